From an optimization exercise on the open Yosys and OpenROAD flow, aimed at small area and a short achievable clock period; shortcuts taken in it are not production practice. The RTL was checked by simulation tests, not by an equivalence proof against the original design. Runs are listed by start time; runs that overlapped did not see each other's results, and the first one shown may already differ from the original design. Not every run is shown, and edits may drop behaviour that the tests do not exercise. Power figures rest on the tool's default switching activity, not on a simulated workload.

==> flow/design.v <==
/*verilator lint_off UNUSEDSIGNAL*/
/*verilator lint_off UNUSEDPARAM*/
/*verilator lint_off WIDTHEXPAND*/
/*verilator lint_off WIDTHTRUNC*/
/*verilator lint_off CASEINCOMPLETE*/
module IntegerUnits #(
    parameter NUM_PHYS_REGS = 64,
    parameter NUM_ALU = 2,
    parameter CDB_WIDTH = 4
) (
    input   logic                           clk,
    input   logic                           rst,
    input   logic   [NUM_ALU-1:0]           alu_valid,
    input   logic   [NUM_ALU-1:0][$clog2(NUM_PHYS_REGS)-1:0] alu_prd,
    input   logic   [NUM_ALU-1:0][31:0]                  alu_src1,
    input   logic   [NUM_ALU-1:0][31:0]                  alu_src2,
    input   logic   [NUM_ALU-1:0][3:0]                   alu_control,
    input   logic   [NUM_ALU-1:0][1:0]                   alu_src_sel,
    input   logic   [NUM_ALU-1:0][31:0]                  alu_imm,
    input   logic   [NUM_ALU-1:0][4:0]                   alu_shamt,
    input   logic   [NUM_ALU-1:0]           alu_reg_write,
    input   logic   [NUM_ALU-1:0][31:0]                  alu_pc,
    input   logic   [NUM_ALU-1:0][31:0]                  alu_pc_plus_4,
    input   logic   [NUM_ALU-1:0][6:0]                   alu_rob_idx,
    output  logic   [NUM_ALU-1:0]           alu_available,
    output  logic   [NUM_ALU-1:0]           alu_result_valid,
    output  logic   [NUM_ALU-1:0][$clog2(NUM_PHYS_REGS)-1:0] alu_result_prd,
    output  logic   [NUM_ALU-1:0][31:0]                  alu_result_data,
    output  logic   [NUM_ALU-1:0][6:0]                   alu_result_rob_idx,
    input   logic                           mul_valid,
    input   logic   [$clog2(NUM_PHYS_REGS)-1:0] mul_prd,
    input   logic   [31:0]                  mul_src1,
    input   logic   [31:0]                  mul_src2,
    input   logic                           mul_signed_op,   
    input   logic   [6:0]                   mul_rob_idx,
    output  logic                           mul_available,
    output  logic                           mul_result_valid,
    output  logic   [$clog2(NUM_PHYS_REGS)-1:0] mul_result_prd,
    output  logic   [31:0]                  mul_result_data,
    output  logic   [6:0]                   mul_result_rob_idx,
    input   logic                           div_valid,
    input   logic   [$clog2(NUM_PHYS_REGS)-1:0] div_prd,
    input   logic   [31:0]                  div_src1,
    input   logic   [31:0]                  div_src2,
    input   logic                           div_signed_op,   
    input   logic                           div_remainder,   
    input   logic   [6:0]                   div_rob_idx,
    output  logic                           div_available,
    output  logic                           div_result_valid,
    output  logic   [$clog2(NUM_PHYS_REGS)-1:0] div_result_prd,
    output  logic   [31:0]                  div_result_data,
    output  logic   [6:0]                   div_result_rob_idx,
    input   logic                           flush
);
    localparam PREG_BITS = $clog2(NUM_PHYS_REGS);
    logic [NUM_ALU-1:0][31:0] alu_op1;
    logic [NUM_ALU-1:0][31:0] alu_op2;
    logic [NUM_ALU-1:0][31:0] alu_raw_result;
    generate
        for (genvar a = 0; a < NUM_ALU; a++) begin : alu_gen
            always_comb begin
                alu_op1[a] = alu_src_sel[a][0] ? {27'b0, alu_shamt[a]} : alu_src1[a];
                alu_op2[a] = alu_src_sel[a][1] ? alu_imm[a] : alu_src2[a];
            end
            always_comb begin
                case (alu_control[a])
                    4'b0000: alu_raw_result[a] = alu_op1[a] + alu_op2[a];                     
                    4'b0001: alu_raw_result[a] = alu_op1[a] - alu_op2[a];                     
                    4'b0010: alu_raw_result[a] = alu_op1[a] & alu_op2[a];                     
                    4'b0011: alu_raw_result[a] = alu_op1[a] | alu_op2[a];                     
                    4'b0100: alu_raw_result[a] = ~(alu_op1[a] | alu_op2[a]);                  
                    4'b0101: alu_raw_result[a] = alu_op1[a] ^ alu_op2[a];                     
                    4'b0110: alu_raw_result[a] = alu_op2[a] << alu_op1[a][4:0];               
                    4'b0111: alu_raw_result[a] = $signed(alu_op2[a]) >>> alu_op1[a][4:0];     
                    4'b1000: alu_raw_result[a] = alu_op2[a] >> alu_op1[a][4:0];               
                    4'b1001: alu_raw_result[a] = {31'b0, $signed(alu_op1[a]) < $signed(alu_op2[a])};  
                    4'b1010: alu_raw_result[a] = {31'b0, alu_op1[a] < alu_op2[a]};            
                    4'b1011: alu_raw_result[a] = {alu_op2[a][15:0], 16'b0};                   
                    4'b1100: alu_raw_result[a] = alu_pc_plus_4[a] + 32'd4;                    
                    4'b1110: alu_raw_result[a] = alu_op1[a];                                  
                    4'b1111: alu_raw_result[a] = alu_op2[a];                                  
                    default: alu_raw_result[a] = 32'b0;
                endcase
            end
        end
    endgenerate
    assign alu_available = {NUM_ALU{1'b1}};
    always_ff @(posedge clk) begin
        if (rst || flush) begin
            for (int a = 0; a < NUM_ALU; a++) begin
                alu_result_valid[a] <= 1'b0;
                alu_result_prd[a] <= '0;
                alu_result_data[a] <= '0;
                alu_result_rob_idx[a] <= '0;
            end
        end else begin
            for (int a = 0; a < NUM_ALU; a++) begin
                alu_result_valid[a] <= alu_valid[a] && alu_reg_write[a];
                alu_result_prd[a] <= alu_prd[a];
                alu_result_data[a] <= alu_raw_result[a];
                alu_result_rob_idx[a] <= alu_rob_idx[a];
            end
        end
    end
    localparam MUL_STAGES = 4;
    logic [MUL_STAGES-1:0] mul_pipe_valid;
    logic [MUL_STAGES-1:0][PREG_BITS-1:0] mul_pipe_prd;
    logic [MUL_STAGES-1:0][6:0] mul_pipe_rob_idx;
    logic [MUL_STAGES-1:0][63:0] mul_pipe_result;
    assign mul_available = 1'b1;
    always_ff @(posedge clk) begin
        if (rst || flush) begin
            for (int s = 0; s < MUL_STAGES; s++) begin
                mul_pipe_valid[s] <= 1'b0;
                mul_pipe_prd[s] <= '0;
                mul_pipe_rob_idx[s] <= '0;
                mul_pipe_result[s] <= '0;
            end
            mul_result_valid <= 1'b0;
            mul_result_prd <= '0;
            mul_result_data <= '0;
            mul_result_rob_idx <= '0;
        end else begin
            mul_pipe_valid[0] <= mul_valid;
            mul_pipe_prd[0] <= mul_prd;
            mul_pipe_rob_idx[0] <= mul_rob_idx;
            if (mul_signed_op) begin
                mul_pipe_result[0] <= $signed(mul_src1) * $signed(mul_src2);
            end else begin
                mul_pipe_result[0] <= mul_src1 * mul_src2;
            end
            for (int s = 1; s < MUL_STAGES; s++) begin
                mul_pipe_valid[s] <= mul_pipe_valid[s-1];
                mul_pipe_prd[s] <= mul_pipe_prd[s-1];
                mul_pipe_rob_idx[s] <= mul_pipe_rob_idx[s-1];
                mul_pipe_result[s] <= mul_pipe_result[s-1];
            end
            mul_result_valid <= mul_pipe_valid[MUL_STAGES-1];
            mul_result_prd <= mul_pipe_prd[MUL_STAGES-1];
            mul_result_data <= mul_pipe_result[MUL_STAGES-1][31:0];  
            mul_result_rob_idx <= mul_pipe_rob_idx[MUL_STAGES-1];
        end
    end
    localparam DIV_LATENCY = 16;
    typedef enum logic [1:0] {
        DIV_IDLE,
        DIV_BUSY,
        DIV_DONE
    } div_state_t;
    div_state_t div_state;
    logic [4:0] div_counter;
    logic [PREG_BITS-1:0] div_saved_prd;
    logic [6:0] div_saved_rob_idx;
    logic [31:0] div_saved_src1, div_saved_src2;
    logic div_saved_signed, div_saved_remainder;
    logic [31:0] div_quotient, div_remainder_val;
    logic [31:0] div_abs1, div_abs2;
    assign div_abs1 = div_saved_src1[31] ? (~div_saved_src1 + 32'd1) : div_saved_src1;
    assign div_abs2 = div_saved_src2[31] ? (~div_saved_src2 + 32'd1) : div_saved_src2;
    assign div_available = (div_state == DIV_IDLE);
    always_ff @(posedge clk) begin
        if (rst || flush) begin
            div_state <= DIV_IDLE;
            div_counter <= '0;
            div_result_valid <= 1'b0;
            div_result_prd <= '0;
            div_result_data <= '0;
            div_result_rob_idx <= '0;
            div_saved_prd <= '0;
            div_saved_rob_idx <= '0;
            div_saved_src1 <= '0;
            div_saved_src2 <= '0;
            div_saved_signed <= 1'b0;
            div_saved_remainder <= 1'b0;
        end else begin
            div_result_valid <= 1'b0;
            case (div_state)
                DIV_IDLE: begin
                    if (div_valid && div_src2 != 32'b0) begin
                        div_state <= DIV_BUSY;
                        div_counter <= DIV_LATENCY - 1;
                        div_saved_prd <= div_prd;
                        div_saved_rob_idx <= div_rob_idx;
                        div_saved_src1 <= div_src1;
                        div_saved_src2 <= div_src2;
                        div_saved_signed <= div_signed_op;
                        div_saved_remainder <= div_remainder;
                    end
                end
                DIV_BUSY: begin
                    if (div_counter == 0) begin
                        div_state <= DIV_DONE;
                        if (div_saved_signed) begin
                            div_quotient <= (div_saved_src1[31] ^ div_saved_src2[31]) ?
                                            -(div_abs1 / div_abs2) : (div_abs1 / div_abs2);
                            div_remainder_val <= div_saved_src1[31] ?
                                            -(div_abs1 % div_abs2) : (div_abs1 % div_abs2);
                        end else begin
                            div_quotient <= div_saved_src1 / div_saved_src2;
                            div_remainder_val <= div_saved_src1 % div_saved_src2;
                        end
                    end else begin
                        div_counter <= div_counter - 1;
                    end
                end
                DIV_DONE: begin
                    div_state <= DIV_IDLE;
                    div_result_valid <= 1'b1;
                    div_result_prd <= div_saved_prd;
                    div_result_rob_idx <= div_saved_rob_idx;
                    div_result_data <= div_saved_remainder ? div_remainder_val : div_quotient;
                end
            endcase
        end
    end
endmodule
module int_exec (
    input  logic        clk,
    input  logic        rst,
    input  logic        flush,
    input  logic [1:0]  alu_valid,
    input  logic [11:0] alu_prd,
    input  logic [63:0] alu_src1,
    input  logic [63:0] alu_src2,
    input  logic [7:0]  alu_control,
    input  logic [3:0]  alu_src_sel,
    input  logic [63:0] alu_imm,
    input  logic [9:0]  alu_shamt,
    input  logic [1:0]  alu_reg_write,
    input  logic [63:0] alu_pc,
    input  logic [63:0] alu_pc_plus_4,
    input  logic [13:0] alu_rob_idx,
    output logic [1:0]  alu_available,
    output logic [1:0]  alu_result_valid,
    output logic [11:0] alu_result_prd,
    output logic [63:0] alu_result_data,
    output logic [13:0] alu_result_rob_idx,
    input  logic        mul_valid,
    input  logic [5:0]  mul_prd,
    input  logic [31:0] mul_src1,
    input  logic [31:0] mul_src2,
    input  logic        mul_signed_op,
    input  logic [6:0]  mul_rob_idx,
    output logic        mul_available,
    output logic        mul_result_valid,
    output logic [5:0]  mul_result_prd,
    output logic [31:0] mul_result_data,
    output logic [6:0]  mul_result_rob_idx,
    input  logic        div_valid,
    input  logic [5:0]  div_prd,
    input  logic [31:0] div_src1,
    input  logic [31:0] div_src2,
    input  logic        div_signed_op,
    input  logic        div_remainder,
    input  logic [6:0]  div_rob_idx,
    output logic        div_available,
    output logic        div_result_valid,
    output logic [5:0]  div_result_prd,
    output logic [31:0] div_result_data,
    output logic [6:0]  div_result_rob_idx
);
    IntegerUnits #(
        .NUM_PHYS_REGS(64),
        .NUM_ALU(2),
        .CDB_WIDTH(4)
    ) units (
        .clk(clk),
        .rst(rst),
        .alu_valid(alu_valid),
        .alu_prd(alu_prd),
        .alu_src1(alu_src1),
        .alu_src2(alu_src2),
        .alu_control(alu_control),
        .alu_src_sel(alu_src_sel),
        .alu_imm(alu_imm),
        .alu_shamt(alu_shamt),
        .alu_reg_write(alu_reg_write),
        .alu_pc(alu_pc),
        .alu_pc_plus_4(alu_pc_plus_4),
        .alu_rob_idx(alu_rob_idx),
        .alu_available(alu_available),
        .alu_result_valid(alu_result_valid),
        .alu_result_prd(alu_result_prd),
        .alu_result_data(alu_result_data),
        .alu_result_rob_idx(alu_result_rob_idx),
        .mul_valid(mul_valid),
        .mul_prd(mul_prd),
        .mul_src1(mul_src1),
        .mul_src2(mul_src2),
        .mul_signed_op(mul_signed_op),
        .mul_rob_idx(mul_rob_idx),
        .mul_available(mul_available),
        .mul_result_valid(mul_result_valid),
        .mul_result_prd(mul_result_prd),
        .mul_result_data(mul_result_data),
        .mul_result_rob_idx(mul_result_rob_idx),
        .div_valid(div_valid),
        .div_prd(div_prd),
        .div_src1(div_src1),
        .div_src2(div_src2),
        .div_signed_op(div_signed_op),
        .div_remainder(div_remainder),
        .div_rob_idx(div_rob_idx),
        .div_available(div_available),
        .div_result_valid(div_result_valid),
        .div_result_prd(div_result_prd),
        .div_result_data(div_result_data),
        .div_result_rob_idx(div_result_rob_idx),
        .flush(flush)
    );
endmodule
==> flow/run.sh <==
#!/bin/bash
# synth_recipe.tcl (not shown) runs the flow's synth.tcl, then flattens the netlist and writes it again
# the make line also repeats each setting of config.mk as NAME=value (left out here)
make -C /OpenROAD-flow-scripts/flow DESIGN_CONFIG=/design/flow/config.mk WORK_HOME=/design/flow/orfs CLKGATE_MAP_FILE= SYNTH_SCRIPT=/design/flow/synth_recipe.tcl finish
==> flow/config.mk <==
export PLATFORM = sky130hd
export DESIGN_NAME = int_exec
export DESIGN_NICKNAME = int_exec
export VERILOG_FILES = /design/flow/design.v
export SDC_FILE = /design/flow/constraint.sdc
export NUM_CORES = 4
export LEC_CHECK = 0
export CAP_MARGIN = 20
export CORE_MARGIN = 2
export CORE_UTILIZATION = 40
export SLEW_MARGIN = 20
==> flow/constraint.sdc <==
create_clock -name core_clock -period 90.0 [get_ports {clk}]
set_input_delay 18.0000 -clock core_clock [delete_from_list [all_inputs] [get_ports {clk}]]
set_output_delay 18.0000 -clock core_clock [all_outputs]
set_load 0.01 [all_outputs]
==> impl_metrics.py, run 1 <==
metrics = {
    "timing": {
        "clock_skew_ps": 62.1,
        "tightestPinTransition_ps": 1250,
        "fin_crit_ps": 85250,
        "period_share": 0.947,
        "hold_viol": 0,
        "finalMaxSlewViolations": 0,
        "setup_viol": 0,
        "fmax_mhz": 11.7,
        "slew_headroom": 0.165,
    },
    "outcome": {
        "outcome": "no timing/DRC/antenna violations",
    },
    "logic_synthesis": {
        "async_flop_share": 0,
        "synth.area.top_cells": "ha_1, fa_1, dfxtp_1",
        "synth.most_common_cell": "nand2_1",
        "syn_inst": 16300,
        "synthFlopType": "dfxtp_1",
        "synth_area_leader_cell": "ha_1",
        "synth_edf_count": 64,
        "ys_seq_area_frac": 0.0936,
        "synth_commonest_cells": "nand2_1, nor2_1, ha_1",
        "syn_area_um2": 118000,
        "yosysWarnings": 1,
        "yosysUniqueCellTypes": 120,
        "synth_top_area_share": 0.157,
        "synth-seq-cells": 518,
        "synth.avg_cell_area_um2": 7.21,
    },
    "clock_tree": {
        "cts-root-buf": "clkbuf_16",
        "cts_made_buffers": 73,
        "cts_tree": "built",
        "insertion_delay_ps": 810,
        "cts.path.max_buffers": 4,
        "clk_pin_slew_worst_paths_ps": 60,
        "htreeDepth": 3,
        "cts.sinks": 518,
    },
    "job": {
        "drv_cap": 0,
    },
    "worst_setup_path": {
        "cp.arrival_ps": 85750,
        "cp_top_family": "compound AO/OA/AOI/OAI gates",
        "cp_num_buf_inv": 50,
        "critPathMaxStageDelay_ps": 700,
        "cp_max_fo": 25,
        "crit_path_top_delay_cell": "or4b_4",
        "critPathKind": "reg -> reg",
        "crit_top_cell": "buf_4",
        "crit_required_ps": 90500,
        "critPathCaptureType": "register",
        "start_kind": "register",
    },
    "global_routing": {
        "grt_pass1_wl_mm": 756,
        "overflow": 0,
        "grt_pass1_vias": 124000,
        "track_usage": 0.326,
        "grt_max_degree": 203,
        "antenna_found_initial": 22,
    },
    "placed_design": {
        "gp_congestion": 1.06,
        "placed_area_um2": 143000,
        "port_buffers": 654,
        "place_hpwl_mm": 403,
    },
    "floorplan": {
        "placement_rows": 199,
        "core_area_um2": 293000,
        "die_area_um2": 298000,
        "die_y_um": 546,
        "die_w_um": 546,
        "ios": 722,
        "initial_core_util": 0.401,
    },
    "routing": {
        "ant_nets": 0,
        "drt_wl_total_mm": 505,
        "wl_per_cell_um": 22.5,
        "drtIter0Drc": 12600,
        "via_count": 131000,
        "viasPerCell": 5.82,
        "drc_errors": 0,
        "drt-pass1-iter-count": 7,
    },
    "hold_path": {
        "hold_class": "reg -> reg",
    },
    "cells_and_area": {
        "final_area_um2": 146000,
        "final_nets": 21000,
        "area_growth_pct": 24.1,
        "drive_above_1_share": 0.151,
    },
}
==> placed cells by master (no fill, tap or decap), drive strengths merged, types with 347 or more instances in the layout <==
| cell | instances |
|---|---|
| a21oi | 1310 |
| clkdlybuf4s50 | 647 |
| inv | 1303 |
| xnor2 | 635 |
| buf | 2180 |
| dfxtp | 454 |
| fa | 565 |
| nand2 | 1957 |
| ha | 1475 |
| a21o | 347 |
| o21ai | 909 |
| nor2 | 1516 |
| xor2 | 364 |
| nor3 | 429 |
| and2 | 420 |
==> per-stage QoR <==
| stage | TNS, ps | hold WS [ps] | util | setup WS [ps] | cells |
|---|---|---|---|---|---|
| 3_3_place_gp | 0 | 406 | 0.488 | 2350 | 22300 |
| 2_1_floorplan | 0 | 406 | - | 8370 | 16300 |
| 3_5_place_dp | 0 | 410 | 0.488 | 1900 | 22300 |
| 5_1_grt | -719 | 429 | 0.497 | -138 | 22400 |
| 4_1_cts | 0 | 406 | 0.496 | 1390 | 22400 |
| 6_report | 0 | 414 | 0.498 | 4750 | 22400 |
==> cell families (layout without fill, tap and decap cells) <==
kind of cell               Yosys count  after routing  synth area share
AOI/OAI and AO/OA                 4581           4581             0.253
adders and majority gates         2040           2040             0.253
other                                1              9         0.0000319
and+or+nand+nor                   5774           5774             0.229
muxes                              348            348            0.0308
DFF                                518            518            0.0936
xor gates and xnor gates           999            999            0.0744
buffers and inverters             2037           4255            0.0657
==> flip-flops by register name (all words and copies together) (netlist names), 4 cells and up <==
signal / count
units.mul_result_prd: 6
units.div_saved_src1: 32
units.div_remainder_val: 32
units.div_result_data: 32
units.alu_result_data: 64
units.div_saved_src2: 32
units.mul_pipe_result: 128
units.div_saved_rob_idx: 7
units.mul_result_data: 32
units.mul_result_rob_idx: 7
units.div_quotient: 32
units.alu_result_rob_idx: 14
units.div_counter: 5
units.mul_pipe_rob_idx: 28
units.mul_pipe_valid: 4
units.div_result_prd: 6
units.div_saved_prd: 6
units.alu_result_prd: 12
units.div_result_rob_idx: 7
units.mul_pipe_prd: 24
==> what timing repair did <==
item                                    in CTS  in global routing
resized for setup                            0                 86
setup buffers                                0                  9
hold buffers                                 0                  0
endpoints found under the setup margin       0                 64
==> area by class of cell <==
class	instances	area, µm²
diodes	6	15.0
clock buffers	90	1970
clock inverters	34	363
fillers	29700	147000
inverters	1304	4900
multi-input cells	13700	99900
flip-flops and latches	518	11000
well taps	3919	4900
repair buffers	2827	22900
==> routing by layer <==
| metal | GRT usage | up-vias | part of all wire |
|---|---|---|---|
| met1 | 0.432 | 61800 | 0.42 |
| li1 | - | 62100 | - |
| met2 | 0.513 | 5575 | 0.43 |
| met3 | 0.0500 | 1124 | 0.086 |
| met5 | 0 | - | 0.00015 |
| met4 | 0.160 | 12 | 0.057 |
==> path summary, 6_finish.rpt <==
kind                                 endpoint  slack [ps]  depth (start not counted)                  startpoint
hold / removal     units.mul_pipe_result[215]         410                          1  units.mul_pipe_result[151]
setup reg to reg  units.div_remainder_val[21]        4750                        349     units.div_saved_src2[1]
setup / recovery  units.div_remainder_val[21]        4750                        349     units.div_saved_src2[1]
hold reg to reg    units.mul_pipe_result[215]         410                          1  units.mul_pipe_result[151]
Power of run 1 is left out: the tool's default activity adds up to more than one toggle a clock period on the data nets, which glitch-free logic cannot reach.
==> inputs of run 2 (changes only) <==
==> flow/design.v (replaced) <==
/*verilator lint_off UNUSEDSIGNAL*/
/*verilator lint_off UNUSEDPARAM*/
module IntegerUnits #(
    parameter NUM_PHYS_REGS = 64,
    parameter NUM_ALU = 2,
    parameter CDB_WIDTH = 4
) (
    input   logic                           clk,
    input   logic                           rst,
    input   logic   [NUM_ALU-1:0]           alu_valid,
    input   logic   [NUM_ALU-1:0][$clog2(NUM_PHYS_REGS)-1:0] alu_prd,
    input   logic   [NUM_ALU-1:0][31:0]                  alu_src1,
    input   logic   [NUM_ALU-1:0][31:0]                  alu_src2,
    input   logic   [NUM_ALU-1:0][3:0]                   alu_control,
    input   logic   [NUM_ALU-1:0][1:0]                   alu_src_sel,
    input   logic   [NUM_ALU-1:0][31:0]                  alu_imm,
    input   logic   [NUM_ALU-1:0][4:0]                   alu_shamt,
    input   logic   [NUM_ALU-1:0]           alu_reg_write,
    input   logic   [NUM_ALU-1:0][31:0]                  alu_pc,
    input   logic   [NUM_ALU-1:0][31:0]                  alu_pc_plus_4,
    input   logic   [NUM_ALU-1:0][6:0]                   alu_rob_idx,
    output  logic   [NUM_ALU-1:0]           alu_available,
    output  logic   [NUM_ALU-1:0]           alu_result_valid,
    output  logic   [NUM_ALU-1:0][$clog2(NUM_PHYS_REGS)-1:0] alu_result_prd,
    output  logic   [NUM_ALU-1:0][31:0]                  alu_result_data,
    output  logic   [NUM_ALU-1:0][6:0]                   alu_result_rob_idx,
    input   logic                           mul_valid,
    input   logic   [$clog2(NUM_PHYS_REGS)-1:0] mul_prd,
    input   logic   [31:0]                  mul_src1,
    input   logic   [31:0]                  mul_src2,
    input   logic                           mul_signed_op,
    input   logic   [6:0]                   mul_rob_idx,
    output  logic                           mul_available,
    output  logic                           mul_result_valid,
    output  logic   [$clog2(NUM_PHYS_REGS)-1:0] mul_result_prd,
    output  logic   [31:0]                  mul_result_data,
    output  logic   [6:0]                   mul_result_rob_idx,
    input   logic                           div_valid,
    input   logic   [$clog2(NUM_PHYS_REGS)-1:0] div_prd,
    input   logic   [31:0]                  div_src1,
    input   logic   [31:0]                  div_src2,
    input   logic                           div_signed_op,
    input   logic                           div_remainder,
    input   logic   [6:0]                   div_rob_idx,
    output  logic                           div_available,
    output  logic                           div_result_valid,
    output  logic   [$clog2(NUM_PHYS_REGS)-1:0] div_result_prd,
    output  logic   [31:0]                  div_result_data,
    output  logic   [6:0]                   div_result_rob_idx,
    input   logic                           flush
);
    localparam PREG_BITS = $clog2(NUM_PHYS_REGS);
    logic kill;
    assign kill = rst | flush;
    assign alu_available = {NUM_ALU{1'b1}};
    assign mul_available = 1'b1;
    generate
        for (genvar a = 0; a < NUM_ALU; a++) begin : alu_gen
            int_alu alu (
                .clk(clk), .kill(kill),
                .valid(alu_valid[a] & alu_reg_write[a]),
                .prd(alu_prd[a]), .rob_idx(alu_rob_idx[a]),
                .src1(alu_src1[a]), .src2(alu_src2[a]), .imm(alu_imm[a]),
                .shamt(alu_shamt[a]), .src_sel(alu_src_sel[a]), .ctl(alu_control[a]),
                .pc_plus_4(alu_pc_plus_4[a]),
                .res_valid(alu_result_valid[a]), .res_prd(alu_result_prd[a]),
                .res_data(alu_result_data[a]), .res_rob_idx(alu_result_rob_idx[a])
            );
        end
    endgenerate
    int_mul #(.TAG_BITS(PREG_BITS + 7)) mul (
        .clk(clk), .kill(kill), .valid(mul_valid),
        .tag({mul_prd, mul_rob_idx}), .src1(mul_src1), .src2(mul_src2),
        .res_valid(mul_result_valid), .res_tag({mul_result_prd, mul_result_rob_idx}),
        .res_data(mul_result_data)
    );
    int_div #(.TAG_BITS(PREG_BITS + 7)) div (
        .clk(clk), .kill(kill), .valid(div_valid),
        .tag({div_prd, div_rob_idx}), .src1(div_src1), .src2(div_src2),
        .signed_op(div_signed_op), .rem(div_remainder),
        .available(div_available),
        .res_valid(div_result_valid), .res_tag({div_result_prd, div_result_rob_idx}),
        .res_data(div_result_data)
    );
endmodule
module int_alu (
    input  logic        clk,
    input  logic        kill,
    input  logic        valid,
    input  logic [5:0]  prd,
    input  logic [6:0]  rob_idx,
    input  logic [31:0] src1,
    input  logic [31:0] src2,
    input  logic [31:0] imm,
    input  logic [4:0]  shamt,
    input  logic [1:0]  src_sel,
    input  logic [3:0]  ctl,
    input  logic [31:0] pc_plus_4,
    output logic        res_valid,
    output logic [5:0]  res_prd,
    output logic [31:0] res_data,
    output logic [6:0]  res_rob_idx
);
    logic [31:0] op1, op2, res;
    assign op1 = src_sel[0] ? {27'b0, shamt} : src1;
    assign op2 = src_sel[1] ? imm : src2;
    logic        sub, co, slt, sltu, lt;
    logic [31:0] sum;
    assign sub = ctl[0] | ctl[3];       
    int_add #(32) add (.a(op1), .b(op2 ^ {32{sub}}), .ci(sub), .s(sum), .co(co));
    assign sltu = ~co;
    assign slt  = (op1[31] ^ op2[31]) ? op1[31] : sum[31];
    assign lt   = ctl[0] ? slt : sltu;
    logic        rev, fill, lui;
    logic [4:0]  amt;
    logic [31:0] shin, shr, shl, s0, s1, s2, s3;
    assign rev  = ~(ctl[3] ^ ctl[0]);   
    assign lui  = ctl[3] & ctl[0];      
    assign fill = ~ctl[3] & ctl[0] & op2[31];   
    assign amt  = lui ? 5'd16 : op1[4:0];
    for (genvar i = 0; i < 32; i++) begin : g_rev
        assign shin[i] = rev ? op2[31-i] : op2[i];
        assign shl[i]  = shr[31-i];
    end
    assign s0  = amt[0] ? {fill, shin[31:1]} : shin;
    assign s1  = amt[1] ? {{2{fill}}, s0[31:2]} : s0;
    assign s2  = amt[2] ? {{4{fill}}, s1[31:4]} : s1;
    assign s3  = amt[3] ? {{8{fill}}, s2[31:8]} : s2;
    assign shr = amt[4] ? {{16{fill}}, s3[31:16]} : s3;
    logic [3:0]  tt;
    logic [31:0] lg;
    always_comb begin
        case (ctl)
            4'd2:    tt = 4'b1000;    
            4'd3:    tt = 4'b1110;    
            4'd4:    tt = 4'b0001;    
            4'd5:    tt = 4'b0110;    
            4'd14:   tt = 4'b1100;    
            default: tt = 4'b1010;    
        endcase
    end
    for (genvar i = 0; i < 32; i++) begin : g_lg
        assign lg[i] = tt[{op1[i], op2[i]}];
    end
    logic [29:0] pcinc;
    int_add #(30) inc (.a(pc_plus_4[31:2]), .b(30'b0), .ci(1'b1), .s(pcinc), .co());
    always_comb begin
        case (ctl)
            4'd0, 4'd1:                     res = sum;
            4'd2, 4'd3, 4'd4, 4'd5,
            4'd14, 4'd15:                   res = lg;
            4'd6, 4'd11:                    res = shl;
            4'd7, 4'd8:                     res = shr;
            4'd9, 4'd10:                    res = {31'b0, lt};
            4'd12:                          res = {pcinc, pc_plus_4[1:0]};
            default:                        res = 32'b0;
        endcase
    end
    always_ff @(posedge clk) begin
        res_valid   <= ~kill & valid;
        res_prd     <= prd;
        res_data    <= res;
        res_rob_idx <= rob_idx;
    end
endmodule
module int_add #(parameter W = 32) (
    input  logic [W-1:0] a,
    input  logic [W-1:0] b,
    input  logic         ci,
    output logic [W-1:0] s,
    output logic         co
);
    localparam L = $clog2(W);
    logic [W-1:0] g0, p0;
    logic [2*L-1:0][W-1:0] G, P;
    assign g0 = a & b;
    assign p0 = a ^ b;
    assign G[0] = {g0[W-1:1], g0[0] | (p0[0] & ci)};
    assign P[0] = p0;
    for (genvar l = 0; l < L; l++) begin : up
        for (genvar i = 0; i < W; i++) begin : b
            if (((i + 1) % (2 << l)) == 0) begin : n
                assign G[l+1][i] = G[l][i] | (P[l][i] & G[l][i-(1<<l)]);
                assign P[l+1][i] = P[l][i] & P[l][i-(1<<l)];
            end else begin : w
                assign G[l+1][i] = G[l][i];
                assign P[l+1][i] = P[l][i];
            end
        end
    end
    for (genvar l = L - 2; l >= 0; l--) begin : dn
        for (genvar i = 0; i < W; i++) begin : b
            if (((i + 1) % (2 << l)) == (1 << l) && i >= (2 << l)) begin : n
                assign G[2*L-1-l][i] = G[2*L-2-l][i] | (P[2*L-2-l][i] & G[2*L-2-l][i-(1<<l)]);
                assign P[2*L-1-l][i] = P[2*L-2-l][i] & P[2*L-2-l][i-(1<<l)];
            end else begin : w
                assign G[2*L-1-l][i] = G[2*L-2-l][i];
                assign P[2*L-1-l][i] = P[2*L-2-l][i];
            end
        end
    end
    assign s  = p0 ^ {G[2*L-1][W-2:0], ci};
    assign co = G[2*L-1][W-1];
endmodule
module int_csel #(parameter W = 32, parameter H = 16) (
    input  logic [W-1:0] a,
    input  logic [W-1:0] b,
    input  logic         ci,
    output logic [W-1:0] s,
    output logic         co
);
    logic [W:0] c, c0, c1;
    logic [W-1:0] s0, s1;
    assign c[0] = ci;
    for (genvar i = 0; i < H; i++) begin : lo
        assign s[i]   = a[i] ^ b[i] ^ c[i];
        assign c[i+1] = (a[i] & b[i]) | (a[i] & c[i]) | (b[i] & c[i]);
    end
    assign c0[H] = 1'b0;
    assign c1[H] = 1'b1;
    for (genvar i = H; i < W; i++) begin : hi
        assign s0[i]   = a[i] ^ b[i] ^ c0[i];
        assign c0[i+1] = (a[i] & b[i]) | (a[i] & c0[i]) | (b[i] & c0[i]);
        assign s1[i]   = a[i] ^ b[i] ^ c1[i];
        assign c1[i+1] = (a[i] & b[i]) | (a[i] & c1[i]) | (b[i] & c1[i]);
    end
    assign s[W-1:H] = c[H] ? s1[W-1:H] : s0[W-1:H];
    assign co = c[H] ? c1[W] : c0[W];
endmodule
module int_mul #(parameter TAG_BITS = 13) (
    input  logic                clk,
    input  logic                kill,
    input  logic                valid,
    input  logic [TAG_BITS-1:0] tag,
    input  logic [31:0]         src1,
    input  logic [31:0]         src2,
    output logic                res_valid,
    output logic [TAG_BITS-1:0] res_tag,
    output logic [31:0]         res_data
);
    logic [31:0] a, b, p0, p1, p2, p3;
    logic [3:0]  v;
    logic [3:0][TAG_BITS-1:0] t;
    int_mul_lo32 core (.a(a), .b(b), .p(p0));
    always_ff @(posedge clk) begin
        v         <= {v[2:0], valid} & {4{~kill}};
        res_valid <= v[3] & ~kill;
        t         <= {t[2:0], tag};
        res_tag   <= t[3];
        a         <= src1;
        b         <= src2;
        p1        <= p0;
        p2        <= p1;
        p3        <= p2;
        res_data  <= p3;
    end
endmodule
module int_div #(parameter TAG_BITS = 13) (
    input  logic                clk,
    input  logic                kill,
    input  logic                valid,
    input  logic [TAG_BITS-1:0] tag,
    input  logic [31:0]         src1,
    input  logic [31:0]         src2,
    input  logic                signed_op,
    input  logic                rem,
    output logic                available,
    output logic                res_valid,
    output logic [TAG_BITS-1:0] res_tag,
    output logic [31:0]         res_data
);
    logic        busy, last;
    logic [3:0]  cnt;
    logic [31:0] r, q, dx;
    logic        dcin, negq, negr, rsel;
    assign available = ~busy;
    logic s1n, s2n;
    assign s1n = signed_op & src1[31];
    assign s2n = signed_op & src2[31];
    logic [31:0] x1, x2, t1, t2, r1, r2;
    logic        c1, c2, k1, k2;
    assign x1 = {r[30:0], q[31]};
    int_csel #(32, 16) a1 (.a(x1), .b(dx), .ci(dcin), .s(t1), .co(c1));
    assign k1 = r[31] | c1;
    assign r1 = k1 ? t1 : x1;
    assign x2 = {r1[30:0], q[30]};
    int_csel #(32, 16) a2 (.a(x2), .b(dx), .ci(dcin), .s(t2), .co(c2));
    assign k2 = r1[31] | c2;
    assign r2 = k2 ? t2 : x2;
    logic [31:0] nin, nout, por;
    logic        nen;
    assign nin = busy ? (rsel ? r : q) : src1;
    assign nen = busy ? (rsel ? negr : negq) : s1n;
    assign por[0] = 1'b0;
    for (genvar i = 1; i < 32; i++) begin : g_por
        assign por[i] = |nin[i-1:0];
    end
    assign nout = nin ^ (por & {32{nen}});
    always_ff @(posedge clk) begin
        if (kill) begin
            busy      <= 1'b0;
            res_valid <= 1'b0;
        end else begin
            res_valid <= busy & last;
            if (!busy) busy <= valid & (src2 != 32'b0);
            else if (last) busy <= 1'b0;
        end
        cnt  <= busy ? cnt + 4'd1 : 4'd0;
        last <= busy & ~last & (cnt == 4'd15);
        r    <= busy ? r2 : 32'b0;
        q    <= (busy & ~last) ? {q[29:0], k1, k2} : nout;
        if (!busy) begin
            dx      <= s2n ? src2 : ~src2;
            dcin    <= ~s2n;
            negq    <= s1n ^ s2n;
            negr    <= s1n;
            rsel    <= rem;
            res_tag <= tag;
        end
    end
    assign res_data = q;
endmodule
module int_mul_lo32 (
    input  logic [31:0] a,
    input  logic [31:0] b,
    output logic [31:0] p
);
    wire m1 = b[0] ^ 1'b0;
    wire m2 = (b[1] & ~b[0] & ~1'b0) | (~b[1] & b[0] & 1'b0);
    wire m3 = ((m1 & a[0]) | (m2 & 1'b0)) ^ b[1];
    wire m4 = ((m1 & a[1]) | (m2 & a[0])) ^ b[1];
    wire m5 = ((m1 & a[2]) | (m2 & a[1])) ^ b[1];
    wire m6 = ((m1 & a[3]) | (m2 & a[2])) ^ b[1];
    wire m7 = ((m1 & a[4]) | (m2 & a[3])) ^ b[1];
    wire m8 = ((m1 & a[5]) | (m2 & a[4])) ^ b[1];
    wire m9 = ((m1 & a[6]) | (m2 & a[5])) ^ b[1];
    wire m10 = ((m1 & a[7]) | (m2 & a[6])) ^ b[1];
    wire m11 = ((m1 & a[8]) | (m2 & a[7])) ^ b[1];
    wire m12 = ((m1 & a[9]) | (m2 & a[8])) ^ b[1];
    wire m13 = ((m1 & a[10]) | (m2 & a[9])) ^ b[1];
    wire m14 = ((m1 & a[11]) | (m2 & a[10])) ^ b[1];
    wire m15 = ((m1 & a[12]) | (m2 & a[11])) ^ b[1];
    wire m16 = ((m1 & a[13]) | (m2 & a[12])) ^ b[1];
    wire m17 = ((m1 & a[14]) | (m2 & a[13])) ^ b[1];
    wire m18 = ((m1 & a[15]) | (m2 & a[14])) ^ b[1];
    wire m19 = ((m1 & a[16]) | (m2 & a[15])) ^ b[1];
    wire m20 = ((m1 & a[17]) | (m2 & a[16])) ^ b[1];
    wire m21 = ((m1 & a[18]) | (m2 & a[17])) ^ b[1];
    wire m22 = ((m1 & a[19]) | (m2 & a[18])) ^ b[1];
    wire m23 = ((m1 & a[20]) | (m2 & a[19])) ^ b[1];
    wire m24 = ((m1 & a[21]) | (m2 & a[20])) ^ b[1];
    wire m25 = ((m1 & a[22]) | (m2 & a[21])) ^ b[1];
    wire m26 = ((m1 & a[23]) | (m2 & a[22])) ^ b[1];
    wire m27 = ((m1 & a[24]) | (m2 & a[23])) ^ b[1];
    wire m28 = ((m1 & a[25]) | (m2 & a[24])) ^ b[1];
    wire m29 = ((m1 & a[26]) | (m2 & a[25])) ^ b[1];
    wire m30 = ((m1 & a[27]) | (m2 & a[26])) ^ b[1];
    wire m31 = ((m1 & a[28]) | (m2 & a[27])) ^ b[1];
    wire m32 = ((m1 & a[29]) | (m2 & a[28])) ^ b[1];
    wire m33 = ((m1 & a[30]) | (m2 & a[29])) ^ b[1];
    wire m34 = ((m1 & a[31]) | (m2 & a[30])) ^ b[1];
    wire m35 = b[2] ^ b[1];
    wire m36 = (b[3] & ~b[2] & ~b[1]) | (~b[3] & b[2] & b[1]);
    wire m37 = ((m35 & a[0]) | (m36 & 1'b0)) ^ b[3];
    wire m38 = ((m35 & a[1]) | (m36 & a[0])) ^ b[3];
    wire m39 = ((m35 & a[2]) | (m36 & a[1])) ^ b[3];
    wire m40 = ((m35 & a[3]) | (m36 & a[2])) ^ b[3];
    wire m41 = ((m35 & a[4]) | (m36 & a[3])) ^ b[3];
    wire m42 = ((m35 & a[5]) | (m36 & a[4])) ^ b[3];
    wire m43 = ((m35 & a[6]) | (m36 & a[5])) ^ b[3];
    wire m44 = ((m35 & a[7]) | (m36 & a[6])) ^ b[3];
    wire m45 = ((m35 & a[8]) | (m36 & a[7])) ^ b[3];
    wire m46 = ((m35 & a[9]) | (m36 & a[8])) ^ b[3];
    wire m47 = ((m35 & a[10]) | (m36 & a[9])) ^ b[3];
    wire m48 = ((m35 & a[11]) | (m36 & a[10])) ^ b[3];
    wire m49 = ((m35 & a[12]) | (m36 & a[11])) ^ b[3];
    wire m50 = ((m35 & a[13]) | (m36 & a[12])) ^ b[3];
    wire m51 = ((m35 & a[14]) | (m36 & a[13])) ^ b[3];
    wire m52 = ((m35 & a[15]) | (m36 & a[14])) ^ b[3];
    wire m53 = ((m35 & a[16]) | (m36 & a[15])) ^ b[3];
    wire m54 = ((m35 & a[17]) | (m36 & a[16])) ^ b[3];
    wire m55 = ((m35 & a[18]) | (m36 & a[17])) ^ b[3];
    wire m56 = ((m35 & a[19]) | (m36 & a[18])) ^ b[3];
    wire m57 = ((m35 & a[20]) | (m36 & a[19])) ^ b[3];
    wire m58 = ((m35 & a[21]) | (m36 & a[20])) ^ b[3];
    wire m59 = ((m35 & a[22]) | (m36 & a[21])) ^ b[3];
    wire m60 = ((m35 & a[23]) | (m36 & a[22])) ^ b[3];
    wire m61 = ((m35 & a[24]) | (m36 & a[23])) ^ b[3];
    wire m62 = ((m35 & a[25]) | (m36 & a[24])) ^ b[3];
    wire m63 = ((m35 & a[26]) | (m36 & a[25])) ^ b[3];
    wire m64 = ((m35 & a[27]) | (m36 & a[26])) ^ b[3];
    wire m65 = ((m35 & a[28]) | (m36 & a[27])) ^ b[3];
    wire m66 = ((m35 & a[29]) | (m36 & a[28])) ^ b[3];
    wire m67 = b[4] ^ b[3];
    wire m68 = (b[5] & ~b[4] & ~b[3]) | (~b[5] & b[4] & b[3]);
    wire m69 = ((m67 & a[0]) | (m68 & 1'b0)) ^ b[5];
    wire m70 = ((m67 & a[1]) | (m68 & a[0])) ^ b[5];
    wire m71 = ((m67 & a[2]) | (m68 & a[1])) ^ b[5];
    wire m72 = ((m67 & a[3]) | (m68 & a[2])) ^ b[5];
    wire m73 = ((m67 & a[4]) | (m68 & a[3])) ^ b[5];
    wire m74 = ((m67 & a[5]) | (m68 & a[4])) ^ b[5];
    wire m75 = ((m67 & a[6]) | (m68 & a[5])) ^ b[5];
    wire m76 = ((m67 & a[7]) | (m68 & a[6])) ^ b[5];
    wire m77 = ((m67 & a[8]) | (m68 & a[7])) ^ b[5];
    wire m78 = ((m67 & a[9]) | (m68 & a[8])) ^ b[5];
    wire m79 = ((m67 & a[10]) | (m68 & a[9])) ^ b[5];
    wire m80 = ((m67 & a[11]) | (m68 & a[10])) ^ b[5];
    wire m81 = ((m67 & a[12]) | (m68 & a[11])) ^ b[5];
    wire m82 = ((m67 & a[13]) | (m68 & a[12])) ^ b[5];
    wire m83 = ((m67 & a[14]) | (m68 & a[13])) ^ b[5];
    wire m84 = ((m67 & a[15]) | (m68 & a[14])) ^ b[5];
    wire m85 = ((m67 & a[16]) | (m68 & a[15])) ^ b[5];
    wire m86 = ((m67 & a[17]) | (m68 & a[16])) ^ b[5];
    wire m87 = ((m67 & a[18]) | (m68 & a[17])) ^ b[5];
    wire m88 = ((m67 & a[19]) | (m68 & a[18])) ^ b[5];
    wire m89 = ((m67 & a[20]) | (m68 & a[19])) ^ b[5];
    wire m90 = ((m67 & a[21]) | (m68 & a[20])) ^ b[5];
    wire m91 = ((m67 & a[22]) | (m68 & a[21])) ^ b[5];
    wire m92 = ((m67 & a[23]) | (m68 & a[22])) ^ b[5];
    wire m93 = ((m67 & a[24]) | (m68 & a[23])) ^ b[5];
    wire m94 = ((m67 & a[25]) | (m68 & a[24])) ^ b[5];
    wire m95 = ((m67 & a[26]) | (m68 & a[25])) ^ b[5];
    wire m96 = ((m67 & a[27]) | (m68 & a[26])) ^ b[5];
    wire m97 = b[6] ^ b[5];
    wire m98 = (b[7] & ~b[6] & ~b[5]) | (~b[7] & b[6] & b[5]);
    wire m99 = ((m97 & a[0]) | (m98 & 1'b0)) ^ b[7];
    wire m100 = ((m97 & a[1]) | (m98 & a[0])) ^ b[7];
    wire m101 = ((m97 & a[2]) | (m98 & a[1])) ^ b[7];
    wire m102 = ((m97 & a[3]) | (m98 & a[2])) ^ b[7];
    wire m103 = ((m97 & a[4]) | (m98 & a[3])) ^ b[7];
    wire m104 = ((m97 & a[5]) | (m98 & a[4])) ^ b[7];
    wire m105 = ((m97 & a[6]) | (m98 & a[5])) ^ b[7];
    wire m106 = ((m97 & a[7]) | (m98 & a[6])) ^ b[7];
    wire m107 = ((m97 & a[8]) | (m98 & a[7])) ^ b[7];
    wire m108 = ((m97 & a[9]) | (m98 & a[8])) ^ b[7];
    wire m109 = ((m97 & a[10]) | (m98 & a[9])) ^ b[7];
    wire m110 = ((m97 & a[11]) | (m98 & a[10])) ^ b[7];
    wire m111 = ((m97 & a[12]) | (m98 & a[11])) ^ b[7];
    wire m112 = ((m97 & a[13]) | (m98 & a[12])) ^ b[7];
    wire m113 = ((m97 & a[14]) | (m98 & a[13])) ^ b[7];
    wire m114 = ((m97 & a[15]) | (m98 & a[14])) ^ b[7];
    wire m115 = ((m97 & a[16]) | (m98 & a[15])) ^ b[7];
    wire m116 = ((m97 & a[17]) | (m98 & a[16])) ^ b[7];
    wire m117 = ((m97 & a[18]) | (m98 & a[17])) ^ b[7];
    wire m118 = ((m97 & a[19]) | (m98 & a[18])) ^ b[7];
    wire m119 = ((m97 & a[20]) | (m98 & a[19])) ^ b[7];
    wire m120 = ((m97 & a[21]) | (m98 & a[20])) ^ b[7];
    wire m121 = ((m97 & a[22]) | (m98 & a[21])) ^ b[7];
    wire m122 = ((m97 & a[23]) | (m98 & a[22])) ^ b[7];
    wire m123 = ((m97 & a[24]) | (m98 & a[23])) ^ b[7];
    wire m124 = ((m97 & a[25]) | (m98 & a[24])) ^ b[7];
    wire m125 = b[8] ^ b[7];
    wire m126 = (b[9] & ~b[8] & ~b[7]) | (~b[9] & b[8] & b[7]);
    wire m127 = ((m125 & a[0]) | (m126 & 1'b0)) ^ b[9];
    wire m128 = ((m125 & a[1]) | (m126 & a[0])) ^ b[9];
    wire m129 = ((m125 & a[2]) | (m126 & a[1])) ^ b[9];
    wire m130 = ((m125 & a[3]) | (m126 & a[2])) ^ b[9];
    wire m131 = ((m125 & a[4]) | (m126 & a[3])) ^ b[9];
    wire m132 = ((m125 & a[5]) | (m126 & a[4])) ^ b[9];
    wire m133 = ((m125 & a[6]) | (m126 & a[5])) ^ b[9];
    wire m134 = ((m125 & a[7]) | (m126 & a[6])) ^ b[9];
    wire m135 = ((m125 & a[8]) | (m126 & a[7])) ^ b[9];
    wire m136 = ((m125 & a[9]) | (m126 & a[8])) ^ b[9];
    wire m137 = ((m125 & a[10]) | (m126 & a[9])) ^ b[9];
    wire m138 = ((m125 & a[11]) | (m126 & a[10])) ^ b[9];
    wire m139 = ((m125 & a[12]) | (m126 & a[11])) ^ b[9];
    wire m140 = ((m125 & a[13]) | (m126 & a[12])) ^ b[9];
    wire m141 = ((m125 & a[14]) | (m126 & a[13])) ^ b[9];
    wire m142 = ((m125 & a[15]) | (m126 & a[14])) ^ b[9];
    wire m143 = ((m125 & a[16]) | (m126 & a[15])) ^ b[9];
    wire m144 = ((m125 & a[17]) | (m126 & a[16])) ^ b[9];
    wire m145 = ((m125 & a[18]) | (m126 & a[17])) ^ b[9];
    wire m146 = ((m125 & a[19]) | (m126 & a[18])) ^ b[9];
    wire m147 = ((m125 & a[20]) | (m126 & a[19])) ^ b[9];
    wire m148 = ((m125 & a[21]) | (m126 & a[20])) ^ b[9];
    wire m149 = ((m125 & a[22]) | (m126 & a[21])) ^ b[9];
    wire m150 = ((m125 & a[23]) | (m126 & a[22])) ^ b[9];
    wire m151 = b[10] ^ b[9];
    wire m152 = (b[11] & ~b[10] & ~b[9]) | (~b[11] & b[10] & b[9]);
    wire m153 = ((m151 & a[0]) | (m152 & 1'b0)) ^ b[11];
    wire m154 = ((m151 & a[1]) | (m152 & a[0])) ^ b[11];
    wire m155 = ((m151 & a[2]) | (m152 & a[1])) ^ b[11];
    wire m156 = ((m151 & a[3]) | (m152 & a[2])) ^ b[11];
    wire m157 = ((m151 & a[4]) | (m152 & a[3])) ^ b[11];
    wire m158 = ((m151 & a[5]) | (m152 & a[4])) ^ b[11];
    wire m159 = ((m151 & a[6]) | (m152 & a[5])) ^ b[11];
    wire m160 = ((m151 & a[7]) | (m152 & a[6])) ^ b[11];
    wire m161 = ((m151 & a[8]) | (m152 & a[7])) ^ b[11];
    wire m162 = ((m151 & a[9]) | (m152 & a[8])) ^ b[11];
    wire m163 = ((m151 & a[10]) | (m152 & a[9])) ^ b[11];
    wire m164 = ((m151 & a[11]) | (m152 & a[10])) ^ b[11];
    wire m165 = ((m151 & a[12]) | (m152 & a[11])) ^ b[11];
    wire m166 = ((m151 & a[13]) | (m152 & a[12])) ^ b[11];
    wire m167 = ((m151 & a[14]) | (m152 & a[13])) ^ b[11];
    wire m168 = ((m151 & a[15]) | (m152 & a[14])) ^ b[11];
    wire m169 = ((m151 & a[16]) | (m152 & a[15])) ^ b[11];
    wire m170 = ((m151 & a[17]) | (m152 & a[16])) ^ b[11];
    wire m171 = ((m151 & a[18]) | (m152 & a[17])) ^ b[11];
    wire m172 = ((m151 & a[19]) | (m152 & a[18])) ^ b[11];
    wire m173 = ((m151 & a[20]) | (m152 & a[19])) ^ b[11];
    wire m174 = ((m151 & a[21]) | (m152 & a[20])) ^ b[11];
    wire m175 = b[12] ^ b[11];
    wire m176 = (b[13] & ~b[12] & ~b[11]) | (~b[13] & b[12] & b[11]);
    wire m177 = ((m175 & a[0]) | (m176 & 1'b0)) ^ b[13];
    wire m178 = ((m175 & a[1]) | (m176 & a[0])) ^ b[13];
    wire m179 = ((m175 & a[2]) | (m176 & a[1])) ^ b[13];
    wire m180 = ((m175 & a[3]) | (m176 & a[2])) ^ b[13];
    wire m181 = ((m175 & a[4]) | (m176 & a[3])) ^ b[13];
    wire m182 = ((m175 & a[5]) | (m176 & a[4])) ^ b[13];
    wire m183 = ((m175 & a[6]) | (m176 & a[5])) ^ b[13];
    wire m184 = ((m175 & a[7]) | (m176 & a[6])) ^ b[13];
    wire m185 = ((m175 & a[8]) | (m176 & a[7])) ^ b[13];
    wire m186 = ((m175 & a[9]) | (m176 & a[8])) ^ b[13];
    wire m187 = ((m175 & a[10]) | (m176 & a[9])) ^ b[13];
    wire m188 = ((m175 & a[11]) | (m176 & a[10])) ^ b[13];
    wire m189 = ((m175 & a[12]) | (m176 & a[11])) ^ b[13];
    wire m190 = ((m175 & a[13]) | (m176 & a[12])) ^ b[13];
    wire m191 = ((m175 & a[14]) | (m176 & a[13])) ^ b[13];
    wire m192 = ((m175 & a[15]) | (m176 & a[14])) ^ b[13];
    wire m193 = ((m175 & a[16]) | (m176 & a[15])) ^ b[13];
    wire m194 = ((m175 & a[17]) | (m176 & a[16])) ^ b[13];
    wire m195 = ((m175 & a[18]) | (m176 & a[17])) ^ b[13];
    wire m196 = ((m175 & a[19]) | (m176 & a[18])) ^ b[13];
    wire m197 = b[14] ^ b[13];
    wire m198 = (b[15] & ~b[14] & ~b[13]) | (~b[15] & b[14] & b[13]);
    wire m199 = ((m197 & a[0]) | (m198 & 1'b0)) ^ b[15];
    wire m200 = ((m197 & a[1]) | (m198 & a[0])) ^ b[15];
    wire m201 = ((m197 & a[2]) | (m198 & a[1])) ^ b[15];
    wire m202 = ((m197 & a[3]) | (m198 & a[2])) ^ b[15];
    wire m203 = ((m197 & a[4]) | (m198 & a[3])) ^ b[15];
    wire m204 = ((m197 & a[5]) | (m198 & a[4])) ^ b[15];
    wire m205 = ((m197 & a[6]) | (m198 & a[5])) ^ b[15];
    wire m206 = ((m197 & a[7]) | (m198 & a[6])) ^ b[15];
    wire m207 = ((m197 & a[8]) | (m198 & a[7])) ^ b[15];
    wire m208 = ((m197 & a[9]) | (m198 & a[8])) ^ b[15];
    wire m209 = ((m197 & a[10]) | (m198 & a[9])) ^ b[15];
    wire m210 = ((m197 & a[11]) | (m198 & a[10])) ^ b[15];
    wire m211 = ((m197 & a[12]) | (m198 & a[11])) ^ b[15];
    wire m212 = ((m197 & a[13]) | (m198 & a[12])) ^ b[15];
    wire m213 = ((m197 & a[14]) | (m198 & a[13])) ^ b[15];
    wire m214 = ((m197 & a[15]) | (m198 & a[14])) ^ b[15];
    wire m215 = ((m197 & a[16]) | (m198 & a[15])) ^ b[15];
    wire m216 = ((m197 & a[17]) | (m198 & a[16])) ^ b[15];
    wire m217 = b[16] ^ b[15];
    wire m218 = (b[17] & ~b[16] & ~b[15]) | (~b[17] & b[16] & b[15]);
    wire m219 = ((m217 & a[0]) | (m218 & 1'b0)) ^ b[17];
    wire m220 = ((m217 & a[1]) | (m218 & a[0])) ^ b[17];
    wire m221 = ((m217 & a[2]) | (m218 & a[1])) ^ b[17];
    wire m222 = ((m217 & a[3]) | (m218 & a[2])) ^ b[17];
    wire m223 = ((m217 & a[4]) | (m218 & a[3])) ^ b[17];
    wire m224 = ((m217 & a[5]) | (m218 & a[4])) ^ b[17];
    wire m225 = ((m217 & a[6]) | (m218 & a[5])) ^ b[17];
    wire m226 = ((m217 & a[7]) | (m218 & a[6])) ^ b[17];
    wire m227 = ((m217 & a[8]) | (m218 & a[7])) ^ b[17];
    wire m228 = ((m217 & a[9]) | (m218 & a[8])) ^ b[17];
    wire m229 = ((m217 & a[10]) | (m218 & a[9])) ^ b[17];
    wire m230 = ((m217 & a[11]) | (m218 & a[10])) ^ b[17];
    wire m231 = ((m217 & a[12]) | (m218 & a[11])) ^ b[17];
    wire m232 = ((m217 & a[13]) | (m218 & a[12])) ^ b[17];
    wire m233 = ((m217 & a[14]) | (m218 & a[13])) ^ b[17];
    wire m234 = ((m217 & a[15]) | (m218 & a[14])) ^ b[17];
    wire m235 = b[18] ^ b[17];
    wire m236 = (b[19] & ~b[18] & ~b[17]) | (~b[19] & b[18] & b[17]);
    wire m237 = ((m235 & a[0]) | (m236 & 1'b0)) ^ b[19];
    wire m238 = ((m235 & a[1]) | (m236 & a[0])) ^ b[19];
    wire m239 = ((m235 & a[2]) | (m236 & a[1])) ^ b[19];
    wire m240 = ((m235 & a[3]) | (m236 & a[2])) ^ b[19];
    wire m241 = ((m235 & a[4]) | (m236 & a[3])) ^ b[19];
    wire m242 = ((m235 & a[5]) | (m236 & a[4])) ^ b[19];
    wire m243 = ((m235 & a[6]) | (m236 & a[5])) ^ b[19];
    wire m244 = ((m235 & a[7]) | (m236 & a[6])) ^ b[19];
    wire m245 = ((m235 & a[8]) | (m236 & a[7])) ^ b[19];
    wire m246 = ((m235 & a[9]) | (m236 & a[8])) ^ b[19];
    wire m247 = ((m235 & a[10]) | (m236 & a[9])) ^ b[19];
    wire m248 = ((m235 & a[11]) | (m236 & a[10])) ^ b[19];
    wire m249 = ((m235 & a[12]) | (m236 & a[11])) ^ b[19];
    wire m250 = ((m235 & a[13]) | (m236 & a[12])) ^ b[19];
    wire m251 = b[20] ^ b[19];
    wire m252 = (b[21] & ~b[20] & ~b[19]) | (~b[21] & b[20] & b[19]);
    wire m253 = ((m251 & a[0]) | (m252 & 1'b0)) ^ b[21];
    wire m254 = ((m251 & a[1]) | (m252 & a[0])) ^ b[21];
    wire m255 = ((m251 & a[2]) | (m252 & a[1])) ^ b[21];
    wire m256 = ((m251 & a[3]) | (m252 & a[2])) ^ b[21];
    wire m257 = ((m251 & a[4]) | (m252 & a[3])) ^ b[21];
    wire m258 = ((m251 & a[5]) | (m252 & a[4])) ^ b[21];
    wire m259 = ((m251 & a[6]) | (m252 & a[5])) ^ b[21];
    wire m260 = ((m251 & a[7]) | (m252 & a[6])) ^ b[21];
    wire m261 = ((m251 & a[8]) | (m252 & a[7])) ^ b[21];
    wire m262 = ((m251 & a[9]) | (m252 & a[8])) ^ b[21];
    wire m263 = ((m251 & a[10]) | (m252 & a[9])) ^ b[21];
    wire m264 = ((m251 & a[11]) | (m252 & a[10])) ^ b[21];
    wire m265 = b[22] ^ b[21];
    wire m266 = (b[23] & ~b[22] & ~b[21]) | (~b[23] & b[22] & b[21]);
    wire m267 = ((m265 & a[0]) | (m266 & 1'b0)) ^ b[23];
    wire m268 = ((m265 & a[1]) | (m266 & a[0])) ^ b[23];
    wire m269 = ((m265 & a[2]) | (m266 & a[1])) ^ b[23];
    wire m270 = ((m265 & a[3]) | (m266 & a[2])) ^ b[23];
    wire m271 = ((m265 & a[4]) | (m266 & a[3])) ^ b[23];
    wire m272 = ((m265 & a[5]) | (m266 & a[4])) ^ b[23];
    wire m273 = ((m265 & a[6]) | (m266 & a[5])) ^ b[23];
    wire m274 = ((m265 & a[7]) | (m266 & a[6])) ^ b[23];
    wire m275 = ((m265 & a[8]) | (m266 & a[7])) ^ b[23];
    wire m276 = ((m265 & a[9]) | (m266 & a[8])) ^ b[23];
    wire m277 = b[24] ^ b[23];
    wire m278 = (b[25] & ~b[24] & ~b[23]) | (~b[25] & b[24] & b[23]);
    wire m279 = ((m277 & a[0]) | (m278 & 1'b0)) ^ b[25];
    wire m280 = ((m277 & a[1]) | (m278 & a[0])) ^ b[25];
    wire m281 = ((m277 & a[2]) | (m278 & a[1])) ^ b[25];
    wire m282 = ((m277 & a[3]) | (m278 & a[2])) ^ b[25];
    wire m283 = ((m277 & a[4]) | (m278 & a[3])) ^ b[25];
    wire m284 = ((m277 & a[5]) | (m278 & a[4])) ^ b[25];
    wire m285 = ((m277 & a[6]) | (m278 & a[5])) ^ b[25];
    wire m286 = ((m277 & a[7]) | (m278 & a[6])) ^ b[25];
    wire m287 = b[26] ^ b[25];
    wire m288 = (b[27] & ~b[26] & ~b[25]) | (~b[27] & b[26] & b[25]);
    wire m289 = ((m287 & a[0]) | (m288 & 1'b0)) ^ b[27];
    wire m290 = ((m287 & a[1]) | (m288 & a[0])) ^ b[27];
    wire m291 = ((m287 & a[2]) | (m288 & a[1])) ^ b[27];
    wire m292 = ((m287 & a[3]) | (m288 & a[2])) ^ b[27];
    wire m293 = ((m287 & a[4]) | (m288 & a[3])) ^ b[27];
    wire m294 = ((m287 & a[5]) | (m288 & a[4])) ^ b[27];
    wire m295 = b[28] ^ b[27];
    wire m296 = (b[29] & ~b[28] & ~b[27]) | (~b[29] & b[28] & b[27]);
    wire m297 = ((m295 & a[0]) | (m296 & 1'b0)) ^ b[29];
    wire m298 = ((m295 & a[1]) | (m296 & a[0])) ^ b[29];
    wire m299 = ((m295 & a[2]) | (m296 & a[1])) ^ b[29];
    wire m300 = ((m295 & a[3]) | (m296 & a[2])) ^ b[29];
    wire m301 = b[30] ^ b[29];
    wire m302 = (b[31] & ~b[30] & ~b[29]) | (~b[31] & b[30] & b[29]);
    wire m303 = ((m301 & a[0]) | (m302 & 1'b0)) ^ b[31];
    wire m304 = ((m301 & a[1]) | (m302 & a[0])) ^ b[31];
    wire m305 = m27 ^ m59;
    wire m306 = m27 & m59;
    wire m307 = m28 ^ m60;
    wire m308 = m28 & m60;
    wire m309 = m29 ^ m61 ^ m91;
    wire m310 = (m29 & m61) | (m29 & m91) | (m61 & m91);
    wire m311 = m119 ^ m145;
    wire m312 = m119 & m145;
    wire m313 = m30 ^ m62 ^ m92;
    wire m314 = (m30 & m62) | (m30 & m92) | (m62 & m92);
    wire m315 = m120 ^ m146;
    wire m316 = m120 & m146;
    wire m317 = m31 ^ m63 ^ m93;
    wire m318 = (m31 & m63) | (m31 & m93) | (m63 & m93);
    wire m319 = m121 ^ m147 ^ m171;
    wire m320 = (m121 & m147) | (m121 & m171) | (m147 & m171);
    wire m321 = m193 ^ m213;
    wire m322 = m193 & m213;
    wire m323 = m32 ^ m64 ^ m94;
    wire m324 = (m32 & m64) | (m32 & m94) | (m64 & m94);
    wire m325 = m122 ^ m148 ^ m172;
    wire m326 = (m122 & m148) | (m122 & m172) | (m148 & m172);
    wire m327 = m194 ^ m214;
    wire m328 = m194 & m214;
    wire m329 = m33 ^ m65 ^ m95;
    wire m330 = (m33 & m65) | (m33 & m95) | (m65 & m95);
    wire m331 = m123 ^ m149 ^ m173;
    wire m332 = (m123 & m149) | (m123 & m173) | (m149 & m173);
    wire m333 = m195 ^ m215 ^ m233;
    wire m334 = (m195 & m215) | (m195 & m233) | (m215 & m233);
    wire m335 = m249 ^ m263;
    wire m336 = m249 & m263;
    wire m337 = m34 ^ m66 ^ m96;
    wire m338 = m124 ^ m150 ^ m174;
    wire m339 = m196 ^ m216 ^ m234;
    wire m340 = m250 ^ m264;
    wire m341 = m19 ^ m51;
    wire m342 = m19 & m51;
    wire m343 = m20 ^ m52;
    wire m344 = m20 & m52;
    wire m345 = m21 ^ m53 ^ m83;
    wire m346 = (m21 & m53) | (m21 & m83) | (m53 & m83);
    wire m347 = m111 ^ m137;
    wire m348 = m111 & m137;
    wire m349 = m22 ^ m54 ^ m84;
    wire m350 = (m22 & m54) | (m22 & m84) | (m54 & m84);
    wire m351 = m112 ^ m138;
    wire m352 = m112 & m138;
    wire m353 = m23 ^ m55 ^ m85;
    wire m354 = (m23 & m55) | (m23 & m85) | (m55 & m85);
    wire m355 = m113 ^ m139 ^ m163;
    wire m356 = (m113 & m139) | (m113 & m163) | (m139 & m163);
    wire m357 = m185 ^ m205;
    wire m358 = m185 & m205;
    wire m359 = m24 ^ m56 ^ m86;
    wire m360 = (m24 & m56) | (m24 & m86) | (m56 & m86);
    wire m361 = m114 ^ m140 ^ m164;
    wire m362 = (m114 & m140) | (m114 & m164) | (m140 & m164);
    wire m363 = m186 ^ m206;
    wire m364 = m186 & m206;
    wire m365 = m25 ^ m57 ^ m87;
    wire m366 = (m25 & m57) | (m25 & m87) | (m57 & m87);
    wire m367 = m115 ^ m141 ^ m165;
    wire m368 = (m115 & m141) | (m115 & m165) | (m141 & m165);
    wire m369 = m187 ^ m207 ^ m225;
    wire m370 = (m187 & m207) | (m187 & m225) | (m207 & m225);
    wire m371 = m241 ^ m255;
    wire m372 = m241 & m255;
    wire m373 = m26 ^ m58 ^ m88;
    wire m374 = (m26 & m58) | (m26 & m88) | (m58 & m88);
    wire m375 = m116 ^ m142 ^ m166;
    wire m376 = (m116 & m142) | (m116 & m166) | (m142 & m166);
    wire m377 = m188 ^ m208 ^ m226;
    wire m378 = (m188 & m208) | (m188 & m226) | (m208 & m226);
    wire m379 = m242 ^ m256;
    wire m380 = m242 & m256;
    wire m381 = m89 ^ m117 ^ m143;
    wire m382 = (m89 & m117) | (m89 & m143) | (m117 & m143);
    wire m383 = m167 ^ m189 ^ m209;
    wire m384 = (m167 & m189) | (m167 & m209) | (m189 & m209);
    wire m385 = m227 ^ m243 ^ m257;
    wire m386 = (m227 & m243) | (m227 & m257) | (m243 & m257);
    wire m387 = m269 ^ m279 ^ b[25];
    wire m388 = (m269 & m279) | (m269 & b[25]) | (m279 & b[25]);
    wire m389 = m90 ^ m118 ^ m144;
    wire m390 = (m90 & m118) | (m90 & m144) | (m118 & m144);
    wire m391 = m168 ^ m190 ^ m210;
    wire m392 = (m168 & m190) | (m168 & m210) | (m190 & m210);
    wire m393 = m228 ^ m244 ^ m258;
    wire m394 = (m228 & m244) | (m228 & m258) | (m244 & m258);
    wire m395 = m270 ^ m280 ^ m307;
    wire m396 = (m270 & m280) | (m270 & m307) | (m280 & m307);
    wire m397 = m169 ^ m191 ^ m211;
    wire m398 = (m169 & m191) | (m169 & m211) | (m191 & m211);
    wire m399 = m229 ^ m245 ^ m259;
    wire m400 = (m229 & m245) | (m229 & m259) | (m245 & m259);
    wire m401 = m271 ^ m281 ^ m289;
    wire m402 = (m271 & m281) | (m271 & m289) | (m281 & m289);
    wire m403 = b[27] ^ m309 ^ m311;
    wire m404 = (b[27] & m309) | (b[27] & m311) | (m309 & m311);
    wire m405 = m170 ^ m192 ^ m212;
    wire m406 = (m170 & m192) | (m170 & m212) | (m192 & m212);
    wire m407 = m230 ^ m246 ^ m260;
    wire m408 = (m230 & m246) | (m230 & m260) | (m246 & m260);
    wire m409 = m272 ^ m282 ^ m290;
    wire m410 = (m272 & m282) | (m272 & m290) | (m282 & m290);
    wire m411 = m313 ^ m315 ^ m310;
    wire m412 = (m313 & m315) | (m313 & m310) | (m315 & m310);
    wire m413 = m231 ^ m247 ^ m261;
    wire m414 = (m231 & m247) | (m231 & m261) | (m247 & m261);
    wire m415 = m273 ^ m283 ^ m291;
    wire m416 = (m273 & m283) | (m273 & m291) | (m283 & m291);
    wire m417 = m297 ^ b[29] ^ m317;
    wire m418 = (m297 & b[29]) | (m297 & m317) | (b[29] & m317);
    wire m419 = m319 ^ m321 ^ m314;
    wire m420 = (m319 & m321) | (m319 & m314) | (m321 & m314);
    wire m421 = m232 ^ m248 ^ m262;
    wire m422 = (m232 & m248) | (m232 & m262) | (m248 & m262);
    wire m423 = m274 ^ m284 ^ m292;
    wire m424 = (m274 & m284) | (m274 & m292) | (m284 & m292);
    wire m425 = m298 ^ m323 ^ m325;
    wire m426 = (m298 & m323) | (m298 & m325) | (m323 & m325);
    wire m427 = m327 ^ m318 ^ m320;
    wire m428 = (m327 & m318) | (m327 & m320) | (m318 & m320);
    wire m429 = m275 ^ m285 ^ m293;
    wire m430 = (m275 & m285) | (m275 & m293) | (m285 & m293);
    wire m431 = m299 ^ m303 ^ b[31];
    wire m432 = (m299 & m303) | (m299 & b[31]) | (m303 & b[31]);
    wire m433 = m329 ^ m331 ^ m333;
    wire m434 = (m329 & m331) | (m329 & m333) | (m331 & m333);
    wire m435 = m335 ^ m324 ^ m326;
    wire m436 = (m335 & m324) | (m335 & m326) | (m324 & m326);
    wire m437 = m276 ^ m286 ^ m294;
    wire m438 = m300 ^ m304 ^ m337;
    wire m439 = m338 ^ m339 ^ m340;
    wire m440 = m330 ^ m332 ^ m334;
    wire m441 = m13 ^ m45;
    wire m442 = m13 & m45;
    wire m443 = m14 ^ m46;
    wire m444 = m14 & m46;
    wire m445 = m15 ^ m47 ^ m77;
    wire m446 = (m15 & m47) | (m15 & m77) | (m47 & m77);
    wire m447 = m105 ^ m131;
    wire m448 = m105 & m131;
    wire m449 = m16 ^ m48 ^ m78;
    wire m450 = (m16 & m48) | (m16 & m78) | (m48 & m78);
    wire m451 = m106 ^ m132;
    wire m452 = m106 & m132;
    wire m453 = m17 ^ m49 ^ m79;
    wire m454 = (m17 & m49) | (m17 & m79) | (m49 & m79);
    wire m455 = m107 ^ m133 ^ m157;
    wire m456 = (m107 & m133) | (m107 & m157) | (m133 & m157);
    wire m457 = m179 ^ m199;
    wire m458 = m179 & m199;
    wire m459 = m18 ^ m50 ^ m80;
    wire m460 = (m18 & m50) | (m18 & m80) | (m50 & m80);
    wire m461 = m108 ^ m134 ^ m158;
    wire m462 = (m108 & m134) | (m108 & m158) | (m134 & m158);
    wire m463 = m180 ^ m200;
    wire m464 = m180 & m200;
    wire m465 = m81 ^ m109 ^ m135;
    wire m466 = (m81 & m109) | (m81 & m135) | (m109 & m135);
    wire m467 = m159 ^ m181 ^ m201;
    wire m468 = (m159 & m181) | (m159 & m201) | (m181 & m201);
    wire m469 = m219 ^ b[17] ^ m341;
    wire m470 = (m219 & b[17]) | (m219 & m341) | (b[17] & m341);
    wire m471 = m82 ^ m110 ^ m136;
    wire m472 = (m82 & m110) | (m82 & m136) | (m110 & m136);
    wire m473 = m160 ^ m182 ^ m202;
    wire m474 = (m160 & m182) | (m160 & m202) | (m182 & m202);
    wire m475 = m220 ^ m343 ^ m342;
    wire m476 = (m220 & m343) | (m220 & m342) | (m343 & m342);
    wire m477 = m161 ^ m183 ^ m203;
    wire m478 = (m161 & m183) | (m161 & m203) | (m183 & m203);
    wire m479 = m221 ^ m237 ^ b[19];
    wire m480 = (m221 & m237) | (m221 & b[19]) | (m237 & b[19]);
    wire m481 = m345 ^ m347 ^ m344;
    wire m482 = (m345 & m347) | (m345 & m344) | (m347 & m344);
    wire m483 = m162 ^ m184 ^ m204;
    wire m484 = (m162 & m184) | (m162 & m204) | (m184 & m204);
    wire m485 = m222 ^ m238 ^ m349;
    wire m486 = (m222 & m238) | (m222 & m349) | (m238 & m349);
    wire m487 = m351 ^ m346 ^ m348;
    wire m488 = (m351 & m346) | (m351 & m348) | (m346 & m348);
    wire m489 = m223 ^ m239 ^ m253;
    wire m490 = (m223 & m239) | (m223 & m253) | (m239 & m253);
    wire m491 = b[21] ^ m353 ^ m355;
    wire m492 = (b[21] & m353) | (b[21] & m355) | (m353 & m355);
    wire m493 = m357 ^ m350 ^ m352;
    wire m494 = (m357 & m350) | (m357 & m352) | (m350 & m352);
    wire m495 = m224 ^ m240 ^ m254;
    wire m496 = (m224 & m240) | (m224 & m254) | (m240 & m254);
    wire m497 = m359 ^ m361 ^ m363;
    wire m498 = (m359 & m361) | (m359 & m363) | (m361 & m363);
    wire m499 = m354 ^ m356 ^ m358;
    wire m500 = (m354 & m356) | (m354 & m358) | (m356 & m358);
    wire m501 = m267 ^ b[23] ^ m365;
    wire m502 = (m267 & b[23]) | (m267 & m365) | (b[23] & m365);
    wire m503 = m367 ^ m369 ^ m371;
    wire m504 = (m367 & m369) | (m367 & m371) | (m369 & m371);
    wire m505 = m360 ^ m362 ^ m364;
    wire m506 = (m360 & m362) | (m360 & m364) | (m362 & m364);
    wire m507 = m268 ^ m373 ^ m375;
    wire m508 = (m268 & m373) | (m268 & m375) | (m373 & m375);
    wire m509 = m377 ^ m379 ^ m366;
    wire m510 = (m377 & m379) | (m377 & m366) | (m379 & m366);
    wire m511 = m368 ^ m370 ^ m372;
    wire m512 = (m368 & m370) | (m368 & m372) | (m370 & m372);
    wire m513 = m305 ^ m381 ^ m383;
    wire m514 = (m305 & m381) | (m305 & m383) | (m381 & m383);
    wire m515 = m385 ^ m387 ^ m374;
    wire m516 = (m385 & m387) | (m385 & m374) | (m387 & m374);
    wire m517 = m376 ^ m378 ^ m380;
    wire m518 = (m376 & m378) | (m376 & m380) | (m378 & m380);
    wire m519 = m306 ^ m389 ^ m391;
    wire m520 = (m306 & m389) | (m306 & m391) | (m389 & m391);
    wire m521 = m393 ^ m395 ^ m382;
    wire m522 = (m393 & m395) | (m393 & m382) | (m395 & m382);
    wire m523 = m384 ^ m386 ^ m388;
    wire m524 = (m384 & m386) | (m384 & m388) | (m386 & m388);
    wire m525 = m308 ^ m397 ^ m399;
    wire m526 = (m308 & m397) | (m308 & m399) | (m397 & m399);
    wire m527 = m401 ^ m403 ^ m390;
    wire m528 = (m401 & m403) | (m401 & m390) | (m403 & m390);
    wire m529 = m392 ^ m394 ^ m396;
    wire m530 = (m392 & m394) | (m392 & m396) | (m394 & m396);
    wire m531 = m312 ^ m405 ^ m407;
    wire m532 = (m312 & m405) | (m312 & m407) | (m405 & m407);
    wire m533 = m409 ^ m411 ^ m398;
    wire m534 = (m409 & m411) | (m409 & m398) | (m411 & m398);
    wire m535 = m400 ^ m402 ^ m404;
    wire m536 = (m400 & m402) | (m400 & m404) | (m402 & m404);
    wire m537 = m316 ^ m413 ^ m415;
    wire m538 = (m316 & m413) | (m316 & m415) | (m413 & m415);
    wire m539 = m417 ^ m419 ^ m406;
    wire m540 = (m417 & m419) | (m417 & m406) | (m419 & m406);
    wire m541 = m408 ^ m410 ^ m412;
    wire m542 = (m408 & m410) | (m408 & m412) | (m410 & m412);
    wire m543 = m322 ^ m421 ^ m423;
    wire m544 = (m322 & m421) | (m322 & m423) | (m421 & m423);
    wire m545 = m425 ^ m427 ^ m414;
    wire m546 = (m425 & m427) | (m425 & m414) | (m427 & m414);
    wire m547 = m416 ^ m418 ^ m420;
    wire m548 = (m416 & m418) | (m416 & m420) | (m418 & m420);
    wire m549 = m328 ^ m429 ^ m431;
    wire m550 = (m328 & m429) | (m328 & m431) | (m429 & m431);
    wire m551 = m433 ^ m435 ^ m422;
    wire m552 = (m433 & m435) | (m433 & m422) | (m435 & m422);
    wire m553 = m424 ^ m426 ^ m428;
    wire m554 = (m424 & m426) | (m424 & m428) | (m426 & m428);
    wire m555 = m336 ^ m437 ^ m438;
    wire m556 = m439 ^ m440 ^ m430;
    wire m557 = m432 ^ m434 ^ m436;
    wire m558 = m9 ^ m41;
    wire m559 = m9 & m41;
    wire m560 = m10 ^ m42;
    wire m561 = m10 & m42;
    wire m562 = m11 ^ m43 ^ m73;
    wire m563 = (m11 & m43) | (m11 & m73) | (m43 & m73);
    wire m564 = m101 ^ m127;
    wire m565 = m101 & m127;
    wire m566 = m12 ^ m44 ^ m74;
    wire m567 = (m12 & m44) | (m12 & m74) | (m44 & m74);
    wire m568 = m102 ^ m128;
    wire m569 = m102 & m128;
    wire m570 = m75 ^ m103 ^ m129;
    wire m571 = (m75 & m103) | (m75 & m129) | (m103 & m129);
    wire m572 = m153 ^ b[11] ^ m441;
    wire m573 = (m153 & b[11]) | (m153 & m441) | (b[11] & m441);
    wire m574 = m76 ^ m104 ^ m130;
    wire m575 = (m76 & m104) | (m76 & m130) | (m104 & m130);
    wire m576 = m154 ^ m443 ^ m442;
    wire m577 = (m154 & m443) | (m154 & m442) | (m443 & m442);
    wire m578 = m155 ^ m177 ^ b[13];
    wire m579 = (m155 & m177) | (m155 & b[13]) | (m177 & b[13]);
    wire m580 = m445 ^ m447 ^ m444;
    wire m581 = (m445 & m447) | (m445 & m444) | (m447 & m444);
    wire m582 = m156 ^ m178 ^ m449;
    wire m583 = (m156 & m178) | (m156 & m449) | (m178 & m449);
    wire m584 = m451 ^ m446 ^ m448;
    wire m585 = (m451 & m446) | (m451 & m448) | (m446 & m448);
    wire m586 = b[15] ^ m453 ^ m455;
    wire m587 = (b[15] & m453) | (b[15] & m455) | (m453 & m455);
    wire m588 = m457 ^ m450 ^ m452;
    wire m589 = (m457 & m450) | (m457 & m452) | (m450 & m452);
    wire m590 = m459 ^ m461 ^ m463;
    wire m591 = (m459 & m461) | (m459 & m463) | (m461 & m463);
    wire m592 = m454 ^ m456 ^ m458;
    wire m593 = (m454 & m456) | (m454 & m458) | (m456 & m458);
    wire m594 = m465 ^ m467 ^ m469;
    wire m595 = (m465 & m467) | (m465 & m469) | (m467 & m469);
    wire m596 = m460 ^ m462 ^ m464;
    wire m597 = (m460 & m462) | (m460 & m464) | (m462 & m464);
    wire m598 = m471 ^ m473 ^ m475;
    wire m599 = (m471 & m473) | (m471 & m475) | (m473 & m475);
    wire m600 = m466 ^ m468 ^ m470;
    wire m601 = (m466 & m468) | (m466 & m470) | (m468 & m470);
    wire m602 = m477 ^ m479 ^ m481;
    wire m603 = (m477 & m479) | (m477 & m481) | (m479 & m481);
    wire m604 = m472 ^ m474 ^ m476;
    wire m605 = (m472 & m474) | (m472 & m476) | (m474 & m476);
    wire m606 = m483 ^ m485 ^ m487;
    wire m607 = (m483 & m485) | (m483 & m487) | (m485 & m487);
    wire m608 = m478 ^ m480 ^ m482;
    wire m609 = (m478 & m480) | (m478 & m482) | (m480 & m482);
    wire m610 = m489 ^ m491 ^ m493;
    wire m611 = (m489 & m491) | (m489 & m493) | (m491 & m493);
    wire m612 = m484 ^ m486 ^ m488;
    wire m613 = (m484 & m486) | (m484 & m488) | (m486 & m488);
    wire m614 = m495 ^ m497 ^ m499;
    wire m615 = (m495 & m497) | (m495 & m499) | (m497 & m499);
    wire m616 = m490 ^ m492 ^ m494;
    wire m617 = (m490 & m492) | (m490 & m494) | (m492 & m494);
    wire m618 = m501 ^ m503 ^ m505;
    wire m619 = (m501 & m503) | (m501 & m505) | (m503 & m505);
    wire m620 = m496 ^ m498 ^ m500;
    wire m621 = (m496 & m498) | (m496 & m500) | (m498 & m500);
    wire m622 = m507 ^ m509 ^ m511;
    wire m623 = (m507 & m509) | (m507 & m511) | (m509 & m511);
    wire m624 = m502 ^ m504 ^ m506;
    wire m625 = (m502 & m504) | (m502 & m506) | (m504 & m506);
    wire m626 = m513 ^ m515 ^ m517;
    wire m627 = (m513 & m515) | (m513 & m517) | (m515 & m517);
    wire m628 = m508 ^ m510 ^ m512;
    wire m629 = (m508 & m510) | (m508 & m512) | (m510 & m512);
    wire m630 = m519 ^ m521 ^ m523;
    wire m631 = (m519 & m521) | (m519 & m523) | (m521 & m523);
    wire m632 = m514 ^ m516 ^ m518;
    wire m633 = (m514 & m516) | (m514 & m518) | (m516 & m518);
    wire m634 = m525 ^ m527 ^ m529;
    wire m635 = (m525 & m527) | (m525 & m529) | (m527 & m529);
    wire m636 = m520 ^ m522 ^ m524;
    wire m637 = (m520 & m522) | (m520 & m524) | (m522 & m524);
    wire m638 = m531 ^ m533 ^ m535;
    wire m639 = (m531 & m533) | (m531 & m535) | (m533 & m535);
    wire m640 = m526 ^ m528 ^ m530;
    wire m641 = (m526 & m528) | (m526 & m530) | (m528 & m530);
    wire m642 = m537 ^ m539 ^ m541;
    wire m643 = (m537 & m539) | (m537 & m541) | (m539 & m541);
    wire m644 = m532 ^ m534 ^ m536;
    wire m645 = (m532 & m534) | (m532 & m536) | (m534 & m536);
    wire m646 = m543 ^ m545 ^ m547;
    wire m647 = (m543 & m545) | (m543 & m547) | (m545 & m547);
    wire m648 = m538 ^ m540 ^ m542;
    wire m649 = (m538 & m540) | (m538 & m542) | (m540 & m542);
    wire m650 = m549 ^ m551 ^ m553;
    wire m651 = (m549 & m551) | (m549 & m553) | (m551 & m553);
    wire m652 = m544 ^ m546 ^ m548;
    wire m653 = (m544 & m546) | (m544 & m548) | (m546 & m548);
    wire m654 = m555 ^ m556 ^ m557;
    wire m655 = m550 ^ m552 ^ m554;
    wire m656 = m7 ^ m39;
    wire m657 = m7 & m39;
    wire m658 = m8 ^ m40;
    wire m659 = m8 & m40;
    wire m660 = m71 ^ m99 ^ b[7];
    wire m661 = (m71 & m99) | (m71 & b[7]) | (m99 & b[7]);
    wire m662 = m72 ^ m100 ^ m560;
    wire m663 = (m72 & m100) | (m72 & m560) | (m100 & m560);
    wire m664 = b[9] ^ m562 ^ m564;
    wire m665 = (b[9] & m562) | (b[9] & m564) | (m562 & m564);
    wire m666 = m566 ^ m568 ^ m563;
    wire m667 = (m566 & m568) | (m566 & m563) | (m568 & m563);
    wire m668 = m570 ^ m572 ^ m567;
    wire m669 = (m570 & m572) | (m570 & m567) | (m572 & m567);
    wire m670 = m574 ^ m576 ^ m571;
    wire m671 = (m574 & m576) | (m574 & m571) | (m576 & m571);
    wire m672 = m578 ^ m580 ^ m575;
    wire m673 = (m578 & m580) | (m578 & m575) | (m580 & m575);
    wire m674 = m582 ^ m584 ^ m579;
    wire m675 = (m582 & m584) | (m582 & m579) | (m584 & m579);
    wire m676 = m586 ^ m588 ^ m583;
    wire m677 = (m586 & m588) | (m586 & m583) | (m588 & m583);
    wire m678 = m590 ^ m592 ^ m587;
    wire m679 = (m590 & m592) | (m590 & m587) | (m592 & m587);
    wire m680 = m594 ^ m596 ^ m591;
    wire m681 = (m594 & m596) | (m594 & m591) | (m596 & m591);
    wire m682 = m598 ^ m600 ^ m595;
    wire m683 = (m598 & m600) | (m598 & m595) | (m600 & m595);
    wire m684 = m602 ^ m604 ^ m599;
    wire m685 = (m602 & m604) | (m602 & m599) | (m604 & m599);
    wire m686 = m606 ^ m608 ^ m603;
    wire m687 = (m606 & m608) | (m606 & m603) | (m608 & m603);
    wire m688 = m610 ^ m612 ^ m607;
    wire m689 = (m610 & m612) | (m610 & m607) | (m612 & m607);
    wire m690 = m614 ^ m616 ^ m611;
    wire m691 = (m614 & m616) | (m614 & m611) | (m616 & m611);
    wire m692 = m618 ^ m620 ^ m615;
    wire m693 = (m618 & m620) | (m618 & m615) | (m620 & m615);
    wire m694 = m622 ^ m624 ^ m619;
    wire m695 = (m622 & m624) | (m622 & m619) | (m624 & m619);
    wire m696 = m626 ^ m628 ^ m623;
    wire m697 = (m626 & m628) | (m626 & m623) | (m628 & m623);
    wire m698 = m630 ^ m632 ^ m627;
    wire m699 = (m630 & m632) | (m630 & m627) | (m632 & m627);
    wire m700 = m634 ^ m636 ^ m631;
    wire m701 = (m634 & m636) | (m634 & m631) | (m636 & m631);
    wire m702 = m638 ^ m640 ^ m635;
    wire m703 = (m638 & m640) | (m638 & m635) | (m640 & m635);
    wire m704 = m642 ^ m644 ^ m639;
    wire m705 = (m642 & m644) | (m642 & m639) | (m644 & m639);
    wire m706 = m646 ^ m648 ^ m643;
    wire m707 = (m646 & m648) | (m646 & m643) | (m648 & m643);
    wire m708 = m650 ^ m652 ^ m647;
    wire m709 = (m650 & m652) | (m650 & m647) | (m652 & m647);
    wire m710 = m654 ^ m655 ^ m651;
    wire m711 = m5 ^ m37;
    wire m712 = m5 & m37;
    wire m713 = m6 ^ m38;
    wire m714 = m6 & m38;
    wire m715 = m69 ^ b[5] ^ m656;
    wire m716 = (m69 & b[5]) | (m69 & m656) | (b[5] & m656);
    wire m717 = m70 ^ m658 ^ m657;
    wire m718 = (m70 & m658) | (m70 & m657) | (m658 & m657);
    wire m719 = m558 ^ m660 ^ m659;
    wire m720 = (m558 & m660) | (m558 & m659) | (m660 & m659);
    wire m721 = m559 ^ m662 ^ m661;
    wire m722 = (m559 & m662) | (m559 & m661) | (m662 & m661);
    wire m723 = m561 ^ m664 ^ m663;
    wire m724 = (m561 & m664) | (m561 & m663) | (m664 & m663);
    wire m725 = m565 ^ m666 ^ m665;
    wire m726 = (m565 & m666) | (m565 & m665) | (m666 & m665);
    wire m727 = m569 ^ m668 ^ m667;
    wire m728 = (m569 & m668) | (m569 & m667) | (m668 & m667);
    wire m729 = m573 ^ m670 ^ m669;
    wire m730 = (m573 & m670) | (m573 & m669) | (m670 & m669);
    wire m731 = m577 ^ m672 ^ m671;
    wire m732 = (m577 & m672) | (m577 & m671) | (m672 & m671);
    wire m733 = m581 ^ m674 ^ m673;
    wire m734 = (m581 & m674) | (m581 & m673) | (m674 & m673);
    wire m735 = m585 ^ m676 ^ m675;
    wire m736 = (m585 & m676) | (m585 & m675) | (m676 & m675);
    wire m737 = m589 ^ m678 ^ m677;
    wire m738 = (m589 & m678) | (m589 & m677) | (m678 & m677);
    wire m739 = m593 ^ m680 ^ m679;
    wire m740 = (m593 & m680) | (m593 & m679) | (m680 & m679);
    wire m741 = m597 ^ m682 ^ m681;
    wire m742 = (m597 & m682) | (m597 & m681) | (m682 & m681);
    wire m743 = m601 ^ m684 ^ m683;
    wire m744 = (m601 & m684) | (m601 & m683) | (m684 & m683);
    wire m745 = m605 ^ m686 ^ m685;
    wire m746 = (m605 & m686) | (m605 & m685) | (m686 & m685);
    wire m747 = m609 ^ m688 ^ m687;
    wire m748 = (m609 & m688) | (m609 & m687) | (m688 & m687);
    wire m749 = m613 ^ m690 ^ m689;
    wire m750 = (m613 & m690) | (m613 & m689) | (m690 & m689);
    wire m751 = m617 ^ m692 ^ m691;
    wire m752 = (m617 & m692) | (m617 & m691) | (m692 & m691);
    wire m753 = m621 ^ m694 ^ m693;
    wire m754 = (m621 & m694) | (m621 & m693) | (m694 & m693);
    wire m755 = m625 ^ m696 ^ m695;
    wire m756 = (m625 & m696) | (m625 & m695) | (m696 & m695);
    wire m757 = m629 ^ m698 ^ m697;
    wire m758 = (m629 & m698) | (m629 & m697) | (m698 & m697);
    wire m759 = m633 ^ m700 ^ m699;
    wire m760 = (m633 & m700) | (m633 & m699) | (m700 & m699);
    wire m761 = m637 ^ m702 ^ m701;
    wire m762 = (m637 & m702) | (m637 & m701) | (m702 & m701);
    wire m763 = m641 ^ m704 ^ m703;
    wire m764 = (m641 & m704) | (m641 & m703) | (m704 & m703);
    wire m765 = m645 ^ m706 ^ m705;
    wire m766 = (m645 & m706) | (m645 & m705) | (m706 & m705);
    wire m767 = m649 ^ m708 ^ m707;
    wire m768 = (m649 & m708) | (m649 & m707) | (m708 & m707);
    wire m769 = m653 ^ m710 ^ m709;
    wire m770 = m3 ^ b[1];
    wire m771 = m3 & b[1];
    wire m772 = m4 ^ m771;
    wire m773 = m4 & m771;
    wire m774 = b[3] ^ m711 ^ m773;
    wire m775 = (b[3] & m711) | (b[3] & m773) | (m711 & m773);
    wire m776 = m713 ^ m712 ^ m775;
    wire m777 = (m713 & m712) | (m713 & m775) | (m712 & m775);
    wire m778 = m715 ^ m714 ^ m777;
    wire m779 = (m715 & m714) | (m715 & m777) | (m714 & m777);
    wire m780 = m717 ^ m716 ^ m779;
    wire m781 = (m717 & m716) | (m717 & m779) | (m716 & m779);
    wire m782 = m719 ^ m718 ^ m781;
    wire m783 = (m719 & m718) | (m719 & m781) | (m718 & m781);
    wire m784 = m721 ^ m720 ^ m783;
    wire m785 = (m721 & m720) | (m721 & m783) | (m720 & m783);
    wire m786 = m723 ^ m722 ^ m785;
    wire m787 = (m723 & m722) | (m723 & m785) | (m722 & m785);
    wire m788 = m725 ^ m724 ^ m787;
    wire m789 = (m725 & m724) | (m725 & m787) | (m724 & m787);
    wire m790 = m727 ^ m726 ^ m789;
    wire m791 = (m727 & m726) | (m727 & m789) | (m726 & m789);
    wire m792 = m729 ^ m728 ^ m791;
    wire m793 = (m729 & m728) | (m729 & m791) | (m728 & m791);
    wire m794 = m731 ^ m730 ^ m793;
    wire m795 = (m731 & m730) | (m731 & m793) | (m730 & m793);
    wire m796 = m733 ^ m732 ^ m795;
    wire m797 = (m733 & m732) | (m733 & m795) | (m732 & m795);
    wire m798 = m735 ^ m734 ^ m797;
    wire m799 = (m735 & m734) | (m735 & m797) | (m734 & m797);
    wire m800 = m737 ^ m736 ^ m799;
    wire m801 = (m737 & m736) | (m737 & m799) | (m736 & m799);
    wire m802 = m739 ^ m738 ^ m801;
    wire m803 = (m739 & m738) | (m739 & m801) | (m738 & m801);
    wire m804 = m741 ^ m740 ^ m803;
    wire m805 = (m741 & m740) | (m741 & m803) | (m740 & m803);
    wire m806 = m743 ^ m742 ^ m805;
    wire m807 = (m743 & m742) | (m743 & m805) | (m742 & m805);
    wire m808 = m745 ^ m744 ^ m807;
    wire m809 = (m745 & m744) | (m745 & m807) | (m744 & m807);
    wire m810 = m747 ^ m746 ^ m809;
    wire m811 = (m747 & m746) | (m747 & m809) | (m746 & m809);
    wire m812 = m749 ^ m748 ^ m811;
    wire m813 = (m749 & m748) | (m749 & m811) | (m748 & m811);
    wire m814 = m751 ^ m750 ^ m813;
    wire m815 = (m751 & m750) | (m751 & m813) | (m750 & m813);
    wire m816 = m753 ^ m752 ^ m815;
    wire m817 = (m753 & m752) | (m753 & m815) | (m752 & m815);
    wire m818 = m755 ^ m754 ^ m817;
    wire m819 = (m755 & m754) | (m755 & m817) | (m754 & m817);
    wire m820 = m757 ^ m756 ^ m819;
    wire m821 = (m757 & m756) | (m757 & m819) | (m756 & m819);
    wire m822 = m759 ^ m758 ^ m821;
    wire m823 = (m759 & m758) | (m759 & m821) | (m758 & m821);
    wire m824 = m761 ^ m760 ^ m823;
    wire m825 = (m761 & m760) | (m761 & m823) | (m760 & m823);
    wire m826 = m763 ^ m762 ^ m825;
    wire m827 = (m763 & m762) | (m763 & m825) | (m762 & m825);
    wire m828 = m765 ^ m764 ^ m827;
    wire m829 = (m765 & m764) | (m765 & m827) | (m764 & m827);
    wire m830 = m767 ^ m766 ^ m829;
    wire m831 = (m767 & m766) | (m767 & m829) | (m766 & m829);
    wire m832 = m769 ^ m768 ^ m831;
    assign p = {m832, m830, m828, m826, m824, m822, m820, m818, m816, m814, m812, m810, m808, m806, m804, m802, m800, m798, m796, m794, m792, m790, m788, m786, m784, m782, m780, m778, m776, m774, m772, m770};
endmodule
module int_exec (
    input  logic        clk,
    input  logic        rst,
    input  logic        flush,
    input  logic [1:0]  alu_valid,
    input  logic [11:0] alu_prd,
    input  logic [63:0] alu_src1,
    input  logic [63:0] alu_src2,
    input  logic [7:0]  alu_control,
    input  logic [3:0]  alu_src_sel,
    input  logic [63:0] alu_imm,
    input  logic [9:0]  alu_shamt,
    input  logic [1:0]  alu_reg_write,
    input  logic [63:0] alu_pc,
    input  logic [63:0] alu_pc_plus_4,
    input  logic [13:0] alu_rob_idx,
    output logic [1:0]  alu_available,
    output logic [1:0]  alu_result_valid,
    output logic [11:0] alu_result_prd,
    output logic [63:0] alu_result_data,
    output logic [13:0] alu_result_rob_idx,
    input  logic        mul_valid,
    input  logic [5:0]  mul_prd,
    input  logic [31:0] mul_src1,
    input  logic [31:0] mul_src2,
    input  logic        mul_signed_op,
    input  logic [6:0]  mul_rob_idx,
    output logic        mul_available,
    output logic        mul_result_valid,
    output logic [5:0]  mul_result_prd,
    output logic [31:0] mul_result_data,
    output logic [6:0]  mul_result_rob_idx,
    input  logic        div_valid,
    input  logic [5:0]  div_prd,
    input  logic [31:0] div_src1,
    input  logic [31:0] div_src2,
    input  logic        div_signed_op,
    input  logic        div_remainder,
    input  logic [6:0]  div_rob_idx,
    output logic        div_available,
    output logic        div_result_valid,
    output logic [5:0]  div_result_prd,
    output logic [31:0] div_result_data,
    output logic [6:0]  div_result_rob_idx
);
    IntegerUnits #(
        .NUM_PHYS_REGS(64),
        .NUM_ALU(2),
        .CDB_WIDTH(4)
    ) units (
        .clk(clk),
        .rst(rst),
        .alu_valid(alu_valid),
        .alu_prd(alu_prd),
        .alu_src1(alu_src1),
        .alu_src2(alu_src2),
        .alu_control(alu_control),
        .alu_src_sel(alu_src_sel),
        .alu_imm(alu_imm),
        .alu_shamt(alu_shamt),
        .alu_reg_write(alu_reg_write),
        .alu_pc(alu_pc),
        .alu_pc_plus_4(alu_pc_plus_4),
        .alu_rob_idx(alu_rob_idx),
        .alu_available(alu_available),
        .alu_result_valid(alu_result_valid),
        .alu_result_prd(alu_result_prd),
        .alu_result_data(alu_result_data),
        .alu_result_rob_idx(alu_result_rob_idx),
        .mul_valid(mul_valid),
        .mul_prd(mul_prd),
        .mul_src1(mul_src1),
        .mul_src2(mul_src2),
        .mul_signed_op(mul_signed_op),
        .mul_rob_idx(mul_rob_idx),
        .mul_available(mul_available),
        .mul_result_valid(mul_result_valid),
        .mul_result_prd(mul_result_prd),
        .mul_result_data(mul_result_data),
        .mul_result_rob_idx(mul_result_rob_idx),
        .div_valid(div_valid),
        .div_prd(div_prd),
        .div_src1(div_src1),
        .div_src2(div_src2),
        .div_signed_op(div_signed_op),
        .div_remainder(div_remainder),
        .div_rob_idx(div_rob_idx),
        .div_available(div_available),
        .div_result_valid(div_result_valid),
        .div_result_prd(div_result_prd),
        .div_result_data(div_result_data),
        .div_result_rob_idx(div_result_rob_idx),
        .flush(flush)
    );
endmodule
--- a/flow/config.mk
+++ b/flow/config.mk
@@ -5,6 +5,7 @@
 export SDC_FILE = /design/flow/constraint.sdc
 export NUM_CORES = 4
 export LEC_CHECK = 0
+export ABC_AREA = 1
 export CAP_MARGIN = 20
 export CORE_MARGIN = 2
 export CORE_UTILIZATION = 40
==> run 2 against run 1 <==
Compared with the run above:
- synthesized area fell by 66%
- worst hold slack lost 110 ps
- maximum frequency increased to 3.4 times the previous value
- cell area decreased by 66%
- still clean
- non-clock buffer count fell by 2091
- worst setup slack improved by 60000 ps
- die area down 66%
==> impl_metrics.py, run 2 <==
metrics = {
    "floorplan": {
        "core_area_um2": 98000,
        "ios": 722,
        "die_w_um": 318,
        "placement_rows": 115,
        "initial_core_util": 0.402,
        "die_y_um": 318,
        "die_area_um2": 101000,
    },
    "placed_design": {
        "port_buffers": 653,
        "gp_congestion": 0.951,
        "place_hpwl_mm": 110,
        "dp.cells": 6945,
        "pre_cts_slack_ps": 64200,
    },
    "timing": {
        "setup_viol": 0,
        "rsz0062_at_grt": "false",
        "finalMaxSlewViolations": 0,
        "slew_headroom": 0.220,
        "hold_viol": 0,
        "period_share": 0.281,
        "fin_tns_setup_ps": 0,
        "fin_crit_ps": 25330,
        "fmax_mhz": 39.5,
        "clock_skew_ps": 24.6,
        "setup_ws_ps": 64680,
        "tightestPinTransition_ps": 1170,
    },
    "clock_tree": {
        "cts.path.max_buffers": 3,
        "cts_resized": 0,
        "cts.sinks": 474,
        "clk_pin_slew_worst_paths_ps": 70,
        "cts_setup_buffers": 0,
        "cts-root-buf": "clkbuf_16",
        "htreeDepth": 2,
        "cts_tree": "built",
        "insertion_delay_ps": 640,
        "holdBufCountCts": 0,
        "cts_made_buffers": 55,
    },
    "worst_setup_path": {
        "critPathKind": "in -> reg",
        "cp-startpoint": "alu_control[4]",
        "critPathCaptureType": "register",
        "r2r_start": "units.div.q[31]",
        "cp_max_fo": 35,
        "r2r_slack_ps": 71410,
        "critPathMaxStageDelay_ps": 660,
        "crit_required_ps": 90530,
        "cp.arrival_ps": 25850,
        "start_kind": "input pin",
        "crit_path_top_delay_cell": "a221oi_1",
    },
    "global_routing": {
        "grt_max_degree": 77,
        "track_usage": 0.274,
        "overflow": 0,
        "grt_pass1_wl_mm": 216,
        "antenna_found_initial": 13,
        "grt_pass1_vias": 36000,
    },
    "routing": {
        "via_count": 37600,
        "drt_wl_total_mm": 142,
        "drt-pass1-iter-count": 6,
        "ant_nets": 0,
        "drc_errors": 0,
        "viasPerCell": 5.32,
        "wl_per_cell_um": 20.1,
        "drtIter0Drc": 3604,
    },
    "logic_synthesis": {
        "synth.most_common_cell": "nand2_1",
        "syn_area_um2": 39400,
        "synthMuxAreaShare": 0.00407,
        "synth_xor_area_frac": 0.105,
        "async_flop_share": 0,
        "synth_compound_area_frac": 0.185,
        "synth.area.top_cells": "dfxtp_1, fa_1, xor2_1",
        "synthAdderAreaFrac": 0.193,
        "synth_area_leader_cell": "dfxtp_1",
        "yosysWarnings": 3,
        "synth_top_family_by_area": "adder cells",
        "synthFlopType": "dfxtp_1",
        "syn_inst": 5227,
        "synthSimpleGateAreaFrac": 0.163,
        "synth_edf_count": 49,
        "synth-seq-cells": 474,
        "yosysUniqueCellTypes": 55,
        "synth_commonest_cells": "nand2_1, inv_1, o21ai_0",
        "ys_seq_area_frac": 0.253,
        "synth_top_area_share": 0.216,
        "synth.avg_cell_area_um2": 7.54,
    },
    "cells_and_area": {
        "final_nets": 6689,
        "mostFrequentLayoutCells": "nand2_1, inv_1, clkdlybuf4s50_1, o21ai_0, dfxtp_1",
        "top_register": "units.alu_gen.alu.res_data",
        "fin_cells": 7056,
        "area_growth_pct": 24.5,
        "reg_top3": "units.alu_gen.alu.res_data x64, units.mul.t x52",
        "largest_reg_flops": 64,
        "drive_above_1_share": 0.0583,
        "layout_commonest_cell": "nand2_1",
    },
    "hold_path": {
        "hold_path_startpoint": "units.mul.p2[13]",
        "hold_class": "reg -> reg",
    },
    "pwr": {
        "power.total_mw": 1.63,
        "power.leakage_nw": 21.8,
        "irDropWorstVdd_mv": 0.104,
        "p_per_area_nw_per_um2": 33.3,
    },
    "job": {
        "drv_cap": 0,
    },
    "outcome": {
        "outcome": "no timing/DRC/antenna violations",
    },
}
[run 2: changes by cell type in the layout (fill, tap and decap cells not counted), sizes merged, moves of 260 or more]
cell and delta:
nand2 -1022, xnor2 -566, ha -1314, and2 -419, o21a -260, a21oi -1133, nor2 -1232, buf -2097
a21o -339, fa -286, inv -621, nor3 -420
[run 2: cells by family (layout without fill, tap and decap cells)]
logic type / Yosys count / count (layout)
and+or+nand+nor: 1542 / 1542
AOI/OAI and AO/OA: 1286 / 1286
buffers and inverters: 997 / 1528
DFF: 474 / 474
xor gates and xnor gates: 471 / 471
adders and majority gates: 440 / 440
muxes: 16 / 16
other: 1 / 12
[run 2: metal layers]
| metal | up-vias | track usage | routed length [µm] |
|---|---|---|---|
| met1 | 17800 | 0.358 | 59400 |
| met5 | - | 0 | 0 |
| met4 | 0 | 0.0823 | 4050 |
| li1 | 18000 | - | - |
| met2 | 1469 | 0.468 | 68600 |
| met3 | 233 | 0.0370 | 9940 |
[run 2: worst paths after layout]
kind,cells past startpoint,endpoint
min reg2reg,0,units.mul.p3[13]
max reg2reg,48,units.div.r[1]
max,33,units.alu_gen[1].alu.res_data[0]
min,0,units.mul.p3[13]
[run 2: worst max-delay path, delay by kind of cell]
family,cells,cell delay [ps]
XOR/XNOR,1,210
adder cells (fa/ha/maj),3,1090
buffers and inverters,7,1740
AO/OA/AOI/OAI,11,3160
AND/OR/NAND/NOR,11,1580
[run 2: layout make-up]
class                      count  area, µm²
fill                        9514      49000
multi-input combinational   3758      25700
sequential                   474       9980
timing repair buffer         736       7170
inverter                     690       2590
clock buffer                  78       1660
tap                         1287       1610
clock inverter                24        267
antenna                        9       22.5
[run 2: where the power goes]
| group | total, mW | switching, mW | internal (mW) | leakage, nW |
|---|---|---|---|---|
| Clock | 0.232 | 0.0962 | 0.135 | 0.942 |
| Combinational | 1.09 | 0.633 | 0.461 | 16.8 |
| Sequential | 0.309 | 0.0253 | 0.284 | 4.08 |
[run 2: stage by stage]
step	hold slack, ps	area (µm²)	util
4_1_cts	315	49000	0.500
6_report	307	49000	0.500
3_5_place_dp	312	47100	0.481
2_1_floorplan	310	39400	-
5_1_grt	314	49000	0.500
3_3_place_gp	310	47100	0.480
==> inputs of run 3 (changes only) <==
==> flow/flow/run.sh (new file) <==
#!/bin/bash
set -euo pipefail
bash standard.sh "BUFFER_PORTS_ARGS=-buffer_cell sky130_fd_sc_hd__buf_1" \
    SETUP_SLACK_MARGIN=${SETUP_MARGIN:-67} finish > flow_make.log 2>&1
==> flow/standard.sh (new file) <==
#!/bin/bash
# synth_recipe.tcl (not shown) runs the flow's synth.tcl, then flattens the netlist and writes it again
# the make line also repeats each setting of config.mk as NAME=value (left out here)
make -C /OpenROAD-flow-scripts/flow DESIGN_CONFIG=/design/flow/config.mk WORK_HOME=/design/flow/orfs CLKGATE_MAP_FILE= SYNTH_SCRIPT=/design/flow/synth_recipe.tcl "${@:-finish}"
--- a/flow/config.mk
+++ b/flow/config.mk
@@ -9,4 +9,5 @@
 export CAP_MARGIN = 20
 export CORE_MARGIN = 2
 export CORE_UTILIZATION = 40
+export CTS_BUF_LIST = sky130_fd_sc_hd__clkbuf_4
 export SLEW_MARGIN = 20
removed: flow/run.sh
==> run 3 against run 2 <==
Compared with the run above:
- count of clock-buffer cells in the layout rose by 108
- critical path depth fell by 1
- worst hold slack got worse by 30 ps
- critical endpoint unchanged
- non-clock buffer count rose by 11
- critical path type unchanged
- die area did not move
==> impl_metrics.py, run 3 <==
metrics = {
    "logic_synthesis": {
        "synth_top_area_share": 0.216,
        "ys_seq_area_frac": 0.253,
        "synth.area.top_cells": "dfxtp_1, fa_1, xor2_1",
        "synth_area_leader_cell": "dfxtp_1",
        "yosysUniqueCellTypes": 55,
        "synth_commonest_cells": "nand2_1, inv_1, o21ai_0",
        "synth_edf_count": 49,
        "syn_area_um2": 39400,
        "syn_inst": 5227,
        "async_flop_share": 0,
        "synth.most_common_cell": "nand2_1",
        "yosysWarnings": 3,
        "synth.avg_cell_area_um2": 7.54,
        "synthFlopType": "dfxtp_1",
        "synth-seq-cells": 474,
    },
    "timing": {
        "hold_viol": 0,
        "slew_headroom": 0.310,
        "setup_ws_ps": 67130,
        "fmax_mhz": 43.7,
        "fin_crit_ps": 22870,
        "rsz0062_at_grt": "false",
        "tightestPinTransition_ps": 1030,
        "fin_tns_setup_ps": 0,
        "period_share": 0.254,
        "setup_viol": 0,
        "clock_skew_ps": 70.4,
        "timing.hold.ws_ps": 277,
        "finalMaxSlewViolations": 0,
    },
    "global_routing": {
        "antenna_found_initial": 12,
        "grt_max_degree": 77,
        "grt_pass1_wl_mm": 210,
        "grt_pass1_vias": 36300,
        "track_usage": 0.266,
        "overflow": 0,
    },
    "floorplan": {
        "core_area_um2": 98000,
        "die_y_um": 318,
        "initial_core_util": 0.402,
        "ios": 722,
        "die_w_um": 318,
        "die_area_um2": 101000,
        "placement_rows": 115,
    },
    "cells_and_area": {
        "final_util": 0.460,
        "drive_above_1_share": 0.0834,
        "largest_reg_flops": 64,
        "final_nets": 6785,
        "final_area_um2": 45100,
        "mostFrequentLayoutCells": "nand2_1, inv_1, buf_1, o21ai_0, dfxtp_1",
        "layout_commonest_cell": "nand2_1",
        "reg_top3": "units.alu_gen.alu.res_data x64, units.mul.t x52",
        "area_growth_pct": 14.5,
        "top_register": "units.alu_gen.alu.res_data",
    },
    "outcome": {
        "outcome": "no timing/DRC/antenna violations",
    },
    "clock_tree": {
        "cts.path.max_buffers": 3,
        "htreeDepth": 4,
        "insertion_delay_ps": 1030,
        "cts-root-buf": "clkbuf_4",
        "cts_made_buffers": 137,
        "cts_tree": "built",
        "clk_pin_slew_worst_paths_ps": 60,
        "cts.sinks": 474,
    },
    "routing": {
        "ant_nets": 0,
        "drt-pass1-iter-count": 7,
        "drtIter0Drc": 3139,
        "drc_errors": 0,
        "drt_wl_total_mm": 138,
        "via_count": 38300,
        "wl_per_cell_um": 19.2,
        "viasPerCell": 5.31,
    },
    "worst_setup_path": {
        "cp.arrival_ps": 23700,
        "cp_max_fo": 32,
        "critPathCaptureType": "register",
        "critPathKind": "in -> reg",
        "crit_required_ps": 90830,
        "cp_top_family": "compound AO/OA/AOI/OAI gates",
        "critPathMaxStageDelay_ps": 410,
        "start_kind": "input pin",
        "crit_path_top_delay_cell": "a221oi_4",
        "ff2ff_path_depth": 48,
        "cp_num_cells": 32,
        "cp_num_buf_inv": 6,
        "crit_top_cell": "inv_1",
    },
    "job": {
        "drv_cap": 0,
    },
    "placed_design": {
        "placed_area_um2": 42900,
        "gp_congestion": 0.993,
        "place_hpwl_mm": 105,
        "pre_cts_slack_ps": 64730,
        "port_buffers": 653,
    },
    "pwr": {
        "power.leakage_nw": 20.2,
        "irDropWorstVdd_mv": 0.119,
        "p_per_area_nw_per_um2": 34.9,
    },
    "hold_path": {
        "hold_class": "reg -> reg",
        "hold_depth": 0,
    },
}
==> run 3: final cells by class <==
class                   count  area [µm²]
repair buffers            747        3260
well taps                1287        1610
inverters                 690        2600
repair inverters            3        15.0
clock inverters            55         318
fillers                  9984       52900
diodes                      9        22.5
multi-input cells        3758       25900
flip-flops and latches    474        9980
clock buffers             186        1400
==> run 3: path summary, 6_finish.rpt <==
| path | startpoint | end | slack, ps |
|---|---|---|---|
| max | alu_src_sel[2] | units.alu_gen[1].alu.res_data[0] | 67130 |
| min | units.mul.t[6] | units.mul.t[19] | 280 |
| max reg2reg | units.div.q[31] | units.div.r[26] | 71280 |
| min reg2reg | units.mul.t[6] | units.mul.t[19] | 280 |
==> run 3: logic make-up after synthesis <==
group                      share of synthesized area
buffers and inverters                         0.0966
DFF                                            0.253
xor gates and xnor gates                       0.105
and+or+nand+nor                                0.163
AOI/OAI and AO/OA                              0.185
adders and majority gates                      0.193
other                                      0.0000952
muxes                                        0.00407
==> run 3: stage by stage <==
stage	cells	power, mW
2_1_floorplan	5229	1.08
3_3_place_gp	6938	1.39
3_5_place_dp	6938	1.39
4_1_cts	7187	1.61
5_1_grt	7207	1.77
6_report	7209	1.57
==> run 3: power by group <==
group / internal, mW / switching, mW / total, mW
Clock: 0.0987 / 0.102 / 0.200
Sequential: 0.284 / 0.0259 / 0.309
Combinational: 0.431 / 0.633 / 1.06
==> run 3: metal layers <==
layer	GRT usage	vias up	share of wire
met3	0.0475	302	0.077
met2	0.442	1535	0.47
met4	0.108	10	0.036
met1	0.342	18100	0.41
li1	-	18300	-
met5	0	-	0.00050
==> run 3: worst reg2reg max path: cells and delay by family (launching register included) <==
family	cells	cell delay (ps)
flip-flops	1	430
AND/OR/NAND/NOR	10	2450
adder cells (fa/ha/maj)	31	13520
buffers and inverters	6	1900
AO/OA/AOI/OAI	1	260
==> run 3: what timing repair did <==
action                                 4_1_cts  5_1_grt
pin swaps                                    1       11
endpoints found under the hold margin        0        0
setup endpoints to repair                   10        9
cloned                                       2        2
buffers inserted                             6       10
resized for setup                           17       41
hold buffers                                 0        0
==> inputs of run 4 (changes only) <==
==> flow/flow/run.sh (replaced) <==
#!/bin/bash
set -euo pipefail
bash standard.sh \
    "BUFFER_PORTS_ARGS=-buffer_cell sky130_fd_sc_hd__buf_1" \
    "CTS_ARGS=-sink_clustering_enable -repair_clock_nets -buf_list sky130_fd_sc_hd__clkbuf_4 -dont_use_dummy_load" \
    SETUP_SLACK_MARGIN=${SETUP_MARGIN:-68.5} finish > flow_make.log 2>&1
--- a/flow/config.mk
+++ b/flow/config.mk
@@ -8,6 +8,5 @@
 export ABC_AREA = 1
 export CAP_MARGIN = 20
 export CORE_MARGIN = 2
-export CORE_UTILIZATION = 40
-export CTS_BUF_LIST = sky130_fd_sc_hd__clkbuf_4
+export CORE_UTILIZATION = 60
 export SLEW_MARGIN = 20
==> run 4 against run 3 <==
Compared with the run above:
- non-clock buffer count increased by 66
- largest cell class unchanged
- power decreased by 2.3%
- register-to-register slack improved by 240 ps
- global-route usage increased by 11 points
- largest power group unchanged
- first-iteration DRC count increased by 30%
- maximum frequency increased by 3.7%
- wire length decreased by 4.6%
- combinational power increased by 4%
- utilization increased by 23 points
- cell area decreased by 0.42%
==> impl_metrics.py, run 4 <==
metrics = {
    "timing": {
        "fin_tns_setup_ps": 0,
        "fin_crit_ps": 22060,
        "finalMaxSlewViolations": 0,
        "hold_viol": 0,
        "slew_headroom": 0.211,
        "fmax_mhz": 45.3,
        "clock_skew_ps": 164,
        "rsz0062_at_grt": "true",
        "setup_viol": 0,
        "period_share": 0.245,
        "tightestPinTransition_ps": 1170,
    },
    "worst_setup_path": {
        "critPathKind": "in -> reg",
        "r2r_slack_ps": 71520,
        "critPathMaxStageDelay_ps": 360,
        "critPathCaptureType": "register",
        "crit_end": "units.alu_gen[1].alu.res_data[0]",
        "ff2ff_path_depth": 48,
        "cp-startpoint": "alu_src_sel[3]",
        "crit_required_ps": 90760,
        "cp_max_fo": 8,
        "crit_path_top_delay_cell": "fa_2",
        "r2r_start": "units.div.q[31]",
        "cp.arrival_ps": 22830,
        "start_kind": "input pin",
        "reg2reg_to": "units.div.r[17]",
    },
    "global_routing": {
        "antenna_found_initial": 6,
        "grt_use_met2": 0.589,
        "grt.busiest_layer": "met2",
        "grt_max_degree": 77,
        "overflow": 0,
        "met3_usage": 0.0841,
        "grt_use_met1": 0.500,
        "track_usage": 0.377,
        "grt_pass1_wl_mm": 199,
        "grt_pass1_vias": 36000,
    },
    "clock_tree": {
        "cts_tree": "built",
        "cts.sinks": 474,
        "holdBufCountCts": 0,
        "insertion_delay_ps": 940,
        "cts-root-buf": "clkbuf_4",
        "htreeDepth": 3,
        "cts.path.max_buffers": 3,
        "clk_pin_slew_worst_paths_ps": 60,
        "cts_made_buffers": 115,
    },
    "pwr": {
        "p_per_area_nw_per_um2": 34.2,
        "irDropWorstVdd_mv": 0.119,
        "power.leakage_nw": 20.3,
    },
    "routing": {
        "drt-pass1-iter-count": 6,
        "wl_per_cell_um": 19.6,
        "drtIter0Drc": 4080,
        "viasPerCell": 5.80,
        "drt_wl_total_mm": 132,
        "drc_errors": 0,
        "ant_nets": 0,
        "via_count": 39000,
    },
    "cells_and_area": {
        "reg_top3": "units.alu_gen.alu.res_data x64, units.mul.t x52",
        "final_area_um2": 44900,
        "fin_cells": 6714,
        "final_nets": 6828,
        "top_register": "units.alu_gen.alu.res_data",
        "mostFrequentLayoutCells": "nand2_1, inv_1, buf_1, o21ai_0, dfxtp_1",
        "nFillCells": 5595,
        "seqCellArea_um2": 9980,
        "drive_above_1_share": 0.0950,
        "multi_input_area_um2": 26300,
        "layout_commonest_cell": "nand2_1",
        "largest_reg_flops": 64,
        "area_growth_pct": 14.0,
    },
    "placed_design": {
        "dp.cells": 6501,
        "placed_area_um2": 42500,
        "port_buffers": 653,
        "place_hpwl_mm": 97.6,
        "gp_congestion": 1.00,
    },
    "logic_synthesis": {
        "synth_top_area_share": 0.216,
        "synth.area.top_cells": "dfxtp_1, fa_1, xor2_1",
        "syn_area_um2": 39400,
        "synth-seq-cells": 474,
        "yosysUniqueCellTypes": 55,
        "synth_edf_count": 49,
        "ys_seq_area_frac": 0.253,
        "yosysWarnings": 3,
        "synth_area_leader_cell": "dfxtp_1",
        "async_flop_share": 0,
        "synth.most_common_cell": "nand2_1",
        "synth.avg_cell_area_um2": 7.54,
        "synth_commonest_cells": "nand2_1, inv_1, o21ai_0",
        "synthFlopType": "dfxtp_1",
        "syn_inst": 5227,
    },
    "floorplan": {
        "placement_rows": 93,
        "die_area_um2": 67700,
        "die_y_um": 260,
        "core_area_um2": 64700,
        "die_w_um": 260,
        "ios": 722,
        "initial_core_util": 0.609,
    },
    "outcome": {
        "outcome": "no timing/DRC/antenna violations",
    },
    "job": {
        "drv_cap": 0,
    },
    "hold_path": {
        "hold_class": "reg -> reg",
    },
}
## run 4: cell counts after synthesis
Identical to the previous run, type by type.
## run 4: layout make-up
class                           instances  share of cell area
Antenna cell                            7            0.000390
Inverter                              690              0.0585
Timing Repair Buffer                  813              0.0889
Clock buffer                          115              0.0192
Sequential cell                       474               0.222
Tap cell                              855              0.0238
Timing Repair inverter                  2            0.000362
Multi-Input combinational cell       3758               0.586
## run 4: worst min-delay path by stage
| stage | from | endpoint | slack, ps | cells past startpoint |
|---|---|---|---|---|
| global placement | units.mul.p3[8] | units.mul.res_data[8] | 310 | 0 |
| finish | units.mul.t[20] | units.mul.t[33] | 240 | 0 |
| CTS | units.mul.t[20] | units.mul.t[33] | 240 | 0 |
| detailed placement | units.mul.p1[2] | units.mul.p2[2] | 310 | 0 |
| global route | units.mul.t[20] | units.mul.t[33] | 240 | 0 |
| floorplan | units.mul.p1[0] | units.mul.p2[0] | 310 | 0 |
## run 4: metrics by stage
| stage | power [mW] | setup slack, ps | utilization | hold WS (ps) |
|---|---|---|---|---|
| 2_1_floorplan | 1.09 | 67400 | - | 310 |
| 5_1_grt | 1.71 | 67840 | 0.694 | 240 |
| 3_3_place_gp | 1.36 | 65780 | 0.658 | 310 |
| 4_1_cts | 1.55 | 67810 | 0.686 | 240 |
| 3_5_place_dp | 1.39 | 65760 | 0.658 | 312 |
| 6_report | 1.54 | 67940 | 0.694 | 240 |
## run 4: critical path: cells and delay by family
kind	cells	cell delay, ps
buffers and inverters	7	680
AOI/OAI and AO/OA	11	1750
and+or+nand+nor	14	1420
xor gates and xnor gates	2	300
adders and majority gates	2	640
## run 4: logic make-up after synthesis
| family | count (synthesis) | share of synthesized area |
|---|---|---|
| fa+ha+maj | 440 | 0.193 |
| compound gates | 1286 | 0.185 |
| xor+xnor | 471 | 0.105 |
| simple gates | 1542 | 0.163 |
| mux | 16 | 0.00407 |
| buf+inv | 997 | 0.0966 |
| other cells | 1 | 0.0000952 |
| flops | 474 | 0.253 |
## run 4: layer usage
layer	wire (µm)	vias to the layer above	part of all wire
met5	0	-	0
li1	-	18300	-
met1	51900	17900	0.39
met2	58600	2291	0.44
met4	6260	0	0.048
met3	15100	414	0.11
## run 4: power breakdown
part | internal [mW] | switching [mW] | leakage, nW
Clock | 0.0573 | 0.0754 | 0.529
Combinational | 0.437 | 0.659 | 15.7
Sequential | 0.283 | 0.0250 | 4.08
Total | 0.777 | 0.760 | 20.3
## run 4: what timing repair did
action,CTS,global route
gates cloned,7,1
gates resized for setup,110,58
pin swaps,39,44
endpoints found under the setup margin,33,18
setup buffers,55,27
==> inputs of run 5 (changes only) <==
--- a/flow/design.v
+++ b/flow/design.v
@@ -202,30 +202,20 @@
     assign s  = p0 ^ {G[2*L-1][W-2:0], ci};
     assign co = G[2*L-1][W-1];
 endmodule
-module int_csel #(parameter W = 32, parameter H = 16) (
+module int_rca #(parameter W = 32) (
     input  logic [W-1:0] a,
     input  logic [W-1:0] b,
     input  logic         ci,
     output logic [W-1:0] s,
     output logic         co
 );
-    logic [W:0] c, c0, c1;
-    logic [W-1:0] s0, s1;
+    logic [W:0] c;
     assign c[0] = ci;
-    for (genvar i = 0; i < H; i++) begin : lo
+    for (genvar i = 0; i < W; i++) begin : g
         assign s[i]   = a[i] ^ b[i] ^ c[i];
         assign c[i+1] = (a[i] & b[i]) | (a[i] & c[i]) | (b[i] & c[i]);
     end
-    assign c0[H] = 1'b0;
-    assign c1[H] = 1'b1;
-    for (genvar i = H; i < W; i++) begin : hi
-        assign s0[i]   = a[i] ^ b[i] ^ c0[i];
-        assign c0[i+1] = (a[i] & b[i]) | (a[i] & c0[i]) | (b[i] & c0[i]);
-        assign s1[i]   = a[i] ^ b[i] ^ c1[i];
-        assign c1[i+1] = (a[i] & b[i]) | (a[i] & c1[i]) | (b[i] & c1[i]);
-    end
-    assign s[W-1:H] = c[H] ? s1[W-1:H] : s0[W-1:H];
-    assign co = c[H] ? c1[W] : c0[W];
+    assign co = c[W];
 endmodule
 module int_mul #(parameter TAG_BITS = 13) (
     input  logic                clk,
@@ -277,16 +267,19 @@
     logic s1n, s2n;
     assign s1n = signed_op & src1[31];
     assign s2n = signed_op & src2[31];
-    logic [31:0] x1, x2, t1, t2, r1, r2;
-    logic        c1, c2, k1, k2;
+    logic [31:0] x1, xa, xb, t1, ta, tb, r2;
+    logic        c1, ca, cb, k1, ka, kb, k2;
     assign x1 = {r[30:0], q[31]};
-    int_csel #(32, 16) a1 (.a(x1), .b(dx), .ci(dcin), .s(t1), .co(c1));
+    int_rca #(32) a1 (.a(x1), .b(dx), .ci(dcin), .s(t1), .co(c1));
     assign k1 = r[31] | c1;
-    assign r1 = k1 ? t1 : x1;
-    assign x2 = {r1[30:0], q[30]};
-    int_csel #(32, 16) a2 (.a(x2), .b(dx), .ci(dcin), .s(t2), .co(c2));
-    assign k2 = r1[31] | c2;
-    assign r2 = k2 ? t2 : x2;
+    assign xa = {t1[30:0], q[30]};
+    int_rca #(32) aa (.a(xa), .b(dx), .ci(dcin), .s(ta), .co(ca));
+    assign ka = t1[31] | ca;
+    assign xb = {x1[30:0], q[30]};
+    int_rca #(32) ab (.a(xb), .b(dx), .ci(dcin), .s(tb), .co(cb));
+    assign kb = x1[31] | cb;
+    assign k2 = k1 ? ka : kb;
+    assign r2 = k1 ? (ka ? ta : xa) : (kb ? tb : xb);
     logic [31:0] nin, nout, por;
     logic        nen;
     assign nin = busy ? (rsel ? r : q) : src1;
==> run 5 against run 4 <==
Compared with the run above:
- global-route usage increased by 1.1 points
- cell area decreased by 0.96%
- maximum frequency increased by 3.5%
- still clean on timing, DRC and antenna
- power decreased by 20%
- register-to-register slack improved by 1300 ps
- count of clock-buffer cells in the layout increased by 3
- first-iteration DRC count increased by 1.8%
- synthesized area increased by 2.6%
- combinational power decreased by 28%
==> impl_metrics.py, run 5 <==
metrics = {
    "placed_design": {
        "gp_congestion": 1.02,
        "place_hpwl_mm": 106,
        "dp.cells": 6638,
        "pre_cts_slack_ps": 66350,
        "placed_area_um2": 43300,
        "port_buffers": 653,
    },
    "outcome": {
        "outcome": "no timing/DRC/antenna violations",
    },
    "cells_and_area": {
        "final_util": 0.665,
        "final_area_um2": 44500,
        "fin_cells": 6781,
        "largest_reg_flops": 64,
        "area_growth_pct": 10.1,
        "reg_top3": "units.alu_gen.alu.res_data x64, units.mul.t x52",
        "final_nets": 6897,
        "drive_above_1_share": 0.0587,
        "layout_commonest_cell": "nand2_1",
        "top_register": "units.alu_gen.alu.res_data",
        "mostFrequentLayoutCells": "nand2_1, buf_1, inv_1, nand3_1, dfxtp_1",
    },
    "logic_synthesis": {
        "synth_area_leader_cell": "dfxtp_1",
        "synth-seq-cells": 474,
        "synthSimpleGateAreaFrac": 0.219,
        "synth_xor_area_frac": 0.0891,
        "synth_top_family_by_area": "simple AND/OR/NAND/NOR gates",
        "async_flop_share": 0,
        "synth_compound_area_frac": 0.144,
        "synthFlopType": "dfxtp_1",
        "ys_seq_area_frac": 0.247,
        "syn_area_um2": 40400,
        "synth.most_common_cell": "nand2_1",
        "synth.avg_cell_area_um2": 7.59,
        "synthAdderAreaFrac": 0.209,
        "yosysUniqueCellTypes": 60,
        "yosysWarnings": 3,
        "synth_commonest_cells": "nand2_1, inv_1, nand3_1",
        "syn_inst": 5322,
        "synth.area.top_cells": "dfxtp_1, fa_1, nand2_1",
        "synthMuxAreaShare": 0.00124,
        "synth_edf_count": 49,
        "synth_top_area_share": 0.211,
    },
    "worst_setup_path": {
        "critPathMaxStageDelay_ps": 400,
        "reg2reg_to": "units.div.r[24]",
        "critPathCaptureType": "register",
        "cp_max_fo": 31,
        "r2r_start": "units.div.q[31]",
        "cp_num_buf_inv": 5,
        "ff2ff_path_depth": 36,
        "crit_top_cell": "nand2_1",
        "cp_top_family": "simple AND/OR/NAND/NOR gates",
        "r2r_slack_ps": 72830,
        "critPathKind": "in -> reg",
        "crit_required_ps": 90740,
        "cp.arrival_ps": 22060,
        "start_kind": "input pin",
        "crit_path_top_delay_cell": "maj3_1",
    },
    "clock_tree": {
        "cts.sinks": 474,
        "htreeDepth": 3,
        "clk_pin_slew_worst_paths_ps": 60,
        "insertion_delay_ps": 990,
        "cts-root-buf": "clkbuf_4",
        "cts_made_buffers": 118,
        "cts.path.max_buffers": 3,
        "cts_tree": "built",
    },
    "timing": {
        "fmax_mhz": 46.9,
        "setup_viol": 0,
        "period_share": 0.237,
        "slew_headroom": 0.245,
        "tightestPinTransition_ps": 1120,
        "clock_skew_ps": 154,
        "hold_viol": 0,
        "finalMaxSlewViolations": 0,
        "fin_crit_ps": 21320,
        "fin_tns_setup_ps": 0,
        "setup_ws_ps": 68680,
        "rsz0062_at_grt": "false",
    },
    "hold_path": {
        "hold_path_startpoint": "units.mul.t[27]",
        "hold_class": "reg -> reg",
        "hold_depth": 0,
        "hold_end": "units.mul.t[40]",
    },
    "floorplan": {
        "ios": 722,
        "die_area_um2": 69400,
        "initial_core_util": 0.604,
        "core_area_um2": 66900,
        "placement_rows": 95,
        "die_y_um": 264,
        "die_w_um": 264,
    },
    "routing": {
        "drt-pass1-iter-count": 8,
        "via_count": 39700,
        "drt_wl_total_mm": 137,
        "drtIter0Drc": 4153,
        "viasPerCell": 5.86,
        "drc_errors": 0,
        "wl_per_cell_um": 20.3,
        "ant_nets": 0,
    },
    "pwr": {
        "power.leakage_nw": 20.6,
        "p_per_area_nw_per_um2": 27.5,
        "irDropWorstVdd_mv": 0.136,
    },
    "global_routing": {
        "track_usage": 0.387,
        "grt_pass1_vias": 37200,
        "grt_pass1_wl_mm": 209,
        "grt_max_degree": 68,
        "overflow": 0,
        "antenna_found_initial": 14,
    },
    "job": {
        "drv_cap": 0,
    },
}
run 5: changes by cell type after synthesis, moves of 66 or more:
cell | before | now
nand3_1 | 145 | 536
inv_1 | 667 | 558
nor2_1 | 284 | 160
buf_2 | 0 | 66
o21ai_0 | 651 | 238
clkbuf_1 | 263 | 164
or2_2 | 114 | 24
nand2_1 | 931 | 1249
run 5: through the flow:
step           total power, mW  hold slack (ps)
3_3_place_gp              1.08              309
6_report                  1.22              230
5_1_grt                   1.38              235
3_5_place_dp              1.10              312
2_1_floorplan            0.871              310
4_1_cts                   1.24              196
run 5: cell type report:
class	count	area [µm²]
well taps	873	1090
fillers	6023	22400
inverters	607	2320
repair buffers	745	3200
multi-input cells	3947	27000
flip-flops and latches	474	9980
clock buffers	118	886
diodes	17	42.5
run 5: report_power, final:
part / internal, mW / switching (mW) / total (mW)
sequential: 0.276 / 0.0202 / 0.297
combinational: 0.330 / 0.462 / 0.792
clock: 0.0587 / 0.0754 / 0.134
run 5: cells by family (layout without fill, tap and decap cells):
logic type / count (synthesis) / in the layout
AOI/OAI and AO/OA: 986 / 986
xor gates and xnor gates: 411 / 411
and+or+nand+nor: 2071 / 2071
adders and majority gates: 471 / 471
DFF: 474 / 474
buffers and inverters: 903 / 1470
other: 1 / 20
muxes: 5 / 5
run 5: layer usage:
metal | vias to the layer above | GRT usage | routed length, µm
li1 | 18600 | - | -
met1 | 18500 | 0.495 | 52600
met2 | 2285 | 0.627 | 63200
met3 | 349 | 0.0776 | 14200
met4 | 4 | 0.190 | 7350
met5 | - | 0 | 25
run 5: how the worst max path moves through the flow:
stage | from | to | slack (ps) | cells after the start
2_1_floorplan | alu_control[7] | units.alu_gen[1].alu.res_data[0] | 68500 | 25
3_3_place_gp | alu_control[0] | units.alu_gen[0].alu.res_data[0] | 66340 | 25
3_5_place_dp | alu_control[0] | units.alu_gen[0].alu.res_data[0] | 66350 | 25
4_1_cts | alu_src_sel[1] | units.alu_gen[0].alu.res_data[0] | 68530 | 27
5_1_grt | alu_src_sel[3] | units.alu_gen[1].alu.res_data[0] | 68510 | 26
6_report | alu_src_sel[0] | units.alu_gen[0].alu.res_data[0] | 68680 | 25
run 5: repair_timing:
item	in CTS	in global routing
setup endpoints to repair	41	5
hold buffers	0	0
pin swaps	2	2
gates cloned	0	1
resized for setup	24	22
setup buffers	5	1
==> inputs of run 6 (changes only) <==
==> flow/design.v (replaced) <==
/*verilator lint_off UNUSEDSIGNAL*/
/*verilator lint_off UNUSEDPARAM*/
module IntegerUnits #(
    parameter NUM_PHYS_REGS = 64,
    parameter NUM_ALU = 2,
    parameter CDB_WIDTH = 4
) (
    input   logic                           clk,
    input   logic                           rst,
    input   logic   [NUM_ALU-1:0]           alu_valid,
    input   logic   [NUM_ALU-1:0][$clog2(NUM_PHYS_REGS)-1:0] alu_prd,
    input   logic   [NUM_ALU-1:0][31:0]                  alu_src1,
    input   logic   [NUM_ALU-1:0][31:0]                  alu_src2,
    input   logic   [NUM_ALU-1:0][3:0]                   alu_control,
    input   logic   [NUM_ALU-1:0][1:0]                   alu_src_sel,
    input   logic   [NUM_ALU-1:0][31:0]                  alu_imm,
    input   logic   [NUM_ALU-1:0][4:0]                   alu_shamt,
    input   logic   [NUM_ALU-1:0]           alu_reg_write,
    input   logic   [NUM_ALU-1:0][31:0]                  alu_pc,
    input   logic   [NUM_ALU-1:0][31:0]                  alu_pc_plus_4,
    input   logic   [NUM_ALU-1:0][6:0]                   alu_rob_idx,
    output  logic   [NUM_ALU-1:0]           alu_available,
    output  logic   [NUM_ALU-1:0]           alu_result_valid,
    output  logic   [NUM_ALU-1:0][$clog2(NUM_PHYS_REGS)-1:0] alu_result_prd,
    output  logic   [NUM_ALU-1:0][31:0]                  alu_result_data,
    output  logic   [NUM_ALU-1:0][6:0]                   alu_result_rob_idx,
    input   logic                           mul_valid,
    input   logic   [$clog2(NUM_PHYS_REGS)-1:0] mul_prd,
    input   logic   [31:0]                  mul_src1,
    input   logic   [31:0]                  mul_src2,
    input   logic                           mul_signed_op,
    input   logic   [6:0]                   mul_rob_idx,
    output  logic                           mul_available,
    output  logic                           mul_result_valid,
    output  logic   [$clog2(NUM_PHYS_REGS)-1:0] mul_result_prd,
    output  logic   [31:0]                  mul_result_data,
    output  logic   [6:0]                   mul_result_rob_idx,
    input   logic                           div_valid,
    input   logic   [$clog2(NUM_PHYS_REGS)-1:0] div_prd,
    input   logic   [31:0]                  div_src1,
    input   logic   [31:0]                  div_src2,
    input   logic                           div_signed_op,
    input   logic                           div_remainder,
    input   logic   [6:0]                   div_rob_idx,
    output  logic                           div_available,
    output  logic                           div_result_valid,
    output  logic   [$clog2(NUM_PHYS_REGS)-1:0] div_result_prd,
    output  logic   [31:0]                  div_result_data,
    output  logic   [6:0]                   div_result_rob_idx,
    input   logic                           flush
);
    localparam PREG_BITS = $clog2(NUM_PHYS_REGS);
    logic kill;
    assign kill = rst | flush;
    assign alu_available = {NUM_ALU{1'b1}};
    assign mul_available = 1'b1;
    generate
        for (genvar a = 0; a < NUM_ALU; a++) begin : alu_gen
            int_alu alu (
                .clk(clk), .kill(kill),
                .valid(alu_valid[a] & alu_reg_write[a]),
                .prd(alu_prd[a]), .rob_idx(alu_rob_idx[a]),
                .src1(alu_src1[a]), .src2(alu_src2[a]), .imm(alu_imm[a]),
                .shamt(alu_shamt[a]), .src_sel(alu_src_sel[a]), .ctl(alu_control[a]),
                .pc_plus_4(alu_pc_plus_4[a]),
                .res_valid(alu_result_valid[a]), .res_prd(alu_result_prd[a]),
                .res_data(alu_result_data[a]), .res_rob_idx(alu_result_rob_idx[a])
            );
        end
    endgenerate
    int_mul #(.TAG_BITS(PREG_BITS + 7)) mul (
        .clk(clk), .kill(kill), .valid(mul_valid),
        .tag({mul_prd, mul_rob_idx}), .src1(mul_src1), .src2(mul_src2),
        .res_valid(mul_result_valid), .res_tag({mul_result_prd, mul_result_rob_idx}),
        .res_data(mul_result_data)
    );
    int_div #(.TAG_BITS(PREG_BITS + 7)) div (
        .clk(clk), .kill(kill), .valid(div_valid),
        .tag({div_prd, div_rob_idx}), .src1(div_src1), .src2(div_src2),
        .signed_op(div_signed_op), .rem(div_remainder),
        .available(div_available),
        .res_valid(div_result_valid), .res_tag({div_result_prd, div_result_rob_idx}),
        .res_data(div_result_data)
    );
endmodule
module int_alu (
    input  logic        clk,
    input  logic        kill,
    input  logic        valid,
    input  logic [5:0]  prd,
    input  logic [6:0]  rob_idx,
    input  logic [31:0] src1,
    input  logic [31:0] src2,
    input  logic [31:0] imm,
    input  logic [4:0]  shamt,
    input  logic [1:0]  src_sel,
    input  logic [3:0]  ctl,
    input  logic [31:0] pc_plus_4,
    output logic        res_valid,
    output logic [5:0]  res_prd,
    output logic [31:0] res_data,
    output logic [6:0]  res_rob_idx
);
    logic [31:0] op1, op2, res;
    assign op1 = src_sel[0] ? {27'b0, shamt} : src1;
    assign op2 = src_sel[1] ? imm : src2;
    logic        sub, co, slt, sltu, lt;
    logic [31:0] sum;
    assign sub = ctl[0] | ctl[3];       
    int_add #(32) add (.a(op1), .b(op2 ^ {32{sub}}), .ci(sub), .s(sum), .co(co));
    assign sltu = ~co;
    assign slt  = (op1[31] ^ op2[31]) ? op1[31] : sum[31];
    assign lt   = ctl[0] ? slt : sltu;
    logic        rev, fill, lui;
    logic [4:0]  amt;
    logic [31:0] shin, shr, shl, s0, s1, s2, s3;
    assign rev  = ~(ctl[3] ^ ctl[0]);   
    assign lui  = ctl[3] & ctl[0];      
    assign fill = ~ctl[3] & ctl[0] & op2[31];   
    assign amt  = lui ? 5'd16 : op1[4:0];
    for (genvar i = 0; i < 32; i++) begin : g_rev
        assign shin[i] = rev ? op2[31-i] : op2[i];
        assign shl[i]  = shr[31-i];
    end
    assign s0  = amt[0] ? {fill, shin[31:1]} : shin;
    assign s1  = amt[1] ? {{2{fill}}, s0[31:2]} : s0;
    assign s2  = amt[2] ? {{4{fill}}, s1[31:4]} : s1;
    assign s3  = amt[3] ? {{8{fill}}, s2[31:8]} : s2;
    assign shr = amt[4] ? {{16{fill}}, s3[31:16]} : s3;
    logic [3:0]  tt;
    logic [31:0] lg;
    always_comb begin
        case (ctl)
            4'd2:    tt = 4'b1000;    
            4'd3:    tt = 4'b1110;    
            4'd4:    tt = 4'b0001;    
            4'd5:    tt = 4'b0110;    
            4'd14:   tt = 4'b1100;    
            default: tt = 4'b1010;    
        endcase
    end
    for (genvar i = 0; i < 32; i++) begin : g_lg
        assign lg[i] = tt[{op1[i], op2[i]}];
    end
    logic [29:0] pcinc;
    int_add #(30) inc (.a(pc_plus_4[31:2]), .b(30'b0), .ci(1'b1), .s(pcinc), .co());
    always_comb begin
        case (ctl)
            4'd0, 4'd1:                     res = sum;
            4'd2, 4'd3, 4'd4, 4'd5,
            4'd14, 4'd15:                   res = lg;
            4'd6, 4'd11:                    res = shl;
            4'd7, 4'd8:                     res = shr;
            4'd9, 4'd10:                    res = {31'b0, lt};
            4'd12:                          res = {pcinc, pc_plus_4[1:0]};
            default:                        res = 32'b0;
        endcase
    end
    always_ff @(posedge clk) begin
        res_valid   <= ~kill & valid;
        res_prd     <= prd;
        res_data    <= res;
        res_rob_idx <= rob_idx;
    end
endmodule
module int_add #(parameter W = 32) (
    input  logic [W-1:0] a,
    input  logic [W-1:0] b,
    input  logic         ci,
    output logic [W-1:0] s,
    output logic         co
);
    localparam L = $clog2(W);
    logic [W-1:0] g0, p0;
    logic [2*L-1:0][W-1:0] G, P;
    assign g0 = a & b;
    assign p0 = a ^ b;
    assign G[0] = {g0[W-1:1], g0[0] | (p0[0] & ci)};
    assign P[0] = p0;
    for (genvar l = 0; l < L; l++) begin : up
        for (genvar i = 0; i < W; i++) begin : b
            if (((i + 1) % (2 << l)) == 0) begin : n
                assign G[l+1][i] = G[l][i] | (P[l][i] & G[l][i-(1<<l)]);
                assign P[l+1][i] = P[l][i] & P[l][i-(1<<l)];
            end else begin : w
                assign G[l+1][i] = G[l][i];
                assign P[l+1][i] = P[l][i];
            end
        end
    end
    for (genvar l = L - 2; l >= 0; l--) begin : dn
        for (genvar i = 0; i < W; i++) begin : b
            if (((i + 1) % (2 << l)) == (1 << l) && i >= (2 << l)) begin : n
                assign G[2*L-1-l][i] = G[2*L-2-l][i] | (P[2*L-2-l][i] & G[2*L-2-l][i-(1<<l)]);
                assign P[2*L-1-l][i] = P[2*L-2-l][i] & P[2*L-2-l][i-(1<<l)];
            end else begin : w
                assign G[2*L-1-l][i] = G[2*L-2-l][i];
                assign P[2*L-1-l][i] = P[2*L-2-l][i];
            end
        end
    end
    assign s  = p0 ^ {G[2*L-1][W-2:0], ci};
    assign co = G[2*L-1][W-1];
endmodule
module int_rca #(parameter W = 32) (
    input  logic [W-1:0] a,
    input  logic [W-1:0] b,
    input  logic         ci,
    output logic [W-1:0] s,
    output logic         co
);
    logic [W:0] c;
    assign c[0] = ci;
    for (genvar i = 0; i < W; i++) begin : g
        assign s[i]   = a[i] ^ b[i] ^ c[i];
        assign c[i+1] = (a[i] & b[i]) | (a[i] & c[i]) | (b[i] & c[i]);
    end
    assign co = c[W];
endmodule
module int_mul #(parameter TAG_BITS = 13) (
    input  logic                clk,
    input  logic                kill,
    input  logic                valid,
    input  logic [TAG_BITS-1:0] tag,
    input  logic [31:0]         src1,
    input  logic [31:0]         src2,
    output logic                res_valid,
    output logic [TAG_BITS-1:0] res_tag,
    output logic [31:0]         res_data
);
    logic [31:0] a, b, p0, p1, p2, p3;
    logic [3:0]  v;
    logic [3:0][TAG_BITS-1:0] t;
    int_mul_lo32 core (.a(a), .b(b), .p(p0));
    always_ff @(posedge clk) begin
        v         <= {v[2:0], valid} & {4{~kill}};
        res_valid <= v[3] & ~kill;
        t         <= {t[2:0], tag};
        res_tag   <= t[3];
        a         <= src1;
        b         <= src2;
        p1        <= p0;
        p2        <= p1;
        p3        <= p2;
        res_data  <= p3;
    end
endmodule
module int_div #(parameter TAG_BITS = 13) (
    input  logic                clk,
    input  logic                kill,
    input  logic                valid,
    input  logic [TAG_BITS-1:0] tag,
    input  logic [31:0]         src1,
    input  logic [31:0]         src2,
    input  logic                signed_op,
    input  logic                rem,
    output logic                available,
    output logic                res_valid,
    output logic [TAG_BITS-1:0] res_tag,
    output logic [31:0]         res_data
);
    logic        busy, last;
    logic [3:0]  cnt;
    logic [31:0] r, q, dx;
    logic        dcin, negq, negr, rsel;
    assign available = ~busy;
    logic s1n, s2n;
    assign s1n = signed_op & src1[31];
    assign s2n = signed_op & src2[31];
    logic [31:0] x1, xa, xb, t1, ta, tb, r2;
    logic        c1, ca, cb, k1, ka, kb, k2;
    assign x1 = {r[30:0], q[31]};
    int_rca #(32) a1 (.a(x1), .b(dx), .ci(dcin), .s(t1), .co(c1));
    assign k1 = r[31] | c1;
    assign xa = {t1[30:0], q[30]};
    int_rca #(32) aa (.a(xa), .b(dx), .ci(dcin), .s(ta), .co(ca));
    assign ka = t1[31] | ca;
    assign xb = {x1[30:0], q[30]};
    int_rca #(32) ab (.a(xb), .b(dx), .ci(dcin), .s(tb), .co(cb));
    assign kb = x1[31] | cb;
    assign k2 = k1 ? ka : kb;
    assign r2 = k1 ? (ka ? ta : xa) : (kb ? tb : xb);
    logic [31:0] nin, nout, por;
    logic        nen;
    assign nin = busy ? (rsel ? r : q) : src1;
    assign nen = busy ? (rsel ? negr : negq) : s1n;
    assign por[0] = 1'b0;
    for (genvar i = 1; i < 32; i++) begin : g_por
        assign por[i] = |nin[i-1:0];
    end
    assign nout = nin ^ (por & {32{nen}});
    always_ff @(posedge clk) begin
        if (kill) begin
            busy      <= 1'b0;
            res_valid <= 1'b0;
        end else begin
            res_valid <= busy & last;
            if (!busy) busy <= valid & (src2 != 32'b0);
            else if (last) busy <= 1'b0;
        end
        cnt  <= busy ? cnt + 4'd1 : 4'd0;
        last <= busy & ~last & (cnt == 4'd15);
        r    <= busy ? r2 : 32'b0;
        q    <= (busy & ~last) ? {q[29:0], k1, k2} : nout;
        if (!busy) begin
            dx      <= s2n ? src2 : ~src2;
            dcin    <= ~s2n;
            negq    <= s1n ^ s2n;
            negr    <= s1n;
            rsel    <= rem;
            res_tag <= tag;
        end
    end
    assign res_data = q;
endmodule
module int_mul_lo32 (
    input  logic [31:0] a,
    input  logic [31:0] b,
    output logic [31:0] p
);
    wire m1 = b[0] ^ 1'b0;
    wire m2 = (b[1] & ~b[0] & ~1'b0) | (~b[1] & b[0] & 1'b0);
    wire m3 = m1 | m2;
    wire m4 = ((m2 ? 1'b0 : a[0]) & m3) ^ b[1];
    wire m5 = ((m2 ? a[0] : a[1]) & m3) ^ b[1];
    wire m6 = ((m2 ? a[1] : a[2]) & m3) ^ b[1];
    wire m7 = ((m2 ? a[2] : a[3]) & m3) ^ b[1];
    wire m8 = ((m2 ? a[3] : a[4]) & m3) ^ b[1];
    wire m9 = ((m2 ? a[4] : a[5]) & m3) ^ b[1];
    wire m10 = ((m2 ? a[5] : a[6]) & m3) ^ b[1];
    wire m11 = ((m2 ? a[6] : a[7]) & m3) ^ b[1];
    wire m12 = ((m2 ? a[7] : a[8]) & m3) ^ b[1];
    wire m13 = ((m2 ? a[8] : a[9]) & m3) ^ b[1];
    wire m14 = ((m2 ? a[9] : a[10]) & m3) ^ b[1];
    wire m15 = ((m2 ? a[10] : a[11]) & m3) ^ b[1];
    wire m16 = ((m2 ? a[11] : a[12]) & m3) ^ b[1];
    wire m17 = ((m2 ? a[12] : a[13]) & m3) ^ b[1];
    wire m18 = ((m2 ? a[13] : a[14]) & m3) ^ b[1];
    wire m19 = ((m2 ? a[14] : a[15]) & m3) ^ b[1];
    wire m20 = ((m2 ? a[15] : a[16]) & m3) ^ b[1];
    wire m21 = ((m2 ? a[16] : a[17]) & m3) ^ b[1];
    wire m22 = ((m2 ? a[17] : a[18]) & m3) ^ b[1];
    wire m23 = ((m2 ? a[18] : a[19]) & m3) ^ b[1];
    wire m24 = ((m2 ? a[19] : a[20]) & m3) ^ b[1];
    wire m25 = ((m2 ? a[20] : a[21]) & m3) ^ b[1];
    wire m26 = ((m2 ? a[21] : a[22]) & m3) ^ b[1];
    wire m27 = ((m2 ? a[22] : a[23]) & m3) ^ b[1];
    wire m28 = ((m2 ? a[23] : a[24]) & m3) ^ b[1];
    wire m29 = ((m2 ? a[24] : a[25]) & m3) ^ b[1];
    wire m30 = ((m2 ? a[25] : a[26]) & m3) ^ b[1];
    wire m31 = ((m2 ? a[26] : a[27]) & m3) ^ b[1];
    wire m32 = ((m2 ? a[27] : a[28]) & m3) ^ b[1];
    wire m33 = ((m2 ? a[28] : a[29]) & m3) ^ b[1];
    wire m34 = ((m2 ? a[29] : a[30]) & m3) ^ b[1];
    wire m35 = ((m2 ? a[30] : a[31]) & m3) ^ b[1];
    wire m36 = b[2] ^ b[1];
    wire m37 = (b[3] & ~b[2] & ~b[1]) | (~b[3] & b[2] & b[1]);
    wire m38 = m36 | m37;
    wire m39 = ((m37 ? 1'b0 : a[0]) & m38) ^ b[3];
    wire m40 = ((m37 ? a[0] : a[1]) & m38) ^ b[3];
    wire m41 = ((m37 ? a[1] : a[2]) & m38) ^ b[3];
    wire m42 = ((m37 ? a[2] : a[3]) & m38) ^ b[3];
    wire m43 = ((m37 ? a[3] : a[4]) & m38) ^ b[3];
    wire m44 = ((m37 ? a[4] : a[5]) & m38) ^ b[3];
    wire m45 = ((m37 ? a[5] : a[6]) & m38) ^ b[3];
    wire m46 = ((m37 ? a[6] : a[7]) & m38) ^ b[3];
    wire m47 = ((m37 ? a[7] : a[8]) & m38) ^ b[3];
    wire m48 = ((m37 ? a[8] : a[9]) & m38) ^ b[3];
    wire m49 = ((m37 ? a[9] : a[10]) & m38) ^ b[3];
    wire m50 = ((m37 ? a[10] : a[11]) & m38) ^ b[3];
    wire m51 = ((m37 ? a[11] : a[12]) & m38) ^ b[3];
    wire m52 = ((m37 ? a[12] : a[13]) & m38) ^ b[3];
    wire m53 = ((m37 ? a[13] : a[14]) & m38) ^ b[3];
    wire m54 = ((m37 ? a[14] : a[15]) & m38) ^ b[3];
    wire m55 = ((m37 ? a[15] : a[16]) & m38) ^ b[3];
    wire m56 = ((m37 ? a[16] : a[17]) & m38) ^ b[3];
    wire m57 = ((m37 ? a[17] : a[18]) & m38) ^ b[3];
    wire m58 = ((m37 ? a[18] : a[19]) & m38) ^ b[3];
    wire m59 = ((m37 ? a[19] : a[20]) & m38) ^ b[3];
    wire m60 = ((m37 ? a[20] : a[21]) & m38) ^ b[3];
    wire m61 = ((m37 ? a[21] : a[22]) & m38) ^ b[3];
    wire m62 = ((m37 ? a[22] : a[23]) & m38) ^ b[3];
    wire m63 = ((m37 ? a[23] : a[24]) & m38) ^ b[3];
    wire m64 = ((m37 ? a[24] : a[25]) & m38) ^ b[3];
    wire m65 = ((m37 ? a[25] : a[26]) & m38) ^ b[3];
    wire m66 = ((m37 ? a[26] : a[27]) & m38) ^ b[3];
    wire m67 = ((m37 ? a[27] : a[28]) & m38) ^ b[3];
    wire m68 = ((m37 ? a[28] : a[29]) & m38) ^ b[3];
    wire m69 = b[4] ^ b[3];
    wire m70 = (b[5] & ~b[4] & ~b[3]) | (~b[5] & b[4] & b[3]);
    wire m71 = m69 | m70;
    wire m72 = ((m70 ? 1'b0 : a[0]) & m71) ^ b[5];
    wire m73 = ((m70 ? a[0] : a[1]) & m71) ^ b[5];
    wire m74 = ((m70 ? a[1] : a[2]) & m71) ^ b[5];
    wire m75 = ((m70 ? a[2] : a[3]) & m71) ^ b[5];
    wire m76 = ((m70 ? a[3] : a[4]) & m71) ^ b[5];
    wire m77 = ((m70 ? a[4] : a[5]) & m71) ^ b[5];
    wire m78 = ((m70 ? a[5] : a[6]) & m71) ^ b[5];
    wire m79 = ((m70 ? a[6] : a[7]) & m71) ^ b[5];
    wire m80 = ((m70 ? a[7] : a[8]) & m71) ^ b[5];
    wire m81 = ((m70 ? a[8] : a[9]) & m71) ^ b[5];
    wire m82 = ((m70 ? a[9] : a[10]) & m71) ^ b[5];
    wire m83 = ((m70 ? a[10] : a[11]) & m71) ^ b[5];
    wire m84 = ((m70 ? a[11] : a[12]) & m71) ^ b[5];
    wire m85 = ((m70 ? a[12] : a[13]) & m71) ^ b[5];
    wire m86 = ((m70 ? a[13] : a[14]) & m71) ^ b[5];
    wire m87 = ((m70 ? a[14] : a[15]) & m71) ^ b[5];
    wire m88 = ((m70 ? a[15] : a[16]) & m71) ^ b[5];
    wire m89 = ((m70 ? a[16] : a[17]) & m71) ^ b[5];
    wire m90 = ((m70 ? a[17] : a[18]) & m71) ^ b[5];
    wire m91 = ((m70 ? a[18] : a[19]) & m71) ^ b[5];
    wire m92 = ((m70 ? a[19] : a[20]) & m71) ^ b[5];
    wire m93 = ((m70 ? a[20] : a[21]) & m71) ^ b[5];
    wire m94 = ((m70 ? a[21] : a[22]) & m71) ^ b[5];
    wire m95 = ((m70 ? a[22] : a[23]) & m71) ^ b[5];
    wire m96 = ((m70 ? a[23] : a[24]) & m71) ^ b[5];
    wire m97 = ((m70 ? a[24] : a[25]) & m71) ^ b[5];
    wire m98 = ((m70 ? a[25] : a[26]) & m71) ^ b[5];
    wire m99 = ((m70 ? a[26] : a[27]) & m71) ^ b[5];
    wire m100 = b[6] ^ b[5];
    wire m101 = (b[7] & ~b[6] & ~b[5]) | (~b[7] & b[6] & b[5]);
    wire m102 = m100 | m101;
    wire m103 = ((m101 ? 1'b0 : a[0]) & m102) ^ b[7];
    wire m104 = ((m101 ? a[0] : a[1]) & m102) ^ b[7];
    wire m105 = ((m101 ? a[1] : a[2]) & m102) ^ b[7];
    wire m106 = ((m101 ? a[2] : a[3]) & m102) ^ b[7];
    wire m107 = ((m101 ? a[3] : a[4]) & m102) ^ b[7];
    wire m108 = ((m101 ? a[4] : a[5]) & m102) ^ b[7];
    wire m109 = ((m101 ? a[5] : a[6]) & m102) ^ b[7];
    wire m110 = ((m101 ? a[6] : a[7]) & m102) ^ b[7];
    wire m111 = ((m101 ? a[7] : a[8]) & m102) ^ b[7];
    wire m112 = ((m101 ? a[8] : a[9]) & m102) ^ b[7];
    wire m113 = ((m101 ? a[9] : a[10]) & m102) ^ b[7];
    wire m114 = ((m101 ? a[10] : a[11]) & m102) ^ b[7];
    wire m115 = ((m101 ? a[11] : a[12]) & m102) ^ b[7];
    wire m116 = ((m101 ? a[12] : a[13]) & m102) ^ b[7];
    wire m117 = ((m101 ? a[13] : a[14]) & m102) ^ b[7];
    wire m118 = ((m101 ? a[14] : a[15]) & m102) ^ b[7];
    wire m119 = ((m101 ? a[15] : a[16]) & m102) ^ b[7];
    wire m120 = ((m101 ? a[16] : a[17]) & m102) ^ b[7];
    wire m121 = ((m101 ? a[17] : a[18]) & m102) ^ b[7];
    wire m122 = ((m101 ? a[18] : a[19]) & m102) ^ b[7];
    wire m123 = ((m101 ? a[19] : a[20]) & m102) ^ b[7];
    wire m124 = ((m101 ? a[20] : a[21]) & m102) ^ b[7];
    wire m125 = ((m101 ? a[21] : a[22]) & m102) ^ b[7];
    wire m126 = ((m101 ? a[22] : a[23]) & m102) ^ b[7];
    wire m127 = ((m101 ? a[23] : a[24]) & m102) ^ b[7];
    wire m128 = ((m101 ? a[24] : a[25]) & m102) ^ b[7];
    wire m129 = b[8] ^ b[7];
    wire m130 = (b[9] & ~b[8] & ~b[7]) | (~b[9] & b[8] & b[7]);
    wire m131 = m129 | m130;
    wire m132 = ((m130 ? 1'b0 : a[0]) & m131) ^ b[9];
    wire m133 = ((m130 ? a[0] : a[1]) & m131) ^ b[9];
    wire m134 = ((m130 ? a[1] : a[2]) & m131) ^ b[9];
    wire m135 = ((m130 ? a[2] : a[3]) & m131) ^ b[9];
    wire m136 = ((m130 ? a[3] : a[4]) & m131) ^ b[9];
    wire m137 = ((m130 ? a[4] : a[5]) & m131) ^ b[9];
    wire m138 = ((m130 ? a[5] : a[6]) & m131) ^ b[9];
    wire m139 = ((m130 ? a[6] : a[7]) & m131) ^ b[9];
    wire m140 = ((m130 ? a[7] : a[8]) & m131) ^ b[9];
    wire m141 = ((m130 ? a[8] : a[9]) & m131) ^ b[9];
    wire m142 = ((m130 ? a[9] : a[10]) & m131) ^ b[9];
    wire m143 = ((m130 ? a[10] : a[11]) & m131) ^ b[9];
    wire m144 = ((m130 ? a[11] : a[12]) & m131) ^ b[9];
    wire m145 = ((m130 ? a[12] : a[13]) & m131) ^ b[9];
    wire m146 = ((m130 ? a[13] : a[14]) & m131) ^ b[9];
    wire m147 = ((m130 ? a[14] : a[15]) & m131) ^ b[9];
    wire m148 = ((m130 ? a[15] : a[16]) & m131) ^ b[9];
    wire m149 = ((m130 ? a[16] : a[17]) & m131) ^ b[9];
    wire m150 = ((m130 ? a[17] : a[18]) & m131) ^ b[9];
    wire m151 = ((m130 ? a[18] : a[19]) & m131) ^ b[9];
    wire m152 = ((m130 ? a[19] : a[20]) & m131) ^ b[9];
    wire m153 = ((m130 ? a[20] : a[21]) & m131) ^ b[9];
    wire m154 = ((m130 ? a[21] : a[22]) & m131) ^ b[9];
    wire m155 = ((m130 ? a[22] : a[23]) & m131) ^ b[9];
    wire m156 = b[10] ^ b[9];
    wire m157 = (b[11] & ~b[10] & ~b[9]) | (~b[11] & b[10] & b[9]);
    wire m158 = m156 | m157;
    wire m159 = ((m157 ? 1'b0 : a[0]) & m158) ^ b[11];
    wire m160 = ((m157 ? a[0] : a[1]) & m158) ^ b[11];
    wire m161 = ((m157 ? a[1] : a[2]) & m158) ^ b[11];
    wire m162 = ((m157 ? a[2] : a[3]) & m158) ^ b[11];
    wire m163 = ((m157 ? a[3] : a[4]) & m158) ^ b[11];
    wire m164 = ((m157 ? a[4] : a[5]) & m158) ^ b[11];
    wire m165 = ((m157 ? a[5] : a[6]) & m158) ^ b[11];
    wire m166 = ((m157 ? a[6] : a[7]) & m158) ^ b[11];
    wire m167 = ((m157 ? a[7] : a[8]) & m158) ^ b[11];
    wire m168 = ((m157 ? a[8] : a[9]) & m158) ^ b[11];
    wire m169 = ((m157 ? a[9] : a[10]) & m158) ^ b[11];
    wire m170 = ((m157 ? a[10] : a[11]) & m158) ^ b[11];
    wire m171 = ((m157 ? a[11] : a[12]) & m158) ^ b[11];
    wire m172 = ((m157 ? a[12] : a[13]) & m158) ^ b[11];
    wire m173 = ((m157 ? a[13] : a[14]) & m158) ^ b[11];
    wire m174 = ((m157 ? a[14] : a[15]) & m158) ^ b[11];
    wire m175 = ((m157 ? a[15] : a[16]) & m158) ^ b[11];
    wire m176 = ((m157 ? a[16] : a[17]) & m158) ^ b[11];
    wire m177 = ((m157 ? a[17] : a[18]) & m158) ^ b[11];
    wire m178 = ((m157 ? a[18] : a[19]) & m158) ^ b[11];
    wire m179 = ((m157 ? a[19] : a[20]) & m158) ^ b[11];
    wire m180 = ((m157 ? a[20] : a[21]) & m158) ^ b[11];
    wire m181 = b[12] ^ b[11];
    wire m182 = (b[13] & ~b[12] & ~b[11]) | (~b[13] & b[12] & b[11]);
    wire m183 = m181 | m182;
    wire m184 = ((m182 ? 1'b0 : a[0]) & m183) ^ b[13];
    wire m185 = ((m182 ? a[0] : a[1]) & m183) ^ b[13];
    wire m186 = ((m182 ? a[1] : a[2]) & m183) ^ b[13];
    wire m187 = ((m182 ? a[2] : a[3]) & m183) ^ b[13];
    wire m188 = ((m182 ? a[3] : a[4]) & m183) ^ b[13];
    wire m189 = ((m182 ? a[4] : a[5]) & m183) ^ b[13];
    wire m190 = ((m182 ? a[5] : a[6]) & m183) ^ b[13];
    wire m191 = ((m182 ? a[6] : a[7]) & m183) ^ b[13];
    wire m192 = ((m182 ? a[7] : a[8]) & m183) ^ b[13];
    wire m193 = ((m182 ? a[8] : a[9]) & m183) ^ b[13];
    wire m194 = ((m182 ? a[9] : a[10]) & m183) ^ b[13];
    wire m195 = ((m182 ? a[10] : a[11]) & m183) ^ b[13];
    wire m196 = ((m182 ? a[11] : a[12]) & m183) ^ b[13];
    wire m197 = ((m182 ? a[12] : a[13]) & m183) ^ b[13];
    wire m198 = ((m182 ? a[13] : a[14]) & m183) ^ b[13];
    wire m199 = ((m182 ? a[14] : a[15]) & m183) ^ b[13];
    wire m200 = ((m182 ? a[15] : a[16]) & m183) ^ b[13];
    wire m201 = ((m182 ? a[16] : a[17]) & m183) ^ b[13];
    wire m202 = ((m182 ? a[17] : a[18]) & m183) ^ b[13];
    wire m203 = ((m182 ? a[18] : a[19]) & m183) ^ b[13];
    wire m204 = b[14] ^ b[13];
    wire m205 = (b[15] & ~b[14] & ~b[13]) | (~b[15] & b[14] & b[13]);
    wire m206 = m204 | m205;
    wire m207 = ((m205 ? 1'b0 : a[0]) & m206) ^ b[15];
    wire m208 = ((m205 ? a[0] : a[1]) & m206) ^ b[15];
    wire m209 = ((m205 ? a[1] : a[2]) & m206) ^ b[15];
    wire m210 = ((m205 ? a[2] : a[3]) & m206) ^ b[15];
    wire m211 = ((m205 ? a[3] : a[4]) & m206) ^ b[15];
    wire m212 = ((m205 ? a[4] : a[5]) & m206) ^ b[15];
    wire m213 = ((m205 ? a[5] : a[6]) & m206) ^ b[15];
    wire m214 = ((m205 ? a[6] : a[7]) & m206) ^ b[15];
    wire m215 = ((m205 ? a[7] : a[8]) & m206) ^ b[15];
    wire m216 = ((m205 ? a[8] : a[9]) & m206) ^ b[15];
    wire m217 = ((m205 ? a[9] : a[10]) & m206) ^ b[15];
    wire m218 = ((m205 ? a[10] : a[11]) & m206) ^ b[15];
    wire m219 = ((m205 ? a[11] : a[12]) & m206) ^ b[15];
    wire m220 = ((m205 ? a[12] : a[13]) & m206) ^ b[15];
    wire m221 = ((m205 ? a[13] : a[14]) & m206) ^ b[15];
    wire m222 = ((m205 ? a[14] : a[15]) & m206) ^ b[15];
    wire m223 = ((m205 ? a[15] : a[16]) & m206) ^ b[15];
    wire m224 = ((m205 ? a[16] : a[17]) & m206) ^ b[15];
    wire m225 = b[16] ^ b[15];
    wire m226 = (b[17] & ~b[16] & ~b[15]) | (~b[17] & b[16] & b[15]);
    wire m227 = m225 | m226;
    wire m228 = ((m226 ? 1'b0 : a[0]) & m227) ^ b[17];
    wire m229 = ((m226 ? a[0] : a[1]) & m227) ^ b[17];
    wire m230 = ((m226 ? a[1] : a[2]) & m227) ^ b[17];
    wire m231 = ((m226 ? a[2] : a[3]) & m227) ^ b[17];
    wire m232 = ((m226 ? a[3] : a[4]) & m227) ^ b[17];
    wire m233 = ((m226 ? a[4] : a[5]) & m227) ^ b[17];
    wire m234 = ((m226 ? a[5] : a[6]) & m227) ^ b[17];
    wire m235 = ((m226 ? a[6] : a[7]) & m227) ^ b[17];
    wire m236 = ((m226 ? a[7] : a[8]) & m227) ^ b[17];
    wire m237 = ((m226 ? a[8] : a[9]) & m227) ^ b[17];
    wire m238 = ((m226 ? a[9] : a[10]) & m227) ^ b[17];
    wire m239 = ((m226 ? a[10] : a[11]) & m227) ^ b[17];
    wire m240 = ((m226 ? a[11] : a[12]) & m227) ^ b[17];
    wire m241 = ((m226 ? a[12] : a[13]) & m227) ^ b[17];
    wire m242 = ((m226 ? a[13] : a[14]) & m227) ^ b[17];
    wire m243 = ((m226 ? a[14] : a[15]) & m227) ^ b[17];
    wire m244 = b[18] ^ b[17];
    wire m245 = (b[19] & ~b[18] & ~b[17]) | (~b[19] & b[18] & b[17]);
    wire m246 = m244 | m245;
    wire m247 = ((m245 ? 1'b0 : a[0]) & m246) ^ b[19];
    wire m248 = ((m245 ? a[0] : a[1]) & m246) ^ b[19];
    wire m249 = ((m245 ? a[1] : a[2]) & m246) ^ b[19];
    wire m250 = ((m245 ? a[2] : a[3]) & m246) ^ b[19];
    wire m251 = ((m245 ? a[3] : a[4]) & m246) ^ b[19];
    wire m252 = ((m245 ? a[4] : a[5]) & m246) ^ b[19];
    wire m253 = ((m245 ? a[5] : a[6]) & m246) ^ b[19];
    wire m254 = ((m245 ? a[6] : a[7]) & m246) ^ b[19];
    wire m255 = ((m245 ? a[7] : a[8]) & m246) ^ b[19];
    wire m256 = ((m245 ? a[8] : a[9]) & m246) ^ b[19];
    wire m257 = ((m245 ? a[9] : a[10]) & m246) ^ b[19];
    wire m258 = ((m245 ? a[10] : a[11]) & m246) ^ b[19];
    wire m259 = ((m245 ? a[11] : a[12]) & m246) ^ b[19];
    wire m260 = ((m245 ? a[12] : a[13]) & m246) ^ b[19];
    wire m261 = b[20] ^ b[19];
    wire m262 = (b[21] & ~b[20] & ~b[19]) | (~b[21] & b[20] & b[19]);
    wire m263 = m261 | m262;
    wire m264 = ((m262 ? 1'b0 : a[0]) & m263) ^ b[21];
    wire m265 = ((m262 ? a[0] : a[1]) & m263) ^ b[21];
    wire m266 = ((m262 ? a[1] : a[2]) & m263) ^ b[21];
    wire m267 = ((m262 ? a[2] : a[3]) & m263) ^ b[21];
    wire m268 = ((m262 ? a[3] : a[4]) & m263) ^ b[21];
    wire m269 = ((m262 ? a[4] : a[5]) & m263) ^ b[21];
    wire m270 = ((m262 ? a[5] : a[6]) & m263) ^ b[21];
    wire m271 = ((m262 ? a[6] : a[7]) & m263) ^ b[21];
    wire m272 = ((m262 ? a[7] : a[8]) & m263) ^ b[21];
    wire m273 = ((m262 ? a[8] : a[9]) & m263) ^ b[21];
    wire m274 = ((m262 ? a[9] : a[10]) & m263) ^ b[21];
    wire m275 = ((m262 ? a[10] : a[11]) & m263) ^ b[21];
    wire m276 = b[22] ^ b[21];
    wire m277 = (b[23] & ~b[22] & ~b[21]) | (~b[23] & b[22] & b[21]);
    wire m278 = m276 | m277;
    wire m279 = ((m277 ? 1'b0 : a[0]) & m278) ^ b[23];
    wire m280 = ((m277 ? a[0] : a[1]) & m278) ^ b[23];
    wire m281 = ((m277 ? a[1] : a[2]) & m278) ^ b[23];
    wire m282 = ((m277 ? a[2] : a[3]) & m278) ^ b[23];
    wire m283 = ((m277 ? a[3] : a[4]) & m278) ^ b[23];
    wire m284 = ((m277 ? a[4] : a[5]) & m278) ^ b[23];
    wire m285 = ((m277 ? a[5] : a[6]) & m278) ^ b[23];
    wire m286 = ((m277 ? a[6] : a[7]) & m278) ^ b[23];
    wire m287 = ((m277 ? a[7] : a[8]) & m278) ^ b[23];
    wire m288 = ((m277 ? a[8] : a[9]) & m278) ^ b[23];
    wire m289 = b[24] ^ b[23];
    wire m290 = (b[25] & ~b[24] & ~b[23]) | (~b[25] & b[24] & b[23]);
    wire m291 = m289 | m290;
    wire m292 = ((m290 ? 1'b0 : a[0]) & m291) ^ b[25];
    wire m293 = ((m290 ? a[0] : a[1]) & m291) ^ b[25];
    wire m294 = ((m290 ? a[1] : a[2]) & m291) ^ b[25];
    wire m295 = ((m290 ? a[2] : a[3]) & m291) ^ b[25];
    wire m296 = ((m290 ? a[3] : a[4]) & m291) ^ b[25];
    wire m297 = ((m290 ? a[4] : a[5]) & m291) ^ b[25];
    wire m298 = ((m290 ? a[5] : a[6]) & m291) ^ b[25];
    wire m299 = ((m290 ? a[6] : a[7]) & m291) ^ b[25];
    wire m300 = b[26] ^ b[25];
    wire m301 = (b[27] & ~b[26] & ~b[25]) | (~b[27] & b[26] & b[25]);
    wire m302 = m300 | m301;
    wire m303 = ((m301 ? 1'b0 : a[0]) & m302) ^ b[27];
    wire m304 = ((m301 ? a[0] : a[1]) & m302) ^ b[27];
    wire m305 = ((m301 ? a[1] : a[2]) & m302) ^ b[27];
    wire m306 = ((m301 ? a[2] : a[3]) & m302) ^ b[27];
    wire m307 = ((m301 ? a[3] : a[4]) & m302) ^ b[27];
    wire m308 = ((m301 ? a[4] : a[5]) & m302) ^ b[27];
    wire m309 = b[28] ^ b[27];
    wire m310 = (b[29] & ~b[28] & ~b[27]) | (~b[29] & b[28] & b[27]);
    wire m311 = m309 | m310;
    wire m312 = ((m310 ? 1'b0 : a[0]) & m311) ^ b[29];
    wire m313 = ((m310 ? a[0] : a[1]) & m311) ^ b[29];
    wire m314 = ((m310 ? a[1] : a[2]) & m311) ^ b[29];
    wire m315 = ((m310 ? a[2] : a[3]) & m311) ^ b[29];
    wire m316 = b[30] ^ b[29];
    wire m317 = (b[31] & ~b[30] & ~b[29]) | (~b[31] & b[30] & b[29]);
    wire m318 = m316 | m317;
    wire m319 = ((m317 ? 1'b0 : a[0]) & m318) ^ b[31];
    wire m320 = ((m317 ? a[0] : a[1]) & m318) ^ b[31];
    wire m321 = m28 ^ m61;
    wire m322 = m28 & m61;
    wire m323 = m29 ^ m62;
    wire m324 = m29 & m62;
    wire m325 = m30 ^ m63 ^ m94;
    wire m326 = (m30 & m63) | (m30 & m94) | (m63 & m94);
    wire m327 = m123 ^ m150;
    wire m328 = m123 & m150;
    wire m329 = m31 ^ m64 ^ m95;
    wire m330 = (m31 & m64) | (m31 & m95) | (m64 & m95);
    wire m331 = m124 ^ m151;
    wire m332 = m124 & m151;
    wire m333 = m32 ^ m65 ^ m96;
    wire m334 = (m32 & m65) | (m32 & m96) | (m65 & m96);
    wire m335 = m125 ^ m152 ^ m177;
    wire m336 = (m125 & m152) | (m125 & m177) | (m152 & m177);
    wire m337 = m200 ^ m221;
    wire m338 = m200 & m221;
    wire m339 = m33 ^ m66 ^ m97;
    wire m340 = (m33 & m66) | (m33 & m97) | (m66 & m97);
    wire m341 = m126 ^ m153 ^ m178;
    wire m342 = (m126 & m153) | (m126 & m178) | (m153 & m178);
    wire m343 = m201 ^ m222;
    wire m344 = m201 & m222;
    wire m345 = m34 ^ m67 ^ m98;
    wire m346 = (m34 & m67) | (m34 & m98) | (m67 & m98);
    wire m347 = m127 ^ m154 ^ m179;
    wire m348 = (m127 & m154) | (m127 & m179) | (m154 & m179);
    wire m349 = m202 ^ m223 ^ m242;
    wire m350 = (m202 & m223) | (m202 & m242) | (m223 & m242);
    wire m351 = m259 ^ m274;
    wire m352 = m259 & m274;
    wire m353 = m35 ^ m68 ^ m99;
    wire m354 = m128 ^ m155 ^ m180;
    wire m355 = m203 ^ m224 ^ m243;
    wire m356 = m260 ^ m275;
    wire m357 = m20 ^ m53;
    wire m358 = m20 & m53;
    wire m359 = m21 ^ m54;
    wire m360 = m21 & m54;
    wire m361 = m22 ^ m55 ^ m86;
    wire m362 = (m22 & m55) | (m22 & m86) | (m55 & m86);
    wire m363 = m115 ^ m142;
    wire m364 = m115 & m142;
    wire m365 = m23 ^ m56 ^ m87;
    wire m366 = (m23 & m56) | (m23 & m87) | (m56 & m87);
    wire m367 = m116 ^ m143;
    wire m368 = m116 & m143;
    wire m369 = m24 ^ m57 ^ m88;
    wire m370 = (m24 & m57) | (m24 & m88) | (m57 & m88);
    wire m371 = m117 ^ m144 ^ m169;
    wire m372 = (m117 & m144) | (m117 & m169) | (m144 & m169);
    wire m373 = m192 ^ m213;
    wire m374 = m192 & m213;
    wire m375 = m25 ^ m58 ^ m89;
    wire m376 = (m25 & m58) | (m25 & m89) | (m58 & m89);
    wire m377 = m118 ^ m145 ^ m170;
    wire m378 = (m118 & m145) | (m118 & m170) | (m145 & m170);
    wire m379 = m193 ^ m214;
    wire m380 = m193 & m214;
    wire m381 = m26 ^ m59 ^ m90;
    wire m382 = (m26 & m59) | (m26 & m90) | (m59 & m90);
    wire m383 = m119 ^ m146 ^ m171;
    wire m384 = (m119 & m146) | (m119 & m171) | (m146 & m171);
    wire m385 = m194 ^ m215 ^ m234;
    wire m386 = (m194 & m215) | (m194 & m234) | (m215 & m234);
    wire m387 = m251 ^ m266;
    wire m388 = m251 & m266;
    wire m389 = m27 ^ m60 ^ m91;
    wire m390 = (m27 & m60) | (m27 & m91) | (m60 & m91);
    wire m391 = m120 ^ m147 ^ m172;
    wire m392 = (m120 & m147) | (m120 & m172) | (m147 & m172);
    wire m393 = m195 ^ m216 ^ m235;
    wire m394 = (m195 & m216) | (m195 & m235) | (m216 & m235);
    wire m395 = m252 ^ m267;
    wire m396 = m252 & m267;
    wire m397 = m92 ^ m121 ^ m148;
    wire m398 = (m92 & m121) | (m92 & m148) | (m121 & m148);
    wire m399 = m173 ^ m196 ^ m217;
    wire m400 = (m173 & m196) | (m173 & m217) | (m196 & m217);
    wire m401 = m236 ^ m253 ^ m268;
    wire m402 = (m236 & m253) | (m236 & m268) | (m253 & m268);
    wire m403 = m281 ^ m292 ^ b[25];
    wire m404 = (m281 & m292) | (m281 & b[25]) | (m292 & b[25]);
    wire m405 = m93 ^ m122 ^ m149;
    wire m406 = (m93 & m122) | (m93 & m149) | (m122 & m149);
    wire m407 = m174 ^ m197 ^ m218;
    wire m408 = (m174 & m197) | (m174 & m218) | (m197 & m218);
    wire m409 = m237 ^ m254 ^ m269;
    wire m410 = (m237 & m254) | (m237 & m269) | (m254 & m269);
    wire m411 = m282 ^ m293 ^ m323;
    wire m412 = (m282 & m293) | (m282 & m323) | (m293 & m323);
    wire m413 = m175 ^ m198 ^ m219;
    wire m414 = (m175 & m198) | (m175 & m219) | (m198 & m219);
    wire m415 = m238 ^ m255 ^ m270;
    wire m416 = (m238 & m255) | (m238 & m270) | (m255 & m270);
    wire m417 = m283 ^ m294 ^ m303;
    wire m418 = (m283 & m294) | (m283 & m303) | (m294 & m303);
    wire m419 = b[27] ^ m325 ^ m327;
    wire m420 = (b[27] & m325) | (b[27] & m327) | (m325 & m327);
    wire m421 = m176 ^ m199 ^ m220;
    wire m422 = (m176 & m199) | (m176 & m220) | (m199 & m220);
    wire m423 = m239 ^ m256 ^ m271;
    wire m424 = (m239 & m256) | (m239 & m271) | (m256 & m271);
    wire m425 = m284 ^ m295 ^ m304;
    wire m426 = (m284 & m295) | (m284 & m304) | (m295 & m304);
    wire m427 = m329 ^ m331 ^ m326;
    wire m428 = (m329 & m331) | (m329 & m326) | (m331 & m326);
    wire m429 = m240 ^ m257 ^ m272;
    wire m430 = (m240 & m257) | (m240 & m272) | (m257 & m272);
    wire m431 = m285 ^ m296 ^ m305;
    wire m432 = (m285 & m296) | (m285 & m305) | (m296 & m305);
    wire m433 = m312 ^ b[29] ^ m333;
    wire m434 = (m312 & b[29]) | (m312 & m333) | (b[29] & m333);
    wire m435 = m335 ^ m337 ^ m330;
    wire m436 = (m335 & m337) | (m335 & m330) | (m337 & m330);
    wire m437 = m241 ^ m258 ^ m273;
    wire m438 = (m241 & m258) | (m241 & m273) | (m258 & m273);
    wire m439 = m286 ^ m297 ^ m306;
    wire m440 = (m286 & m297) | (m286 & m306) | (m297 & m306);
    wire m441 = m313 ^ m339 ^ m341;
    wire m442 = (m313 & m339) | (m313 & m341) | (m339 & m341);
    wire m443 = m343 ^ m334 ^ m336;
    wire m444 = (m343 & m334) | (m343 & m336) | (m334 & m336);
    wire m445 = m287 ^ m298 ^ m307;
    wire m446 = (m287 & m298) | (m287 & m307) | (m298 & m307);
    wire m447 = m314 ^ m319 ^ b[31];
    wire m448 = (m314 & m319) | (m314 & b[31]) | (m319 & b[31]);
    wire m449 = m345 ^ m347 ^ m349;
    wire m450 = (m345 & m347) | (m345 & m349) | (m347 & m349);
    wire m451 = m351 ^ m340 ^ m342;
    wire m452 = (m351 & m340) | (m351 & m342) | (m340 & m342);
    wire m453 = m288 ^ m299 ^ m308;
    wire m454 = m315 ^ m320 ^ m353;
    wire m455 = m354 ^ m355 ^ m356;
    wire m456 = m346 ^ m348 ^ m350;
    wire m457 = m14 ^ m47;
    wire m458 = m14 & m47;
    wire m459 = m15 ^ m48;
    wire m460 = m15 & m48;
    wire m461 = m16 ^ m49 ^ m80;
    wire m462 = (m16 & m49) | (m16 & m80) | (m49 & m80);
    wire m463 = m109 ^ m136;
    wire m464 = m109 & m136;
    wire m465 = m17 ^ m50 ^ m81;
    wire m466 = (m17 & m50) | (m17 & m81) | (m50 & m81);
    wire m467 = m110 ^ m137;
    wire m468 = m110 & m137;
    wire m469 = m18 ^ m51 ^ m82;
    wire m470 = (m18 & m51) | (m18 & m82) | (m51 & m82);
    wire m471 = m111 ^ m138 ^ m163;
    wire m472 = (m111 & m138) | (m111 & m163) | (m138 & m163);
    wire m473 = m186 ^ m207;
    wire m474 = m186 & m207;
    wire m475 = m19 ^ m52 ^ m83;
    wire m476 = (m19 & m52) | (m19 & m83) | (m52 & m83);
    wire m477 = m112 ^ m139 ^ m164;
    wire m478 = (m112 & m139) | (m112 & m164) | (m139 & m164);
    wire m479 = m187 ^ m208;
    wire m480 = m187 & m208;
    wire m481 = m84 ^ m113 ^ m140;
    wire m482 = (m84 & m113) | (m84 & m140) | (m113 & m140);
    wire m483 = m165 ^ m188 ^ m209;
    wire m484 = (m165 & m188) | (m165 & m209) | (m188 & m209);
    wire m485 = m228 ^ b[17] ^ m357;
    wire m486 = (m228 & b[17]) | (m228 & m357) | (b[17] & m357);
    wire m487 = m85 ^ m114 ^ m141;
    wire m488 = (m85 & m114) | (m85 & m141) | (m114 & m141);
    wire m489 = m166 ^ m189 ^ m210;
    wire m490 = (m166 & m189) | (m166 & m210) | (m189 & m210);
    wire m491 = m229 ^ m359 ^ m358;
    wire m492 = (m229 & m359) | (m229 & m358) | (m359 & m358);
    wire m493 = m167 ^ m190 ^ m211;
    wire m494 = (m167 & m190) | (m167 & m211) | (m190 & m211);
    wire m495 = m230 ^ m247 ^ b[19];
    wire m496 = (m230 & m247) | (m230 & b[19]) | (m247 & b[19]);
    wire m497 = m361 ^ m363 ^ m360;
    wire m498 = (m361 & m363) | (m361 & m360) | (m363 & m360);
    wire m499 = m168 ^ m191 ^ m212;
    wire m500 = (m168 & m191) | (m168 & m212) | (m191 & m212);
    wire m501 = m231 ^ m248 ^ m365;
    wire m502 = (m231 & m248) | (m231 & m365) | (m248 & m365);
    wire m503 = m367 ^ m362 ^ m364;
    wire m504 = (m367 & m362) | (m367 & m364) | (m362 & m364);
    wire m505 = m232 ^ m249 ^ m264;
    wire m506 = (m232 & m249) | (m232 & m264) | (m249 & m264);
    wire m507 = b[21] ^ m369 ^ m371;
    wire m508 = (b[21] & m369) | (b[21] & m371) | (m369 & m371);
    wire m509 = m373 ^ m366 ^ m368;
    wire m510 = (m373 & m366) | (m373 & m368) | (m366 & m368);
    wire m511 = m233 ^ m250 ^ m265;
    wire m512 = (m233 & m250) | (m233 & m265) | (m250 & m265);
    wire m513 = m375 ^ m377 ^ m379;
    wire m514 = (m375 & m377) | (m375 & m379) | (m377 & m379);
    wire m515 = m370 ^ m372 ^ m374;
    wire m516 = (m370 & m372) | (m370 & m374) | (m372 & m374);
    wire m517 = m279 ^ b[23] ^ m381;
    wire m518 = (m279 & b[23]) | (m279 & m381) | (b[23] & m381);
    wire m519 = m383 ^ m385 ^ m387;
    wire m520 = (m383 & m385) | (m383 & m387) | (m385 & m387);
    wire m521 = m376 ^ m378 ^ m380;
    wire m522 = (m376 & m378) | (m376 & m380) | (m378 & m380);
    wire m523 = m280 ^ m389 ^ m391;
    wire m524 = (m280 & m389) | (m280 & m391) | (m389 & m391);
    wire m525 = m393 ^ m395 ^ m382;
    wire m526 = (m393 & m395) | (m393 & m382) | (m395 & m382);
    wire m527 = m384 ^ m386 ^ m388;
    wire m528 = (m384 & m386) | (m384 & m388) | (m386 & m388);
    wire m529 = m321 ^ m397 ^ m399;
    wire m530 = (m321 & m397) | (m321 & m399) | (m397 & m399);
    wire m531 = m401 ^ m403 ^ m390;
    wire m532 = (m401 & m403) | (m401 & m390) | (m403 & m390);
    wire m533 = m392 ^ m394 ^ m396;
    wire m534 = (m392 & m394) | (m392 & m396) | (m394 & m396);
    wire m535 = m322 ^ m405 ^ m407;
    wire m536 = (m322 & m405) | (m322 & m407) | (m405 & m407);
    wire m537 = m409 ^ m411 ^ m398;
    wire m538 = (m409 & m411) | (m409 & m398) | (m411 & m398);
    wire m539 = m400 ^ m402 ^ m404;
    wire m540 = (m400 & m402) | (m400 & m404) | (m402 & m404);
    wire m541 = m324 ^ m413 ^ m415;
    wire m542 = (m324 & m413) | (m324 & m415) | (m413 & m415);
    wire m543 = m417 ^ m419 ^ m406;
    wire m544 = (m417 & m419) | (m417 & m406) | (m419 & m406);
    wire m545 = m408 ^ m410 ^ m412;
    wire m546 = (m408 & m410) | (m408 & m412) | (m410 & m412);
    wire m547 = m328 ^ m421 ^ m423;
    wire m548 = (m328 & m421) | (m328 & m423) | (m421 & m423);
    wire m549 = m425 ^ m427 ^ m414;
    wire m550 = (m425 & m427) | (m425 & m414) | (m427 & m414);
    wire m551 = m416 ^ m418 ^ m420;
    wire m552 = (m416 & m418) | (m416 & m420) | (m418 & m420);
    wire m553 = m332 ^ m429 ^ m431;
    wire m554 = (m332 & m429) | (m332 & m431) | (m429 & m431);
    wire m555 = m433 ^ m435 ^ m422;
    wire m556 = (m433 & m435) | (m433 & m422) | (m435 & m422);
    wire m557 = m424 ^ m426 ^ m428;
    wire m558 = (m424 & m426) | (m424 & m428) | (m426 & m428);
    wire m559 = m338 ^ m437 ^ m439;
    wire m560 = (m338 & m437) | (m338 & m439) | (m437 & m439);
    wire m561 = m441 ^ m443 ^ m430;
    wire m562 = (m441 & m443) | (m441 & m430) | (m443 & m430);
    wire m563 = m432 ^ m434 ^ m436;
    wire m564 = (m432 & m434) | (m432 & m436) | (m434 & m436);
    wire m565 = m344 ^ m445 ^ m447;
    wire m566 = (m344 & m445) | (m344 & m447) | (m445 & m447);
    wire m567 = m449 ^ m451 ^ m438;
    wire m568 = (m449 & m451) | (m449 & m438) | (m451 & m438);
    wire m569 = m440 ^ m442 ^ m444;
    wire m570 = (m440 & m442) | (m440 & m444) | (m442 & m444);
    wire m571 = m352 ^ m453 ^ m454;
    wire m572 = m455 ^ m456 ^ m446;
    wire m573 = m448 ^ m450 ^ m452;
    wire m574 = m10 ^ m43;
    wire m575 = m10 & m43;
    wire m576 = m11 ^ m44;
    wire m577 = m11 & m44;
    wire m578 = m12 ^ m45 ^ m76;
    wire m579 = (m12 & m45) | (m12 & m76) | (m45 & m76);
    wire m580 = m105 ^ m132;
    wire m581 = m105 & m132;
    wire m582 = m13 ^ m46 ^ m77;
    wire m583 = (m13 & m46) | (m13 & m77) | (m46 & m77);
    wire m584 = m106 ^ m133;
    wire m585 = m106 & m133;
    wire m586 = m78 ^ m107 ^ m134;
    wire m587 = (m78 & m107) | (m78 & m134) | (m107 & m134);
    wire m588 = m159 ^ b[11] ^ m457;
    wire m589 = (m159 & b[11]) | (m159 & m457) | (b[11] & m457);
    wire m590 = m79 ^ m108 ^ m135;
    wire m591 = (m79 & m108) | (m79 & m135) | (m108 & m135);
    wire m592 = m160 ^ m459 ^ m458;
    wire m593 = (m160 & m459) | (m160 & m458) | (m459 & m458);
    wire m594 = m161 ^ m184 ^ b[13];
    wire m595 = (m161 & m184) | (m161 & b[13]) | (m184 & b[13]);
    wire m596 = m461 ^ m463 ^ m460;
    wire m597 = (m461 & m463) | (m461 & m460) | (m463 & m460);
    wire m598 = m162 ^ m185 ^ m465;
    wire m599 = (m162 & m185) | (m162 & m465) | (m185 & m465);
    wire m600 = m467 ^ m462 ^ m464;
    wire m601 = (m467 & m462) | (m467 & m464) | (m462 & m464);
    wire m602 = b[15] ^ m469 ^ m471;
    wire m603 = (b[15] & m469) | (b[15] & m471) | (m469 & m471);
    wire m604 = m473 ^ m466 ^ m468;
    wire m605 = (m473 & m466) | (m473 & m468) | (m466 & m468);
    wire m606 = m475 ^ m477 ^ m479;
    wire m607 = (m475 & m477) | (m475 & m479) | (m477 & m479);
    wire m608 = m470 ^ m472 ^ m474;
    wire m609 = (m470 & m472) | (m470 & m474) | (m472 & m474);
    wire m610 = m481 ^ m483 ^ m485;
    wire m611 = (m481 & m483) | (m481 & m485) | (m483 & m485);
    wire m612 = m476 ^ m478 ^ m480;
    wire m613 = (m476 & m478) | (m476 & m480) | (m478 & m480);
    wire m614 = m487 ^ m489 ^ m491;
    wire m615 = (m487 & m489) | (m487 & m491) | (m489 & m491);
    wire m616 = m482 ^ m484 ^ m486;
    wire m617 = (m482 & m484) | (m482 & m486) | (m484 & m486);
    wire m618 = m493 ^ m495 ^ m497;
    wire m619 = (m493 & m495) | (m493 & m497) | (m495 & m497);
    wire m620 = m488 ^ m490 ^ m492;
    wire m621 = (m488 & m490) | (m488 & m492) | (m490 & m492);
    wire m622 = m499 ^ m501 ^ m503;
    wire m623 = (m499 & m501) | (m499 & m503) | (m501 & m503);
    wire m624 = m494 ^ m496 ^ m498;
    wire m625 = (m494 & m496) | (m494 & m498) | (m496 & m498);
    wire m626 = m505 ^ m507 ^ m509;
    wire m627 = (m505 & m507) | (m505 & m509) | (m507 & m509);
    wire m628 = m500 ^ m502 ^ m504;
    wire m629 = (m500 & m502) | (m500 & m504) | (m502 & m504);
    wire m630 = m511 ^ m513 ^ m515;
    wire m631 = (m511 & m513) | (m511 & m515) | (m513 & m515);
    wire m632 = m506 ^ m508 ^ m510;
    wire m633 = (m506 & m508) | (m506 & m510) | (m508 & m510);
    wire m634 = m517 ^ m519 ^ m521;
    wire m635 = (m517 & m519) | (m517 & m521) | (m519 & m521);
    wire m636 = m512 ^ m514 ^ m516;
    wire m637 = (m512 & m514) | (m512 & m516) | (m514 & m516);
    wire m638 = m523 ^ m525 ^ m527;
    wire m639 = (m523 & m525) | (m523 & m527) | (m525 & m527);
    wire m640 = m518 ^ m520 ^ m522;
    wire m641 = (m518 & m520) | (m518 & m522) | (m520 & m522);
    wire m642 = m529 ^ m531 ^ m533;
    wire m643 = (m529 & m531) | (m529 & m533) | (m531 & m533);
    wire m644 = m524 ^ m526 ^ m528;
    wire m645 = (m524 & m526) | (m524 & m528) | (m526 & m528);
    wire m646 = m535 ^ m537 ^ m539;
    wire m647 = (m535 & m537) | (m535 & m539) | (m537 & m539);
    wire m648 = m530 ^ m532 ^ m534;
    wire m649 = (m530 & m532) | (m530 & m534) | (m532 & m534);
    wire m650 = m541 ^ m543 ^ m545;
    wire m651 = (m541 & m543) | (m541 & m545) | (m543 & m545);
    wire m652 = m536 ^ m538 ^ m540;
    wire m653 = (m536 & m538) | (m536 & m540) | (m538 & m540);
    wire m654 = m547 ^ m549 ^ m551;
    wire m655 = (m547 & m549) | (m547 & m551) | (m549 & m551);
    wire m656 = m542 ^ m544 ^ m546;
    wire m657 = (m542 & m544) | (m542 & m546) | (m544 & m546);
    wire m658 = m553 ^ m555 ^ m557;
    wire m659 = (m553 & m555) | (m553 & m557) | (m555 & m557);
    wire m660 = m548 ^ m550 ^ m552;
    wire m661 = (m548 & m550) | (m548 & m552) | (m550 & m552);
    wire m662 = m559 ^ m561 ^ m563;
    wire m663 = (m559 & m561) | (m559 & m563) | (m561 & m563);
    wire m664 = m554 ^ m556 ^ m558;
    wire m665 = (m554 & m556) | (m554 & m558) | (m556 & m558);
    wire m666 = m565 ^ m567 ^ m569;
    wire m667 = (m565 & m567) | (m565 & m569) | (m567 & m569);
    wire m668 = m560 ^ m562 ^ m564;
    wire m669 = (m560 & m562) | (m560 & m564) | (m562 & m564);
    wire m670 = m571 ^ m572 ^ m573;
    wire m671 = m566 ^ m568 ^ m570;
    wire m672 = m8 ^ m41;
    wire m673 = m8 & m41;
    wire m674 = m9 ^ m42;
    wire m675 = m9 & m42;
    wire m676 = m74 ^ m103 ^ b[7];
    wire m677 = (m74 & m103) | (m74 & b[7]) | (m103 & b[7]);
    wire m678 = m75 ^ m104 ^ m576;
    wire m679 = (m75 & m104) | (m75 & m576) | (m104 & m576);
    wire m680 = b[9] ^ m578 ^ m580;
    wire m681 = (b[9] & m578) | (b[9] & m580) | (m578 & m580);
    wire m682 = m582 ^ m584 ^ m579;
    wire m683 = (m582 & m584) | (m582 & m579) | (m584 & m579);
    wire m684 = m586 ^ m588 ^ m583;
    wire m685 = (m586 & m588) | (m586 & m583) | (m588 & m583);
    wire m686 = m590 ^ m592 ^ m587;
    wire m687 = (m590 & m592) | (m590 & m587) | (m592 & m587);
    wire m688 = m594 ^ m596 ^ m591;
    wire m689 = (m594 & m596) | (m594 & m591) | (m596 & m591);
    wire m690 = m598 ^ m600 ^ m595;
    wire m691 = (m598 & m600) | (m598 & m595) | (m600 & m595);
    wire m692 = m602 ^ m604 ^ m599;
    wire m693 = (m602 & m604) | (m602 & m599) | (m604 & m599);
    wire m694 = m606 ^ m608 ^ m603;
    wire m695 = (m606 & m608) | (m606 & m603) | (m608 & m603);
    wire m696 = m610 ^ m612 ^ m607;
    wire m697 = (m610 & m612) | (m610 & m607) | (m612 & m607);
    wire m698 = m614 ^ m616 ^ m611;
    wire m699 = (m614 & m616) | (m614 & m611) | (m616 & m611);
    wire m700 = m618 ^ m620 ^ m615;
    wire m701 = (m618 & m620) | (m618 & m615) | (m620 & m615);
    wire m702 = m622 ^ m624 ^ m619;
    wire m703 = (m622 & m624) | (m622 & m619) | (m624 & m619);
    wire m704 = m626 ^ m628 ^ m623;
    wire m705 = (m626 & m628) | (m626 & m623) | (m628 & m623);
    wire m706 = m630 ^ m632 ^ m627;
    wire m707 = (m630 & m632) | (m630 & m627) | (m632 & m627);
    wire m708 = m634 ^ m636 ^ m631;
    wire m709 = (m634 & m636) | (m634 & m631) | (m636 & m631);
    wire m710 = m638 ^ m640 ^ m635;
    wire m711 = (m638 & m640) | (m638 & m635) | (m640 & m635);
    wire m712 = m642 ^ m644 ^ m639;
    wire m713 = (m642 & m644) | (m642 & m639) | (m644 & m639);
    wire m714 = m646 ^ m648 ^ m643;
    wire m715 = (m646 & m648) | (m646 & m643) | (m648 & m643);
    wire m716 = m650 ^ m652 ^ m647;
    wire m717 = (m650 & m652) | (m650 & m647) | (m652 & m647);
    wire m718 = m654 ^ m656 ^ m651;
    wire m719 = (m654 & m656) | (m654 & m651) | (m656 & m651);
    wire m720 = m658 ^ m660 ^ m655;
    wire m721 = (m658 & m660) | (m658 & m655) | (m660 & m655);
    wire m722 = m662 ^ m664 ^ m659;
    wire m723 = (m662 & m664) | (m662 & m659) | (m664 & m659);
    wire m724 = m666 ^ m668 ^ m663;
    wire m725 = (m666 & m668) | (m666 & m663) | (m668 & m663);
    wire m726 = m670 ^ m671 ^ m667;
    wire m727 = m6 ^ m39;
    wire m728 = m6 & m39;
    wire m729 = m7 ^ m40;
    wire m730 = m7 & m40;
    wire m731 = m72 ^ b[5] ^ m672;
    wire m732 = (m72 & b[5]) | (m72 & m672) | (b[5] & m672);
    wire m733 = m73 ^ m674 ^ m673;
    wire m734 = (m73 & m674) | (m73 & m673) | (m674 & m673);
    wire m735 = m574 ^ m676 ^ m675;
    wire m736 = (m574 & m676) | (m574 & m675) | (m676 & m675);
    wire m737 = m575 ^ m678 ^ m677;
    wire m738 = (m575 & m678) | (m575 & m677) | (m678 & m677);
    wire m739 = m577 ^ m680 ^ m679;
    wire m740 = (m577 & m680) | (m577 & m679) | (m680 & m679);
    wire m741 = m581 ^ m682 ^ m681;
    wire m742 = (m581 & m682) | (m581 & m681) | (m682 & m681);
    wire m743 = m585 ^ m684 ^ m683;
    wire m744 = (m585 & m684) | (m585 & m683) | (m684 & m683);
    wire m745 = m589 ^ m686 ^ m685;
    wire m746 = (m589 & m686) | (m589 & m685) | (m686 & m685);
    wire m747 = m593 ^ m688 ^ m687;
    wire m748 = (m593 & m688) | (m593 & m687) | (m688 & m687);
    wire m749 = m597 ^ m690 ^ m689;
    wire m750 = (m597 & m690) | (m597 & m689) | (m690 & m689);
    wire m751 = m601 ^ m692 ^ m691;
    wire m752 = (m601 & m692) | (m601 & m691) | (m692 & m691);
    wire m753 = m605 ^ m694 ^ m693;
    wire m754 = (m605 & m694) | (m605 & m693) | (m694 & m693);
    wire m755 = m609 ^ m696 ^ m695;
    wire m756 = (m609 & m696) | (m609 & m695) | (m696 & m695);
    wire m757 = m613 ^ m698 ^ m697;
    wire m758 = (m613 & m698) | (m613 & m697) | (m698 & m697);
    wire m759 = m617 ^ m700 ^ m699;
    wire m760 = (m617 & m700) | (m617 & m699) | (m700 & m699);
    wire m761 = m621 ^ m702 ^ m701;
    wire m762 = (m621 & m702) | (m621 & m701) | (m702 & m701);
    wire m763 = m625 ^ m704 ^ m703;
    wire m764 = (m625 & m704) | (m625 & m703) | (m704 & m703);
    wire m765 = m629 ^ m706 ^ m705;
    wire m766 = (m629 & m706) | (m629 & m705) | (m706 & m705);
    wire m767 = m633 ^ m708 ^ m707;
    wire m768 = (m633 & m708) | (m633 & m707) | (m708 & m707);
    wire m769 = m637 ^ m710 ^ m709;
    wire m770 = (m637 & m710) | (m637 & m709) | (m710 & m709);
    wire m771 = m641 ^ m712 ^ m711;
    wire m772 = (m641 & m712) | (m641 & m711) | (m712 & m711);
    wire m773 = m645 ^ m714 ^ m713;
    wire m774 = (m645 & m714) | (m645 & m713) | (m714 & m713);
    wire m775 = m649 ^ m716 ^ m715;
    wire m776 = (m649 & m716) | (m649 & m715) | (m716 & m715);
    wire m777 = m653 ^ m718 ^ m717;
    wire m778 = (m653 & m718) | (m653 & m717) | (m718 & m717);
    wire m779 = m657 ^ m720 ^ m719;
    wire m780 = (m657 & m720) | (m657 & m719) | (m720 & m719);
    wire m781 = m661 ^ m722 ^ m721;
    wire m782 = (m661 & m722) | (m661 & m721) | (m722 & m721);
    wire m783 = m665 ^ m724 ^ m723;
    wire m784 = (m665 & m724) | (m665 & m723) | (m724 & m723);
    wire m785 = m669 ^ m726 ^ m725;
    wire m786 = m4 ^ b[1];
    wire m787 = m4 & b[1];
    wire m788 = m5 ^ m787;
    wire m789 = m5 & m787;
    wire m790 = b[3] ^ m727 ^ m789;
    wire m791 = (b[3] & m727) | (b[3] & m789) | (m727 & m789);
    wire m792 = m729 ^ m728 ^ m791;
    wire m793 = (m729 & m728) | (m729 & m791) | (m728 & m791);
    wire m794 = m731 ^ m730 ^ m793;
    wire m795 = (m731 & m730) | (m731 & m793) | (m730 & m793);
    wire m796 = m733 ^ m732 ^ m795;
    wire m797 = (m733 & m732) | (m733 & m795) | (m732 & m795);
    wire m798 = m735 ^ m734 ^ m797;
    wire m799 = (m735 & m734) | (m735 & m797) | (m734 & m797);
    wire m800 = m737 ^ m736 ^ m799;
    wire m801 = (m737 & m736) | (m737 & m799) | (m736 & m799);
    wire m802 = m739 ^ m738 ^ m801;
    wire m803 = (m739 & m738) | (m739 & m801) | (m738 & m801);
    wire m804 = m741 ^ m740 ^ m803;
    wire m805 = (m741 & m740) | (m741 & m803) | (m740 & m803);
    wire m806 = m743 ^ m742 ^ m805;
    wire m807 = (m743 & m742) | (m743 & m805) | (m742 & m805);
    wire m808 = m745 ^ m744 ^ m807;
    wire m809 = (m745 & m744) | (m745 & m807) | (m744 & m807);
    wire m810 = m747 ^ m746 ^ m809;
    wire m811 = (m747 & m746) | (m747 & m809) | (m746 & m809);
    wire m812 = m749 ^ m748 ^ m811;
    wire m813 = (m749 & m748) | (m749 & m811) | (m748 & m811);
    wire m814 = m751 ^ m750 ^ m813;
    wire m815 = (m751 & m750) | (m751 & m813) | (m750 & m813);
    wire m816 = m753 ^ m752 ^ m815;
    wire m817 = (m753 & m752) | (m753 & m815) | (m752 & m815);
    wire m818 = m755 ^ m754 ^ m817;
    wire m819 = (m755 & m754) | (m755 & m817) | (m754 & m817);
    wire m820 = m757 ^ m756 ^ m819;
    wire m821 = (m757 & m756) | (m757 & m819) | (m756 & m819);
    wire m822 = m759 ^ m758 ^ m821;
    wire m823 = (m759 & m758) | (m759 & m821) | (m758 & m821);
    wire m824 = m761 ^ m760 ^ m823;
    wire m825 = (m761 & m760) | (m761 & m823) | (m760 & m823);
    wire m826 = m763 ^ m762 ^ m825;
    wire m827 = (m763 & m762) | (m763 & m825) | (m762 & m825);
    wire m828 = m765 ^ m764 ^ m827;
    wire m829 = (m765 & m764) | (m765 & m827) | (m764 & m827);
    wire m830 = m767 ^ m766 ^ m829;
    wire m831 = (m767 & m766) | (m767 & m829) | (m766 & m829);
    wire m832 = m769 ^ m768 ^ m831;
    wire m833 = (m769 & m768) | (m769 & m831) | (m768 & m831);
    wire m834 = m771 ^ m770 ^ m833;
    wire m835 = (m771 & m770) | (m771 & m833) | (m770 & m833);
    wire m836 = m773 ^ m772 ^ m835;
    wire m837 = (m773 & m772) | (m773 & m835) | (m772 & m835);
    wire m838 = m775 ^ m774 ^ m837;
    wire m839 = (m775 & m774) | (m775 & m837) | (m774 & m837);
    wire m840 = m777 ^ m776 ^ m839;
    wire m841 = (m777 & m776) | (m777 & m839) | (m776 & m839);
    wire m842 = m779 ^ m778 ^ m841;
    wire m843 = (m779 & m778) | (m779 & m841) | (m778 & m841);
    wire m844 = m781 ^ m780 ^ m843;
    wire m845 = (m781 & m780) | (m781 & m843) | (m780 & m843);
    wire m846 = m783 ^ m782 ^ m845;
    wire m847 = (m783 & m782) | (m783 & m845) | (m782 & m845);
    wire m848 = m785 ^ m784 ^ m847;
    assign p = {m848, m846, m844, m842, m840, m838, m836, m834, m832, m830, m828, m826, m824, m822, m820, m818, m816, m814, m812, m810, m808, m806, m804, m802, m800, m798, m796, m794, m792, m790, m788, m786};
endmodule
module int_exec (
    input  logic        clk,
    input  logic        rst,
    input  logic        flush,
    input  logic [1:0]  alu_valid,
    input  logic [11:0] alu_prd,
    input  logic [63:0] alu_src1,
    input  logic [63:0] alu_src2,
    input  logic [7:0]  alu_control,
    input  logic [3:0]  alu_src_sel,
    input  logic [63:0] alu_imm,
    input  logic [9:0]  alu_shamt,
    input  logic [1:0]  alu_reg_write,
    input  logic [63:0] alu_pc,
    input  logic [63:0] alu_pc_plus_4,
    input  logic [13:0] alu_rob_idx,
    output logic [1:0]  alu_available,
    output logic [1:0]  alu_result_valid,
    output logic [11:0] alu_result_prd,
    output logic [63:0] alu_result_data,
    output logic [13:0] alu_result_rob_idx,
    input  logic        mul_valid,
    input  logic [5:0]  mul_prd,
    input  logic [31:0] mul_src1,
    input  logic [31:0] mul_src2,
    input  logic        mul_signed_op,
    input  logic [6:0]  mul_rob_idx,
    output logic        mul_available,
    output logic        mul_result_valid,
    output logic [5:0]  mul_result_prd,
    output logic [31:0] mul_result_data,
    output logic [6:0]  mul_result_rob_idx,
    input  logic        div_valid,
    input  logic [5:0]  div_prd,
    input  logic [31:0] div_src1,
    input  logic [31:0] div_src2,
    input  logic        div_signed_op,
    input  logic        div_remainder,
    input  logic [6:0]  div_rob_idx,
    output logic        div_available,
    output logic        div_result_valid,
    output logic [5:0]  div_result_prd,
    output logic [31:0] div_result_data,
    output logic [6:0]  div_result_rob_idx
);
    IntegerUnits #(
        .NUM_PHYS_REGS(64),
        .NUM_ALU(2),
        .CDB_WIDTH(4)
    ) units (
        .clk(clk),
        .rst(rst),
        .alu_valid(alu_valid),
        .alu_prd(alu_prd),
        .alu_src1(alu_src1),
        .alu_src2(alu_src2),
        .alu_control(alu_control),
        .alu_src_sel(alu_src_sel),
        .alu_imm(alu_imm),
        .alu_shamt(alu_shamt),
        .alu_reg_write(alu_reg_write),
        .alu_pc(alu_pc),
        .alu_pc_plus_4(alu_pc_plus_4),
        .alu_rob_idx(alu_rob_idx),
        .alu_available(alu_available),
        .alu_result_valid(alu_result_valid),
        .alu_result_prd(alu_result_prd),
        .alu_result_data(alu_result_data),
        .alu_result_rob_idx(alu_result_rob_idx),
        .mul_valid(mul_valid),
        .mul_prd(mul_prd),
        .mul_src1(mul_src1),
        .mul_src2(mul_src2),
        .mul_signed_op(mul_signed_op),
        .mul_rob_idx(mul_rob_idx),
        .mul_available(mul_available),
        .mul_result_valid(mul_result_valid),
        .mul_result_prd(mul_result_prd),
        .mul_result_data(mul_result_data),
        .mul_result_rob_idx(mul_result_rob_idx),
        .div_valid(div_valid),
        .div_prd(div_prd),
        .div_src1(div_src1),
        .div_src2(div_src2),
        .div_signed_op(div_signed_op),
        .div_remainder(div_remainder),
        .div_rob_idx(div_rob_idx),
        .div_available(div_available),
        .div_result_valid(div_result_valid),
        .div_result_prd(div_result_prd),
        .div_result_data(div_result_data),
        .div_result_rob_idx(div_result_rob_idx),
        .flush(flush)
    );
endmodule
==> run 6 against run 5 <==
Compared with the run above:
- count of clock-buffer cells in the layout fell by 3
- critical path type unchanged
- final cell count fell by 3.2%
- sequential cell count did not move
- critical path depth rose by 1
- combinational power rose by 3.9%
- critical endpoint unchanged
- sequential power barely moved
- register-to-register slack improved by 120 ps
- clock skew fell by 36 ps
- clock power barely moved
==> impl_metrics.py, run 6 <==
metrics = {
    "pwr": {
        "p_switching_uw": 577,
        "pwr-share-seq": 0.236,
        "clkPwrFrac": 0.106,
        "p_int_uw": 673,
        "irDropWorstVdd_mv": 0.166,
        "p_per_area_nw_per_um2": 28.7,
        "p_sw_frac": 0.461,
        "power.leakage_nw": 19.7,
        "comb_power_share": 0.658,
    },
    "logic_synthesis": {
        "synthFlopType": "dfxtp_1",
        "synth.avg_cell_area_um2": 7.69,
        "synth.most_common_cell": "nand2_1",
        "synth_edf_count": 49,
        "syn_area_um2": 39700,
        "syn_inst": 5161,
        "synth_commonest_cells": "nand2_1, inv_1, dfxtp_1",
        "synth_top_area_share": 0.214,
        "synth_area_leader_cell": "dfxtp_1",
        "yosysUniqueCellTypes": 57,
        "ys_seq_area_frac": 0.251,
        "async_flop_share": 0,
        "synth.area.top_cells": "dfxtp_1, fa_1, nand2_1",
        "yosysWarnings": 3,
        "synth-seq-cells": 474,
    },
    "placed_design": {
        "port_buffers": 653,
        "gp_congestion": 1.01,
        "dp.cells": 6436,
        "place_hpwl_mm": 100,
    },
    "hold_path": {
        "hold_class": "reg -> reg",
    },
    "floorplan": {
        "die_w_um": 261,
        "initial_core_util": 0.605,
        "die_y_um": 261,
        "placement_rows": 94,
        "core_area_um2": 65600,
        "die_area_um2": 68200,
        "ios": 722,
    },
    "routing": {
        "via_count": 38300,
        "ant_nets": 0,
        "drtIter0Drc": 3939,
        "drt-pass1-iter-count": 6,
        "drt_wl_total_mm": 131,
        "drc_errors": 0,
        "wl_per_cell_um": 19.9,
        "viasPerCell": 5.84,
    },
    "global_routing": {
        "grt_pass1_wl_mm": 198,
        "track_usage": 0.374,
        "overflow": 0,
        "grt_pass1_vias": 35500,
        "grt_max_degree": 67,
        "antenna_found_initial": 7,
    },
    "timing": {
        "fin_tns_setup_ps": 0,
        "fin_crit_ps": 21340,
        "clock_skew_ps": 118,
        "fmax_mhz": 46.9,
        "tightestPinTransition_ps": 1100,
        "rsz0062_at_grt": "true",
        "finalMaxSlewViolations": 0,
        "hold_viol": 0,
        "setup_viol": 0,
        "slew_headroom": 0.266,
        "period_share": 0.237,
    },
    "clock_tree": {
        "cts_tree": "built",
        "cts.sinks": 474,
        "cts_made_buffers": 115,
        "htreeDepth": 3,
        "cts-root-buf": "clkbuf_4",
        "clk_pin_slew_worst_paths_ps": 60,
        "cts.path.max_buffers": 3,
        "insertion_delay_ps": 880,
    },
    "cells_and_area": {
        "top_register": "units.alu_gen.alu.res_data",
        "final_util": 0.664,
        "mostFrequentLayoutCells": "nand2_1, buf_1, inv_1, dfxtp_1, nand3_1",
        "reg_top3": "units.alu_gen.alu.res_data x64, units.mul.t x52",
        "nFillCells": 5925,
        "final_nets": 6702,
        "area_growth_pct": 9.84,
        "fin_cells": 6563,
        "drive_above_1_share": 0.0507,
        "largest_reg_flops": 64,
        "layout_commonest_cell": "nand2_1",
    },
    "worst_setup_path": {
        "crit_path_top_delay_cell": "fa_1",
        "crit_top_cell": "nand2_1",
        "start_kind": "input pin",
        "critPathCaptureType": "register",
        "cp_top_family": "simple AND/OR/NAND/NOR gates",
        "cp_max_fo": 32,
        "cp.arrival_ps": 22010,
        "critPathMaxStageDelay_ps": 400,
        "critPathKind": "in -> reg",
        "crit_required_ps": 90670,
        "cp_num_buf_inv": 5,
    },
    "outcome": {
        "outcome": "no timing/DRC/antenna violations",
    },
    "job": {
        "drv_cap": 0,
    },
}
## run 6: final timing paths
check	from	slack, ps	depth (start not counted)	end
min	units.mul.p3[19]	210	0	units.mul.res_data[19]
max	alu_src_sel[0]	68660	26	units.alu_gen[0].alu.res_data[0]
max reg2reg	units.div.q[31]	72950	36	units.div.r[25]
min reg2reg	units.mul.p3[19]	210	0	units.mul.res_data[19]
## run 6: area by class of cell
| type | instances | area (µm²) | area share |
|---|---|---|---|
| clock buffer | 115 | 863 | 0.0198 |
| inverter | 599 | 2300 | 0.0527 |
| antenna | 3 | 7.51 | 0.000172 |
| tap | 864 | 1080 | 0.0248 |
| sequential | 474 | 9980 | 0.229 |
| multi-input combinational | 3794 | 26400 | 0.605 |
| timing repair buffer | 714 | 3010 | 0.0689 |
## run 6: logic make-up (layout without fill, tap and decap cells)
| logic type | count (synthesis) | after routing | share of synthesized area |
|---|---|---|---|
| AOI/OAI and AO/OA | 1118 | 1118 | 0.164 |
| xor gates and xnor gates | 413 | 413 | 0.0911 |
| adders and majority gates | 471 | 471 | 0.213 |
| buffers and inverters | 895 | 1428 | 0.0894 |
| DFF | 474 | 474 | 0.251 |
| muxes | 5 | 5 | 0.00126 |
| other | 1 | 6 | 0.0000945 |
| and+or+nand+nor | 1784 | 1784 | 0.189 |
## run 6: metal layers
metal	part of all wire	track usage	vias to the layer above	wire length, µm
met5	0.00041	0	-	54
met3	0.094	0.0706	402	12200
met1	0.40	0.494	17900	51800
li1	-	-	18100	-
met4	0.055	0.189	8	7120
met2	0.45	0.590	2012	59300
## run 6: per-stage QoR
stage / setup slack, ps / cell area, µm² / hold WS [ps] / total power, mW
2_1_floorplan: 68510 / 39800 / 310 / 0.854
3_3_place_gp: 66670 / 42400 / 310 / 1.10
3_5_place_dp: 66730 / 42400 / 312 / 1.12
4_1_cts: 68510 / 43400 / 200 / 1.27
5_1_grt: 68430 / 43600 / 204 / 1.40
6_report: 68660 / 43600 / 210 / 1.25
## run 6: power by group through the flow
stage | registers [mW] | logic [mW] | clock network (mW)
2_1_floorplan | 0.299 | 0.555 | 0
3_3_place_gp | 0.297 | 0.802 | 0
3_5_place_dp | 0.298 | 0.826 | 0
4_1_cts | 0.294 | 0.837 | 0.137
5_1_grt | 0.298 | 0.953 | 0.147
6_report | 0.295 | 0.823 | 0.133
## run 6: timing repair
item / CTS / global route
endpoints found under the setup margin: 34 / 14
gates resized for setup: 16 / 38
pin swaps: 1 / 1
buffers inserted: 2 / 4
cloned: 0 / 2
hold buffers: 0 / 0
endpoints found under the hold margin: 0 / 0
==> inputs of run 7 (changes only) <==
==> flow/flow/run.sh (replaced) <==
#!/bin/bash
set -euo pipefail
bash standard.sh \
    "BUFFER_PORTS_ARGS=-buffer_cell sky130_fd_sc_hd__buf_1" \
    "CTS_ARGS=-sink_clustering_enable -repair_clock_nets -buf_list sky130_fd_sc_hd__clkbuf_4 -dont_use_dummy_load" \
    SETUP_SLACK_MARGIN=${SETUP_MARGIN:-69} finish > flow_make.log 2>&1
==> run 7 against run 6 <==
Compared with the run above:
- worst hold slack worse by 12 ps
- power down 1.2%
- die area unchanged
- count of clock-buffer cells in the layout up 1
- final cell count up 0.52%
- utilization up 0.72 points
- sequential power about the same
- synthesized cell count unchanged
- critical path depth up 1
- worst setup slack better by 400 ps
==> impl_metrics.py, run 7 <==
metrics = {
    "outcome": {
        "outcome": "no timing/DRC/antenna violations",
    },
    "cells_and_area": {
        "reg_top3": "units.alu_gen.alu.res_data x64, units.mul.t x52",
        "seqCellArea_um2": 9980,
        "nFillCells": 5887,
        "layout_commonest_cell": "nand2_1",
        "top_register": "units.alu_gen.alu.res_data",
        "area_growth_pct": 11.0,
        "multi_input_area_um2": 26500,
        "final_nets": 6732,
        "mostFrequentLayoutCells": "nand2_1, buf_1, inv_1, dfxtp_1, nand3_1",
        "fin_cells": 6597,
        "largest_reg_flops": 64,
        "drive_above_1_share": 0.0623,
    },
    "pwr": {
        "comb_power_share": 0.655,
        "pwr-share-seq": 0.238,
        "power.leakage_nw": 19.9,
        "irDropWorstVdd_mv": 0.176,
        "p_switching_uw": 565,
        "clkPwrFrac": 0.106,
        "p_per_area_nw_per_um2": 28.0,
        "p_int_uw": 670,
        "p_sw_frac": 0.457,
    },
    "clock_tree": {
        "cts_tree": "built",
        "cts.path.max_buffers": 3,
        "cts_made_buffers": 116,
        "clk_pin_slew_worst_paths_ps": 60,
        "htreeDepth": 3,
        "cts-root-buf": "clkbuf_4",
        "cts.sinks": 474,
        "insertion_delay_ps": 980,
    },
    "logic_synthesis": {
        "syn_area_um2": 39700,
        "synth.avg_cell_area_um2": 7.69,
        "yosysUniqueCellTypes": 57,
        "synth.area.top_cells": "dfxtp_1, fa_1, nand2_1",
        "synth_commonest_cells": "nand2_1, inv_1, dfxtp_1",
        "async_flop_share": 0,
        "ys_seq_area_frac": 0.251,
        "syn_inst": 5161,
        "synth_top_area_share": 0.214,
        "synth-seq-cells": 474,
        "synthFlopType": "dfxtp_1",
        "synth_area_leader_cell": "dfxtp_1",
        "yosysWarnings": 3,
        "synth.most_common_cell": "nand2_1",
        "synth_edf_count": 49,
    },
    "routing": {
        "drtIter0Drc": 4022,
        "drc_errors": 0,
        "ant_nets": 0,
        "drt-pass1-iter-count": 6,
        "drt_wl_total_mm": 130,
        "wl_per_cell_um": 19.7,
        "viasPerCell": 5.81,
        "via_count": 38300,
    },
    "timing": {
        "rsz0062_at_grt": "true",
        "fmax_mhz": 47.7,
        "fin_tns_setup_ps": 0,
        "period_share": 0.233,
        "setup_viol": 0,
        "slew_headroom": 0.249,
        "tightestPinTransition_ps": 1120,
        "hold_viol": 0,
        "clock_skew_ps": 171,
        "finalMaxSlewViolations": 0,
        "fin_crit_ps": 20950,
    },
    "placed_design": {
        "place_hpwl_mm": 99.0,
        "gp_congestion": 1.01,
        "port_buffers": 653,
        "dp.cells": 6445,
    },
    "worst_setup_path": {
        "cp-startpoint": "alu_src_sel[1]",
        "critPathCaptureType": "register",
        "start_kind": "input pin",
        "cp_max_fo": 10,
        "r2r_start": "units.div.q[31]",
        "r2r_slack_ps": 72930,
        "critPathKind": "in -> reg",
        "crit_required_ps": 90730,
        "cp.arrival_ps": 21670,
    },
    "global_routing": {
        "grt_use_met1": 0.493,
        "grt_max_degree": 78,
        "grt_pass1_wl_mm": 196,
        "met3_usage": 0.0572,
        "grt_pass1_vias": 35500,
        "grt_use_met2": 0.593,
        "antenna_found_initial": 4,
        "track_usage": 0.370,
        "grt.busiest_layer": "met2",
        "overflow": 0,
    },
    "floorplan": {
        "die_w_um": 261,
        "ios": 722,
        "initial_core_util": 0.605,
        "core_area_um2": 65600,
        "placement_rows": 94,
        "die_y_um": 261,
        "die_area_um2": 68200,
    },
    "hold_path": {
        "hold_class": "reg -> reg",
        "hold_path_startpoint": "units.mul.p2[16]",
    },
    "job": {
        "drv_cap": 0,
    },
}
-- run 7: cell counts after synthesis --
No cell type changed its count.
-- run 7: cells by family after synthesis --
group | Yosys count | share of synthesized area
and+or+nand+nor | 1784 | 0.189
AOI/OAI and AO/OA | 1118 | 0.164
buffers and inverters | 895 | 0.0894
DFF | 474 | 0.251
adders and majority gates | 471 | 0.213
xor gates and xnor gates | 413 | 0.0911
muxes | 5 | 0.00126
other | 1 | 0.0000945
-- run 7: stage by stage --
step | area (µm²) | power, mW | setup slack, ps | utilization | hold WS (ps)
after global routing | 44100 | 1.38 | 68920 | 0.671 | 188
after floorplan | 39900 | 0.856 | 68610 | - | 310
after CTS | 43700 | 1.25 | 69000 | 0.666 | 205
after detailed placement | 42600 | 1.10 | 66850 | 0.649 | 312
final | 44100 | 1.24 | 69050 | 0.672 | 199
after global placement | 42600 | 1.10 | 66850 | 0.649 | 310
-- run 7: what timing repair did --
item                                    in CTS  in global routing
hold buffers                                 0                  0
resized for setup                           47                 40
hold endpoints to repair                     0                  0
gates cloned                                 3                  1
setup buffers                                6                 18
pin swaps                                    1                  9
endpoints found under the setup margin      54                 13
-- run 7: worst paths after layout --
kind                                      end  cells past startpoint
max          units.alu_gen[0].alu.res_data[0]                     27
min                          units.mul.p3[16]                      0
max reg2reg                   units.div.r[21]                     36
min reg2reg                  units.mul.p3[16]                      0
-- run 7: layer usage --
layer	vias to the layer above	part of all wire
li1	18100	-
met1	17800	0.39
met2	2005	0.46
met3	354	0.091
met4	2	0.051
met5	-	0.000092
-- run 7: power by group through the flow --
stage | Combinational (mW) | Clock [mW] | Sequential (mW)
after global placement | 0.799 | 0 | 0.297
after CTS | 0.821 | 0.136 | 0.294
after global routing | 0.937 | 0.146 | 0.298
after floorplan | 0.556 | 0 | 0.299
final | 0.809 | 0.131 | 0.294
after detailed placement | 0.805 | 0 | 0.298
-- run 7: area by class of cell --
type                    count  share of cell area
repair inverters            1            0.000199
clock buffers             116              0.0198
multi-input cells        3794               0.601
diodes                      7            0.000397
flip-flops and latches    474               0.226
inverters                 599              0.0529
well taps                 864              0.0245
repair buffers            742              0.0746
-- run 7: critical path, cell delays in order --
cell and delay (ps):
buf_2 150, buf_12 160, nand2_1 180, nand2_2 140, nand2_1 120, o21ai_0 120
fa_2 380, nand3_2 100, nand3_2 100, nand2_1 90, and2_4 170, inv_2 40
nand3b_1 80, nand2_2 110, nand2_1 80, nand2_1 100, inv_1 100, nor2_1 60
nor2_2 130, o21ai_2 100, fa_2 410, xor2_2 170, maj3_2 310, nand2_1 60
a21oi_1 60, nand2_1 60, nand4_1 80
==> inputs of run 8 (changes only) <==
==> flow/flow/run.sh (replaced) <==
#!/bin/bash
set -euo pipefail
bash standard.sh \
    "BUFFER_PORTS_ARGS=-buffer_cell sky130_fd_sc_hd__buf_1" \
    "CTS_ARGS=-sink_clustering_enable -repair_clock_nets -buf_list sky130_fd_sc_hd__clkbuf_4 -dont_use_dummy_load -sink_clustering_size 8 -sink_clustering_max_diameter 40" \
    SETUP_SLACK_MARGIN=${SETUP_MARGIN:-69} finish > flow_make.log 2>&1
==> run 8 against run 7 <==
Compared with the run above:
- utilization decreased by 0.23 points
- cell area down 0.35%
- critical endpoint is now units.alu_gen[1].alu.res_data[29]
- global-route usage is 0.19 points lower
- worst hold slack improved by 86 ps
- non-clock buffer count up 8
- final cell count shrank 0.44%
- sequential share of layout area rose by 0.079 points
- worst setup slack got worse by 24 ps
- critical path type unchanged
- die area unchanged
- critical path depth decreased by 4
- register-to-register slack improved by 80 ps
- sequential cell count unchanged
==> impl_metrics.py, run 8 <==
metrics = {
    "global_routing": {
        "overflow": 0,
        "grt_pass1_vias": 35100,
        "grt_pass1_wl_mm": 195,
        "track_usage": 0.368,
        "antenna_found_initial": 5,
        "grt_max_degree": 78,
    },
    "cells_and_area": {
        "reg_top3": "units.alu_gen.alu.res_data x64, units.mul.t x52",
        "multi_input_area_um2": 26500,
        "layout_commonest_cell": "nand2_1",
        "largest_reg_flops": 64,
        "seqCellArea_um2": 9980,
        "mostFrequentLayoutCells": "nand2_1, buf_1, inv_1, dfxtp_1, nand3_1",
        "fin_cells": 6568,
        "final_nets": 6704,
        "drive_above_1_share": 0.0595,
        "final_util": 0.669,
        "nFillCells": 5930,
        "area_growth_pct": 10.6,
        "top_register": "units.alu_gen.alu.res_data",
    },
    "routing": {
        "drt-pass1-iter-count": 7,
        "drtIter0Drc": 4137,
        "viasPerCell": 5.82,
        "wl_per_cell_um": 19.8,
        "drc_errors": 0,
        "ant_nets": 0,
        "drt_wl_total_mm": 130,
        "via_count": 38200,
    },
    "outcome": {
        "outcome": "no timing/DRC/antenna violations",
    },
    "clock_tree": {
        "clk_pin_slew_worst_paths_ps": 80,
        "cts_tree": "built",
        "cts.path.max_buffers": 3,
        "holdBufCountCts": 0,
        "cts.sinks": 474,
        "insertion_delay_ps": 880,
        "htreeDepth": 3,
        "cts-root-buf": "clkbuf_4",
        "cts_made_buffers": 78,
    },
    "worst_setup_path": {
        "cp_max_fo": 12,
        "critPathKind": "in -> reg",
        "crit_end": "units.alu_gen[1].alu.res_data[29]",
        "start_kind": "input pin",
        "reg2reg_to": "units.div.r[24]",
        "ff2ff_path_depth": 36,
        "crit_required_ps": 90710,
        "critPathCaptureType": "register",
        "cp.arrival_ps": 21680,
        "r2r_slack_ps": 73010,
        "r2r_start": "units.div.q[31]",
        "cp-startpoint": "alu_control[4]",
    },
    "floorplan": {
        "die_w_um": 261,
        "die_y_um": 261,
        "die_area_um2": 68200,
        "ios": 722,
        "placement_rows": 94,
        "core_area_um2": 65600,
        "initial_core_util": 0.605,
    },
    "logic_synthesis": {
        "syn_inst": 5161,
        "syn_area_um2": 39700,
        "synth.area.top_cells": "dfxtp_1, fa_1, nand2_1",
        "synthFlopType": "dfxtp_1",
        "synth_commonest_cells": "nand2_1, inv_1, dfxtp_1",
        "synth.most_common_cell": "nand2_1",
        "synth.avg_cell_area_um2": 7.69,
        "synth_top_area_share": 0.214,
        "synth_edf_count": 49,
        "synth_area_leader_cell": "dfxtp_1",
        "synth-seq-cells": 474,
        "async_flop_share": 0,
        "yosysUniqueCellTypes": 57,
        "yosysWarnings": 3,
        "ys_seq_area_frac": 0.251,
    },
    "timing": {
        "period_share": 0.233,
        "tightestPinTransition_ps": 1170,
        "clock_skew_ps": 116,
        "fin_tns_setup_ps": 0,
        "slew_headroom": 0.219,
        "finalMaxSlewViolations": 0,
        "fin_crit_ps": 20970,
        "hold_viol": 0,
        "fmax_mhz": 47.7,
        "rsz0062_at_grt": "true",
        "setup_viol": 0,
    },
    "pwr": {
        "power.leakage_nw": 19.8,
        "p_per_area_nw_per_um2": 27.6,
        "irDropWorstVdd_mv": 0.172,
    },
    "placed_design": {
        "port_buffers": 653,
        "dp.cells": 6445,
        "gp_congestion": 1.01,
        "place_hpwl_mm": 99.0,
    },
    "job": {
        "drv_cap": 0,
    },
    "hold_path": {
        "hold_class": "reg -> reg",
    },
}
[run 8: cell counts after synthesis]
No cell type changed its count.
[run 8: where the power goes]
part	internal [mW]	leakage [nW]	switching (mW)
Combinational	0.338	15.4	0.472
Clock	0.0396	0.359	0.0679
Sequential	0.275	4.07	0.0193
Total	0.652	19.8	0.560
[run 8: cells by family (layout without fill, tap and decap cells)]
kind of cell / Yosys count / after routing / synth area share
simple gates: 1784 / 1784 / 0.189
fa+ha+maj: 471 / 471 / 0.213
xor+xnor: 413 / 413 / 0.0911
compound gates: 1118 / 1118 / 0.164
other cells: 1 / 9 / 0.0000945
mux: 5 / 5 / 0.00126
flops: 474 / 474 / 0.251
buf+inv: 895 / 1430 / 0.0894
[run 8: repair_timing]
| item | 4_1_cts | 5_1_grt |
|---|---|---|
| setup endpoints to repair | 56 | 18 |
| cloned | 2 | 4 |
| resized for setup | 43 | 59 |
| buffers inserted | 4 | 28 |
| pin swaps | 0 | 14 |
[run 8: layout make-up]
| cell class | instances | share of cell area |
|---|---|---|
| Timing Repair inverter | 3 | 0.000598 |
| Multi-Input combinational cell | 3794 | 0.604 |
| Timing Repair Buffer | 750 | 0.0763 |
| Inverter | 599 | 0.0534 |
| Antenna cell | 6 | 0.000342 |
| Sequential cell | 474 | 0.227 |
| Tap cell | 864 | 0.0246 |
| Clock buffer | 78 | 0.0133 |
[run 8: layer usage]
layer,global-route usage,vias up,part of all wire
met5,0,-,0.000092
met4,0.178,2,0.051
met3,0.0527,336,0.087
met2,0.590,1987,0.46
met1,0.493,17800,0.40
li1,-,18100,-
[run 8: worst min-delay path by stage]
stage	slack [ps]	depth (start not counted)	start	to
finish	280	0	units.mul.p3[12]	units.mul.res_data[12]
global route	280	0	units.mul.p2[16]	units.mul.p3[16]
CTS	280	0	units.mul.p3[12]	units.mul.res_data[12]
detailed placement	310	0	units.mul.p1[18]	units.mul.p2[18]
global placement	310	0	units.mul.p1[6]	units.mul.p2[6]
floorplan	310	0	units.mul.p1[0]	units.mul.p2[0]
[run 8: per-stage QoR]
step,power [mW],cell area [µm²],setup slack [ps],hold WS (ps)
2_1_floorplan,0.856,39900,68610,310
3_3_place_gp,1.10,42600,66850,310
3_5_place_dp,1.10,42600,66850,312
4_1_cts,1.23,43400,68840,282
5_1_grt,1.36,43900,68960,279
6_report,1.21,43900,69030,285
[run 8: critical path, cell delays in order]
cell,delay (ps)
buf_2,130
buf_12,150
clkinv_8,90
ha_4,210
buf_4,150
buf_6,160
xor2_1,170
ha_1,350
inv_1,60
nor3_1,220
nand2_1,100
o211a_1,130
nand2_2,130
nand2_1,80
nand2_2,100
inv_2,50
nor2_1,190
nor2_2,80
fa_1,390
xor2_1,170
o22ai_1,120
a31oi_2,280
nand3_1,130

-- port drivers added, routing unchanged --
How much do the figures lean on ideal ports? The routed layouts below were timed once more, with nothing changed but the port constraints. Step 1 assumes that a clkbuf_16 drives the clock port and a buf_2 every other input. Step 2 times the ports against the registers' clock, not the clock port: input delays grow and output delays shrink by t, the midpoint of the rising clock arrivals with the driver on. a / b / c = ideal ports / drivers / drivers and shift; a / b = the first two.
| run | shift t [ns] | setup WS [ns] | slew at the worst register clock pin (ns) |
|---|---|---|---|
| run 1 | 0.873 | 4.749 / 4.749 / 4.749 | 0.07 / 0.07 |
| run 2 | 0.704 | 64.675 / 64.687 / 63.983 | 0.07 / 0.07 |
| run 3 | 1.049 | 67.128 / 67.155 / 66.106 | 0.08 / 0.08 |
| run 4 | 0.893 | 67.936 / 67.936 / 67.043 | 0.07 / 0.07 |
| run 5 | 0.962 | 68.676 / 68.714 / 67.753 | 0.07 / 0.07 |
| run 6 | 0.909 | 68.656 / 68.689 / 67.779 | 0.07 / 0.07 |
| run 7 | 0.943 | 69.054 / 69.067 / 68.124 | 0.08 / 0.08 |
| run 8 | 0.868 | 69.030 / 69.064 / 68.196 | 0.09 / 0.09 |
After both steps every run listed still meets setup and hold. The setup slack of run 3, which loses most, moves by +0.027 ns with the drivers and by -1.022 ns with both steps.
